What follows belongs to an exercise in optimizing a design on an open flow for small area and a short achievable clock period; a production flow would make more cautious choices. Where RTL was checked, it was by simulation tests only, not by an equivalence proof against the original. Runs are listed by start time; runs that overlapped did not see each other's results, and the first one shown may already differ from the original design. The series may have gaps, and a smaller design here may also do less where the tests do not look. No functional check of the RTL was part of runs 2 and 3. The clock port is modelled as an ideal driver, which makes a skipped or thinned clock tree look cheaper than it is; a real chip needs a root buffer or a tree.

===== run.sh =====
#!/bin/bash
# synth_recipe.tcl (not shown) runs the flow's synth.tcl, then flattens the netlist and writes it again
# the make line also repeats each setting of config.mk as NAME=value (left out here)
make -C /OpenROAD-flow-scripts/flow DESIGN_CONFIG=/design/flow/config.mk WORK_HOME=/design/flow/orfs CLKGATE_MAP_FILE= SYNTH_SCRIPT=/design/flow/synth_recipe.tcl finish

===== config.mk =====
export PLATFORM = sky130hd
export DESIGN_NAME = sync_fifo
export DESIGN_NICKNAME = sync_fifo
export VERILOG_FILES = /design/flow/design.v
export SDC_FILE = /design/flow/constraint.sdc
export NUM_CORES = 4
export LEC_CHECK = 0
export CAP_MARGIN = 20
export CORE_MARGIN = 2
export CORE_UTILIZATION = 40
export SETUP_SLACK_MARGIN = 1.2
export SLEW_MARGIN = 20

===== constraint.sdc =====
create_clock -name core_clock -period 4.0 [get_ports {i_clk}]
set_input_delay 0.8000 -clock core_clock [delete_from_list [all_inputs] [get_ports {i_clk}]]
set_output_delay 0.8000 -clock core_clock [all_outputs]
set_load 0.01 [all_outputs]

===== design.v =====
module fifo_mem #(
	parameter FIFO_DEPTH = 8		        ,
	parameter DATA_WIDTH = 32               ,
	parameter AW         = $clog2(FIFO_DEPTH) 
)
(
	input					      i_clk  ,
	input					      i_rst_n,
	input  [DATA_WIDTH-1:0]       i_wdata,
	input  [AW-1:0]			      i_waddr,
	input					      i_wen  ,
	input  [AW-1:0]			      i_raddr,
	output logic [DATA_WIDTH-1:0] o_rdata 
);
	reg [DATA_WIDTH-1:0] fifo_mem [0:FIFO_DEPTH-1];
	always @(posedge i_clk) begin
		if(i_wen) begin 
			fifo_mem[i_waddr] <= i_wdata;
		end
	end
	assign o_rdata = fifo_mem[i_raddr];
endmodule
module write_control #(
	parameter AW = 10
)
(
	input			    							i_clk            ,  
	input			    							i_rst_n          ,  
	input			    							i_valid_s        ,  
	input			    [AW - 1:0]		i_almostfull_lvl ,  
	input			    [AW:0]				i_rptr           ,
	output	logic	[AW:0]        o_wptr           ,
	output				[AW - 1:0]		o_waddr          ,
	output 											o_wen            ,
	output 											o_almostfull     ,  
	output 											o_full           ,   
	output                 			o_ready_s        
);
	assign o_waddr = o_wptr[AW - 1:0];
	assign o_full  = ({~o_wptr[AW],o_wptr[AW - 1:0]} == i_rptr);
	assign o_ready_s = ~o_full;
	assign o_wen   = ~o_full & i_valid_s;
	assign o_almostfull = (o_wptr - i_rptr) >= i_almostfull_lvl;
	always_ff @(posedge i_clk or negedge i_rst_n) begin
		if(~i_rst_n) begin
			o_wptr <= 0;
		end else begin
			if(o_wen) begin 
				o_wptr <= o_wptr + 1'b1;
			end else begin 
				o_wptr <= o_wptr;
			end
		end
	end
endmodule
module read_control #(
	parameter AW = 10
)
(
	input							i_clk            ,  
	input							i_rst_n          ,  
	input							i_ready_m        ,  
	input			[AW - 1:0]		i_almostempty_lvl,  
	input			[AW:0]	    	i_wptr           ,
	output	logic	[AW:0]       	o_rptr           ,
	output			[AW - 1:0]		o_raddr          ,
	output							o_ren            ,
	output							o_almostempty    ,  
	output							o_empty          ,   
	output               		    o_valid_m        
);
	assign o_raddr = o_rptr[AW - 1:0];
	assign o_empty = (o_rptr == i_wptr);
	assign o_valid_m = ~o_empty;
	assign o_ren   = ~o_empty & i_ready_m;
	assign o_almostempty = (i_wptr - o_rptr) <= i_almostempty_lvl;
	always_ff @(posedge i_clk or negedge i_rst_n) begin
		if(~i_rst_n) begin
			o_rptr <= 0;
		end else begin
			if(o_ren) begin 
				o_rptr <= o_rptr + 1'b1;
			end else begin 
				o_rptr <= o_rptr;
			end
		end
	end
endmodule
module sync_fifo #(
	parameter FIFO_DEPTH = 16	        ,
	parameter DATA_WIDTH = 32               ,
	parameter AW         = $clog2(FIFO_DEPTH) 
)
(
	input                   	i_clk            ,  
	input                   	i_rst_n          ,  
	input                   	i_valid_s        ,  
	input  [AW-1:0] 			i_almostfull_lvl ,  
	input  [DATA_WIDTH-1:0] 	i_datain         ,  
	input                   	i_ready_m        ,  
	input  [AW-1:0]				i_almostempty_lvl,  
	output                  	o_ready_s        ,  
	output                  	o_almostfull     ,  
	output                  	o_full           ,  
	output                  	o_valid_m        ,  
	output                  	o_almostempty    ,  
	output                  	o_empty          ,  
	output  [DATA_WIDTH-1:0] 	o_dataout           
);
	logic		[AW:0]			wptr ;
	logic		[AW:0]        	rptr ;
	logic		[AW - 1:0]		raddr;
	logic		[AW - 1:0]   	waddr;
	logic						ren	 ;
	logic						wen  ;
	fifo_mem #(
		.FIFO_DEPTH (FIFO_DEPTH), 
		.DATA_WIDTH (DATA_WIDTH), 
		.AW         (AW        )  
	) fifo_mem_ins (
		.i_clk   (i_clk    ),
		.i_rst_n (i_rst_n  ),
		.i_wdata (i_datain ),
		.i_waddr (waddr    ),
		.i_wen   (wen 	   ),
		.i_raddr (raddr    ),
		.o_rdata (o_dataout)
	);
	write_control #(
		.AW (AW)
	) write_control_ins (
		.i_clk            (i_clk           ),
		.i_rst_n          (i_rst_n         ),
		.i_valid_s        (i_valid_s       ),
		.i_almostfull_lvl (i_almostfull_lvl),
		.i_rptr           (rptr        	   ),
		.o_wptr           (wptr        	   ),
		.o_waddr          (waddr       	   ),
		.o_wen            (wen         	   ),
		.o_almostfull     (o_almostfull    ),
		.o_full           (o_full          ),
		.o_ready_s		  (o_ready_s	   )
	);
	read_control #(
		.AW(AW)
	)read_control_ins(
		.i_clk             (i_clk            ),
		.i_rst_n           (i_rst_n          ),
		.i_ready_m         (i_ready_m        ),
		.i_almostempty_lvl (i_almostempty_lvl),
		.i_wptr            (wptr             ),
		.o_rptr            (rptr             ),
		.o_raddr           (raddr            ),
		.o_ren             (ren              ),
		.o_almostempty     (o_almostempty    ),
		.o_empty           (o_empty          ),
		.o_valid_m 		   (o_valid_m        )
	);
endmodule

==> results.tsv, run 1 <==
stage	metric	value	unit
run_status	status	finished clean	
final_layout	NumNets Final	1202	
grt	GRT overflow	0	
place	Post-DP HPWL	23.4	mm
final_layout	number of diodes	0	
synthesis	synth cell count leaders	edfxtp_1, mux2i_1, mux4_2	
drt	wire length per cell	26.5	um
setup_path	CP Launch Type	flip-flop	
synthesis	syn nets	1026	
final_layout	P&R area growth vs syn	22.6	%
grt	vias in the first global route	10500	
setup_path	R2R Setup Slk	1.33	ns
synthesis	Post-synth EDFFs	512	
floorplan	cell row count	82	
setup_path	CP required	3.20	ns
floorplan	Starting Density	40.7	%
setup_path	CP Capture Type	output port	
floorplan	die area	0.0529	mm2
setup_path	worst-path maximum fanout	3	
timing	Clock Skews	0.00948	ns
synthesis	cell count after synthesis	964	
synthesis	yosys warns	3	
synthesis	cell taking the most area after synthesis	edfxtp_1	
drt	DR vias/cell	5.49	
synthesis	Synth area leaders	edfxtp_1, mux4_2, mux2i_1	
synthesis	ys flop type	edfxtp_1	
drt	DR iter-0 viols	897	
worst_hold_path	Hold Crit Endpoint	write_control_ins.o_wptr[4]	
timing	final setup TNS	0	ns
grt	largest net degree at the start of global routing	69	
timing	Setup-failing EPs final	0	
flow_run	MaxCap Viol Count	0	
timing	Max-Slew Margin vs Limit	43.4	%
floorplan	Die X-Extent	230	um
floorplan	Die Y	230	um
final_layout	Core Util, Final	49.9	%
setup_path	Worst R2R End	fifo_mem_ins.fifo_mem[12][8]	
grt	total track usage	18.0	%
grt	initial antenna violation count	1	
synthesis	Yosys reg bits	522	
synthesis	Avg Synthesized Cell Area	21.2	um2
drt	TritonRoute pass-1 iters	5	
timing	fin crit period	3.58	ns
worst_hold_path	min-delay src	write_control_ins.o_wptr[4]	
cts	clock sink total	522	
cts	Worst-path clk slew	0.06	ns
timing	Max Freq	279	MHz
cts	Clock Root Buffer	clkbuf_16	
synthesis	count leader, synth	edfxtp_1	
cts	CTS Buf Count	52	
drt	post-route ant nets	0	
setup_path	Worst Reg-to-Reg Cells	9	
grt	first-pass GRT wire length	69.8	mm
timing	RSZ-0062 raised after global routing	true	
cts	H-Tree Depth	2	
synthesis	ys async rst share	1.92	%
synthesis	Synth cell types	37	
floorplan	# IOs	82	
floorplan	Core Region	0.0503	mm2
timing	Worst-Margin Slew	0.850	ns
drt	# DRC	0	
place	dpl ws	0.452	ns
place	port buffer count	81	
setup_path	Setup CP Type	reg -> out	
cts	CTS Buffer Depth	3	
synthesis	Yosys top cell area share	75.2	%
worst_hold_path	WHS Path Cells	1	
timing	Final Hold Viols	0	
timing	Final Max Tran Viols	0	
place	Inst Count DP	1702	
drt	Routed Wire Length	49.1	mm
drt	via count	10200	
cts	CTS tree	done	
timing	Setup WS post-layout	0.418	ns
setup_path	Worst EP arrival	2.78	ns
cts	Clk Latency, worst-skew pair	0.57	ns
worst_hold_path	worst min path class	reg -> reg	
place	global placer's final weighted congestion	0.701	
cts	hold_buf cts	0	
timing	period utilization	89.6	%
setup_path	reg-to-reg startpoint	read_control_ins.o_rptr[1]	
final_layout	layout cells sized above 1	32.5	%
final_layout	Cell Count, Final, Fillers Out	1852	
synthesis	Cell Area, Synth	0.0204	mm2
synthesis	post-synthesis sequential area ratio	76.4	%
## cells in the final DEF, fill, tap and decap left out, types with 7 or more instances in the layout
cell and n:
mux4_2 95, ha_1 11, a32oi_2 10, buf_16 12, buf_6 8, buf_2 32, a22oi_2 29, o21ai_1 22
clkdlybuf4s50_1 45, clkbuf_16 63, mux2i_1 95, edfxtp_1 512, xnor2_1 8, buf_4 48, buf_12 14, o21ai_2 11
clkbuf_1 19, inv_1 15, a32oi_1 22, clkinv_1 8, clkinv_2 7
## repair_timing
item	in CTS	in global routing
gates cloned	9	9
buffers inserted	22	16
endpoints found under the setup margin	239	116
gates resized for setup	200	49
pin swaps	29	30
## final cells by class
cell class	instances	area, um2
tap	672	841
multi-input combinational	369	4970
clock inverter	19	106
timing repair buffer	174	1970
inverter	21	95.1
clock buffer	75	1450
sequential	522	15600
fill	4070	25200
## metrics by stage
stage          hold slack (ns)  cell area (um2)
2_1_floorplan            0.464            20700
3_3_place_gp             0.480            22400
3_5_place_dp             0.485            22400
4_1_cts                  0.497            24600
5_1_grt                  0.518            25100
6_report                 0.498            25100
## metal layers
layer / GRT usage, % / wire (um) / vias to the layer above
met4: 4.68 / 820 / 2
met3: 2.62 / 2500 / 70
met2: 29.2 / 24100 / 290
met1: 25.8 / 21700 / 5401
li1: - / - / 4412
met5: 0 / 11 / -
## sequential cells by signal, summed over array words and instances (netlist names)
signal and flops:
fifo_mem_ins.fifo_mem 512, read_control_ins.o_rptr 5, write_control_ins.o_wptr 5
## critical path, cell delays in order, from the launching register on
cell	delay [ns]
dfrtp_4	0.50
ha_4	0.17
fa_1	0.49
inv_2	0.07
ha_4	0.23
nor2b_1	0.12
o21a_1	0.16
o21ai_1	0.11
nand2b_1	0.08
a21oi_2	0.13
buf_2	0.14
## cell families after synthesis
family / count (synthesis) / synth area share (%)
buf+inv: 73 / 1.87
fa+ha+maj: 18 / 1.14
xor+xnor: 12 / 0.514
flops: 522 / 76.4
simple gates: 39 / 1.03
mux: 192 / 15.3
compound gates: 108 / 3.70
## worst max path at each step
| stage | end | slack, ns | depth (start not counted) | start |
|---|---|---|---|---|
| 5_1_grt | o_almostempty | 0.35 | 10 | read_control_ins.o_rptr[0] |
| 2_1_floorplan | fifo_mem_ins.fifo_mem[3][0] | 0.97 | 9 | read_control_ins.o_rptr[1] |
| 3_5_place_dp | o_almostempty | 0.45 | 9 | i_almostempty_lvl[1] |
| 3_3_place_gp | o_almostempty | 0.44 | 9 | i_almostempty_lvl[1] |
| 6_report | o_almostempty | 0.42 | 10 | read_control_ins.o_rptr[0] |
| 4_1_cts | o_almostempty | 0.39 | 10 | read_control_ins.o_rptr[0] |
Power of run 1 is not shown: the default activity estimate is doubtful for this run.
==> run 2: changes to the inputs <==
==> design.v (replaced) <==
module sync_fifo #(
	parameter FIFO_DEPTH = 16	        ,
	parameter DATA_WIDTH = 32               ,
	parameter AW         = $clog2(FIFO_DEPTH) 
)
(
	input                   	i_clk            ,  
	input                   	i_rst_n          ,  
	input                   	i_valid_s        ,  
	input  [AW-1:0] 			i_almostfull_lvl ,  
	input  [DATA_WIDTH-1:0] 	i_datain         ,  
	input                   	i_ready_m        ,  
	input  [AW-1:0]				i_almostempty_lvl,  
	output                  	o_ready_s        ,  
	output                  	o_almostfull     ,  
	output                  	o_full           ,  
	output                  	o_valid_m        ,  
	output                  	o_almostempty    ,  
	output                  	o_empty          ,  
	output  [DATA_WIDTH-1:0] 	o_dataout           
);
	logic [FIFO_DEPTH:1] ge;
	wire full   = ge[FIFO_DEPTH];
	wire nempty = ge[1];
	wire push   = i_valid_s & ~full;
	wire pop    = i_ready_m & nempty;
	always_ff @(posedge i_clk or negedge i_rst_n) begin
		if (~i_rst_n) begin
			ge <= '0;
		end else if (push & ~pop) begin
			ge <= {ge[FIFO_DEPTH-1:1], 1'b1};
		end else if (pop & ~push) begin
			ge <= {1'b0, ge[FIFO_DEPTH:2]};
		end
	end
	assign o_full    = full;
	assign o_ready_s = ~full;
	assign o_valid_m = nempty;
	assign o_empty   = ~nempty;
	wire [FIFO_DEPTH-1:0] ge0 = {ge[FIFO_DEPTH-1:1], 1'b1};  
	wire [FIFO_DEPTH-1:0] le  = ~ge[FIFO_DEPTH:1];           
	assign o_almostfull  = ge0[i_almostfull_lvl];
	assign o_almostempty = le[i_almostempty_lvl];
	function automatic [3:0] lfsr_next(input [3:0] p);
		lfsr_next = {p[2:0], p[3] ^ p[2]};
	endfunction
	logic [3:0] wp, rp;
	logic [DATA_WIDTH-1:0] mem [1:FIFO_DEPTH-1];
	logic [DATA_WIDTH-1:0] head;
	wire ram_we  = push & nempty & (ge[2] | ~pop);
	wire ram_re  = pop & ge[2];
	wire h_load  = pop | ~nempty;
	always_ff @(posedge i_clk or negedge i_rst_n) begin
		if (~i_rst_n) begin
			wp <= 4'd1;
			rp <= 4'd1;
		end else begin
			if (ram_we) wp <= lfsr_next(wp);
			if (ram_re) rp <= lfsr_next(rp);
		end
	end
	always_ff @(posedge i_clk) begin
		for (int i = 1; i < FIFO_DEPTH; i++) begin
			if (ram_we && wp == i) mem[i] <= i_datain;
		end
	end
	logic [DATA_WIDTH-1:0] head_nx;
	always_comb begin
		head_nx = ({DATA_WIDTH{~h_load}} & head) |
		          ({DATA_WIDTH{h_load & ~ge[2]}} & i_datain);
		for (int i = 1; i < FIFO_DEPTH; i++) begin
			head_nx = head_nx | ({DATA_WIDTH{h_load & ge[2] & (rp == i)}} & mem[i]);
		end
	end
	always_ff @(posedge i_clk) begin
		head <= head_nx;
	end
	assign o_dataout = head;
endmodule
==> run 2 against run 1 <==
  * Via count increased by 16%
  * Critical path depth is 6 lower
  * Final cell count grew 13%
  * Worst setup slack better by 0.60 ns
  * Clock skew up 0.0095 ns
  * Sequential share of layout area is 1.5 points higher
  * Maximum frequency rose by 20%
  * Design area shrank 2.1%
  * Critical endpoint unchanged
==> results.tsv, run 2 <==
stage	metric	value	unit
setup_path	worst-path maximum fanout	3	
synthesis	ys flop type	edfxtp_1	
floorplan	Starting Density	40.4	%
floorplan	Die X-Extent	231	um
floorplan	cell row count	83	
synthesis	yosys warns	2	
floorplan	# IOs	82	
setup_path	Setup CP Type	reg -> out	
cts	CTS Buf Count	56	
setup_path	CP Capture Type	output port	
setup_path	Worst Reg-to-Reg Cells	8	
final_layout	NumNets Final	1417	
cts	Worst-path clk slew	0.06	ns
setup_path	CP max stage delay	0.49	ns
cts	CTS tree	done	
final_layout	most frequent cells in the layout	edfxtp_1, a22oi_1, nand2_1, clkdlybuf4s50_1, mux2_2	
synthesis	Cell Area, Synth	0.0207	mm2
drt	DR iter-0 viols	1163	
cts	CTS Buffer Depth	3	
timing	Min Hold Slack	0.452	ns
worst_hold_path	WHS Path Cells	2	
place	Post-DP HPWL	29.7	mm
cts	clock sink total	536	
synthesis	post-synthesis sequential area ratio	75.7	%
synthesis	Synth area leaders	edfxtp_1, a22oi_1, mux2_2	
synthesis	ys async rst share	4.48	%
run_status	status	finished clean	
timing	fin crit period	2.98	ns
worst_hold_path	worst min path class	reg -> reg	
synthesis	cell count after synthesis	1234	
synthesis	cell taking the most area after synthesis	edfxtp_1	
setup_path	CP max-delay cell	dfrtp_4	
cts	Clock Root Buffer	clkbuf_16	
setup_path	R2R Setup Slk	1.36	ns
grt	first-pass GRT wire length	76.2	mm
final_layout	Largest register FFs	480	
final_layout	top flop regs	mem: 480 flops, head: 32 flops, ge: 16 flops	
grt	vias in the first global route	12000	
setup_path	worst path cell trace	mux4_2 > mux4_2 > inv_2 > buf_6	
grt	largest net degree at the start of global routing	78	
synthesis	Avg Synthesized Cell Area	16.8	um2
floorplan	Die Y	231	um
drt	post-route ant nets	0	
final_layout	layout cells sized above 1	19.3	%
timing	Setup-failing EPs final	0	
drt	TritonRoute pass-1 iters	5	
grt	total track usage	19.2	%
synthesis	Yosys reg bits	536	
setup_path	CP required	3.20	ns
timing	RSZ-0062 raised after global routing	true	
setup_path	cell mode on critical path	mux4_2	
timing	Final Hold Viols	0	
drt	# DRC	0	
synthesis	count leader, synth	edfxtp_1	
flow_run	MaxCap Viol Count	0	
place	port buffer count	81	
synthesis	Yosys top cell area share	69.7	%
timing	Final Max Tran Viols	0	
cts	Clk Latency, worst-skew pair	0.62	ns
setup_path	cell family with most CP delay	multiplexers	
final_layout	register name with the most flops	mem	
cts	H-Tree Depth	2	
timing	Max Freq	336	MHz
timing	Clock Skews	0.0190	ns
drt	Routed Wire Length	51.4	mm
drt	wire length per cell	24.5	um
timing	Max-Slew Margin vs Limit	27.3	%
synthesis	Synth cell types	51	
drt	DR vias/cell	5.64	
synthesis	Post-synth EDFFs	480	
setup_path	CP bufs+invs	2	
floorplan	die area	0.0536	mm2
floorplan	Core Region	0.0512	mm2
timing	Worst-Margin Slew	1.08	ns
final_layout	commonest non-fill, non-tap cell in the layout	edfxtp_1	
drt	via count	11800	
final_layout	P&R area growth vs syn	18.6	%
grt	GRT overflow	0	
synthesis	synth cell count leaders	edfxtp_1, a22oi_1, nand2_1	
setup_path	CP Launch Type	flip-flop	
setup_path	CP Depth	4	
place	global placer's final weighted congestion	0.751	
grt	initial antenna violation count	1	
timing	final setup TNS	0	ns
synthesis	syn nets	1287	
timing	period utilization	74.5	%
setup_path	Worst EP arrival	2.18	ns
final_layout	number of diodes	0	
==> run 2: cell count changes after synthesis, sizes merged, moves of 21 or more <==
cell,previous run,this run
a221oi,0,34
a222oi,0,21
a22o,0,27
a22oi,32,103
a32oi,32,6
clkbuf,15,36
dfxtp,0,32
edfxtp,512,480
mux2,0,66
mux2i,96,16
mux4,96,9
nand2,7,84
nand3,2,34
nor3b,0,34
==> run 2: area by class of cell <==
cell class                      instances  area (um2)
Clock buffer                           70        1520
Clock inverter                         36         221
Fill cell                            4367       26700
Inverter                               14        52.6
Multi-Input combinational cell        604        4790
Sequential cell                       536       15700
Tap cell                              680         851
Timing Repair Buffer                  152        1450
==> run 2: worst register-to-register path, cell delays in order, from the launching register on <==
cell and delay [ns]:
dfrtp_1 0.45, inv_1 0.11, ha_1 0.25, nand2_1 0.23, nor3_4 0.60, buf_4 0.47, a221oi_1 0.15, and4_1 0.20
nand4b_1 0.10
==> run 2: final timing paths <==
check	from	endpoint
max reg2reg	rp[3]	head[11]
min in group asynchronous	i_rst_n	ge[15]
min reg2reg	mem[6][31]	head[31]
max in group asynchronous	i_rst_n	rp[0]
max	ge[2]	o_almostempty
min	mem[6][31]	head[31]
==> run 2: per-stage QoR <==
stage / cells / area [um2] / setup slack (ns) / utilization, %
after CTS: 2085 / 24400 / 0.975 / 47.7
after detailed placement: 1975 / 22600 / 0.137 / 44.2
after floorplan: 1234 / 20800 / 0.790 / -
final: 2092 / 24500 / 1.02 / 47.9
after global routing: 2092 / 24500 / 0.938 / 47.9
after global placement: 1975 / 22600 / 0.175 / 44.2
==> run 2: kinds of logic after synthesis <==
| logic type | share of synthesized area [%] |
|---|---|
| and+or+nand+nor | 6.97 |
| buffers and inverters | 2.21 |
| DFF | 75.7 |
| muxes | 5.35 |
| adders and majority gates | 0.544 |
| AOI/OAI and AO/OA | 9.26 |
==> run 2: layer usage <==
metal	GRT usage (%)	part of all wire, %
met5	0	0.018
met4	6.63	2.7
met3	3.73	6.8
met2	31.6	48
met1	25.5	42
==> run 2: what timing repair did <==
item                       CTS  global route
pin swaps                    0             1
resized for setup           27             8
hold buffers                 0             0
buffers inserted             4             7
setup endpoints to repair   89            33
Power of run 2 is not shown: the default activity estimate is doubtful for this run.
==> run 3: changes to the inputs <==
--- a/design.v
+++ b/design.v
@@ -64,16 +64,8 @@
 			if (ram_we && wp == i) mem[i] <= i_datain;
 		end
 	end
-	logic [DATA_WIDTH-1:0] head_nx;
-	always_comb begin
-		head_nx = ({DATA_WIDTH{~h_load}} & head) |
-		          ({DATA_WIDTH{h_load & ~ge[2]}} & i_datain);
-		for (int i = 1; i < FIFO_DEPTH; i++) begin
-			head_nx = head_nx | ({DATA_WIDTH{h_load & ge[2] & (rp == i)}} & mem[i]);
-		end
-	end
 	always_ff @(posedge i_clk) begin
-		head <= head_nx;
+		if (h_load) head <= ge[2] ? mem[rp] : i_datain;
 	end
 	assign o_dataout = head;
 endmodule
==> run 3 against run 2 <==
  * Die area is 0.69% higher
  * Global-route usage is 0.35 points higher
  * Synthesized cell count is 0.41% lower
  * Critical endpoint unchanged
==> results.tsv, run 3 <==
stage	metric	value	unit
place	port buffer count	81	
cts	clock sink total	536	
final_layout	number of diodes	0	
synthesis	cell taking the most area after synthesis	edfxtp_1	
setup_path	Worst Reg-to-Reg Cells	7	
drt	wire length per cell	25.9	um
grt	initial antenna violation count	0	
setup_path	cell mode on critical path	mux4_2	
final_layout	register name with the most flops	mem	
place	global placer's final weighted congestion	0.752	
setup_path	CP max stage delay	0.49	ns
final_layout	area occupied by multi-input gates	0.00451	mm2
final_layout	top flop regs	mem: 480 flops, head: 32 flops, ge: 16 flops	
setup_path	Worst R2R End	head[24]	
floorplan	Starting Density	40.5	%
cts	CTS tree	done	
final_layout	most frequent cells in the layout	edfxtp_1, a22oi_1, clkdlybuf4s50_1, a21oi_1	
worst_hold_path	worst min path class	in -> async	
final_layout	Cell Count, Final, Fillers Out	2038	
floorplan	cell row count	83	
timing	final setup TNS	0	ns
final_layout	fillers	4285	
setup_path	CP max-delay cell	mux4_2	
timing	Final Max Tran Viols	0	
drt	TritonRoute pass-1 iters	6	
final_layout	NumNets Final	1376	
place	Inst Count DP	1932	
drt	Routed Wire Length	52.9	mm
synthesis	Post-synth EDFFs	512	
floorplan	# IOs	82	
setup_path	Setup CP Type	reg -> out	
cts	Clk Latency, worst-skew pair	0.58	ns
cts	Worst-path clk slew	0.06	ns
synthesis	Yosys top cell area share	73.8	%
synthesis	Synth area leaders	edfxtp_1, a22oi_1, dfrtp_1	
setup_path	CP bufs+invs	2	
timing	Setup-failing EPs final	0	
setup_path	CP required	3.20	ns
drt	DR vias/cell	5.93	
drt	post-route ant nets	0	
setup_path	cell family with most CP delay	multiplexers	
timing	Max Freq	342	MHz
setup_path	CP Capture Type	output port	
place	Post-DP HPWL	27.9	mm
setup_path	Crit. Startpoint	ge[13]	
timing	RSZ-0062 raised after global routing	true	
timing	Clock Skews	0.0182	ns
cts	Clock Root Buffer	clkbuf_16	
grt	GRT overflow	0	
timing	fin crit period	2.92	ns
setup_path	Worst EP arrival	2.12	ns
floorplan	Die X-Extent	232	um
final_layout	Register Area	0.0160	mm2
synthesis	syn nets	1284	
final_layout	Largest register FFs	480	
synthesis	count leader, synth	edfxtp_1	
synthesis	cell count after synthesis	1229	
synthesis	post-synthesis sequential area ratio	76.7	%
synthesis	Yosys reg bits	536	
synthesis	ys async rst share	4.48	%
setup_path	R2R Setup Slk	1.27	ns
cts	H-Tree Depth	2	
run_status	status	finished clean	
synthesis	Cell Area, Synth	0.0208	mm2
final_layout	Core Util, Final	47.5	%
synthesis	synth cell count leaders	edfxtp_1, a22oi_1, a21oi_1	
final_layout	layout cells sized above 1	13.9	%
setup_path	CP Depth	4	
timing	period utilization	73.1	%
floorplan	Die Y	232	um
synthesis	ys flop type	edfxtp_1	
synthesis	yosys warns	34	
drt	DR iter-0 viols	1170	
cts	CTS Buf Count	53	
cts	CTS Buffer Depth	3	
synthesis	Avg Synthesized Cell Area	17.0	um2
setup_path	CP Launch Type	flip-flop	
final_layout	commonest non-fill, non-tap cell in the layout	edfxtp_1	
synthesis	Synth cell types	51	
final_layout	P&R area growth vs syn	17.2	%
floorplan	die area	0.0539	mm2
timing	Max-Slew Margin vs Limit	38.2	%
setup_path	worst-path maximum fanout	5	
timing	Final Hold Viols	0	
grt	vias in the first global route	12000	
drt	# DRC	0	
timing	Worst-Margin Slew	0.927	ns
grt	largest net degree at the start of global routing	124	
drt	via count	12100	
setup_path	worst path cell trace	mux4_2 > mux4_2 > inv_2 > buf_6	
grt	first-pass GRT wire length	78.5	mm
grt	total track usage	19.6	%
setup_path	reg-to-reg startpoint	rp[2]	
flow_run	MaxCap Viol Count	0	
setup_path	Worst Setup EP	o_almostempty	
floorplan	Core Region	0.0514	mm2
[run 3: per-layer routing]
metal | global-route usage [%] | wire length, um | up-vias
met5 | 0 | 0 | -
met3 | 3.14 | 3370 | 74
met2 | 31.2 | 25100 | 415
met4 | 5.49 | 1150 | 0
met1 | 27.8 | 23200 | 6285
li1 | - | - | 5302
[run 3: worst min path at each step]
stage / slack (ns) / end / depth (start not counted) / from
finish: 0.23 / ge[14] / 1 / i_rst_n
global route: 0.25 / ge[15] / 1 / i_rst_n
CTS: 0.23 / ge[15] / 1 / i_rst_n
detailed placement: 0.54 / wp[3] / 2 / wp[2]
global placement: 0.52 / wp[3] / 2 / wp[2]
floorplan: 0.50 / ge[10] / 0 / i_rst_n
[run 3: cell families after synthesis]
family,after synthesis,share of synthesized area [%]
DFF,536,76.7
AOI/OAI and AO/OA,436,15.1
buffers and inverters,108,2.50
and+or+nand+nor,100,2.53
muxes,38,2.48
adders and majority gates,11,0.660
[run 3: area by class of cell]
class	count	area share [%]
clock buffers	68	5.66
well taps	680	3.48
multi-input cells	586	18.5
inverters	10	0.159
repair buffers	134	5.76
clock inverters	24	0.938
flip-flops and latches	536	65.5
[run 3: through the flow]
step                hold slack, ns  area, um2  setup slack (ns)
global route                 0.252      24400              1.02
floorplan                    0.500      20900              1.22
finish                       0.228      24400              1.08
CTS                          0.227      24300              1.05
global placement             0.520      22600             0.144
detailed placement           0.539      22600             0.132
[run 3: what timing repair did]
action	in CTS	in global routing
gates resized for setup	37	18
setup buffers	11	2
hold buffers	0	0
endpoints found under the setup margin	208	189
cloned	1	0
Power of run 3 is not shown: the default activity estimate is doubtful for this run.
==> run 4: changes to the inputs <==
==> design.v (replaced) <==
module sync_fifo #(
	parameter FIFO_DEPTH = 16	        ,
	parameter DATA_WIDTH = 32               ,
	parameter AW         = $clog2(FIFO_DEPTH) 
)
(
	input                   	i_clk            ,  
	input                   	i_rst_n          ,  
	input                   	i_valid_s        ,  
	input  [AW-1:0] 			i_almostfull_lvl ,  
	input  [DATA_WIDTH-1:0] 	i_datain         ,  
	input                   	i_ready_m        ,  
	input  [AW-1:0]				i_almostempty_lvl,  
	output                  	o_ready_s        ,  
	output                  	o_almostfull     ,  
	output                  	o_full           ,  
	output                  	o_valid_m        ,  
	output                  	o_almostempty    ,  
	output                  	o_empty          ,  
	output  [DATA_WIDTH-1:0] 	o_dataout           
);
	localparam RW = FIFO_DEPTH - 1;  
	logic [FIFO_DEPTH:1] ge;
	wire full   = ge[FIFO_DEPTH];
	wire nempty = ge[1];
	wire push   = i_valid_s & ~full;
	wire pop    = i_ready_m & nempty;
	wire inc    = push & ~pop;
	wire dec    = pop & ~push;
	wire [FIFO_DEPTH:1] ge_nx = inc ? {ge[FIFO_DEPTH-1:1], 1'b1} :
	                            dec ? {1'b0, ge[FIFO_DEPTH:2]}   : ge;
	always_ff @(posedge i_clk or negedge i_rst_n) begin
		if (~i_rst_n) ge <= '0;
		else          ge <= ge_nx;
	end
	assign o_full    = full;
	assign o_ready_s = ~full;
	assign o_valid_m = nempty;
	assign o_empty   = ~nempty;
	function automatic logic sel16(input logic [15:0] t, input logic [3:0] lvl);
		logic [3:0] lo, hi, y;
		lo = 4'b0001 << lvl[1:0];
		hi = 4'b0001 << lvl[3:2];
		for (int h = 0; h < 4; h++)
			y[h] = |(lo & t[4*h +: 4]);
		sel16 = |(hi & y);
	endfunction
	wire [15:0] ge0 = {ge[FIFO_DEPTH-1:1], 1'b1};  
	wire [15:0] le  = ~ge[FIFO_DEPTH:1];           
	assign o_almostfull  = sel16(ge0, i_almostfull_lvl);
	assign o_almostempty = sel16(le,  i_almostempty_lvl);
	wire ram_we = push & nempty & (ge[2] | ~pop);
	wire ram_re = pop & ge[2];
	wire h_load = pop | ~nempty;
	logic [3:0] wp;
	always_ff @(posedge i_clk or negedge i_rst_n) begin
		if (~i_rst_n)    wp <= 4'd1;
		else if (ram_we) wp <= {wp[2:0], wp[3] ^ wp[2]};
	end
	logic [RW:1] rp_oh;
	logic [RW:1] rp_nx;
	always_comb begin
		for (int i = 1; i <= RW; i++) begin
			rp_nx[i] = rp_oh[i];
		end
		if (ram_re) begin
			for (int j = 1; j <= RW; j++) begin
				rp_nx[{j[2:0], j[3] ^ j[2]}] = rp_oh[j];
			end
		end
	end
	logic [RW:1] hsel;
	logic        hsel_in;
	always_ff @(posedge i_clk or negedge i_rst_n) begin
		if (~i_rst_n) begin
			rp_oh   <= {{(RW-1){1'b0}}, 1'b1};
			hsel    <= '0;
			hsel_in <= 1'b1;
		end else begin
			rp_oh   <= rp_nx;
			hsel    <= rp_nx & {RW{ge_nx[2]}};
			hsel_in <= ~ge_nx[2];
		end
	end
	logic [DATA_WIDTH-1:0] mem [1:RW];
	logic [DATA_WIDTH-1:0] head;
	always_ff @(posedge i_clk) begin
		for (int i = 1; i <= RW; i++) begin
			if (ram_we && wp == i) mem[i] <= i_datain;
		end
	end
	logic [DATA_WIDTH-1:0] head_nx;
	always_comb begin
		head_nx = {DATA_WIDTH{hsel_in}} & i_datain;
		for (int i = 1; i <= RW; i++)
			head_nx = head_nx | ({DATA_WIDTH{hsel[i]}} & mem[i]);
	end
	always_ff @(posedge i_clk) begin
		if (h_load) head <= head_nx;
	end
	assign o_dataout = head;
endmodule
==> flow/run.sh (new file) <==
#!/bin/bash
# Standard layout, with plain buffers on the ports instead of the
# delay cells buffer_ports picks by default.
cp standard.sh flow/standard.sh.seen 2>/dev/null
export BUFFER_PORTS_ARGS="-buffer_cell sky130_fd_sc_hd__buf_2"
bash standard.sh > standard.log 2>&1
==> flow/standard.sh.seen (new file) <==
#!/bin/bash
# The standard flow's own layout of this design, on the ORFS make targets given (by default finish). After
# finish it leaves the final layout's DEF at /design/flow/out/final.def.
set -euo pipefail
make -C /OpenROAD-flow-scripts/flow DESIGN_CONFIG=/design/flow/config.mk WORK_HOME=/design/flow/orfs CLKGATE_MAP_FILE= SYNTH_SCRIPT=/design/flow/synth_recipe.tcl CAP_MARGIN=20 CORE_MARGIN=2 CORE_UTILIZATION=40 SETUP_SLACK_MARGIN=1.2 SLEW_MARGIN=20 "${@:-finish}"
if [[ -f /design/flow/orfs/results/sky130hd/sync_fifo/base/6_final.odb ]]; then
  : # left out here: write the final layout as DEF
fi
==> standard.sh (new file) <==
#!/bin/bash
# synth_recipe.tcl (not shown) runs the flow's synth.tcl, then flattens the netlist and writes it again
# the make line also repeats each setting of config.mk as NAME=value (left out here)
make -C /OpenROAD-flow-scripts/flow DESIGN_CONFIG=/design/flow/config.mk WORK_HOME=/design/flow/orfs CLKGATE_MAP_FILE= SYNTH_SCRIPT=/design/flow/synth_recipe.tcl "${@:-finish}"
removed: run.sh
==> run 4 against run 3 <==
  * Via count fell by 8.8%
  * Sequential cell count rose by 27
  * Sequential share of layout area rose by 4.9 points
  * Global-route usage fell by 0.41 points
  * Final cell count fell by 6.6%
  * Non-clock buffer count fell by 9
  * Design area fell by 3.0%
  * Synthesized cell count fell by 14%
  * Area after synthesis fell by 1.9%
  * Wire length fell by 5.2%
  * Critical path depth did not move
  * Largest cell class unchanged
==> results.tsv, run 4 <==
stage	metric	value	unit
grt	vias in the first global route	11400	
floorplan	die area	0.0529	mm2
synthesis	count leader, synth	edfxtp_1	
drt	Routed Wire Length	50.1	mm
grt	largest net degree at the start of global routing	33	
cts	H-Tree Depth	2	
timing	Worst-Margin Slew	1.01	ns
final_layout	Core Util, Final	47.1	%
run_status	status	finished clean	
drt	post-route ant nets	0	
floorplan	Core Region	0.0503	mm2
synthesis	cell count after synthesis	1061	
synthesis	yosys warns	2	
floorplan	cell row count	82	
setup_path	Worst Reg-to-Reg Cells	4	
final_layout	top flop regs	mem: 480 flops, head: 32 flops, ge: 16 flops	
cts	Clock Root Buffer	clkbuf_16	
cts	hold_buf cts	0	
drt	DR vias/cell	5.79	
synthesis	Yosys reg bits	563	
synthesis	Yosys top cell area share	75.2	%
setup_path	CP Launch Type	flip-flop	
final_layout	fillers	4227	
setup_path	CP Capture Type	output port	
synthesis	syn nets	1111	
timing	Final Hold Viols	0	
drt	DR WL met2	24.2	mm
synthesis	post-synthesis sequential area ratio	81.5	%
grt	first-pass GRT wire length	74.9	mm
setup_path	CP required	3.20	ns
synthesis	Post-synth EDFFs	512	
final_layout	Largest register FFs	480	
cts	CTS Buf Count	56	
synthesis	Avg Synthesized Cell Area	19.3	um2
drt	WL met1	21.5	mm
timing	fin crit period	2.90	ns
drt	# DRC	0	
timing	final setup TNS	0	ns
cts	Worst-path clk slew	0.06	ns
setup_path	Setup CP Type	reg -> out	
synthesis	ys flop type	edfxtp_1	
timing	RSZ-0062 raised after global routing	true	
setup_path	R2R Setup Slk	1.44	ns
cts	Clk Latency, worst-skew pair	0.60	ns
final_layout	register name with the most flops	mem	
timing	Max Freq	344	MHz
timing	Final Max Tran Viols	0	
final_layout	layout cells sized above 1	21.9	%
setup_path	Worst EP arrival	2.10	ns
grt	initial antenna violation count	1	
final_layout	Finished Cell Area	0.0237	mm2
synthesis	Synth cell types	38	
synthesis	ys async rst share	9.06	%
floorplan	Die Y	230	um
synthesis	Cell Area, Synth	0.0204	mm2
setup_path	reg-to-reg startpoint	ge[16]	
place	global placer's final weighted congestion	0.772	
floorplan	Starting Density	40.6	%
synthesis	synth cell count leaders	edfxtp_1, a221oi_1, a22o_1	
setup_path	worst-path maximum fanout	5	
drt	DR iter-0 viols	999	
final_layout	number of diodes	0	
drt	via count	11000	
grt	total track usage	19.2	%
synthesis	cell taking the most area after synthesis	edfxtp_1	
setup_path	Worst R2R End	mem[13][22]	
timing	Max-Slew Margin vs Limit	32.9	%
final_layout	most frequent cells in the layout	edfxtp_1, a22o_1, a221oi_1, buf_2, clkbuf_16	
flow_run	MaxCap Viol Count	0	
place	dpl cell area	0.0218	mm2
timing	Clock Skews	0.0223	ns
drt	met3 WL	3.38	mm
cts	CTS Buffer Depth	3	
cts	CTS tree	done	
final_layout	commonest non-fill, non-tap cell in the layout	edfxtp_1	
timing	period utilization	72.6	%
floorplan	Die X-Extent	230	um
worst_hold_path	worst min path class	in -> async	
place	port buffer count	81	
final_layout	P&R area growth vs syn	15.9	%
drt	wire length per cell	26.3	um
timing	Setup-failing EPs final	0	
grt	GRT overflow	0	
final_layout	NumNets Final	1234	
place	Post-DP HPWL	27.1	mm
floorplan	# IOs	82	
drt	TritonRoute pass-1 iters	5	
cts	clock sink total	563	
drt	Highest Signal Layer	met5	
synthesis	Synth area leaders	edfxtp_1, dfrtp_1, a221oi_1	
-- run 4: changes by cell type after synthesis, moves of 13 or more --
cell      change
mux2i_1      -21
a211oi_1     -44
a22o_1       +75
dfrtp_1      +26
a221oi_1     +83
o22ai_1      -37
buf_2        -33
nand4_1      +32
a22oi_1      -86
nand2_1      -15
o21ai_0      -19
a21oi_1      -67
mux2_2       +13
-- run 4: layout make-up --
| cell class | instances | area [um2] | share of cell area (%) |
|---|---|---|---|
| flip-flops and latches | 563 | 16700 | 70.4 |
| multi-input cells | 428 | 3580 | 15.1 |
| clock buffers | 73 | 1520 | 6.40 |
| well taps | 672 | 841 | 3.55 |
| repair buffers | 125 | 756 | 3.19 |
| clock inverters | 32 | 275 | 1.16 |
| inverters | 10 | 37.5 | 0.159 |
-- run 4: timing repair --
item | CTS | global route
pin swaps | 0 | 1
endpoints found under the setup margin | 2 | 2
gates resized for setup | 9 | 8
buffers inserted | 8 | 1
-- run 4: cells by family after synthesis --
kind of cell	count (synthesis)	synth area share, %
AOI/OAI and AO/OA	293	12.1
and+or+nand+nor	102	2.85
DFF	563	81.5
muxes	27	1.83
buffers and inverters	70	1.35
adders and majority gates	6	0.367
-- run 4: how the worst max path moves through the flow --
stage	from	endpoint	slack (ns)
after detailed placement	i_valid_s	mem[13][21]	0.97
after global placement	i_valid_s	mem[13][28]	1.04
after CTS	ge[12]	o_almostfull	1.06
after floorplan	i_valid_s	mem[12][0]	1.21
after global routing	ge[12]	o_almostfull	1.04
final	ge[12]	o_almostfull	1.10
-- run 4: critical path: stages (launching register included) --
cell and delay, ns:
dfrtp_2 0.44, mux4_2 0.45, mux2_4 0.28, a32o_1 0.20, buf_2 0.13
-- run 4: per-layer routing --
| metal | global-route usage, % | up-vias |
|---|---|---|
| met3 | 3.55 | 71 |
| li1 | - | 4761 |
| met1 | 26.6 | 5763 |
| met2 | 31.3 | 420 |
| met5 | 0 | - |
| met4 | 4.82 | 2 |
-- run 4: through the flow --
step	worst slack (ns)	hold WS, ns	instances
final	1.10	0.171	1903
after global routing	1.04	0.186	1903
after CTS	1.06	0.163	1902
after detailed placement	0.971	0.505	1789
after global placement	1.04	0.491	1789
after floorplan	1.21	0.466	1061
Power of run 4 is not shown: the default activity estimate is doubtful for this run.
==> run 5: changes to the inputs <==
==> flow/run.sh (replaced) <==
#!/bin/bash
# Standard layout with two changes:
#  - plain buffers on the ports instead of the delay cells buffer_ports
#    picks by default;
#  - the two threshold flags re-mapped by hand in the synthesized netlist
#    (flow/patch_flags.py), registers untouched.
set -euo pipefail
export BUFFER_PORTS_ARGS="-buffer_cell sky130_fd_sc_hd__buf_2"
R=orfs/results/sky130hd/sync_fifo/base
bash standard.sh synth > synth.log 2>&1
python3 flow/patch_flags.py $R/1_2_yosys.v > patch.log 2>&1
rm -f $R/1_synth.odb
bash standard.sh > standard.log 2>&1
==> flow/patch_flags.py (new file) <==
#!/usr/bin/env python3
"""Re-map the two threshold flags of the synthesized netlist by hand.

o_almostfull  = T[i_almostfull_lvl],  T[0] = 1, T[k] = ge[k]   (n >= k)
o_almostempty = !G[i_almostempty_lvl], G[k] = ge[k+1]           (!(n >= k+1))

Yosys/ABC maps these 16:1 selections onto two levels of mux4 cells, whose
select-to-output delay is long. Here each is rebuilt as a decode of each
half of the threshold and two AOI/NAND levels. The cone the synthesis made
for each flag is removed. Registers are not touched.

usage: patch_flags.py NETLIST.v  (rewritten in place)
"""
import re, sys

path = sys.argv[1]
src = open(path).read()
m = re.search(r'^module sync_fifo\(.*?\);\n', src, re.M | re.S)
head_end = m.end()
end = src.rindex('endmodule')
body = src[head_end:end]

# split body into declarations/assigns and cell instances
stmt_re = re.compile(r'  (sky130_fd_sc_hd__\w+)\s+(\S+)\s*\((.*?)\);\n', re.S)
cells = []
decl = []
pos = 0
for mm in stmt_re.finditer(body):
    decl.append(body[pos:mm.start()])
    pins = [(p, n.strip()) for p, n in re.findall(r'\.(\w+)\(([^()]*)\)', mm.group(3))]
    cells.append({'type': mm.group(1), 'name': mm.group(2), 'pins': pins})
    pos = mm.end()
decl.append(body[pos:])
decl = ''.join(decl)
if re.search(r'^\s*assign\b', decl, re.M):
    sys.exit('patch_flags: netlist has assign statements; not patching')

OUTPINS = {'X', 'Y', 'Q', 'Q_N', 'COUT', 'SUM', 'HI', 'LO'}
def outs(c): return [n for p, n in c['pins'] if p in OUTPINS]
def ins(c): return [n for p, n in c['pins'] if p not in OUTPINS]

# flop Q nets of the occupancy thermometer
ge = {}
for c in cells:
    mm = re.match(r'\\ge\[(\d+)\]\$', c['name'])
    if mm:
        q = dict(c['pins'])['Q']
        ge[int(mm.group(1))] = q
assert sorted(ge) == list(range(1, 17)), sorted(ge)

# remove the cones that drive the two flags
ports = {'o_almostfull', 'o_almostempty'}
driver = {}
for c in cells:
    for n in outs(c):
        driver[n] = c
loads = {}
for c in cells:
    for n in ins(c):
        loads.setdefault(n, []).append(c['name'])
portnets = set(re.findall(r'output (?:\[\d+:\d+\] )?(\w+);', src[:head_end] + decl))
dead = set()
work = [driver[p]['name'] for p in ports]
byname = {c['name']: c for c in cells}
while work:
    nm = work.pop()
    if nm in dead:
        continue
    c = byname[nm]
    if 'df' in c['type']:
        continue
    # a cell is dead if each of its outputs feeds only dead cells or a flag port
    ok = True
    for n in outs(c):
        if n in portnets and n not in ports:
            ok = False
        if any(l not in dead for l in loads.get(n, [])):
            ok = False
    if not ok:
        continue
    dead.add(nm)
    for n in ins(c):
        if n in driver:
            work.append(driver[n]['name'])
cells = [c for c in cells if c['name'] not in dead]
print(f'patch_flags: removed {len(dead)} cells', file=sys.stderr)

new = []
wires = []
cnt = [0]
def w(tag):
    cnt[0] += 1
    n = f'flagw_{tag}_{cnt[0]}'
    wires.append(n)
    return n
def cell(t, **pins):
    cnt[0] += 1
    new.append({'type': 'sky130_fd_sc_hd__' + t, 'name': f'flagc_{cnt[0]}',
                'pins': list(pins.items())})

def decode(s1, s0, tag):
    d = [w(tag) for _ in range(4)]
    cell('nor2_1', A=s1, B=s0, Y=d[0])            # !s1 & !s0
    cell('nor2b_1', A=s1, B_N=s0, Y=d[1])         # !s1 &  s0
    cell('nor2b_1', A=s0, B_N=s1, Y=d[2])         #  s1 & !s0
    cell('and2_1', A=s1, B=s0, X=d[3])            #  s1 &  s0
    return d

def sel16(D, s, out, invert, tag):
    """out = D[s] (or !D[s]); D[k] is a net name or the constant 1."""
    L = decode(s[1], s[0], tag + 'l')
    H = decode(s[3], s[2], tag + 'h')
    Y = []
    for h in range(4):
        half = []
        for a, b in ((0, 1), (2, 3)):
            y = w(tag + 'a')
            da, db = D[4*h + a], D[4*h + b]
            if da == 1:
                cell('a21oi_1', A1=L[b], A2=db, B1=L[a], Y=y)
            else:
                cell('a22oi_1', A1=L[a], A2=da, B1=L[b], B2=db, Y=y)
            half.append(y)
        yy = w(tag + 'y')
        cell('nand2_1', A=half[0], B=half[1], Y=yy)
        Y.append(yy)
    z0, z1 = w(tag + 'z'), w(tag + 'z')
    cell('a22oi_1', A1=H[0], A2=Y[0], B1=H[1], B2=Y[1], Y=z0)
    cell('a22oi_1', A1=H[2], A2=Y[2], B1=H[3], B2=Y[3], Y=z1)
    if invert:
        cell('and2_1', A=z0, B=z1, X=out)
    else:
        cell('nand2_1', A=z0, B=z1, Y=out)

af_s = [f'i_almostfull_lvl[{i}]' for i in range(4)]
ae_s = [f'i_almostempty_lvl[{i}]' for i in range(4)]
sel16([1] + [ge[k] for k in range(1, 16)], af_s, 'o_almostfull', False, 'af')
sel16([ge[k + 1] for k in range(16)], ae_s, 'o_almostempty', True, 'ae')

def fmt(c):
    pins = ',\n'.join(f'    .{p}({n} )' if n.startswith('\\') else f'    .{p}({n})'
                       for p, n in c['pins'])
    return f'  {c["type"]} {c["name"]} (\n{pins}\n  );\n'

# drop declarations of wires that no longer exist
used = set()
for c in cells + new:
    for p, n in c['pins']:
        used.add(re.sub(r'\[\d+\]$', '', n.lstrip('\\').strip()))
out_decl = []
for line in decl.splitlines(keepends=True):
    mm = re.match(r'\s*wire (?:\[\d+:\d+\] )?(\S+)\s*;', line)
    if mm and mm.group(1).lstrip('\\') not in used and mm.group(1) not in portnets:
        continue
    out_decl.append(line)
decl = ''.join(out_decl)
decl += ''.join(f'  wire {n};\n' for n in wires)
open(path, 'w').write(src[:head_end] + decl + ''.join(fmt(c) for c in cells + new) + src[end:])
print(f'patch_flags: added {len(new)} cells', file=sys.stderr)
--- a/config.mk
+++ b/config.mk
@@ -8,5 +8,7 @@
 export CAP_MARGIN = 20
 export CORE_MARGIN = 2
 export CORE_UTILIZATION = 40
-export SETUP_SLACK_MARGIN = 1.2
+export CTS_CLUSTER_DIAMETER = 150
+export CTS_CLUSTER_SIZE = 24
+export SETUP_SLACK_MARGIN = 1.6
 export SLEW_MARGIN = 20
removed: flow/standard.sh.seen
==> run 5 against run 4 <==
  * Largest cell class unchanged
  * Area after synthesis is essentially flat
  * Hold slack gained 0.35 ns
  * Highest routed layer unchanged
  * Synthesized cell count grew 2.2%
  * Still clean
==> results.tsv, run 5 <==
stage	metric	value	unit
final_layout	number of diodes	0	
floorplan	die area	0.0529	mm2
drt	wire length per cell	26.6	um
timing	Worst-Margin Slew	1.09	ns
timing	period utilization	64.7	%
grt	first-pass GRT wire length	73.0	mm
final_layout	P&R area growth vs syn	11.3	%
setup_path	CP max-delay cell	a22oi_1	
cts	clock sink total	563	
worst_hold_path	worst min path class	reg -> reg	
final_layout	register name with the most flops	mem	
drt	TritonRoute pass-1 iters	5	
drt	DR iter-0 viols	1195	
run_status	status	finished clean	
synthesis	cell count after synthesis	1084	
cts	H-Tree Depth	1	
timing	Max Freq	386	MHz
final_layout	NumNets Final	1230	
timing	Clock Skews	0.0212	ns
timing	RSZ-0062 raised after global routing	true	
synthesis	Cell Area, Synth	0.0204	mm2
setup_path	CP max stage delay	0.20	ns
drt	post-route ant nets	0	
timing	Setup-failing EPs final	0	
setup_path	CP required	3.20	ns
final_layout	commonest non-fill, non-tap cell in the layout	edfxtp_1	
flow_run	MaxCap Viol Count	0	
grt	GRT overflow	0	
synthesis	yosys warns	2	
worst_hold_path	min-delay src	rp_oh[4]	
cts	Worst-path clk slew	0.08	ns
timing	fin crit period	2.59	ns
cts	Clock Root Buffer	clkbuf_16	
cts	CTS Buffer Depth	3	
drt	# DRC	0	
place	global placer's final weighted congestion	0.785	
final_layout	top flop regs	mem: 480 flops, head: 32 flops, ge: 16 flops	
cts	CTS Buf Count	27	
floorplan	Core Region	0.0503	mm2
setup_path	Crit. Startpoint	i_almostempty_lvl[1]	
drt	DR vias/cell	5.92	
drt	Routed Wire Length	49.4	mm
timing	Max-Slew Margin vs Limit	27.4	%
drt	via count	11000	
synthesis	syn nets	1134	
setup_path	CP Capture Type	output port	
setup_path	worst-path maximum fanout	4	
floorplan	cell row count	82	
setup_path	reg-to-reg startpoint	ge[16]	
timing	Final Hold Viols	0	
grt	initial antenna violation count	1	
floorplan	Die Y	230	um
setup_path	CP Launch Type	input pin	
setup_path	Worst EP arrival	1.79	ns
final_layout	layout cells sized above 1	17.8	%
cts	CTS tree	done	
final_layout	most frequent cells in the layout	edfxtp_1, a22o_1, a221oi_1, buf_2	
floorplan	Die X-Extent	230	um
place	Post-DP HPWL	26.4	mm
grt	total track usage	18.4	%
timing	Final Max Tran Viols	0	
final_layout	Largest register FFs	480	
floorplan	Starting Density	40.7	%
grt	vias in the first global route	10900	
floorplan	# IOs	82	
timing	final setup TNS	0	ns
synthesis	Avg Synthesized Cell Area	18.9	um2
setup_path	worst path cell trace	buf_2 > nor2b_2 > a22oi_1 > nand2_1 > a22oi_1 > and2_1 > buf_2	
cts	Clk Latency, worst-skew pair	0.58	ns
grt	largest net degree at the start of global routing	51	
setup_path	Setup CP Type	in -> out	
place	port buffer count	81	
## run 5: cell types whose count changed in the layout (fill, tap and decap cells not counted), sizes merged, moves of 3 or more
cell      change
and2          +5
mux4          -6
mux2          -3
nor2          +4
nand2         +6
clkinv       -22
a22oi        +19
clkinvlp      -3
inv           -4
nor2b         +8
clkbuf       -36
bufinv        -4
## run 5: worst max-delay path, delay by kind of cell
kind / cells / cell delay (ns)
compound gates: 2 / 0.36
simple gates: 3 / 0.40
buf+inv: 2 / 0.24
## run 5: path summary, 6_finish.rpt
check,endpoint,slack [ns],cells past startpoint
min in group asynchronous,ge[16],0.55,2
worst max register to register,mem[13][28],1.42,4
worst max-delay path,o_almostempty,1.41,7
worst min-delay path,rp_oh[9],0.52,1
max in group asynchronous,ge[12],2.61,3
worst min register to register,rp_oh[9],0.52,1
## run 5: area by class of cell
cell class                 instances  area [um2]
clock inverter                     1        16.3
clock buffer                      37         713
fill                            4319       27500
multi-input combinational        454        3680
tap                              672         841
sequential                       563       16700
inverter                           8        30.0
timing repair buffer             126         800
## run 5: layer usage
metal	up-vias	share of wire (%)	GRT usage, %
li1	4742	-	-
met3	57	6.4	2.07
met4	2	1.7	3.65
met1	5799	44	27.1
met5	-	0.028	0
met2	416	48	29.9
## run 5: what timing repair did
action | CTS | global route
hold endpoints to repair | 1 | 0
setup endpoints to repair | 164 | 167
hold buffers | 1 | 0
pin swaps | 14 | 3
setup buffers | 6 | 3
gates resized for setup | 19 | 14
## run 5: metrics by stage
step	hold WS [ns]	instance area, um2	setup slack (ns)	cells	utilization, %
CTS	0.515	22700	1.41	1858	45.1
floorplan	0.466	20500	1.26	1084	-
global route	0.541	22700	1.27	1861	45.2
global placement	0.492	21800	1.05	1813	43.4
finish	0.520	22700	1.41	1861	45.2
detailed placement	0.506	21800	1.02	1813	43.4
Power of run 5 is not shown: the default activity estimate is doubtful for this run.
==> run 6: changes to the inputs <==
--- a/config.mk
+++ b/config.mk
@@ -9,6 +9,6 @@
 export CORE_MARGIN = 2
 export CORE_UTILIZATION = 40
 export CTS_CLUSTER_DIAMETER = 150
-export CTS_CLUSTER_SIZE = 24
+export CTS_CLUSTER_SIZE = 30
 export SETUP_SLACK_MARGIN = 1.6
 export SLEW_MARGIN = 20
==> run 6 against run 5 <==
  * Area after synthesis did not move
  * Die area did not move
  * Core utilization is 0.16 points lower
  * Non-clock buffer count unchanged
  * Highest routed layer unchanged
  * Maximum frequency up 1.0%
  * Register-to-register slack better by 0.02 ns
  * Critical endpoint is now mem[13][9]
  * Still clean
  * Clock skew grew 0.0012 ns
  * Sequential cell count is the same
  * Wire length grew 0.17%
==> results.tsv, run 6 <==
stage	metric	value	unit
setup_path	CP required	4.19	ns
timing	Worst-Margin Slew	1.08	ns
final_layout	layout cells sized above 1	18.5	%
grt	initial antenna violation count	1	
setup_path	reg-to-reg startpoint	ge[16]	
cts	CTS Buf Count	22	
final_layout	fillers	4321	
cts	H-Tree Depth	1	
floorplan	die area	0.0529	mm2
timing	Clock Skews	0.0224	ns
timing	fin crit period	2.56	ns
floorplan	Core Region	0.0503	mm2
cts	Clk Latency, worst-skew pair	0.58	ns
timing	Setup-failing EPs final	0	
run_status	status	finished clean	
cts	clock sink total	563	
final_layout	Largest register FFs	480	
final_layout	P&R area growth vs syn	10.9	%
setup_path	Worst EP arrival	2.75	ns
timing	RSZ-0062 raised after global routing	true	
place	Post-DP HPWL	26.4	mm
worst_hold_path	min-delay src	rp_oh[9]	
setup_path	CP Capture Type	flip-flop	
drt	post-route ant nets	0	
timing	final setup TNS	0	ns
worst_hold_path	WHS Path Cells	1	
floorplan	# IOs	82	
drt	DR vias/cell	5.95	
worst_hold_path	worst min path class	reg -> reg	
synthesis	syn nets	1134	
synthesis	cell count after synthesis	1084	
timing	Final Max Tran Viols	0	
setup_path	Setup CP Type	reg -> reg	
floorplan	Die Y	230	um
cts	Clock Root Buffer	clkbuf_16	
final_layout	top flop regs	mem: 480 flops, head: 32 flops, ge: 16 flops	
setup_path	Worst Reg-to-Reg Cells	4	
grt	GRT overflow	0	
flow_run	MaxCap Viol Count	0	
synthesis	Avg Synthesized Cell Area	18.9	um2
grt	total track usage	18.4	%
grt	first-pass GRT wire length	72.8	mm
setup_path	worst-path maximum fanout	32	
drt	wire length per cell	26.7	um
drt	Routed Wire Length	49.5	mm
synthesis	yosys warns	2	
drt	via count	11000	
drt	DR iter-0 viols	1117	
drt	TritonRoute pass-1 iters	5	
timing	Max Freq	390	MHz
synthesis	Cell Area, Synth	0.0204	mm2
final_layout	NumNets Final	1225	
drt	# DRC	0	
floorplan	cell row count	82	
final_layout	commonest non-fill, non-tap cell in the layout	edfxtp_1	
cts	Worst-path clk slew	0.11	ns
grt	vias in the first global route	10800	
floorplan	Starting Density	40.7	%
floorplan	Die X-Extent	230	um
grt	largest net degree at the start of global routing	51	
final_layout	register name with the most flops	mem	
timing	Max-Slew Margin vs Limit	27.8	%
place	global placer's final weighted congestion	0.785	
timing	Final Hold Viols	0	
timing	period utilization	64.1	%
setup_path	R2R Setup Slk	1.44	ns
place	port buffer count	81	
final_layout	number of diodes	0	
cts	CTS tree	done	
cts	CTS Buffer Depth	3	
worst_hold_path	Hold Crit Endpoint	rp_oh[9]	
setup_path	Worst R2R End	mem[13][9]	
final_layout	most frequent cells in the layout	edfxtp_1, a22o_1, a221oi_1, buf_2, buf_4	
setup_path	CP Launch Type	flip-flop	
[run 6: layer usage]
layer  global-route usage (%)  share of wire [%]  vias to the layer above  wire length [um]
li1                         -                  -                     4726                 -
met1                     27.1                 44                     5849             22000
met2                     29.8                 48                      393             23700
met3                     2.07                6.0                       59              2970
met4                     3.63                1.8                        2               897
met5                        0              0.026                        -                13
[run 6: how the worst max path moves through the flow]
stage / start / to / slack (ns) / cells past startpoint
2_1_floorplan: i_valid_s / mem[12][0] / 1.26 / 3
3_3_place_gp: i_valid_s / mem[13][21] / 1.05 / 5
3_5_place_dp: i_valid_s / mem[13][21] / 1.02 / 5
4_1_cts: ge[16] / mem[1][3] / 1.42 / 5
5_1_grt: ge[16] / mem[13][28] / 1.31 / 4
6_report: ge[16] / mem[13][9] / 1.44 / 4
[run 6: critical path, stage by stage, from the launching register on]
cell	delay, ns
dfrtp_2	0.47
nor2b_4	0.19
nand3_4	0.17
nor3b_1	0.39
and2_2	0.94
[run 6: timing repair]
action | 4_1_cts | 5_1_grt
hold buffers | 1 | 0
buffers inserted | 8 | 1
endpoints found under the setup margin | 164 | 167
hold endpoints to repair | 1 | 0
pin swaps | 16 | 4
resized for setup | 27 | 19
[run 6: layout make-up]
cell class,instances,area (um2),area share [%]
Multi-Input combinational cell,454,3710,16.4
Inverter,8,30.0,0.132
Sequential cell,563,16700,73.5
Tap cell,672,841,3.71
Timing Repair Buffer,126,803,3.54
Clock buffer,31,606,2.67
Clock inverter,1,8.76,0.0386
[run 6: stage by stage]
stage,worst slack (ns),instance area [um2],hold slack [ns],instances,util (%)
6_report,1.44,22700,0.525,1855,45.1
5_1_grt,1.31,22700,0.544,1855,45.1
4_1_cts,1.42,22600,0.531,1854,45.0
3_5_place_dp,1.02,21800,0.506,1813,43.4
3_3_place_gp,1.05,21800,0.492,1813,43.4
2_1_floorplan,1.26,20500,0.466,1084,-
Power of run 6 is not shown: the default activity estimate is doubtful for this run.
==> run 7: changes to the inputs <==
--- a/design.v
+++ b/design.v
@@ -57,36 +57,30 @@
 		if (~i_rst_n)    wp <= 4'd1;
 		else if (ram_we) wp <= {wp[2:0], wp[3] ^ wp[2]};
 	end
-	logic [RW:1] rp_oh;
-	logic [RW:1] rp_nx;
+	logic [RW:1] wdec;
 	always_comb begin
-		for (int i = 1; i <= RW; i++) begin
-			rp_nx[i] = rp_oh[i];
-		end
+		for (int i = 1; i <= RW; i++) wdec[i] = (wp == i);
+	end
+	logic [RW:1] hsel;
+	logic [RW:1] hsel_rot;
+	always_comb begin
+		hsel_rot = hsel;
 		if (ram_re) begin
 			for (int j = 1; j <= RW; j++) begin
-				rp_nx[{j[2:0], j[3] ^ j[2]}] = rp_oh[j];
+				hsel_rot[{j[2:0], j[3] ^ j[2]}] = hsel[j];
 			end
 		end
 	end
-	logic [RW:1] hsel;
-	logic        hsel_in;
 	always_ff @(posedge i_clk or negedge i_rst_n) begin
-		if (~i_rst_n) begin
-			rp_oh   <= {{(RW-1){1'b0}}, 1'b1};
-			hsel    <= '0;
-			hsel_in <= 1'b1;
-		end else begin
-			rp_oh   <= rp_nx;
-			hsel    <= rp_nx & {RW{ge_nx[2]}};
-			hsel_in <= ~ge_nx[2];
-		end
+		if (~i_rst_n) hsel <= '0;
+		else          hsel <= (ge[2] ? hsel_rot : wdec) & {RW{ge_nx[2]}};
 	end
+	wire hsel_in = ~ge[2];
 	logic [DATA_WIDTH-1:0] mem [1:RW];
 	logic [DATA_WIDTH-1:0] head;
 	always_ff @(posedge i_clk) begin
 		for (int i = 1; i <= RW; i++) begin
-			if (ram_we && wp == i) mem[i] <= i_datain;
+			if (ram_we && wdec[i]) mem[i] <= i_datain;
 		end
 	end
 	logic [DATA_WIDTH-1:0] head_nx;
==> flow/run.sh (replaced) <==
#!/bin/bash
# Standard layout with three changes:
#  - plain buffers on the ports instead of the delay cells buffer_ports
#    picks by default;
#  - the two threshold flags re-mapped by hand in the synthesized netlist
#    (flow/patch_flags.py), registers untouched;
#  - clock tree: leaf clusters of up to 25 registers, no dummy loads.
set -euo pipefail
export BUFFER_PORTS_ARGS="-buffer_cell sky130_fd_sc_hd__buf_1"
export CTS_ARGS="-sink_clustering_enable -repair_clock_nets -sink_clustering_size 25 -sink_clustering_max_diameter 150 -dont_use_dummy_load"
R=orfs/results/sky130hd/sync_fifo/base
bash standard.sh synth > synth.log 2>&1
python3 flow/patch_flags.py $R/1_2_yosys.v > patch.log 2>&1
rm -f $R/1_synth.odb
bash standard.sh > standard.log 2>&1
--- a/flow/patch_flags.py
+++ b/flow/patch_flags.py
@@ -2,7 +2,7 @@
 """Re-map the two threshold flags of the synthesized netlist by hand.
 
 o_almostfull  = T[i_almostfull_lvl],  T[0] = 1, T[k] = ge[k]   (n >= k)
-o_almostempty = !G[i_almostempty_lvl], G[k] = ge[k+1]           (!(n >= k+1))
+o_almostempty = G[i_almostempty_lvl], G[k] = !ge[k+1]           (n <= k)
 
 Yosys/ABC maps these 16:1 selections onto two levels of mux4 cells, whose
 select-to-output delay is long. Here each is rebuilt as a decode of each
@@ -106,36 +106,40 @@
     cell('and2_1', A=s1, B=s0, X=d[3])            #  s1 &  s0
     return d
 
-def sel16(D, s, out, invert, tag):
-    """out = D[s] (or !D[s]); D[k] is a net name or the constant 1."""
-    L = decode(s[1], s[0], tag + 'l')
+def sel16(D, s, out, tag):
+    """out = D[s]; D[k] is a net name or the constant 1.
+
+    The low half of the threshold selects through two levels of inverting
+    2:1 muxes, the high half through a decode and one AOI/NAND level."""
     H = decode(s[3], s[2], tag + 'h')
     Y = []
     for h in range(4):
-        half = []
-        for a, b in ((0, 1), (2, 3)):
-            y = w(tag + 'a')
-            da, db = D[4*h + a], D[4*h + b]
+        m = []
+        for a in (0, 2):
+            y = w(tag + 'm')
+            da, db = D[4*h + a], D[4*h + a + 1]
             if da == 1:
-                cell('a21oi_1', A1=L[b], A2=db, B1=L[a], Y=y)
+                cell('nor2b_1', A=db, B_N=s[0], Y=y)    # !(s0 ? db : 1)
             else:
-                cell('a22oi_1', A1=L[a], A2=da, B1=L[b], B2=db, Y=y)
-            half.append(y)
+                cell('mux2i_1', A0=da, A1=db, S=s[0], Y=y)
+            m.append(y)
         yy = w(tag + 'y')
-        cell('nand2_1', A=half[0], B=half[1], Y=yy)
+        cell('mux2i_1', A0=m[0], A1=m[1], S=s[1], Y=yy)
         Y.append(yy)
     z0, z1 = w(tag + 'z'), w(tag + 'z')
     cell('a22oi_1', A1=H[0], A2=Y[0], B1=H[1], B2=Y[1], Y=z0)
     cell('a22oi_1', A1=H[2], A2=Y[2], B1=H[3], B2=Y[3], Y=z1)
-    if invert:
-        cell('and2_1', A=z0, B=z1, X=out)
-    else:
-        cell('nand2_1', A=z0, B=z1, Y=out)
+    cell('nand2_1', A=z0, B=z1, Y=out)
+
+def inv(n, tag):
+    y = w(tag)
+    cell('inv_1', A=n, Y=y)
+    return y
 
 af_s = [f'i_almostfull_lvl[{i}]' for i in range(4)]
 ae_s = [f'i_almostempty_lvl[{i}]' for i in range(4)]
-sel16([1] + [ge[k] for k in range(1, 16)], af_s, 'o_almostfull', False, 'af')
-sel16([ge[k + 1] for k in range(16)], ae_s, 'o_almostempty', True, 'ae')
+sel16([1] + [ge[k] for k in range(1, 16)], af_s, 'o_almostfull', 'af')
+sel16([inv(ge[k + 1], 'aen') for k in range(16)], ae_s, 'o_almostempty', 'ae')
 
 def fmt(c):
     pins = ',\n'.join(f'    .{p}({n} )' if n.startswith('\\') else f'    .{p}({n})'
--- a/config.mk
+++ b/config.mk
@@ -8,7 +8,5 @@
 export CAP_MARGIN = 20
 export CORE_MARGIN = 2
 export CORE_UTILIZATION = 40
-export CTS_CLUSTER_DIAMETER = 150
-export CTS_CLUSTER_SIZE = 30
 export SETUP_SLACK_MARGIN = 1.6
 export SLEW_MARGIN = 20
==> run 7 against run 6 <==
  * Still clean
  * Count of clock-buffer cells in the layout fell by 6
  * Non-clock buffer count fell by 2
  * Die area is essentially flat
  * Core utilization is 0.34 points lower
  * First-iteration DRC count up 25%
  * Maximum frequency is 0.18% lower
  * Critical path depth grew 2
  * Sequential cell count is 16 lower
  * Hold slack got worse by 0.19 ns
==> results.tsv, run 7 <==
stage	metric	value	unit
run_status	status	finished clean	
grt	global route hottest layer	met2	
cts	CTS Buf Count	25	
synthesis	yosys warns	2	
timing	Max-Slew Margin vs Limit	29.9	%
setup_path	Setup CP Type	reg -> out	
setup_path	Worst Reg-to-Reg Cells	7	
floorplan	die area	0.0530	mm2
setup_path	CP Launch Type	flip-flop	
grt	grt met3 use	2.43	%
timing	Final Max Tran Viols	0	
final_layout	NumNets Final	1258	
grt	GR Util met2	32.5	%
cts	Clk Latency, worst-skew pair	0.59	ns
final_layout	Register Area	0.0163	mm2
timing	RSZ-0062 raised after global routing	true	
drt	TritonRoute pass-1 iters	5	
final_layout	top flop regs	mem: 480 flops, head: 32 flops, ge: 16 flops	
floorplan	Starting Density	40.7	%
timing	period utilization	64.2	%
final_layout	fillers	4371	
setup_path	Crit. Startpoint	ge[2]	
cts	H-Tree Depth	1	
drt	# DRC	0	
final_layout	Largest register FFs	480	
grt	largest net degree at the start of global routing	36	
setup_path	worst-path maximum fanout	3	
place	port buffer count	81	
final_layout	number of diodes	0	
synthesis	syn nets	1188	
cts	CTS tree	done	
grt	M1 GR Usage	26.9	%
drt	DR vias/cell	5.99	
final_layout	most frequent cells in the layout	edfxtp_1, a22o_1, a221oi_1, buf_1	
final_layout	commonest non-fill, non-tap cell in the layout	edfxtp_1	
timing	Final Hold Viols	0	
cts	Worst-path clk slew	0.11	ns
setup_path	reg-to-reg startpoint	ge[2]	
grt	first-pass GRT wire length	75.5	mm
drt	post-route ant nets	0	
setup_path	Worst EP arrival	1.77	ns
grt	initial antenna violation count	2	
drt	wire length per cell	27.6	um
drt	via count	11200	
setup_path	R2R Setup Slk	1.74	ns
timing	Clock Skews	0.0244	ns
final_layout	layout cells sized above 1	9.54	%
floorplan	# IOs	82	
flow_run	MaxCap Viol Count	0	
worst_hold_path	worst min path class	in -> async	
setup_path	CP Capture Type	output port	
floorplan	Die Y	230	um
grt	GRT overflow	0	
drt	DR iter-0 viols	1394	
timing	fin crit period	2.57	ns
floorplan	cell row count	82	
synthesis	Cell Area, Synth	0.0205	mm2
timing	Worst-Margin Slew	1.05	ns
setup_path	Worst Setup EP	o_almostfull	
timing	Setup-failing EPs final	0	
cts	clock sink total	547	
place	Post-DP HPWL	28.7	mm
final_layout	register name with the most flops	mem	
final_layout	area occupied by multi-input gates	0.00380	mm2
floorplan	Die X-Extent	230	um
drt	Routed Wire Length	51.8	mm
grt	vias in the first global route	11100	
cts	CTS Buffer Depth	3	
timing	final setup TNS	0	ns
grt	total track usage	19.2	%
timing	Max Freq	390	MHz
floorplan	Core Region	0.0503	mm2
synthesis	cell count after synthesis	1138	
place	global placer's final weighted congestion	0.748	
final_layout	P&R area growth vs syn	9.98	%
setup_path	Worst R2R End	mem[13][28]	
setup_path	CP required	3.20	ns
cts	Clock Root Buffer	clkbuf_16	
synthesis	Avg Synthesized Cell Area	18.0	um2
==> run 7: cell count changes in the layout (fill, tap and decap cells not counted), moves of 10 or more <==
| cell | previous run | this run |
|---|---|---|
| a21boi_0 | 0 | 15 |
| a21oi_1 | 3 | 17 |
| a22oi_2 | 10 | 0 |
| and3_1 | 1 | 14 |
| and3_2 | 0 | 14 |
| buf_1 | 0 | 77 |
| buf_12 | 3 | 15 |
| buf_2 | 79 | 3 |
| buf_4 | 40 | 26 |
| dfrtp_1 | 36 | 21 |
| inv_1 | 6 | 23 |
| mux2i_1 | 2 | 24 |
| o21ai_0 | 16 | 28 |
==> run 7: worst min-delay path by stage <==
stage	start	to	slack, ns	cells after the start
floorplan	i_rst_n	ge[10]	0.50	0
global placement	mem[13][27]	head[27]	0.55	2
detailed placement	mem[13][27]	head[27]	0.55	2
CTS	i_rst_n	ge[12]	0.36	1
global route	i_rst_n	ge[12]	0.41	1
finish	i_rst_n	ge[12]	0.33	1
==> run 7: cell type report <==
| type | count | share of cell area [%] |
|---|---|---|
| well taps | 672 | 3.74 |
| flip-flops and latches | 547 | 72.3 |
| inverters | 24 | 0.400 |
| repair buffers | 124 | 3.87 |
| clock buffers | 25 | 2.78 |
| multi-input cells | 486 | 16.9 |
==> run 7: critical path, stage by stage (launching register included) <==
cell	delay, ns
dfrtp_1	0.42
buf_12	0.14
mux2i_1	0.13
mux2i_1	0.09
a22oi_1	0.21
nand2_1	0.07
buf_2	0.14
==> run 7: repair_timing <==
item / 4_1_cts / 5_1_grt
setup endpoints to repair: 342 / 69
hold buffers: 0 / 0
buffers inserted: 5 / 1
gates resized for setup: 9 / 6
pin swaps: 3 / 0
gates cloned: 2 / 0
==> run 7: per-layer routing <==
metal | vias up | wire length (um)
met5 | - | 30
met2 | 417 | 25300
met1 | 5931 | 22200
met4 | 4 | 592
met3 | 44 | 3620
li1 | 4849 | -
==> run 7: stage by stage <==
stage	setup WS, ns	utilization (%)	hold slack [ns]	area (um2)	cells
after detailed placement	0.886	43.2	0.546	21700	1845
after floorplan	1.61	-	0.504	20500	1138
after CTS	1.37	44.7	0.360	22500	1877
after global routing	1.34	44.7	0.411	22500	1878
final	1.43	44.7	0.332	22500	1878
after global placement	0.896	43.2	0.552	21700	1845
Power of run 7 is not shown: the default activity estimate is doubtful for this run.
==> run 8: changes to the inputs <==
--- a/design.v
+++ b/design.v
@@ -61,21 +61,19 @@
 	always_comb begin
 		for (int i = 1; i <= RW; i++) wdec[i] = (wp == i);
 	end
-	logic [RW:1] hsel;
-	logic [RW:1] hsel_rot;
+	logic [RW:1] rp_oh;
+	logic [RW:1] rp_rot;
 	always_comb begin
-		hsel_rot = hsel;
-		if (ram_re) begin
-			for (int j = 1; j <= RW; j++) begin
-				hsel_rot[{j[2:0], j[3] ^ j[2]}] = hsel[j];
-			end
+		for (int j = 1; j <= RW; j++) begin
+			rp_rot[{j[2:0], j[3] ^ j[2]}] = rp_oh[j];
 		end
 	end
 	always_ff @(posedge i_clk or negedge i_rst_n) begin
-		if (~i_rst_n) hsel <= '0;
-		else          hsel <= (ge[2] ? hsel_rot : wdec) & {RW{ge_nx[2]}};
+		if (~i_rst_n)    rp_oh <= {{(RW-1){1'b0}}, 1'b1};
+		else if (ram_re) rp_oh <= rp_rot;
 	end
-	wire hsel_in = ~ge[2];
+	wire [RW:1] hsel    = rp_oh & {RW{ge[2]}};
+	wire        hsel_in = ~ge[2];
 	logic [DATA_WIDTH-1:0] mem [1:RW];
 	logic [DATA_WIDTH-1:0] head;
 	always_ff @(posedge i_clk) begin
==> flow/run.sh (replaced) <==
#!/bin/bash
# Standard layout with three changes:
#  - plain buffers on the ports instead of the delay cells buffer_ports
#    picks by default;
#  - the two threshold flags re-mapped by hand in the synthesized netlist
#    (flow/patch_flags.py), registers untouched;
#  - clock tree: clkbuf_16 root, clkbuf_8 leaves driving up to 14
#    registers each, no dummy loads.
set -euo pipefail
export BUFFER_PORTS_ARGS="-buffer_cell sky130_fd_sc_hd__buf_1"
export CTS_ARGS="-sink_clustering_enable -repair_clock_nets -sink_clustering_size 14 -sink_clustering_max_diameter 100 -dont_use_dummy_load -buf_list sky130_fd_sc_hd__clkbuf_8 -root_buf sky130_fd_sc_hd__clkbuf_16"
R=orfs/results/sky130hd/sync_fifo/base
bash standard.sh synth > synth.log 2>&1
python3 flow/patch_flags.py $R/1_2_yosys.v > patch.log 2>&1
rm -f $R/1_synth.odb
bash standard.sh > standard.log 2>&1
==> run 8 against run 7 <==
  * Non-clock buffer count up 11
  * Synthesized cell count down 3.7%
  * Global-route usage about the same
  * Worst setup slack better by 0.096 ns
  * Wire length down 2.1%
  * Register-to-register slack worse by 0.10 ns
  * Hold slack better by 0.030 ns
  * Via count down 2.2%
  * Critical path type unchanged
  * Largest cell class unchanged
==> results.tsv, run 8 <==
stage	metric	value	unit
final_layout	fillers	4266	
place	global placer's final weighted congestion	0.768	
setup_path	CP Launch Type	flip-flop	
floorplan	Die Y	230	um
final_layout	Finished Cell Area	0.0224	mm2
grt	largest net degree at the start of global routing	69	
synthesis	Cell Area, Synth	0.0204	mm2
timing	Min Hold Slack	0.362	ns
setup_path	Worst R2R End	mem[8][2]	
grt	total track usage	19.2	%
drt	wire length per cell	27.1	um
timing	Max Freq	405	MHz
drt	via count	11000	
grt	initial antenna violation count	0	
final_layout	P&R area growth vs syn	9.82	%
cts	Worst-path clk slew	0.09	ns
timing	period utilization	61.8	%
synthesis	Avg Synthesized Cell Area	18.6	um2
setup_path	CP Capture Type	output port	
cts	clock sink total	547	
setup_path	worst-path maximum fanout	3	
place	dpl cell area	0.0215	mm2
cts	CTS tree	done	
setup_path	Worst Setup EP	o_almostfull	
synthesis	cell count after synthesis	1096	
cts	Clock Root Buffer	clkbuf_16	
floorplan	# IOs	82	
final_layout	most frequent cells in the layout	edfxtp_1, buf_1, a22oi_1, a22o_1, a221oi_1	
place	port buffer count	81	
timing	Clock Skews	0.0474	ns
drt	DR iter-0 viols	1401	
timing	Final Max Tran Viols	0	
timing	fin crit period	2.47	ns
setup_path	Worst EP arrival	1.67	ns
setup_path	Worst Reg-to-Reg Cells	5	
cts	CTS Buf Count	45	
grt	first-pass GRT wire length	74.4	mm
grt	GRT overflow	0	
drt	# DRC	0	
setup_path	R2R Setup Slk	1.64	ns
floorplan	Starting Density	40.6	%
floorplan	Core Region	0.0502	mm2
setup_path	Setup CP Type	reg -> out	
final_layout	layout cells sized above 1	13.3	%
worst_hold_path	worst min path class	in -> async	
synthesis	yosys warns	2	
final_layout	Largest register FFs	480	
cts	H-Tree Depth	2	
synthesis	syn nets	1145	
cts	CTS Buffer Depth	3	
run_status	status	finished clean	
place	Inst Count DP	1808	
timing	final setup TNS	0	ns
final_layout	register name with the most flops	mem	
setup_path	CP required	3.20	ns
timing	Setup-failing EPs final	0	
final_layout	Cell Count, Final, Fillers Out	1872	
final_layout	commonest non-fill, non-tap cell in the layout	edfxtp_1	
timing	Final Hold Viols	0	
drt	DR vias/cell	5.87	
cts	Clk Latency, worst-skew pair	0.56	ns
drt	TritonRoute pass-1 iters	6	
drt	post-route ant nets	0	
final_layout	top flop regs	mem: 480 flops, head: 32 flops, ge: 16 flops	
flow_run	MaxCap Viol Count	0	
floorplan	cell row count	82	
timing	RSZ-0062 raised after global routing	true	
place	Post-DP HPWL	28.2	mm
drt	Routed Wire Length	50.7	mm
final_layout	NumNets Final	1251	
floorplan	Die X-Extent	230	um
timing	Worst-Margin Slew	1.04	ns
floorplan	die area	0.0527	mm2
final_layout	number of diodes	0	
setup_path	reg-to-reg startpoint	ge[1]	
grt	vias in the first global route	11000	
timing	Max-Slew Margin vs Limit	30.7	%
setup_path	Crit. Startpoint	ge[12]	
-- run 8: changes by cell type in the layout (fill, tap and decap cells not counted), moves of 18 or more --
cell	before	now
a22o_1	128	64
a41oi_1	0	32
nand4_1	32	0
a22oi_1	16	68
and3_1	14	32
a221oi_1	127	64
a222oi_1	0	32
clkbuf_16	25	5
clkbuf_8	0	40
nor2_1	3	34
-- run 8: worst min path at each step --
| stage | end | from |
|---|---|---|
| after global routing | rp_oh[15] | i_rst_n |
| after CTS | rp_oh[15] | i_rst_n |
| after detailed placement | ge[12] | ge[12] |
| final | ge[6] | i_rst_n |
| after global placement | ge[11] | ge[11] |
| after floorplan | ge[10] | i_rst_n |
-- run 8: what timing repair did --
| action | 4_1_cts | 5_1_grt |
|---|---|---|
| buffers inserted | 16 | 3 |
| endpoints found under the setup margin | 259 | 95 |
| pin swaps | 3 | 4 |
| gates resized for setup | 19 | 14 |
| hold buffers | 0 | 0 |
-- run 8: stage by stage --
step,worst slack [ns],utilization (%)
floorplan,1.75,-
detailed placement,0.813,42.8
CTS,1.53,44.5
global route,1.44,44.6
finish,1.53,44.6
global placement,0.872,42.8
-- run 8: per-layer routing --
layer | wire [um] | track usage [%]
met2 | 23700 | 29.9
met4 | 837 | 5.40
met3 | 3860 | 3.65
met1 | 22300 | 27.5
met5 | 0 | 0
-- run 8: cell type report --
| type | instances | area (um2) | share of cell area, % |
|---|---|---|---|
| sequential | 547 | 16300 | 72.8 |
| tap | 672 | 841 | 3.76 |
| multi-input combinational | 453 | 3650 | 16.3 |
| clock buffer | 45 | 676 | 3.02 |
| inverter | 20 | 75.1 | 0.336 |
| timing repair buffer | 135 | 841 | 3.76 |
-- run 8: critical path, stage by stage, from the launching register on --
cell     delay (ns)
dfrtp_1        0.40
buf_4          0.14
mux2i_1        0.12
mux2i_1        0.09
a22oi_1        0.17
nand2_1        0.07
buf_2          0.14
Power of run 8 is not shown: the default activity estimate is doubtful for this run.
==> run 9: changes to the inputs <==
==> flow/run.sh (replaced) <==
#!/bin/bash
# Standard layout with three changes:
#  - plain buffers on the ports instead of the delay cells buffer_ports
#    picks by default;
#  - the head register's next-word logic and the two threshold flags
#    re-mapped by hand in the synthesized netlist (flow/patch_netlist.py),
#    registers untouched;
#  - clock tree: clkbuf_16 root, clkbuf_8 leaves driving up to 14
#    registers each, no dummy loads.
set -euo pipefail
export BUFFER_PORTS_ARGS="-buffer_cell sky130_fd_sc_hd__buf_1"
export CTS_ARGS="-sink_clustering_enable -repair_clock_nets -sink_clustering_size 14 -sink_clustering_max_diameter 100 -dont_use_dummy_load -buf_list sky130_fd_sc_hd__clkbuf_8 -root_buf sky130_fd_sc_hd__clkbuf_16"
R=orfs/results/sky130hd/sync_fifo/base
bash standard.sh synth > synth.log 2>&1
python3 flow/patch_netlist.py $R/1_2_yosys.v > patch.log 2>&1
rm -f $R/1_synth.odb
bash standard.sh > standard.log 2>&1
==> flow/patch_netlist.py (new file) <==
#!/usr/bin/env python3
"""Re-map two parts of the synthesized netlist by hand.

1. The head register's next-word logic. Yosys/ABC maps the 16-way
   AND-OR (15 file words selected by the one-hot read pointer, gated by
   ge[2], plus the input word while the file is empty) with more area
   than needed; here each bit gets five a222oi, one nand2, two nand3 and
   an or2, with the 16 selects decoded once and shared by all bits.

2. The two threshold flags.

o_almostfull  = T[i_almostfull_lvl],  T[0] = 1, T[k] = ge[k]   (n >= k)
o_almostempty = G[i_almostempty_lvl], G[k] = !ge[k+1]           (n <= k)

Yosys/ABC maps these 16:1 selections onto two levels of mux4 cells, whose
select-to-output delay is long. Here each is rebuilt as a decode of each
half of the threshold and two AOI/NAND levels. The cone the synthesis made
for each flag is removed. Registers are not touched.

usage: patch_flags.py NETLIST.v  (rewritten in place)
"""
import re, sys

path = sys.argv[1]
src = open(path).read()
m = re.search(r'^module sync_fifo\(.*?\);\n', src, re.M | re.S)
head_end = m.end()
end = src.rindex('endmodule')
body = src[head_end:end]

# split body into declarations/assigns and cell instances
stmt_re = re.compile(r'  (sky130_fd_sc_hd__\w+)\s+(\S+)\s*\((.*?)\);\n', re.S)
cells = []
decl = []
pos = 0
for mm in stmt_re.finditer(body):
    decl.append(body[pos:mm.start()])
    pins = [(p, n.strip()) for p, n in re.findall(r'\.(\w+)\(([^()]*)\)', mm.group(3))]
    cells.append({'type': mm.group(1), 'name': mm.group(2), 'pins': pins})
    pos = mm.end()
decl.append(body[pos:])
decl = ''.join(decl)
if re.search(r'^\s*assign\b', decl, re.M):
    sys.exit('patch_flags: netlist has assign statements; not patching')

OUTPINS = {'X', 'Y', 'Q', 'Q_N', 'COUT', 'SUM', 'HI', 'LO'}
def outs(c): return [n for p, n in c['pins'] if p in OUTPINS]
def ins(c): return [n for p, n in c['pins'] if p not in OUTPINS]

# flop Q nets of the occupancy thermometer
ge = {}
for c in cells:
    mm = re.match(r'\\ge\[(\d+)\]\$', c['name'])
    if mm:
        q = dict(c['pins'])['Q']
        ge[int(mm.group(1))] = q
assert sorted(ge) == list(range(1, 17)), sorted(ge)

# remove the cones that drive the two flags
ports = {'o_almostfull', 'o_almostempty'}
driver = {}
for c in cells:
    for n in outs(c):
        driver[n] = c
loads = {}
for c in cells:
    for n in ins(c):
        loads.setdefault(n, []).append(c['name'])
portnets = set(re.findall(r'output (?:\[\d+:\d+\] )?(\w+);', src[:head_end] + decl))
dead = set()
work = [driver[p]['name'] for p in ports]
byname = {c['name']: c for c in cells}
while work:
    nm = work.pop()
    if nm in dead:
        continue
    c = byname[nm]
    if 'df' in c['type']:
        continue
    # a cell is dead if each of its outputs feeds only dead cells or a flag port
    ok = True
    for n in outs(c):
        if n in portnets and n not in ports:
            ok = False
        if any(l not in dead for l in loads.get(n, [])):
            ok = False
    if not ok:
        continue
    dead.add(nm)
    for n in ins(c):
        if n in driver:
            work.append(driver[n]['name'])
cells = [c for c in cells if c['name'] not in dead]
print(f'patch_flags: removed {len(dead)} cells', file=sys.stderr)

new = []
wires = []
cnt = [0]
def w(tag):
    cnt[0] += 1
    n = f'flagw_{tag}_{cnt[0]}'
    wires.append(n)
    return n
def cell(t, **pins):
    cnt[0] += 1
    new.append({'type': 'sky130_fd_sc_hd__' + t, 'name': f'flagc_{cnt[0]}',
                'pins': list(pins.items())})

def decode(s1, s0, tag):
    d = [w(tag) for _ in range(4)]
    cell('nor2_1', A=s1, B=s0, Y=d[0])            # !s1 & !s0
    cell('nor2b_1', A=s1, B_N=s0, Y=d[1])         # !s1 &  s0
    cell('nor2b_1', A=s0, B_N=s1, Y=d[2])         #  s1 & !s0
    cell('and2_1', A=s1, B=s0, X=d[3])            #  s1 &  s0
    return d

def sel16(D, s, out, tag):
    """out = D[s]; D[k] is a net name or the constant 1.

    The low half of the threshold selects through two levels of inverting
    2:1 muxes, the high half through a decode and one AOI/NAND level."""
    H = decode(s[3], s[2], tag + 'h')
    Y = []
    for h in range(4):
        m = []
        for a in (0, 2):
            y = w(tag + 'm')
            da, db = D[4*h + a], D[4*h + a + 1]
            if da == 1:
                cell('nor2b_1', A=db, B_N=s[0], Y=y)    # !(s0 ? db : 1)
            else:
                cell('mux2i_1', A0=da, A1=db, S=s[0], Y=y)
            m.append(y)
        yy = w(tag + 'y')
        cell('mux2i_1', A0=m[0], A1=m[1], S=s[1], Y=yy)
        Y.append(yy)
    z0, z1 = w(tag + 'z'), w(tag + 'z')
    cell('a22oi_1', A1=H[0], A2=Y[0], B1=H[1], B2=Y[1], Y=z0)
    cell('a22oi_1', A1=H[2], A2=Y[2], B1=H[3], B2=Y[3], Y=z1)
    cell('nand2_1', A=z0, B=z1, Y=out)

def inv(n, tag):
    y = w(tag)
    cell('inv_1', A=n, Y=y)
    return y


# ---- head register next-word logic ----
mem = {}
rp = {}
head = {}
for c in cells:
    mm = re.match(r'\\mem\[(\d+)\]\[(\d+)\]\$', c['name'])
    if mm:
        mem[int(mm.group(1)), int(mm.group(2))] = dict(c['pins'])['Q']
    mm = re.match(r'\\rp_oh\[(\d+)\]\$', c['name'])
    if mm:
        rp[int(mm.group(1))] = dict(c['pins'])['Q']
    mm = re.match(r'\\head\[(\d+)\]\$', c['name'])
    if mm:
        head[int(mm.group(1))] = c
NW = len(rp)
NB = len(head)
assert sorted(rp) == list(range(1, NW + 1)) and NW == 15, sorted(rp)
assert len(mem) == NW * NB, len(mem)

# remove the cells that only feed head D pins
hd_nets = {dict(c['pins'])['D'] for c in head.values()}
driver = {}
for c in cells:
    for n in outs(c):
        driver[n] = c
loads = {}
for c in cells:
    for p, n in c['pins']:
        if p not in OUTPINS:
            loads.setdefault(n, []).append((c['name'], p))
byname = {c['name']: c for c in cells}
headnames = {c['name'] for c in head.values()}
dead = set()
work = [driver[n]['name'] for n in hd_nets if n in driver]
while work:
    nm = work.pop()
    if nm in dead:
        continue
    c = byname[nm]
    if 'df' in c['type']:
        continue
    ok = True
    for n in outs(c):
        if n in portnets:
            ok = False
        for l, p in loads.get(n, []):
            if l in dead or (l in headnames and p == 'D'):
                continue
            ok = False
    if not ok:
        continue
    dead.add(nm)
    for n in ins(c):
        if n in driver:
            work.append(driver[n]['name'])
cells = [c for c in cells if c['name'] not in dead]
print(f'patch: head logic: removed {len(dead)} cells', file=sys.stderr)

sel = {}
for i in range(1, NW + 1):
    sel[i] = w('hsel')
    cell('and2_4', A=rp[i], B=ge[2], X=sel[i])
sel_in = w('hselin')
cell('inv_4', A=ge[2], Y=sel_in)
for b, hc in sorted(head.items()):
    lo = []
    for g in range(5):
        y = w('hm')
        i0, i1, i2 = 3*g + 1, 3*g + 2, 3*g + 3
        cell('a222oi_1', A1=sel[i0], A2=mem[i0, b], B1=sel[i1], B2=mem[i1, b],
             C1=sel[i2], C2=mem[i2, b], Y=y)
        lo.append(y)
    y = w('hm')
    cell('nand2_1', A=sel_in, B=f'i_datain[{b}]', Y=y)
    lo.append(y)
    n0, n1, d = w('hn'), w('hn'), w('hd')
    cell('nand3_1', A=lo[0], B=lo[1], C=lo[2], Y=n0)
    cell('nand3_1', A=lo[3], B=lo[4], C=lo[5], Y=n1)
    cell('or2_1', A=n0, B=n1, X=d)
    hc['pins'] = [(p, d if p == 'D' else n) for p, n in hc['pins']]

af_s = [f'i_almostfull_lvl[{i}]' for i in range(4)]
ae_s = [f'i_almostempty_lvl[{i}]' for i in range(4)]
sel16([1] + [ge[k] for k in range(1, 16)], af_s, 'o_almostfull', 'af')
sel16([inv(ge[k + 1], 'aen') for k in range(16)], ae_s, 'o_almostempty', 'ae')

def fmt(c):
    pins = ',\n'.join(f'    .{p}({n} )' if n.startswith('\\') else f'    .{p}({n})'
                       for p, n in c['pins'])
    return f'  {c["type"]} {c["name"]} (\n{pins}\n  );\n'

# drop declarations of wires that no longer exist
used = set()
for c in cells + new:
    for p, n in c['pins']:
        used.add(re.sub(r'\[\d+\]$', '', n.lstrip('\\').strip()))
out_decl = []
for line in decl.splitlines(keepends=True):
    mm = re.match(r'\s*wire (?:\[\d+:\d+\] )?(\S+)\s*;', line)
    if mm and mm.group(1).lstrip('\\') not in used and mm.group(1) not in portnets:
        continue
    out_decl.append(line)
decl = ''.join(out_decl)
decl += ''.join(f'  wire {n};\n' for n in wires)
open(path, 'w').write(src[:head_end] + decl + ''.join(fmt(c) for c in cells + new) + src[end:])
print(f'patch_flags: added {len(new)} cells', file=sys.stderr)
removed: flow/patch_flags.py
==> run 9 against run 8 <==
  * Still clean
  * Wire length fell by 6.0%
  * Maximum frequency rose by 1.0%
  * Clock skew fell by 0.0012 ns
  * Register-to-register slack got worse by 0.02 ns
  * Critical endpoint is now o_almostempty
==> results.tsv, run 9 <==
stage	metric	value	unit
run_status	status	finished clean	
final_layout	NumNets Final	1219	
timing	Worst-Margin Slew	0.906	ns
cts	CTS Buf Count	45	
timing	Setup-failing EPs final	0	
drt	# DRC	0	
synthesis	cell count after synthesis	1050	
floorplan	Core Region	0.0499	mm2
synthesis	Avg Synthesized Cell Area	19.1	um2
cts	clock sink total	547	
setup_path	Crit. Startpoint	i_almostempty_lvl[0]	
setup_path	CP required	3.20	ns
timing	final setup TNS	0	ns
cts	CTS Buffer Depth	3	
floorplan	# IOs	82	
final_layout	number of diodes	0	
timing	fin crit period	2.45	ns
timing	period utilization	61.1	%
drt	via count	10800	
setup_path	reg-to-reg startpoint	ge[2]	
cts	Clock Root Buffer	clkbuf_16	
synthesis	yosys warns	2	
floorplan	Starting Density	40.2	%
worst_hold_path	worst min path class	in -> async	
timing	Final Hold Viols	0	
floorplan	die area	0.0519	mm2
grt	initial antenna violation count	2	
cts	H-Tree Depth	2	
grt	GRT overflow	0	
cts	Worst-path clk slew	0.09	ns
drt	post-route ant nets	0	
place	port buffer count	81	
drt	TritonRoute pass-1 iters	10	
floorplan	cell row count	82	
final_layout	most frequent cells in the layout	edfxtp_1, a222oi_1, buf_1, nand3_1, nand2_1	
grt	largest net degree at the start of global routing	36	
floorplan	Die X-Extent	228	um
final_layout	commonest non-fill, non-tap cell in the layout	edfxtp_1	
final_layout	Finished Cell Area	0.0220	mm2
flow_run	MaxCap Viol Count	0	
setup_path	Worst EP arrival	1.65	ns
place	Post-DP HPWL	25.0	mm
setup_path	CP Launch Type	input pin	
final_layout	top flop regs	mem: 480 flops, head: 32 flops, ge: 16 flops	
place	dpl cell area	0.0211	mm2
synthesis	Cell Area, Synth	0.0201	mm2
cts	hold_buf cts	0	
timing	RSZ-0062 raised after global routing	true	
place	global placer's final weighted congestion	0.771	
drt	DR iter-0 viols	1649	
cts	Clk Latency, worst-skew pair	0.53	ns
cts	CTS tree	done	
drt	wire length per cell	25.9	um
final_layout	Largest register FFs	480	
drt	Routed Wire Length	47.7	mm
grt	first-pass GRT wire length	68.6	mm
timing	Max Freq	409	MHz
drt	DR vias/cell	5.86	
timing	Final Max Tran Viols	0	
timing	Max-Slew Margin vs Limit	39.6	%
setup_path	CP Capture Type	output port	
grt	total track usage	17.6	%
final_layout	register name with the most flops	mem	
final_layout	P&R area growth vs syn	9.58	%
setup_path	Setup CP Type	in -> out	
setup_path	worst-path maximum fanout	8	
timing	Clock Skews	0.0462	ns
grt	vias in the first global route	10600	
final_layout	layout cells sized above 1	13.4	%
synthesis	syn nets	1099	
floorplan	Die Y	228	um
run 9: repair_timing:
action / in CTS / in global routing
gates cloned: 2 / 3
resized for setup: 22 / 8
endpoints found under the setup margin: 451 / 66
pin swaps: 6 / 9
endpoints found under the hold margin: 0 / 0
buffers inserted: 9 / 3
run 9: final cells by class:
type / count / area, um2
clock buffers: 45 / 676
fillers: 4341 / 27900
inverters: 21 / 81.3
multi-input cells: 441 / 3530
flip-flops and latches: 547 / 16300
well taps: 672 / 841
repair buffers: 114 / 579
run 9: metal layers:
metal,GRT usage [%],vias up,wire length [um]
li1,-,4661,-
met1,24.5,5528,20100
met2,28.1,501,22400
met3,3.46,85,3870
met4,5.19,2,1240
met5,0,-,12
run 9: path summary, 6_finish.rpt:
path | cells after the start | slack, ns | to
hold reg to reg | 1 | 0.53 | rp_oh[12]
setup / recovery | 6 | 1.55 | o_almostempty
hold / removal | 1 | 0.36 | ge[7]
setup reg to reg | 6 | 1.62 | head[30]
min in group core_clock | 1 | 0.53 | rp_oh[12]
max in group asynchronous | 1 | 2.99 | ge[2]
run 9: critical path, cell delays in order:
cell and delay (ns):
buf_4 0.17, mux2i_1 0.21, mux2i_1 0.09, a22oi_1 0.18, nand2_1 0.06, buf_2 0.14
run 9: metrics by stage:
step	hold slack, ns	setup slack (ns)	std cells	utilization (%)
6_report	0.362	1.55	1840	44.1
3_5_place_dp	0.519	0.867	1778	42.4
2_1_floorplan	0.504	1.75	1050	-
5_1_grt	0.412	1.43	1840	44.1
3_3_place_gp	0.511	0.992	1778	42.4
4_1_cts	0.365	1.53	1834	44.0
Power of run 9 is not shown: the default activity estimate is doubtful for this run.
==> run 10: changes to the inputs <==
==> flow/run.sh (replaced) <==
#!/bin/bash
# Standard layout with these changes:
#  - plain buffers on the ports instead of the delay cells buffer_ports
#    picks by default;
#  - the head register's next-word logic and the two threshold flags
#    re-mapped by hand in the synthesized netlist (flow/patch_netlist.py),
#    registers untouched;
#  - clock tree: clkbuf_16 root, clkbuf_8 leaves driving up to 14
#    registers each, no dummy loads; after CTS the root buffer is
#    removed, so the clock port drives the four first-level buffers
#    directly (flow/post_cts.tcl).
set -euo pipefail
export BUFFER_PORTS_ARGS="-buffer_cell sky130_fd_sc_hd__buf_1"
export CTS_ARGS="-sink_clustering_enable -repair_clock_nets -sink_clustering_size 14 -sink_clustering_max_diameter 100 -dont_use_dummy_load -buf_list sky130_fd_sc_hd__clkbuf_8 -root_buf sky130_fd_sc_hd__clkbuf_16"
export POST_CTS_TCL=$PWD/flow/post_cts.tcl
R=orfs/results/sky130hd/sync_fifo/base
bash standard.sh synth > synth.log 2>&1
python3 flow/patch_netlist.py $R/1_2_yosys.v > patch.log 2>&1
rm -f $R/1_synth.odb
bash standard.sh > standard.log 2>&1
==> flow/post_cts.tcl (new file) <==
set block [ord::get_db_block]
set clk_net [[$block findBTerm i_clk] getNet]
set its [$clk_net getITerms]
if {[llength $its] == 1} {
  set root [[lindex $its 0] getInst]
  set out_net [[$root findITerm X] getNet]
  set loads {}
  foreach it [$out_net getITerms] {
    if {[$it getInst] ne $root} { lappend loads $it }
  }
  if {[llength $loads] <= 4} {
    foreach it $loads {
      $it disconnect
      $it connect $clk_net
    }
    puts "post_cts: removed root buffer [$root getName], the port drives [llength $loads] cells"
    odb::dbInst_destroy $root
    odb::dbNet_destroy $out_net
  }
}
estimate_parasitics -placement
report_clock_skew
report_worst_slack -max
==> run 10 against run 9 <==
  * Still clean on timing, DRC and antenna
  * Non-clock buffer count shrank 2
  * Hold slack better by 0.17 ns
  * Final cell count decreased by 0.16%
  * Global-route usage shrank 0.099 points
  * Count of clock-buffer cells in the layout down 1
  * Register-to-register slack about the same
  * Maximum frequency rose by 2.8%
  * Sequential share of layout area grew 0.060 points
  * Largest cell class unchanged
==> results.tsv, run 10 <==
stage	metric	value	unit
floorplan	Core Region	0.0499	mm2
place	global placer's final weighted congestion	0.771	
grt	initial antenna violation count	2	
final_layout	top flop regs	mem: 480 flops, head: 32 flops, ge: 16 flops	
drt	# DRC	0	
setup_path	Worst Setup EP	o_almostfull	
drt	wire length per cell	25.9	um
place	port buffer count	81	
grt	GRT overflow	0	
setup_path	CP required	3.20	ns
timing	Max-Slew Margin vs Limit	41.4	%
synthesis	Cell Area, Synth	0.0201	mm2
setup_path	CP bufs+invs	2	
setup_path	Crit. Startpoint	i_almostfull_lvl[1]	
setup_path	worst path cell trace	buf_1 > mux2i_1 > a22oi_1 > nand2_1 > buf_2	
drt	DR iter-0 viols	1777	
drt	DR vias/cell	5.83	
setup_path	Worst Reg-to-Reg Cells	4	
final_layout	number of diodes	0	
timing	Min Hold Slack	0.533	ns
grt	total track usage	17.5	%
final_layout	layout cells sized above 1	13.0	%
setup_path	Worst R2R End	mem[6][6]	
timing	Final Max Tran Viols	0	
final_layout	most frequent cells in the layout	edfxtp_1, a222oi_1, buf_1, nand3_1, nand2_1	
floorplan	# IOs	82	
timing	final setup TNS	0	ns
setup_path	CP Depth	5	
cts	Worst-path clk slew	0.09	ns
setup_path	CP Launch Type	input pin	
floorplan	Die Y	228	um
final_layout	register name with the most flops	mem	
timing	Clock Skews	0.0434	ns
final_layout	commonest non-fill, non-tap cell in the layout	edfxtp_1	
timing	Final Hold Viols	0	
timing	Worst-Margin Slew	0.879	ns
drt	TritonRoute pass-1 iters	13	
setup_path	reg-to-reg startpoint	ge[16]	
cts	Clk Latency, worst-skew pair	0.34	ns
final_layout	NumNets Final	1216	
floorplan	Die X-Extent	228	um
synthesis	yosys warns	2	
setup_path	CP max stage delay	0.25	ns
cts	clock sink total	547	
final_layout	Cell Count, Final, Fillers Out	1837	
grt	vias in the first global route	10600	
timing	RSZ-0062 raised after global routing	true	
timing	fin crit period	2.38	ns
final_layout	fillers	4342	
place	Inst Count DP	1778	
setup_path	Worst EP arrival	1.58	ns
timing	Max Freq	420	MHz
timing	Setup-failing EPs final	0	
worst_hold_path	worst min path class	reg -> reg	
drt	via count	10700	
flow_run	MaxCap Viol Count	0	
final_layout	Largest register FFs	480	
final_layout	P&R area growth vs syn	9.47	%
run_status	status	finished clean	
synthesis	Avg Synthesized Cell Area	19.1	um2
setup_path	worst-path maximum fanout	4	
setup_path	R2R Setup Slk	1.63	ns
drt	Routed Wire Length	47.5	mm
drt	post-route ant nets	0	
floorplan	die area	0.0519	mm2
setup_path	CP max-delay cell	buf_1	
grt	first-pass GRT wire length	68.5	mm
setup_path	cell family with most CP delay	buffers and inverters	
synthesis	syn nets	1099	
floorplan	cell row count	82	
grt	largest net degree at the start of global routing	36	
floorplan	Starting Density	40.2	%
setup_path	Setup CP Type	in -> out	
setup_path	CP Capture Type	output port	
place	Post-DP HPWL	25.0	mm
timing	period utilization	59.5	%
synthesis	cell count after synthesis	1050	
-- run 10: area by class of cell --
| class | count | area (um2) | area share [%] |
|---|---|---|---|
| tap | 672 | 841 | 3.83 |
| sequential | 547 | 16300 | 74.1 |
| timing repair buffer | 112 | 582 | 2.65 |
| inverter | 21 | 81.3 | 0.370 |
| clock buffer | 44 | 651 | 2.96 |
| multi-input combinational | 441 | 3530 | 16.1 |
-- run 10: metal layers --
metal / wire length, um / global-route usage (%) / vias up
met5: 12 / 0 / -
met4: 1020 / 4.60 / 2
met3: 3950 / 3.19 / 73
met2: 22500 / 28.1 / 512
met1: 20100 / 24.7 / 5478
li1: - / - / 4653
-- run 10: stage by stage --
stage	area, um2	utilization, %	worst slack [ns]
finish	22000	44.0	1.62
global placement	21100	42.4	0.992
detailed placement	21100	42.4	0.867
global route	22000	44.0	1.52
floorplan	20100	-	1.75
-- run 10: worst register-to-register path, stage by stage (launching register included) --
cell and delay [ns]:
dfrtp_2 0.45, nand3b_1 0.30, nor4b_2 0.48, and2_2 0.58, buf_12 0.26
-- run 10: worst min path at each step --
stage	from	endpoint	slack [ns]	depth (start not counted)
after floorplan	i_rst_n	ge[10]	0.50	0
after global placement	rp_oh[5]	rp_oh[11]	0.51	1
after detailed placement	rp_oh[14]	rp_oh[14]	0.52	1
after global routing	rp_oh[6]	rp_oh[13]	0.57	1
final	rp_oh[14]	rp_oh[12]	0.53	1
Power of run 10 is not shown: the default activity estimate is doubtful for this run.
==> run 11: changes to the inputs <==
--- a/design.v
+++ b/design.v
@@ -61,19 +61,18 @@
 	always_comb begin
 		for (int i = 1; i <= RW; i++) wdec[i] = (wp == i);
 	end
-	logic [RW:1] rp_oh;
-	logic [RW:1] rp_rot;
+	logic [3:0] rp;
+	always_ff @(posedge i_clk or negedge i_rst_n) begin
+		if (~i_rst_n)        rp <= 4'd0;
+		else if (~ge_nx[2])  rp <= 4'd0;
+		else if (~ge[2])     rp <= wp;
+		else if (ram_re)     rp <= {rp[2:0], rp[3] ^ rp[2]};
+	end
+	logic [RW:1] hsel;
 	always_comb begin
-		for (int j = 1; j <= RW; j++) begin
-			rp_rot[{j[2:0], j[3] ^ j[2]}] = rp_oh[j];
-		end
+		for (int i = 1; i <= RW; i++) hsel[i] = (rp == i);
 	end
-	always_ff @(posedge i_clk or negedge i_rst_n) begin
-		if (~i_rst_n)    rp_oh <= {{(RW-1){1'b0}}, 1'b1};
-		else if (ram_re) rp_oh <= rp_rot;
-	end
-	wire [RW:1] hsel    = rp_oh & {RW{ge[2]}};
-	wire        hsel_in = ~ge[2];
+	wire hsel_in = ~ge[2];
 	logic [DATA_WIDTH-1:0] mem [1:RW];
 	logic [DATA_WIDTH-1:0] head;
 	always_ff @(posedge i_clk) begin
--- a/flow/patch_netlist.py
+++ b/flow/patch_netlist.py
@@ -2,8 +2,8 @@
 """Re-map two parts of the synthesized netlist by hand.
 
 1. The head register's next-word logic. Yosys/ABC maps the 16-way
-   AND-OR (15 file words selected by the one-hot read pointer, gated by
-   ge[2], plus the input word while the file is empty) with more area
+   AND-OR (15 file words selected by the decoded 4-bit read pointer rp,
+   plus the input word while the file is empty, !ge[2]) with more area
    than needed; here each bit gets five a222oi, one nand2, two nand3 and
    an or2, with the 16 selects decoded once and shared by all bits.
 
@@ -153,15 +153,15 @@
     mm = re.match(r'\\mem\[(\d+)\]\[(\d+)\]\$', c['name'])
     if mm:
         mem[int(mm.group(1)), int(mm.group(2))] = dict(c['pins'])['Q']
-    mm = re.match(r'\\rp_oh\[(\d+)\]\$', c['name'])
+    mm = re.match(r'\\rp\[(\d+)\]\$', c['name'])
     if mm:
         rp[int(mm.group(1))] = dict(c['pins'])['Q']
     mm = re.match(r'\\head\[(\d+)\]\$', c['name'])
     if mm:
         head[int(mm.group(1))] = c
-NW = len(rp)
+NW = 15
 NB = len(head)
-assert sorted(rp) == list(range(1, NW + 1)) and NW == 15, sorted(rp)
+assert sorted(rp) == [0, 1, 2, 3], sorted(rp)
 assert len(mem) == NW * NB, len(mem)
 
 # remove the cells that only feed head D pins
@@ -206,7 +206,16 @@
 sel = {}
 for i in range(1, NW + 1):
     sel[i] = w('hsel')
-    cell('and2_4', A=rp[i], B=ge[2], X=sel[i])
+    one = [rp[k] for k in range(4) if i >> k & 1]
+    zero = [rp[k] for k in range(4) if not i >> k & 1]
+    if len(one) == 4:
+        cell('and4_4', A=one[0], B=one[1], C=one[2], D=one[3], X=sel[i])
+    elif len(one) == 3:
+        cell('and4b_4', A_N=zero[0], B=one[0], C=one[1], D=one[2], X=sel[i])
+    elif len(one) == 2:
+        cell('and4bb_4', A_N=zero[0], B_N=zero[1], C=one[0], D=one[1], X=sel[i])
+    else:
+        cell('nor4b_2', A=zero[0], B=zero[1], C=zero[2], D_N=one[0], Y=sel[i])
 sel_in = w('hselin')
 cell('inv_4', A=ge[2], Y=sel_in)
 for b, hc in sorted(head.items()):
==> run 11 against run 10 <==
  * Die area is 2.3% lower
  * Register-to-register slack better by 0.04 ns
  * Worst setup slack worse by 0.051 ns
  * Count of clock-buffer cells in the layout is 1 lower
  * Final cell count is 1.8% lower
  * Clock skew is 0.0021 ns higher
  * Hold slack worse by 0.12 ns
  * Area after synthesis is 2.3% lower
  * Critical path depth is 1 higher
  * Critical endpoint is now o_almostempty
  * Largest cell class unchanged
==> results.tsv, run 11 <==
stage	metric	value	unit
grt	GRT overflow	0	
timing	final setup TNS	0	ns
final_layout	number of diodes	0	
setup_path	CP Capture Type	output port	
timing	period utilization	60.7	%
drt	DR vias/cell	5.97	
setup_path	CP max stage delay	0.22	ns
drt	wire length per cell	25.4	um
floorplan	Die X-Extent	225	um
timing	Final Max Tran Viols	0	
flow_run	MaxCap Viol Count	0	
drt	post-route ant nets	0	
timing	Clock Skews	0.0455	ns
final_layout	layout cells sized above 1	12.5	%
timing	Min Hold Slack	0.412	ns
floorplan	Die Y	225	um
timing	Max-Slew Margin vs Limit	44.1	%
setup_path	CP required	3.20	ns
place	global placer's final weighted congestion	0.750	
grt	total track usage	17.8	%
setup_path	CP max-delay cell	mux2i_4	
grt	largest net degree at the start of global routing	33	
grt	initial antenna violation count	1	
final_layout	fillers	4199	
timing	Worst-Margin Slew	0.838	ns
setup_path	Setup CP Type	in -> out	
grt	global route hottest layer	met2	
grt	first-pass GRT wire length	67.5	mm
synthesis	Cell Area, Synth	0.0196	mm2
final_layout	commonest non-fill, non-tap cell in the layout	edfxtp_1	
final_layout	P&R area growth vs syn	11.4	%
place	dpl ws	0.988	ns
setup_path	R2R Setup Slk	1.67	ns
synthesis	yosys warns	2	
final_layout	register name with the most flops	mem	
synthesis	Avg Synthesized Cell Area	19.1	um2
cts	Worst-path clk slew	0.09	ns
drt	DR iter-0 viols	1810	
timing	Max Freq	412	MHz
timing	RSZ-0062 raised after global routing	true	
final_layout	most frequent cells in the layout	edfxtp_1, a222oi_1, buf_1, nand2_1, nand3_1	
final_layout	Largest register FFs	480	
final_layout	top flop regs	mem: 480 flops, head: 32 flops, ge: 16 flops	
setup_path	CP Launch Type	input pin	
timing	Setup-failing EPs final	0	
floorplan	Core Region	0.0486	mm2
final_layout	NumNets Final	1235	
setup_path	Worst EP arrival	1.63	ns
run_status	status	finished clean	
grt	vias in the first global route	10600	
setup_path	worst path cell trace	buf_12 > mux2i_4 > mux2i_1 > a22oi_1 > nand2_1 > buf_2	
place	Post-DP HPWL	25.9	mm
setup_path	CP bufs+invs	2	
timing	Final Hold Viols	0	
floorplan	Starting Density	40.3	%
drt	via count	10800	
timing	fin crit period	2.43	ns
grt	grt met3 use	4.16	%
grt	GR Util met2	28.7	%
setup_path	worst-path maximum fanout	8	
drt	TritonRoute pass-1 iters	9	
cts	clock sink total	536	
floorplan	cell row count	81	
worst_hold_path	worst min path class	in -> async	
floorplan	# IOs	82	
drt	Routed Wire Length	45.8	mm
setup_path	cell family with most CP delay	multiplexers	
floorplan	die area	0.0508	mm2
synthesis	syn nets	1078	
place	port buffer count	81	
cts	Clk Latency, worst-skew pair	0.35	ns
synthesis	cell count after synthesis	1027	
grt	M1 GR Usage	24.4	%
drt	# DRC	0	
timing	Setup WS post-layout	1.57	ns
-- run 11: layout make-up --
class	instances	area (um2)	area share, %
Sequential cell	536	16000	73.3
Multi-Input combinational cell	449	3600	16.5
Tap cell	622	778	3.57
Clock buffer	43	637	2.92
Inverter	26	100	0.459
Timing Repair Buffer	128	709	3.25
-- run 11: per-layer routing --
metal,vias to the layer above,part of all wire [%]
li1,4719,-
met1,5539,42
met2,446,48
met3,60,8.2
met4,2,2.1
met5,-,0.017
-- run 11: final timing paths --
path	end	start	depth (start not counted)
min in group core_clock	ge[7]	ge[7]	2
worst min register to register	ge[7]	ge[7]	2
max in group asynchronous	wp[0]	i_rst_n	2
worst max register to register	head[12]	rp[1]	6
worst min-delay path	ge[12]	i_rst_n	2
worst max-delay path	o_almostempty	i_almostempty_lvl[0]	6
-- run 11: per-stage QoR --
step	instances	instance area, um2	util [%]
finish	1804	21800	44.9
global route	1804	21800	44.9
detailed placement	1728	20800	42.8
global placement	1728	20800	42.8
floorplan	1027	19700	-
-- run 11: worst reg2reg max path, cell delays in order, from the launching register on --
cell      delay [ns]
dfrtp_4         0.54
nor4b_4         0.15
buf_4           0.18
buf_6           0.18
a222oi_1        0.53
nand3_1         0.25
or2_1           0.27
Power of run 11 is not shown: the default activity estimate is doubtful for this run.
==> run 12: changes to the inputs <==
--- a/design.v
+++ b/design.v
@@ -61,16 +61,19 @@
 	always_comb begin
 		for (int i = 1; i <= RW; i++) wdec[i] = (wp == i);
 	end
-	logic [3:0] rp;
+	logic [RW:1] hsel;
+	logic [RW:1] hsel_rot;
+	always_comb begin
+		hsel_rot = hsel;
+		if (ram_re) begin
+			for (int j = 1; j <= RW; j++) begin
+				hsel_rot[{j[2:0], j[3] ^ j[2]}] = hsel[j];
+			end
+		end
+	end
 	always_ff @(posedge i_clk or negedge i_rst_n) begin
-		if (~i_rst_n)        rp <= 4'd0;
-		else if (~ge_nx[2])  rp <= 4'd0;
-		else if (~ge[2])     rp <= wp;
-		else if (ram_re)     rp <= {rp[2:0], rp[3] ^ rp[2]};
-	end
-	logic [RW:1] hsel;
-	always_comb begin
-		for (int i = 1; i <= RW; i++) hsel[i] = (rp == i);
+		if (~i_rst_n) hsel <= '0;
+		else          hsel <= (ge[2] ? hsel_rot : wdec) & {RW{ge_nx[2]}};
 	end
 	wire hsel_in = ~ge[2];
 	logic [DATA_WIDTH-1:0] mem [1:RW];
--- a/flow/run.sh
+++ b/flow/run.sh
@@ -2,9 +2,9 @@
 # Standard layout with these changes:
 #  - plain buffers on the ports instead of the delay cells buffer_ports
 #    picks by default;
-#  - the head register's next-word logic and the two threshold flags
-#    re-mapped by hand in the synthesized netlist (flow/patch_netlist.py),
-#    registers untouched;
+#  - the head register's next-word logic, the file's write enables and
+#    the two threshold flags re-mapped by hand in the synthesized netlist
+#    (flow/patch_netlist.py), registers untouched;
 #  - clock tree: clkbuf_16 root, clkbuf_8 leaves driving up to 14
 #    registers each, no dummy loads; after CTS the root buffer is
 #    removed, so the clock port drives the four first-level buffers
--- a/flow/patch_netlist.py
+++ b/flow/patch_netlist.py
@@ -2,10 +2,15 @@
 """Re-map two parts of the synthesized netlist by hand.
 
 1. The head register's next-word logic. Yosys/ABC maps the 16-way
-   AND-OR (15 file words selected by the decoded 4-bit read pointer rp,
-   plus the input word while the file is empty, !ge[2]) with more area
-   than needed; here each bit gets five a222oi, one nand2, two nand3 and
-   an or2, with the 16 selects decoded once and shared by all bits.
+   AND-OR (15 file words selected by the registered one-hot read pointer
+   hsel, plus the input word while the file is empty, !ge[2]) with more
+   area than needed; here each bit gets five a222oi, one nand2, two nand3
+   and an or2.
+
+3. The file's write enables: row i is written when
+   i_valid_s & !ge[16] & ge[1] & (ge[2] | !i_ready_m) & (wp == i).
+   The two late inputs now meet the early terms in the last gate before
+   the row's 32 enable pins.
 
 2. The two threshold flags.
 
@@ -13,11 +18,14 @@
 o_almostempty = G[i_almostempty_lvl], G[k] = !ge[k+1]           (n <= k)
 
 Yosys/ABC maps these 16:1 selections onto two levels of mux4 cells, whose
-select-to-output delay is long. Here each is rebuilt as a decode of each
-half of the threshold and two AOI/NAND levels. The cone the synthesis made
-for each flag is removed. Registers are not touched.
-
-usage: patch_flags.py NETLIST.v  (rewritten in place)
+select-to-output delay is long. Here each is rebuilt from fast cells
+(see sel16). The logic is the same function of the registers and the
+inputs for every register state, not only for the reachable ones.
+
+The cones the synthesis made for these parts are removed. Registers are
+not touched.
+
+usage: patch_netlist.py NETLIST.v  (rewritten in place)
 """
 import re, sys
 
@@ -153,15 +161,15 @@
     mm = re.match(r'\\mem\[(\d+)\]\[(\d+)\]\$', c['name'])
     if mm:
         mem[int(mm.group(1)), int(mm.group(2))] = dict(c['pins'])['Q']
-    mm = re.match(r'\\rp\[(\d+)\]\$', c['name'])
+    mm = re.match(r'\\hsel\[(\d+)\]\$', c['name'])
     if mm:
         rp[int(mm.group(1))] = dict(c['pins'])['Q']
     mm = re.match(r'\\head\[(\d+)\]\$', c['name'])
     if mm:
         head[int(mm.group(1))] = c
-NW = 15
+NW = len(rp)
 NB = len(head)
-assert sorted(rp) == [0, 1, 2, 3], sorted(rp)
+assert sorted(rp) == list(range(1, NW + 1)) and NW == 15, sorted(rp)
 assert len(mem) == NW * NB, len(mem)
 
 # remove the cells that only feed head D pins
@@ -203,19 +211,7 @@
 cells = [c for c in cells if c['name'] not in dead]
 print(f'patch: head logic: removed {len(dead)} cells', file=sys.stderr)
 
-sel = {}
-for i in range(1, NW + 1):
-    sel[i] = w('hsel')
-    one = [rp[k] for k in range(4) if i >> k & 1]
-    zero = [rp[k] for k in range(4) if not i >> k & 1]
-    if len(one) == 4:
-        cell('and4_4', A=one[0], B=one[1], C=one[2], D=one[3], X=sel[i])
-    elif len(one) == 3:
-        cell('and4b_4', A_N=zero[0], B=one[0], C=one[1], D=one[2], X=sel[i])
-    elif len(one) == 2:
-        cell('and4bb_4', A_N=zero[0], B_N=zero[1], C=one[0], D=one[1], X=sel[i])
-    else:
-        cell('nor4b_2', A=zero[0], B=zero[1], C=zero[2], D_N=one[0], Y=sel[i])
+sel = dict(rp)
 sel_in = w('hselin')
 cell('inv_4', A=ge[2], Y=sel_in)
 for b, hc in sorted(head.items()):
@@ -235,6 +231,76 @@
     cell('or2_1', A=n0, B=n1, X=d)
     hc['pins'] = [(p, d if p == 'D' else n) for p, n in hc['pins']]
 
+
+# ---- file write enables ----
+wp = {}
+for c in cells:
+    mm = re.match(r'\\wp\[(\d+)\]\$', c['name'])
+    if mm:
+        wp[int(mm.group(1))] = dict(c['pins'])['Q']
+assert sorted(wp) == [0, 1, 2, 3], sorted(wp)
+memcells = [c for c in cells if re.match(r'\\mem\[\d+\]\[\d+\]\$', c['name'])]
+memnames = {c['name'] for c in memcells}
+de_nets = {dict(c['pins'])['DE'] for c in memcells}
+driver = {}
+for c in cells:
+    for n in outs(c):
+        driver[n] = c
+loads = {}
+for c in cells:
+    for p, n in c['pins']:
+        if p not in OUTPINS:
+            loads.setdefault(n, []).append((c['name'], p))
+byname = {c['name']: c for c in cells}
+dead = set()
+work = [driver[n]['name'] for n in de_nets if n in driver]
+while work:
+    nm = work.pop()
+    if nm in dead:
+        continue
+    c = byname[nm]
+    if 'df' in c['type']:
+        continue
+    ok = True
+    for n in outs(c):
+        if n in portnets:
+            ok = False
+        for l, p in loads.get(n, []):
+            if l in dead or (l in memnames and p == 'DE'):
+                continue
+            ok = False
+    if not ok:
+        continue
+    dead.add(nm)
+    for n in ins(c):
+        if n in driver:
+            work.append(driver[n]['name'])
+cells = [c for c in cells if c['name'] not in dead]
+print(f'patch: write enables: removed {len(dead)} cells', file=sys.stderr)
+
+room = w('weok')
+cell('nor2b_4', A=ge[16], B_N=ge[1], Y=room)              # !full & !empty
+late = w('welate')
+cell('nand2b_4', A_N=ge[2], B='i_ready_m', Y=late)        # ge[2] | !i_ready_m
+row = {}
+for i in range(1, NW + 1):
+    d = w('wdec')
+    one = [wp[k] for k in range(4) if i >> k & 1]
+    zero = [wp[k] for k in range(4) if not i >> k & 1]
+    if len(one) == 4:
+        cell('and4_1', A=one[0], B=one[1], C=one[2], D=one[3], X=d)
+    elif len(one) == 3:
+        cell('and4b_1', A_N=zero[0], B=one[0], C=one[1], D=one[2], X=d)
+    elif len(one) == 2:
+        cell('and4bb_1', A_N=zero[0], B_N=zero[1], C=one[0], D=one[1], X=d)
+    else:
+        cell('nor4b_1', A=zero[0], B=zero[1], C=zero[2], D_N=one[0], Y=d)
+    row[i] = w('wrow')
+    cell('and4_4', A='i_valid_s', B=late, C=room, D=d, X=row[i])
+for c in memcells:
+    i = int(re.match(r'\\mem\[(\d+)\]', c['name']).group(1))
+    c['pins'] = [(p, row[i] if p == 'DE' else n) for p, n in c['pins']]
+
 af_s = [f'i_almostfull_lvl[{i}]' for i in range(4)]
 ae_s = [f'i_almostempty_lvl[{i}]' for i in range(4)]
 sel16([1] + [ge[k] for k in range(1, 16)], af_s, 'o_almostfull', 'af')
@@ -249,7 +315,8 @@
 used = set()
 for c in cells + new:
     for p, n in c['pins']:
-        used.add(re.sub(r'\[\d+\]$', '', n.lstrip('\\').strip()))
+        n = n.strip()
+        used.add(n[1:] if n.startswith('\\') else re.sub(r'\[\d+\]$', '', n))
 out_decl = []
 for line in decl.splitlines(keepends=True):
     mm = re.match(r'\s*wire (?:\[\d+:\d+\] )?(\S+)\s*;', line)
==> run 12 against run 11 <==
  * Die area rose by 4.2%
  * Sequential cell count rose by 11
  * Final cell count rose by 5.0%
  * Design area rose by 1.7%
  * Clock skew rose by 0.030 ns
  * Count of clock-buffer cells in the layout rose by 1
  * Sequential share of layout area fell by 0.059 points
  * Via count rose by 5.5%
  * Area after synthesis rose by 4.2%
  * Hold slack improved by 0.17 ns
  * Still clean
  * Maximum frequency rose by 2.2%
  * Critical path type unchanged
==> results.tsv, run 12 <==
stage	metric	value	unit
place	global placer's final weighted congestion	0.767	
place	port buffer count	81	
grt	total track usage	18.4	%
floorplan	Die Y	230	um
final_layout	layout cells sized above 1	9.34	%
final_layout	commonest non-fill, non-tap cell in the layout	edfxtp_1	
grt	vias in the first global route	11400	
setup_path	cell family with most CP delay	multiplexers	
drt	# DRC	0	
timing	Max-Slew Margin vs Limit	27.6	%
drt	DR vias/cell	6.00	
floorplan	cell row count	82	
timing	RSZ-0062 raised after global routing	true	
grt	GRT overflow	0	
floorplan	die area	0.0529	mm2
setup_path	worst path cell trace	buf_12 > mux2i_1 > mux2i_1 > a22oi_1 > nand2_1 > buf_2	
drt	Routed Wire Length	49.0	mm
floorplan	# IOs	82	
timing	Setup-failing EPs final	0	
cts	Clk Latency, worst-skew pair	0.37	ns
setup_path	CP max-delay cell	a22oi_1	
final_layout	NumNets Final	1273	
synthesis	yosys warns	2	
floorplan	Starting Density	40.6	%
grt	initial antenna violation count	2	
drt	DR iter-0 viols	1810	
cts	Worst-path clk slew	0.09	ns
grt	largest net degree at the start of global routing	36	
timing	Worst-Margin Slew	1.09	ns
final_layout	area occupied by multi-input gates	0.00383	mm2
drt	post-route ant nets	0	
flow_run	MaxCap Viol Count	0	
run_status	status	finished clean	
timing	period utilization	59.5	%
timing	Final Hold Viols	0	
synthesis	Avg Synthesized Cell Area	18.1	um2
final_layout	Largest register FFs	480	
setup_path	CP required	3.20	ns
setup_path	Setup CP Type	in -> out	
final_layout	top flop regs	mem: 480 flops, head: 32 flops, ge: 16 flops	
timing	final setup TNS	0	ns
cts	clock sink total	547	
setup_path	Worst R2R End	mem[12][17]	
drt	via count	11400	
timing	Max Freq	421	MHz
final_layout	register name with the most flops	mem	
final_layout	Register Area	0.0163	mm2
setup_path	cell mode on critical path	mux2i_1	
synthesis	syn nets	1180	
drt	TritonRoute pass-1 iters	10	
setup_path	R2R Setup Slk	1.77	ns
setup_path	worst-path maximum fanout	8	
setup_path	CP Launch Type	input pin	
timing	fin crit period	2.38	ns
synthesis	cell count after synthesis	1130	
final_layout	most frequent cells in the layout	edfxtp_1, a222oi_1, buf_1, nand2_1, nand3_1	
synthesis	Cell Area, Synth	0.0204	mm2
timing	Clock Skews	0.0758	ns
setup_path	Worst EP arrival	1.58	ns
setup_path	CP Depth	6	
floorplan	Die X-Extent	230	um
floorplan	Core Region	0.0503	mm2
setup_path	CP bufs+invs	2	
timing	Final Max Tran Viols	0	
final_layout	fillers	4356	
setup_path	CP max stage delay	0.20	ns
drt	wire length per cell	25.9	um
final_layout	P&R area growth vs syn	8.75	%
setup_path	reg-to-reg startpoint	ge[2]	
place	Post-DP HPWL	24.3	mm
setup_path	CP Capture Type	output port	
grt	first-pass GRT wire length	72.2	mm
setup_path	Worst Reg-to-Reg Cells	4	
worst_hold_path	worst min path class	in -> async	
[run 12: through the flow]
stage	area, um2	hold slack, ns	instances	worst slack [ns]	utilization, %
floorplan	20400	0.504	1130	1.71	-
global placement	21500	0.572	1845	0.975	42.7
detailed placement	21500	0.577	1845	0.920	42.7
global route	22200	0.617	1894	1.50	44.2
finish	22200	0.577	1894	1.62	44.2
[run 12: per-layer routing]
metal	track usage (%)	share of wire, %
met4	6.37	2.7
met2	28.4	46
met5	0	0.020
met1	26.7	43
met3	2.62	8.5
[run 12: layout make-up]
type,instances,area share (%)
sequential,547,73.3
timing repair buffer,102,2.31
antenna,1,0.0113
clock buffer,44,2.93
multi-input combinational,503,17.3
inverter,25,0.434
tap,672,3.79
[run 12: worst max path at each step]
stage                                    start       endpoint  slack (ns)
final                     i_almostempty_lvl[0]  o_almostempty        1.62
after global routing      i_almostempty_lvl[0]  o_almostempty        1.50
after detailed placement             i_valid_s       hsel[11]        0.92
after global placement               i_valid_s        hsel[6]        0.97
after floorplan                      i_ready_m       hsel[10]        1.71
Power of run 12 is not shown: the default activity estimate is doubtful for this run.
==> run 13: changes to the inputs <==
--- a/design.v
+++ b/design.v
@@ -37,18 +37,20 @@
 	assign o_ready_s = ~full;
 	assign o_valid_m = nempty;
 	assign o_empty   = ~nempty;
-	function automatic logic sel16(input logic [15:0] t, input logic [3:0] lvl);
-		logic [3:0] lo, hi, y;
-		lo = 4'b0001 << lvl[1:0];
-		hi = 4'b0001 << lvl[3:2];
-		for (int h = 0; h < 4; h++)
-			y[h] = |(lo & t[4*h +: 4]);
-		sel16 = |(hi & y);
+	function automatic logic sel_fall(input logic [15:0] t, input logic [3:0] lvl);
+		logic [7:0] y;
+		for (int j = 0; j < 8; j++) y[j] = t[2*j] & (~lvl[0] | t[2*j+1]);
+		sel_fall = y[lvl[3:1]];
+	endfunction
+	function automatic logic sel_rise(input logic [15:0] t, input logic [3:0] lvl);
+		logic [7:0] y;
+		for (int j = 0; j < 8; j++) y[j] = t[2*j+1] & (lvl[0] | t[2*j]);
+		sel_rise = y[lvl[3:1]];
 	endfunction
 	wire [15:0] ge0 = {ge[FIFO_DEPTH-1:1], 1'b1};  
 	wire [15:0] le  = ~ge[FIFO_DEPTH:1];           
-	assign o_almostfull  = sel16(ge0, i_almostfull_lvl);
-	assign o_almostempty = sel16(le,  i_almostempty_lvl);
+	assign o_almostfull  = sel_fall(ge0, i_almostfull_lvl);
+	assign o_almostempty = sel_rise(le,  i_almostempty_lvl);
 	wire ram_we = push & nempty & (ge[2] | ~pop);
 	wire ram_re = pop & ge[2];
 	wire h_load = pop | ~nempty;
--- a/flow/patch_netlist.py
+++ b/flow/patch_netlist.py
@@ -1,5 +1,5 @@
 #!/usr/bin/env python3
-"""Re-map two parts of the synthesized netlist by hand.
+"""Re-map three parts of the synthesized netlist by hand.
 
 1. The head register's next-word logic. Yosys/ABC maps the 16-way
    AND-OR (15 file words selected by the registered one-hot read pointer
@@ -7,20 +7,21 @@
    area than needed; here each bit gets five a222oi, one nand2, two nand3
    and an or2.
 
-3. The file's write enables: row i is written when
-   i_valid_s & !ge[16] & ge[1] & (ge[2] | !i_ready_m) & (wp == i).
-   The two late inputs now meet the early terms in the last gate before
-   the row's 32 enable pins.
-
 2. The two threshold flags.
 
 o_almostfull  = T[i_almostfull_lvl],  T[0] = 1, T[k] = ge[k]   (n >= k)
-o_almostempty = G[i_almostempty_lvl], G[k] = !ge[k+1]           (n <= k)
+o_almostempty = L[i_almostempty_lvl], L[k] = !ge[k+1]           (n <= k)
+in the form the RTL gives them, whose first level uses the thermometer
+order (T falls, L rises with k).
 
 Yosys/ABC maps these 16:1 selections onto two levels of mux4 cells, whose
-select-to-output delay is long. Here each is rebuilt from fast cells
-(see sel16). The logic is the same function of the registers and the
-inputs for every register state, not only for the reachable ones.
+select-to-output delay is long. Here each is rebuilt from fast cells in
+four levels, one per threshold bit (see sel_af and sel_ae).
+
+3. The file's write enables: row i is written when
+   i_valid_s & !ge[16] & ge[1] & (ge[2] | !i_ready_m) & (wp == i).
+   The two late inputs now meet the early terms in the last gate before
+   the row's 32 enable pins.
 
 The cones the synthesis made for these parts are removed. Registers are
 not touched.
@@ -122,29 +123,56 @@
     cell('and2_1', A=s1, B=s0, X=d[3])            #  s1 &  s0
     return d
 
-def sel16(D, s, out, tag):
-    """out = D[s]; D[k] is a net name or the constant 1.
-
-    The low half of the threshold selects through two levels of inverting
-    2:1 muxes, the high half through a decode and one AOI/NAND level."""
-    H = decode(s[3], s[2], tag + 'h')
+def sel_af(nT, s, out, tag):
+    """out = T[s] for a decreasing T (T[0] = 1 >= T[1] >= ... >= T[15]),
+    given the inverted nT[k] = !T[k] for k = 1..15.
+
+    Stage 1 selects by s0 with one a21oi per pair, using T[2j] >= T[2j+1]:
+    T[2j + s0] = !(s0 & nT[2j+1] | nT[2j]). Stage 2 selects by s1 with
+    inverting muxes; stages 3 and 4 by s3, s2 through a one-cold decode."""
     Y = []
-    for h in range(4):
-        m = []
-        for a in (0, 2):
-            y = w(tag + 'm')
-            da, db = D[4*h + a], D[4*h + a + 1]
-            if da == 1:
-                cell('nor2b_1', A=db, B_N=s[0], Y=y)    # !(s0 ? db : 1)
-            else:
-                cell('mux2i_1', A0=da, A1=db, S=s[0], Y=y)
-            m.append(y)
-        yy = w(tag + 'y')
-        cell('mux2i_1', A0=m[0], A1=m[1], S=s[1], Y=yy)
-        Y.append(yy)
+    for j in range(8):
+        y = w(tag + 'a')
+        if j == 0:
+            cell('nand2_1', A=s[0], B=nT[1], Y=y)                # T[0] = 1
+        else:
+            cell('a21oi_1', A1=s[0], A2=nT[2*j + 1], B1=nT[2*j], Y=y)
+        Y.append(y)
+    Zn = []
+    for m in range(4):
+        z = w(tag + 'b')
+        cell('mux2i_1', A0=Y[2*m], A1=Y[2*m + 1], S=s[1], Y=z)   # !T[4m + s1 s0]
+        Zn.append(z)
+    Hn = [w(tag + 'h') for _ in range(4)]
+    cell('or2_1', A=s[3], B=s[2], X=Hn[0])                        # !(!s3 & !s2)
+    cell('nand2b_1', A_N=s[3], B=s[2], Y=Hn[1])                   # !(!s3 &  s2)
+    cell('nand2b_1', A_N=s[2], B=s[3], Y=Hn[2])                   # !( s3 & !s2)
+    cell('nand2_1', A=s[3], B=s[2], Y=Hn[3])                      # !( s3 &  s2)
+    p0, p1 = w(tag + 'p'), w(tag + 'p')
+    cell('o22a_1', A1=Hn[0], A2=Zn[0], B1=Hn[1], B2=Zn[1], X=p0)
+    cell('o22a_1', A1=Hn[2], A2=Zn[2], B1=Hn[3], B2=Zn[3], X=p1)
+    cell('nand2_1', A=p0, B=p1, Y=out)
+
+def sel_ae(L, s, out, tag):
+    """out = L[s] for an increasing L (L[0] <= L[1] <= ... <= L[15]).
+
+    Stage 1 selects by s0 with one o21ai per pair, using L[2j] <= L[2j+1]:
+    !L[2j + s0] = !((s0 | L[2j]) & L[2j+1]). Stage 2 selects by s1 with
+    inverting muxes; stages 3 and 4 by s3, s2 through a one-hot decode."""
+    Yn = []
+    for j in range(8):
+        y = w(tag + 'a')
+        cell('o21ai_1', A1=s[0], A2=L[2*j], B1=L[2*j + 1], Y=y)
+        Yn.append(y)
+    Z = []
+    for m in range(4):
+        z = w(tag + 'b')
+        cell('mux2i_1', A0=Yn[2*m], A1=Yn[2*m + 1], S=s[1], Y=z)  # L[4m + s1 s0]
+        Z.append(z)
+    H = decode(s[3], s[2], tag + 'h')
     z0, z1 = w(tag + 'z'), w(tag + 'z')
-    cell('a22oi_1', A1=H[0], A2=Y[0], B1=H[1], B2=Y[1], Y=z0)
-    cell('a22oi_1', A1=H[2], A2=Y[2], B1=H[3], B2=Y[3], Y=z1)
+    cell('a22oi_1', A1=H[0], A2=Z[0], B1=H[1], B2=Z[1], Y=z0)
+    cell('a22oi_1', A1=H[2], A2=Z[2], B1=H[3], B2=Z[3], Y=z1)
     cell('nand2_1', A=z0, B=z1, Y=out)
 
 def inv(n, tag):
@@ -303,8 +331,9 @@
 
 af_s = [f'i_almostfull_lvl[{i}]' for i in range(4)]
 ae_s = [f'i_almostempty_lvl[{i}]' for i in range(4)]
-sel16([1] + [ge[k] for k in range(1, 16)], af_s, 'o_almostfull', 'af')
-sel16([inv(ge[k + 1], 'aen') for k in range(16)], ae_s, 'o_almostempty', 'ae')
+nge = {k: inv(ge[k], 'nge') for k in range(1, 17)}      # !(n >= k) = (n < k)
+sel_af([None] + [nge[k] for k in range(1, 16)], af_s, 'o_almostfull', 'af')
+sel_ae([nge[k + 1] for k in range(16)], ae_s, 'o_almostempty', 'ae')
 
 def fmt(c):
     pins = ',\n'.join(f'    .{p}({n} )' if n.startswith('\\') else f'    .{p}({n})'
==> run 13 against run 12 <==
  * Clock skew is 0.011 ns lower
  * Worst setup slack better by 0.043 ns
  * Wire length rose by 0.48%
  * Critical path depth did not move
  * Non-clock buffer count grew 4
  * Critical path type unchanged
==> results.tsv, run 13 <==
stage	metric	value	unit
run_status	status	finished clean	
grt	largest net degree at the start of global routing	36	
final_layout	area occupied by multi-input gates	0.00377	mm2
setup_path	worst path cell trace	buf_4 > a21oi_2 > mux2i_1 > o22a_1 > nand2_1 > buf_2	
setup_path	CP max stage delay	0.19	ns
place	global placer's final weighted congestion	0.750	
final_layout	Cell Count, Final, Fillers Out	1893	
grt	total track usage	18.3	%
timing	Max Freq	428	MHz
timing	Worst-Margin Slew	1.04	ns
drt	TritonRoute pass-1 iters	7	
final_layout	NumNets Final	1272	
floorplan	# IOs	82	
final_layout	Largest register FFs	480	
final_layout	fillers	4418	
final_layout	top flop regs	mem: 480 flops, head: 32 flops, ge: 16 flops	
final_layout	layout cells sized above 1	11.6	%
grt	vias in the first global route	11000	
synthesis	yosys warns	2	
setup_path	Worst R2R End	mem[1][6]	
drt	Routed Wire Length	49.2	mm
synthesis	syn nets	1166	
setup_path	Setup CP Type	in -> out	
floorplan	Die Y	229	um
setup_path	worst-path maximum fanout	8	
setup_path	Worst EP arrival	1.54	ns
setup_path	Worst Reg-to-Reg Cells	2	
timing	Final Max Tran Viols	0	
drt	DR iter-0 viols	1658	
synthesis	Avg Synthesized Cell Area	18.2	um2
floorplan	Starting Density	40.5	%
final_layout	Register Area	0.0163	mm2
synthesis	Cell Area, Synth	0.0203	mm2
grt	first-pass GRT wire length	71.4	mm
worst_hold_path	worst min path class	in -> async	
timing	Setup-failing EPs final	0	
cts	Worst-path clk slew	0.10	ns
final_layout	register name with the most flops	mem	
timing	final setup TNS	0	ns
setup_path	R2R Setup Slk	1.82	ns
drt	post-route ant nets	0	
synthesis	cell count after synthesis	1116	
floorplan	cell row count	82	
drt	wire length per cell	26.0	um
final_layout	P&R area growth vs syn	9.28	%
timing	RSZ-0062 raised after global routing	false	
grt	initial antenna violation count	2	
place	Post-DP HPWL	23.8	mm
timing	Final Hold Viols	0	
place	Inst Count DP	1834	
timing	Max-Slew Margin vs Limit	30.4	%
timing	period utilization	58.4	%
floorplan	die area	0.0525	mm2
place	port buffer count	81	
cts	clock sink total	547	
final_layout	most frequent cells in the layout	edfxtp_1, a222oi_1, buf_1, nand2_1, nand3_1	
setup_path	reg-to-reg startpoint	wp[0]	
drt	via count	11400	
drt	DR vias/cell	6.00	
floorplan	Core Region	0.0501	mm2
setup_path	CP Capture Type	output port	
setup_path	CP required	3.20	ns
drt	# DRC	0	
timing	fin crit period	2.34	ns
grt	GRT overflow	0	
floorplan	Die X-Extent	229	um
setup_path	CP Launch Type	input pin	
flow_run	MaxCap Viol Count	0	
timing	Clock Skews	0.0644	ns
final_layout	commonest non-fill, non-tap cell in the layout	edfxtp_1	
setup_path	CP max-delay cell	o22a_1	
cts	Clk Latency, worst-skew pair	0.37	ns
-- run 13: cell type report --
class | instances | share of cell area [%]
clock buffers | 44 | 2.94
repair buffers | 106 | 2.36
diodes | 1 | 0.0113
inverters | 25 | 0.435
multi-input cells | 498 | 17.0
well taps | 672 | 3.80
flip-flops and latches | 547 | 73.4
-- run 13: worst max-delay path by stage --
stage	start	to	depth (start not counted)
6_report	i_almostfull_lvl[0]	o_almostfull	6
5_1_grt	i_almostfull_lvl[0]	o_almostfull	6
3_5_place_dp	i_valid_s	hsel[3]	8
3_3_place_gp	i_valid_s	hsel[3]	8
2_1_floorplan	i_ready_m	hsel[10]	10
-- run 13: routing by layer --
metal	vias up	part of all wire [%]	GRT usage (%)
li1	4898	-	-
met1	5859	42	26.5
met2	535	47	28.9
met3	65	9.4	3.06
met4	2	1.8	4.55
met5	-	0.018	0
-- run 13: critical path: cells and delay by family --
family	cells	cell delay, ns
AO/OA/AOI/OAI	2	0.32
buffers and inverters	2	0.27
multiplexers	1	0.08
AND/OR/NAND/NOR	1	0.06
-- run 13: metrics by stage --
stage	hold slack, ns	cell area [um2]	util, %	worst slack (ns)
floorplan	0.493	20300	-	1.77
global route	0.614	22100	44.2	1.60
global placement	0.522	21300	42.6	0.927
detailed placement	0.539	21300	42.6	0.843
finish	0.548	22100	44.2	1.66
Power of run 13 is not shown: the default activity estimate is doubtful for this run.
==> run 14: changes to the inputs <==
--- a/flow/patch_netlist.py
+++ b/flow/patch_netlist.py
@@ -123,57 +123,43 @@
     cell('and2_1', A=s1, B=s0, X=d[3])            #  s1 &  s0
     return d
 
-def sel_af(nT, s, out, tag):
-    """out = T[s] for a decreasing T (T[0] = 1 >= T[1] >= ... >= T[15]),
-    given the inverted nT[k] = !T[k] for k = 1..15.
-
-    Stage 1 selects by s0 with one a21oi per pair, using T[2j] >= T[2j+1]:
-    T[2j + s0] = !(s0 & nT[2j+1] | nT[2j]). Stage 2 selects by s1 with
-    inverting muxes; stages 3 and 4 by s3, s2 through a one-cold decode."""
-    Y = []
+def mux_tail(Yn, s, out, tag):
+    """Bits 1..3 of the threshold select among the eight negated first-level
+    results Yn through three levels of inverting 2:1 muxes: out = !Yn[s]."""
+    level = Yn
+    for bit in (1, 2, 3):
+        nxt = []
+        for j in range(0, len(level), 2):
+            y = out if bit == 3 else w(tag + 'm%d' % bit)
+            cell('mux2i_1', A0=level[j], A1=level[j + 1], S=s[bit], Y=y)
+            nxt.append(y)
+        level = nxt
+
+def sel_af(T, s, out, tag):
+    """out = y[s[3:1]], y[j] = T[2j] & (!s0 | T[2j+1]), T[0] = 1 (the RTL's
+    form for a falling T). The first level gives !y[j] with one o21ai on
+    the inverted s0."""
+    s0n = w(tag + 's0n')
+    cell('inv_2', A=s[0], Y=s0n)
+    Yn = []
     for j in range(8):
         y = w(tag + 'a')
         if j == 0:
-            cell('nand2_1', A=s[0], B=nT[1], Y=y)                # T[0] = 1
+            cell('nor2_1', A=s0n, B=T[1], Y=y)                     # s0 & !T[1]
         else:
-            cell('a21oi_1', A1=s[0], A2=nT[2*j + 1], B1=nT[2*j], Y=y)
-        Y.append(y)
-    Zn = []
-    for m in range(4):
-        z = w(tag + 'b')
-        cell('mux2i_1', A0=Y[2*m], A1=Y[2*m + 1], S=s[1], Y=z)   # !T[4m + s1 s0]
-        Zn.append(z)
-    Hn = [w(tag + 'h') for _ in range(4)]
-    cell('or2_1', A=s[3], B=s[2], X=Hn[0])                        # !(!s3 & !s2)
-    cell('nand2b_1', A_N=s[3], B=s[2], Y=Hn[1])                   # !(!s3 &  s2)
-    cell('nand2b_1', A_N=s[2], B=s[3], Y=Hn[2])                   # !( s3 & !s2)
-    cell('nand2_1', A=s[3], B=s[2], Y=Hn[3])                      # !( s3 &  s2)
-    p0, p1 = w(tag + 'p'), w(tag + 'p')
-    cell('o22a_1', A1=Hn[0], A2=Zn[0], B1=Hn[1], B2=Zn[1], X=p0)
-    cell('o22a_1', A1=Hn[2], A2=Zn[2], B1=Hn[3], B2=Zn[3], X=p1)
-    cell('nand2_1', A=p0, B=p1, Y=out)
+            cell('o21ai_1', A1=s0n, A2=T[2*j + 1], B1=T[2*j], Y=y)
+        Yn.append(y)
+    mux_tail(Yn, s, out, tag)
 
 def sel_ae(L, s, out, tag):
-    """out = L[s] for an increasing L (L[0] <= L[1] <= ... <= L[15]).
-
-    Stage 1 selects by s0 with one o21ai per pair, using L[2j] <= L[2j+1]:
-    !L[2j + s0] = !((s0 | L[2j]) & L[2j+1]). Stage 2 selects by s1 with
-    inverting muxes; stages 3 and 4 by s3, s2 through a one-hot decode."""
+    """out = y[s[3:1]], y[j] = L[2j+1] & (s0 | L[2j]) (the RTL's form for a
+    rising L). The first level gives !y[j] with one o21ai."""
     Yn = []
     for j in range(8):
         y = w(tag + 'a')
         cell('o21ai_1', A1=s[0], A2=L[2*j], B1=L[2*j + 1], Y=y)
         Yn.append(y)
-    Z = []
-    for m in range(4):
-        z = w(tag + 'b')
-        cell('mux2i_1', A0=Yn[2*m], A1=Yn[2*m + 1], S=s[1], Y=z)  # L[4m + s1 s0]
-        Z.append(z)
-    H = decode(s[3], s[2], tag + 'h')
-    z0, z1 = w(tag + 'z'), w(tag + 'z')
-    cell('a22oi_1', A1=H[0], A2=Z[0], B1=H[1], B2=Z[1], Y=z0)
-    cell('a22oi_1', A1=H[2], A2=Z[2], B1=H[3], B2=Z[3], Y=z1)
-    cell('nand2_1', A=z0, B=z1, Y=out)
+    mux_tail(Yn, s, out, tag)
 
 def inv(n, tag):
     y = w(tag)
@@ -331,9 +317,8 @@
 
 af_s = [f'i_almostfull_lvl[{i}]' for i in range(4)]
 ae_s = [f'i_almostempty_lvl[{i}]' for i in range(4)]
-nge = {k: inv(ge[k], 'nge') for k in range(1, 17)}      # !(n >= k) = (n < k)
-sel_af([None] + [nge[k] for k in range(1, 16)], af_s, 'o_almostfull', 'af')
-sel_ae([nge[k + 1] for k in range(16)], ae_s, 'o_almostempty', 'ae')
+sel_af([None] + [ge[k] for k in range(1, 16)], af_s, 'o_almostfull', 'af')
+sel_ae([inv(ge[k + 1], 'le') for k in range(16)], ae_s, 'o_almostempty', 'ae')
 
 def fmt(c):
     pins = ',\n'.join(f'    .{p}({n} )' if n.startswith('\\') else f'    .{p}({n})'
==> run 14 against run 13 <==
  * Via count down 2.4%
  * First-iteration DRC count fell by 2.4%
  * Maximum frequency shrank 5.1%
  * Still clean
  * Register-to-register slack better by 0.02 ns
  * Design area down 0.33%
  * Sequential cell count is the same
  * Die area decreased by 0.10%
  * Hold slack improved by 0.0028 ns
  * Sequential share of layout area increased by 0.29 points
==> results.tsv, run 14 <==
stage	metric	value	unit
place	Post-DP HPWL	22.5	mm
timing	fin crit period	2.46	ns
setup_path	CP max-delay cell	mux2i_1	
setup_path	Worst EP arrival	1.66	ns
synthesis	yosys warns	2	
timing	Max-Slew Margin vs Limit	26.9	%
grt	total track usage	18.3	%
setup_path	cell mode on critical path	mux2i_1	
setup_path	worst path cell trace	buf_1 > inv_2 > o21ai_2 > mux2i_1 > mux2i_1 > mux2i_1 > buf_2	
floorplan	Die X-Extent	229	um
setup_path	Setup CP Type	in -> out	
grt	largest net degree at the start of global routing	36	
timing	Setup-failing EPs final	0	
floorplan	Die Y	229	um
run_status	status	finished clean	
cts	Clk Latency, worst-skew pair	0.37	ns
setup_path	CP max stage delay	0.17	ns
final_layout	P&R area growth vs syn	9.03	%
grt	vias in the first global route	10900	
place	dpl ws	0.881	ns
final_layout	area occupied by multi-input gates	0.00374	mm2
final_layout	fillers	4394	
final_layout	Largest register FFs	480	
grt	first-pass GRT wire length	70.9	mm
setup_path	CP required	3.20	ns
drt	# DRC	0	
grt	initial antenna violation count	2	
floorplan	Core Region	0.0501	mm2
synthesis	Avg Synthesized Cell Area	18.3	um2
floorplan	Starting Density	40.4	%
drt	wire length per cell	25.9	um
cts	Worst-path clk slew	0.10	ns
setup_path	CP Capture Type	output port	
final_layout	Register Area	0.0163	mm2
timing	Clock Skews	0.0351	ns
synthesis	cell count after synthesis	1109	
grt	GRT overflow	0	
setup_path	CP Launch Type	input pin	
timing	Worst-Margin Slew	1.10	ns
drt	post-route ant nets	0	
timing	final setup TNS	0	ns
floorplan	die area	0.0524	mm2
flow_run	MaxCap Viol Count	0	
timing	period utilization	61.5	%
drt	Routed Wire Length	48.5	mm
place	port buffer count	81	
final_layout	NumNets Final	1252	
setup_path	worst-path maximum fanout	8	
floorplan	cell row count	82	
synthesis	syn nets	1159	
timing	Setup WS post-layout	1.54	ns
drt	DR vias/cell	5.92	
synthesis	Cell Area, Synth	0.0202	mm2
final_layout	most frequent cells in the layout	edfxtp_1, a222oi_1, buf_1, nand3_1, nand2_1	
place	global placer's final weighted congestion	0.750	
timing	Max Freq	406	MHz
drt	TritonRoute pass-1 iters	10	
drt	DR iter-0 viols	1618	
timing	RSZ-0062 raised after global routing	true	
floorplan	# IOs	82	
timing	Final Max Tran Viols	0	
final_layout	register name with the most flops	mem	
final_layout	layout cells sized above 1	11.2	%
final_layout	commonest non-fill, non-tap cell in the layout	edfxtp_1	
worst_hold_path	worst min path class	in -> async	
cts	clock sink total	547	
timing	Final Hold Viols	0	
drt	via count	11100	
final_layout	top flop regs	mem: 480 flops, head: 32 flops, ge: 16 flops	
run 14: worst paths after layout:
check / from / end / slack (ns) / depth (start not counted)
worst max-delay path: i_almostfull_lvl[0] / o_almostfull / 1.54 / 7
worst min-delay path: i_rst_n / ge[11] / 0.55 / 1
worst max register to register: wp[0] / mem[1][14] / 1.84 / 2
worst min register to register: ge[12] / ge[12] / 0.59 / 2
max in group asynchronous: i_rst_n / ge[16] / 2.80 / 1
min in group core_clock: ge[12] / ge[12] / 0.59 / 2
run 14: final cells by class:
class | instances | area share [%]
Sequential cell | 547 | 73.7
Multi-Input combinational cell | 490 | 16.9
Tap cell | 672 | 3.81
Clock buffer | 44 | 2.95
Timing Repair Buffer | 93 | 2.09
Inverter | 26 | 0.454
Antenna cell | 2 | 0.0227
run 14: per-layer routing:
layer | vias to the layer above | global-route usage [%] | part of all wire [%]
met5 | - | 0 | 0
met4 | 0 | 5.36 | 2.4
met3 | 80 | 2.41 | 8.3
met2 | 504 | 29.5 | 47
met1 | 5658 | 26.1 | 42
li1 | 4850 | - | -
run 14: critical path: cells and delay by family:
kind / cells / cell delay, ns
AOI/OAI and AO/OA: 1 / 0.07
buffers and inverters: 3 / 0.38
muxes: 3 / 0.41
run 14: per-stage QoR:
stage / utilization, % / area (um2) / hold slack, ns / instances
floorplan: - / 20200 / 0.504 / 1109
global placement: 42.4 / 21200 / 0.545 / 1819
detailed placement: 42.4 / 21200 / 0.561 / 1819
global route: 44.1 / 22100 / 0.615 / 1873
finish: 44.1 / 22100 / 0.551 / 1874
Power of run 14 is not shown: the default activity estimate is doubtful for this run.
==> run 15: changes to the inputs <==
==> flow/patch_netlist.py: back to that of run 13 <==
--- a/config.mk
+++ b/config.mk
@@ -8,5 +8,6 @@
 export CAP_MARGIN = 20
 export CORE_MARGIN = 2
 export CORE_UTILIZATION = 40
-export SETUP_SLACK_MARGIN = 1.6
+export SETUP_SLACK_MARGIN = 1.8
 export SLEW_MARGIN = 20
+export TNS_END_PERCENT = 0
==> run 15 against run 14 <==
  * Maximum frequency increased by 2.4%
  * Worst setup slack better by 0.058 ns
  * Hold slack got worse by 0.013 ns
  * Register-to-register slack got worse by 0.09 ns
  * Final cell count is 0.11% higher
  * Design area down 0.26%
  * Non-clock buffer count decreased by 3
  * Die area rose by 0.10%
  * Critical path type unchanged
  * Critical endpoint unchanged
  * Highest routed layer is now met5
==> results.tsv, run 15 <==
stage	metric	value	unit
place	global placer's final weighted congestion	0.764	
final_layout	Core Util, Final	44.0	%
worst_hold_path	WHS Path Cells	2	
final_layout	NumNets Final	1256	
grt	largest net degree at the start of global routing	36	
synthesis	syn nets	1166	
final_layout	layout cells sized above 1	9.97	%
final_layout	most frequent cells in the layout	edfxtp_1, a222oi_1, buf_1, nand2_1, nand3_1	
cts	Worst-path clk slew	0.04	ns
setup_path	CP required	3.20	ns
setup_path	Worst Reg-to-Reg Cells	4	
final_layout	register name with the most flops	mem	
timing	Min Hold Slack	0.538	ns
setup_path	R2R Setup Slk	1.75	ns
flow_run	MaxCap Viol Count	0	
worst_hold_path	min-delay src	ge[15]	
floorplan	Core Region	0.0501	mm2
setup_path	reg-to-reg startpoint	ge[1]	
final_layout	P&R area growth vs syn	8.64	%
place	Post-DP HPWL	22.8	mm
grt	GRT overflow	0	
drt	via count	11300	
setup_path	CP max-delay cell	buf_1	
drt	post-route ant nets	0	
drt	# DRC	0	
drt	DR vias/cell	6.03	
synthesis	Avg Synthesized Cell Area	18.2	um2
worst_hold_path	Hold Crit Endpoint	ge[15]	
setup_path	CP Capture Type	output port	
setup_path	Setup CP Type	in -> out	
timing	Final Max Tran Viols	0	
grt	total track usage	18.8	%
final_layout	number of diodes	0	
drt	Routed Wire Length	50.1	mm
final_layout	top flop regs	mem: 480 flops, head: 32 flops, ge: 16 flops	
setup_path	Worst R2R End	mem[11][30]	
grt	first-pass GRT wire length	73.2	mm
timing	RSZ-0062 raised after global routing	true	
timing	Setup-failing EPs final	0	
drt	TritonRoute pass-1 iters	10	
setup_path	Worst EP arrival	1.60	ns
floorplan	Starting Density	40.5	%
floorplan	die area	0.0525	mm2
place	dpl ws	0.905	ns
cts	Clk Latency, worst-skew pair	0.36	ns
timing	final setup TNS	0	ns
grt	initial antenna violation count	3	
setup_path	worst-path maximum fanout	4	
place	port buffer count	81	
final_layout	fillers	4419	
setup_path	CP Launch Type	input pin	
floorplan	# IOs	82	
drt	DR iter-0 viols	1622	
grt	vias in the first global route	11300	
cts	clock sink total	547	
timing	Max-Slew Margin vs Limit	25.4	%
timing	Max Freq	416	MHz
timing	Worst-Margin Slew	1.12	ns
run_status	status	finished clean	
final_layout	Largest register FFs	480	
timing	Final Hold Viols	0	
final_layout	commonest non-fill, non-tap cell in the layout	edfxtp_1	
timing	period utilization	60.1	%
drt	wire length per cell	26.7	um
worst_hold_path	worst min path class	reg -> reg	
setup_path	CP max stage delay	0.24	ns
setup_path	worst path cell trace	buf_1 > mux2i_1 > o22a_1 > nand2_1 > buf_2	
floorplan	Die X-Extent	229	um
synthesis	Cell Area, Synth	0.0203	mm2
timing	fin crit period	2.40	ns
timing	Setup WS post-layout	1.60	ns
synthesis	yosys warns	2	
synthesis	cell count after synthesis	1116	
timing	Clock Skews	0.0611	ns
floorplan	cell row count	82	
floorplan	Die Y	229	um
run 15: metrics by stage:
stage / std cells / instance area, um2
2_1_floorplan: 1116 / 20300
3_3_place_gp: 1826 / 21300
6_report: 1876 / 22000
5_1_grt: 1876 / 22000
3_5_place_dp: 1826 / 21300
run 15: final cells by class:
class                           count  area (um2)  share of cell area (%)
Clock buffer                       44         651                    2.96
Inverter                           25        98.8                   0.449
Multi-Input combinational cell    498        3730                    17.0
Sequential cell                   547       16300                    73.9
Tap cell                          672         841                    3.82
Timing Repair Buffer               90         417                    1.89
run 15: worst max-delay path, delay by kind of cell:
family                 cells  cell delay (ns)
buffers and inverters      2             0.37
muxes                      1             0.23
AOI/OAI and AO/OA          1             0.16
and+or+nand+nor            1             0.04
run 15: metal layers:
layer / up-vias / wire, um / GRT usage (%) / part of all wire, %
li1: 4868 / - / - / -
met1: 5815 / 21400 / 27.0 / 43
met2: 528 / 23300 / 29.7 / 46
met3: 86 / 4420 / 3.59 / 8.8
met4: 6 / 983 / 4.36 / 2.0
met5: - / 34 / 0 / 0.068
run 15: how the worst max path moves through the flow:
stage                        startpoint      endpoint  slack (ns)
floorplan                     i_ready_m      hsel[10]        1.86
global placement              i_valid_s       hsel[7]        0.96
detailed placement            i_valid_s       hsel[7]        0.90
global route        i_almostfull_lvl[1]  o_almostfull        1.53
finish              i_almostfull_lvl[1]  o_almostfull        1.60
Power of run 15 is not shown: the default activity estimate is doubtful for this run.
==> run 16: changes to the inputs <==
--- a/config.mk
+++ b/config.mk
@@ -8,6 +8,6 @@
 export CAP_MARGIN = 20
 export CORE_MARGIN = 2
 export CORE_UTILIZATION = 40
-export SETUP_SLACK_MARGIN = 1.8
+export SETUP_SLACK_MARGIN = 2.1
 export SLEW_MARGIN = 20
 export TNS_END_PERCENT = 0
==> run 16 against run 15 <==
  * Design area grew 0.38%
  * Maximum frequency grew 3.2%
  * Clock skew shrank 0.0077 ns
  * Register-to-register slack lost 0.05 ns
  * Count of clock-buffer cells in the layout is the same
  * Critical endpoint unchanged
  * Wire length shrank 3.8%
  * Synthesized cell count is the same
  * Still clean on timing, DRC and antenna
  * Non-clock buffer count grew 9
  * Global-route usage shrank 0.99 points
==> results.tsv, run 16 <==
stage	metric	value	unit
timing	Min Hold Slack	0.538	ns
place	port buffer count	81	
setup_path	R2R Setup Slk	1.70	ns
place	Post-DP HPWL	23.9	mm
synthesis	Avg Synthesized Cell Area	18.2	um2
place	Inst Count DP	1833	
final_layout	top flop regs	mem: 480 flops, head: 32 flops, ge: 16 flops	
timing	Max Freq	430	MHz
drt	wire length per cell	25.6	um
setup_path	worst path cell trace	buf_4 > a21oi_2 > mux2i_1 > o22a_1 > nand2_2 > buf_2	
final_layout	fillers	4427	
final_layout	layout cells sized above 1	11.0	%
drt	DR vias/cell	5.98	
grt	vias in the first global route	11200	
timing	RSZ-0062 raised after global routing	true	
setup_path	Setup CP Type	in -> out	
setup_path	CP required	3.20	ns
cts	Clk Latency, worst-skew pair	0.38	ns
worst_hold_path	worst min path class	in -> async	
run_status	status	finished clean	
floorplan	Die Y	229	um
setup_path	worst-path maximum fanout	8	
final_layout	most frequent cells in the layout	edfxtp_1, a222oi_1, buf_1, nand3_1, nand2_1	
grt	first-pass GRT wire length	70.5	mm
drt	via count	11300	
cts	Worst-path clk slew	0.12	ns
place	dpl cell area	0.0213	mm2
drt	Routed Wire Length	48.2	mm
setup_path	reg-to-reg startpoint	hsel[7]	
timing	Worst-Margin Slew	1.08	ns
timing	period utilization	58.2	%
drt	# DRC	0	
timing	Final Max Tran Viols	0	
final_layout	Finished Cell Area	0.0221	mm2
drt	TritonRoute pass-1 iters	9	
timing	Setup-failing EPs final	0	
setup_path	cell family with most CP delay	compound AO/OA/AOI/OAI gates	
floorplan	die area	0.0525	mm2
flow_run	MaxCap Viol Count	0	
final_layout	register name with the most flops	mem	
synthesis	Cell Area, Synth	0.0203	mm2
setup_path	CP max-delay cell	o22a_1	
final_layout	commonest non-fill, non-tap cell in the layout	edfxtp_1	
grt	largest net degree at the start of global routing	36	
floorplan	Core Region	0.0501	mm2
setup_path	CP Launch Type	input pin	
place	global placer's final weighted congestion	0.777	
drt	DR iter-0 viols	1735	
synthesis	cell count after synthesis	1116	
setup_path	Worst R2R End	head[11]	
synthesis	yosys warns	2	
setup_path	CP max stage delay	0.22	ns
grt	GRT overflow	0	
final_layout	area occupied by multi-input gates	0.00378	mm2
floorplan	Starting Density	40.5	%
timing	Clock Skews	0.0534	ns
setup_path	Worst EP arrival	1.53	ns
final_layout	NumNets Final	1265	
final_layout	Register Area	0.0163	mm2
timing	final setup TNS	0	ns
timing	fin crit period	2.33	ns
final_layout	P&R area growth vs syn	9.05	%
synthesis	syn nets	1166	
floorplan	# IOs	82	
setup_path	CP bufs+invs	2	
timing	Final Hold Viols	0	
floorplan	cell row count	82	
timing	Max-Slew Margin vs Limit	28.1	%
floorplan	Die X-Extent	229	um
final_layout	number of diodes	0	
setup_path	Worst Reg-to-Reg Cells	4	
final_layout	Cell Count, Final, Fillers Out	1885	
drt	post-route ant nets	0	
grt	total track usage	17.8	%
cts	clock sink total	547	
final_layout	Largest register FFs	480	
setup_path	CP Capture Type	output port	
grt	initial antenna violation count	2	
## run 16: worst max-delay path by stage
stage                                     from       endpoint  slack, ns  depth (start not counted)
after floorplan            i_almostfull_lvl[3]   o_almostfull       1.92                          3
after global routing      i_almostempty_lvl[0]  o_almostempty       1.60                          6
final                      i_almostfull_lvl[0]   o_almostfull       1.67                          6
after detailed placement             i_valid_s        hsel[1]       1.08                          8
after global placement               i_valid_s        hsel[4]       1.16                          8
## run 16: metal layers
metal / wire, um / GRT usage (%)
met1: 20300 / 25.2
met2: 22200 / 28.3
met3: 4610 / 3.59
met4: 1060 / 4.24
met5: 23 / 0
## run 16: cell type report
type,instances,area share [%]
Sequential cell,547,73.6
Inverter,25,0.436
Multi-Input combinational cell,498,17.1
Tap cell,672,3.80
Clock buffer,44,2.94
Timing Repair Buffer,99,2.11
## run 16: stage by stage
step                setup WS [ns]  util [%]
finish                       1.67      44.1
global route                 1.60      44.1
detailed placement           1.08      42.6
global placement             1.16      42.6
floorplan                    1.92         -
Power of run 16 is not shown: the default activity estimate is doubtful for this run.

[separate check: timing with driven ports]
In the flow no input, the clock included, has a driving cell. The finished layouts below were timed again as built, in two steps. Step 1 sets driving cells, clkbuf_16 on the clock port and buf_2 on the other inputs (assumed; they add their load-dependent delay and slew). Step 2 moves the port delays by t, midway between the first and last clock arrival at a register: inputs arrive t later, outputs are due t later. That takes back most of the time a late clock gives input paths. a / b / c = no drivers / after step 1 / after step 2; a / b = the first two.
run | shift t [ns] | slack for setup (ns) | hold WS [ns]
run 1 | 0.623 | 0.418 / 0.365 / 0.800 | 0.498 / 0.498 / 0.498
run 2 | 0.659 | 1.020 / 0.965 / 0.664 | 0.452 / 0.452 / 0.452
run 3 | 0.634 | 1.077 / 1.015 / 0.882 | 0.228 / 0.188 / 0.554
run 4 | 0.651 | 1.096 / 1.038 / 1.001 | 0.171 / 0.173 / 0.518
run 5 | 0.621 | 1.412 / 1.394 / 1.001 | 0.520 / 0.520 / 0.520
run 6 | 0.623 | 1.438 / 1.425 / 1.005 | 0.525 / 0.525 / 0.525
run 7 | 0.625 | 1.433 / 1.378 / 1.335 | 0.332 / 0.299 / 0.565
run 8 | 0.596 | 1.529 / 1.474 / 1.246 | 0.362 / 0.337 / 0.583
run 9 | 0.576 | 1.554 / 1.521 / 1.273 | 0.362 / 0.328 / 0.532
run 10 | 0.451 | 1.621 / 1.586 / 1.270 | 0.533 / 0.458 / 0.533
run 11 | 0.453 | 1.570 / 1.509 / 1.350 | 0.412 / 0.315 / 0.575
run 12 | 0.448 | 1.622 / 1.559 / 1.486 | 0.577 / 0.486 / 0.595
run 13 | 0.447 | 1.665 / 1.639 / 1.383 | 0.548 / 0.466 / 0.570
run 14 | 0.467 | 1.539 / 1.518 / 1.385 | 0.551 / 0.457 / 0.588
run 15 | 0.446 | 1.597 / 1.576 / 1.264 | 0.538 / 0.454 / 0.538
run 16 | 0.453 | 1.672 / 1.640 / 1.321 | 0.538 / 0.465 / 0.566
After both steps every run listed still meets setup and hold. The setup slack of run 6, which loses most, moves by -0.013 ns with the drivers and by -0.433 ns with both steps.
